This is an optimization exercise on Yosys and OpenROAD, whose aim is small area, a short achievable clock period and few clock cycles, not a production implementation. At most, simulation tests tie the RTL to the original design; equivalence was not proved. Order is by start time. A run may have started before the one above it ended, and the first run may already hold edits. The series may have gaps, and a smaller design here may also do less where the tests do not look. The RTL of run 2 was laid out without a check of its function. Power and IR drop assume default switching activity.

### design.v
module gen_regs (
    input  clk,
    input  reset,
    input  wen,
    input  [4:0] regRAddr1, regRAddr2, regWAddr,
    input  [31:0] regWData,
    output [31:0] regRData1,
    output [31:0] regRData2
);
    integer ii;
    reg [31:0] regs[31:0];
    always @(posedge clk or posedge reset) begin
        if(reset) begin
            for(ii=0; ii<32; ii=ii+1)
                regs[ii] <= 32'b0;
        end
        else if(wen & (|regWAddr)) 
                regs[regWAddr] <= regWData;
    end
    assign regRData1 = wen & (regWAddr == regRAddr1) ? regWData
                    : ((regRAddr1 != 5'b0) ? regs[regRAddr1] : 32'b0);
    assign regRData2 = wen & (regWAddr == regRAddr2) ? regWData
                    : ((regRAddr2 != 5'b0) ? regs[regRAddr2] : 32'b0);
endmodule
module alu_ctrl (
    input [2:0]  funct3,
    input [6:0]  funct7,
    input [1:0]  aluCtrlOp,
    input        itype,
    output reg [3:0] aluOp
);
    always @(*) begin
      case(aluCtrlOp)
        2'b00:  aluOp <= 4'b0000;            
        2'b01:  begin
          if(itype & funct3[1:0] != 2'b01)
            aluOp <= {1'b0, funct3};
          else
            aluOp <= {funct7[5], funct3};    
        end
        2'b10:  begin
          case(funct3)                     
            3'b000:  aluOp <= 4'b1001;
            3'b001:  aluOp <= 4'b1010;
            3'b100:  aluOp <= 4'b0010;
            3'b101:  aluOp <= 4'b1100;
            3'b110: aluOp <= 4'b0011;
            3'b111: aluOp <= 4'b1011;
            default:      aluOp <= 4'b1111;
          endcase
          end
        default: aluOp <= 4'b1111;
      endcase
    end
endmodule
module alu (
  input  [31:0] alu_data1_i, 
  input  [31:0] alu_data2_i, 
  input  [ 3:0] alu_op_i, 
  output [31:0] alu_result_o 
);
  reg  [31:0] result;
  wire [31:0] sum    = alu_data1_i + ((alu_op_i[3] | alu_op_i[1]) ? -alu_data2_i : alu_data2_i);
  wire        neq    = |sum;
  wire        cmp    = (alu_data1_i[31] == alu_data2_i[31]) ? sum[31]
                     : alu_op_i[0] ? alu_data2_i[31] : alu_data1_i[31];
  wire [ 4:0] shamt  = alu_data2_i[4:0];
  wire [31:0] shin   = alu_op_i[2] ? alu_data1_i : reverse(alu_data1_i);
  wire [32:0] shift  = {alu_op_i[3] & shin[31], shin};
  wire [32:0] shiftt = ($signed(shift) >>> shamt);
  wire [31:0] shiftr = shiftt[31:0];
  wire [31:0] shiftl = reverse(shiftr);
  always @(*) begin
    case(alu_op_i)
      4'b0000:    result <= sum;
      4'b1000:    result <= sum;
      4'b0001:    result <= shiftl;
      4'b0010:    result <= cmp;
      4'b0011:   result <= cmp;
      4'b0100:    result <= (alu_data1_i ^ alu_data2_i);
      4'b0101:    result <= shiftr;
      4'b1101:    result <= shiftr;
      4'b0110:     result <= (alu_data1_i | alu_data2_i);
      4'b0111:    result <= (alu_data1_i & alu_data2_i);
      4'b1001:     result <= {31'b0, ~neq};
      4'b1010:    result <= {31'b0, neq};
      4'b1100:     result <= {31'b0, ~cmp};
      4'b1011:    result <= {31'b0, ~cmp};
      default:        begin 
                      result <= 32'b0; 
        end
    endcase
  end
  function [31:0] reverse;
    input [31:0] in;
    integer i;
    for(i=0; i<32; i=i+1) begin
      reverse[i] = in[31-i];
    end
  endfunction  
  assign alu_result_o = result;
endmodule
module forwarding (
  input [4:0] rs1,
  input [4:0] rs2,
  input [4:0] exMemRd, 
  input       exMemRw, 
  input [4:0] memWBRd, 
  input       memWBRw, 
  input        mem_wb_ctrl_data_toReg,
  input [31:0] mem_wb_readData,
  input [31:0] mem_wb_data_result,
  input [31:0] id_ex_data_regRData1,
  input [31:0] id_ex_data_regRData2,
  input [31:0] ex_mem_data_result,
  output [31:0] forward_rs1_data,
  output [31:0] forward_rs2_data
);
  wire [1:0] forward_rs1_sel = (exMemRw & (rs1 == exMemRd) & (exMemRd != 5'b0)) ? 2'b01
                              :(memWBRw & (rs1 == memWBRd) & (memWBRd != 5'b0)) ? 2'b10
                              : 2'b00;
  wire [1:0] forward_rs2_sel = (exMemRw & (rs2 == exMemRd) & (exMemRd != 5'b0)) ? 2'b01
                              :(memWBRw & (rs2 == memWBRd) & (memWBRd != 5'b0)) ? 2'b10
                              : 2'b00;
  wire [31:0] regWData = mem_wb_ctrl_data_toReg ? mem_wb_readData : mem_wb_data_result; 
  assign forward_rs1_data = (forward_rs1_sel == 2'b00) ? id_ex_data_regRData1 :
                            (forward_rs1_sel == 2'b01) ? ex_mem_data_result   :
                            (forward_rs1_sel == 2'b10) ? regWData : 32'h0; 
  assign forward_rs2_data = (forward_rs2_sel == 2'b00) ? id_ex_data_regRData2 :
                            (forward_rs2_sel == 2'b01) ? ex_mem_data_result   :
                            (forward_rs2_sel == 2'b10) ? regWData : 32'h0; 
endmodule
module hazard (
  input  [4:0]  rs1,
  input  [4:0]  rs2,
  input         alu_result_0,
  input  [1:0]  id_ex_jump,
  input         id_ex_branch,
  input         id_ex_imm_31,
  input         id_ex_memRead,
  input         id_ex_memWrite,
  input  [4:0]  id_ex_rd,
  input  [1:0]  ex_mem_maskMode,
  input         ex_mem_memWrite,
  output reg    pcFromTaken, 
  output reg    pcStall, 
  output reg    IF_ID_stall, 
  output reg    ID_EX_stall, 
  output reg    ID_EX_flush,
  output reg    EX_MEM_flush,
  output reg    IF_ID_flush
);
  wire branch_do = ((alu_result_0 & ~id_ex_imm_31) | (~alu_result_0 & id_ex_imm_31));
  wire ex_mem_taken = id_ex_jump[0] | (id_ex_branch & branch_do);
  wire id_ex_memAccess = id_ex_memRead | id_ex_memWrite; 
  wire ex_mem_need_stall = ex_mem_memWrite & (ex_mem_maskMode == 2'h0 | ex_mem_maskMode == 2'h1); 
  always @(*) begin
    pcFromTaken  <= 0;
    pcStall      <= 0;
    IF_ID_stall  <= 0;
    ID_EX_stall  <= 0;
    ID_EX_flush  <= 0;
    EX_MEM_flush <= 0;
    IF_ID_flush  <= 0;
    if(id_ex_memAccess && ex_mem_need_stall) begin
      pcFromTaken  <= 0;
      pcStall      <= 1;
      IF_ID_stall  <= 1;
      IF_ID_flush  <= 0;
      ID_EX_stall  <= 1;
      ID_EX_flush  <= 0;
      EX_MEM_flush <= 1;
    end
    else if(ex_mem_taken) begin 
      pcFromTaken  <= 1;
      pcStall      <= 0; 
      IF_ID_flush  <= 1;
      ID_EX_flush  <= 1;
      EX_MEM_flush <= 0;
    end
    else if(id_ex_memRead & (id_ex_rd == rs1 || id_ex_rd == rs2)) begin
      pcFromTaken <= 0;
      pcStall     <= 1;
      IF_ID_stall <= 1;
      ID_EX_flush <= 1;
    end
    else begin
      pcFromTaken    <= 0;  
      pcStall        <= 0; 
      IF_ID_stall    <= 0;
      ID_EX_stall    <= 0;
      ID_EX_flush    <= 0;
      EX_MEM_flush   <= 0;  
      IF_ID_flush    <= 0;
    end
  end
endmodule
module pre_if (
    input  [31:0] instr,
    input  [31:0] pc,
    output [31:0] pre_pc
);
  wire is_bxx = (instr[6:0] == 7'b11_000_11);   
  wire is_jal = (instr[6:0] == 7'b11_011_11);   
  wire [31:0] bimm = {{20{instr[31]}}, instr[7], instr[30:25], instr[11:8], 1'b0};
  wire [31:0] jimm = {{12{instr[31]}}, instr[19:12], instr[20], instr[30:21], 1'b0};
  wire [31:0] adder = is_jal ? jimm : (is_bxx & bimm[31]) ? bimm : 4;
  assign pre_pc = pc + adder;
endmodule
module if_id(           
  input         clk,
  input         reset,
  input  [31:0] in_instr,
  input  [31:0] in_pc,
  input         flush,
  input         valid,
  output [31:0] out_instr,
  output [31:0] out_pc,
  output        out_noflush
);
  reg [31:0] reg_instr; 
  reg [31:0] reg_pc; 
  reg [31:0] reg_pc_next; 
  reg        reg_noflush; 
  assign out_instr = reg_instr; 
  assign out_pc = reg_pc; 
  assign out_noflush = reg_noflush; 
  always @(posedge clk or posedge reset) begin
    if (reset) begin 
      reg_instr <= 32'h0; 
    end else if (flush) begin 
      reg_instr <= 32'h0; 
    end else if (valid) begin 
      reg_instr <= in_instr; 
    end
  end
  always @(posedge clk or posedge reset) begin
    if (reset) begin 
      reg_pc <= 32'h0; 
    end else if (flush) begin 
      reg_pc <= 32'h0; 
    end else if (valid) begin 
      reg_pc <= in_pc; 
    end
  end
  always @(posedge clk or posedge reset) begin  
    if (reset) begin 
      reg_noflush <= 1'h0; 
    end else if (flush) begin 
      reg_noflush <= 1'h0; 
    end else if (valid) begin 
      reg_noflush <= 1'h1; 
    end
  end
endmodule
module decode (
  input  [31:0] instr,   
  output  [4:0] rs1_addr, 
  output  [4:0] rs2_addr, 
  output  [4:0] rd_addr,  
  output  [2:0] funct3,
  output  [6:0] funct7,
  output        branch,
  output [1:0]  jump,
  output        mem_read,
  output        mem_write,
  output        reg_write,
  output        to_reg,
  output [1:0]  result_sel,
  output        alu_src,
  output        pc_add,
  output [6:0]  types,
  output [1:0]  alu_ctrlop,
  output        valid_inst,
  output [31:0] imm
);
localparam DEC_INVALID = 21'b0;
reg [20:0] dec_array;
assign rs1_addr = instr[19:15]; 
assign rs2_addr = instr[24:20];
assign rd_addr = instr[11:7]; 
assign funct7 = instr[31:25]; 
assign funct3 = instr[14:12]; 
localparam DEC_LUI     = {1'b0,  2'b00, 1'b0,    1'b0,     1'b1,     1'b0,  2'b01,     1'b0,   1'b0,  7'b0000100, 2'b00,     1'b1};
localparam DEC_AUIPC   = {1'b0,  2'b00, 1'b0,    1'b0,     1'b1,     1'b0,  2'b00,     1'b1,   1'b1,  7'b0000100, 2'b00,     1'b1};
localparam DEC_JAL     = {1'b0,  2'b00, 1'b0,    1'b0,     1'b1,     1'b0,  2'b10,     1'b0,   1'b0,  7'b0000010, 2'b00,     1'b1};
localparam DEC_JALR    = {1'b0,  2'b11, 1'b0,    1'b0,     1'b1,     1'b0,  2'b10,     1'b1,   1'b0,  7'b0100000, 2'b00,     1'b1};
localparam DEC_BRANCH  = {1'b1,  2'b00, 1'b0,    1'b0,     1'b0,     1'b0,  2'b00,     1'b0,   1'b0,  7'b0001000, 2'b10,     1'b1};
localparam DEC_LOAD    = {1'b0,  2'b00, 1'b1,    1'b0,     1'b1,     1'b1,  2'b00,     1'b1,   1'b0,  7'b0100000, 2'b00,     1'b1};
localparam DEC_STORE   = {1'b0,  2'b00, 1'b0,    1'b1,     1'b0,     1'b0,  2'b00,     1'b1,   1'b0,  7'b0010000, 2'b00,     1'b1};
localparam DEC_ALUI    = {1'b0,  2'b00, 1'b0,    1'b0,     1'b1,     1'b0,  2'b00,     1'b1,   1'b0,  7'b0100000, 2'b01,     1'b1};
localparam DEC_ALUR    = {1'b0,  2'b00, 1'b0,    1'b0,     1'b1,     1'b0,  2'b00,     1'b0,   1'b0,  7'b1000000, 2'b01,     1'b1};
assign  {branch, jump, mem_read, mem_write, reg_write, to_reg, result_sel, alu_src, pc_add, types, alu_ctrlop, valid_inst} = dec_array;
always @(*) begin
  case(instr[6:0])
    7'b01_101_11    :   dec_array <= DEC_LUI;   
    7'b00_101_11  :   dec_array <= DEC_AUIPC; 
    7'b11_011_11    :   dec_array <= DEC_JAL; 
    7'b11_001_11   :   dec_array <= DEC_JALR;   
    7'b11_000_11 :   dec_array <= DEC_BRANCH; 
    7'b00_000_11   :   dec_array <= DEC_LOAD;   
    7'b01_000_11  :   dec_array <= DEC_STORE;  
    7'b00_100_11   :   dec_array <= DEC_ALUI;  
    7'b01_100_11   :   dec_array <= DEC_ALUR;  
    default        :  begin
                 dec_array <= DEC_INVALID;
    end
  endcase
end
wire [31:0] Iimm = {{21{instr[31]}}, instr[30:20]};
wire [31:0] Simm = {{21{instr[31]}}, instr[30:25], instr[11:7]};
wire [31:0] Bimm = {{20{instr[31]}}, instr[7], instr[30:25], instr[11:8], 1'b0};
wire [31:0] Uimm = {instr[31:12], 12'b0};
wire [31:0] Jimm = {{12{instr[31]}}, instr[19:12], instr[20], instr[30:21], 1'b0};   
assign imm = {32{types[5]}} & Iimm
           | {32{types[4]}} & Simm
           | {32{types[3]}} & Bimm
           | {32{types[2]}} & Uimm
           | {32{types[1]}} & Jimm;
endmodule
module id_ex(
  input         clk,
  input         reset,
  input  [4:0]  in_rd_addr,
  input  [6:0]  in_funct7,
  input  [2:0]  in_funct3,
  input  [31:0] in_imm,
  input  [31:0] in_rs2_data,
  input  [31:0] in_rs1_data,
  input  [31:0] hold_rs2_data,   
  input  [31:0] hold_rs1_data,
  input  [31:0] in_pc,
  input  [4:0]  in_rs1_addr,
  input  [4:0]  in_rs2_addr,
  input         flush,
  input         valid,
  output [4:0]  out_rd_addr,
  output [6:0]  out_funct7,
  output [2:0]  out_funct3,
  output [31:0] out_imm,
  output [31:0] out_rs2_data,
  output [31:0] out_rs1_data,
  output [31:0] out_pc,
  output [4:0]  out_rs1_addr,
  output [4:0]  out_rs2_addr
);
  reg [4:0] reg_rd_addr; 
  reg [6:0] reg_funct7; 
  reg [2:0] reg_funct3; 
  reg [31:0] reg_imm; 
  reg [31:0] reg_rs2_data; 
  reg [31:0] reg_rs1_data; 
  reg [31:0] reg_pc; 
  reg [4:0] reg_rs1_addr; 
  reg [4:0] reg_rs2_addr; 
  assign out_rd_addr = reg_rd_addr; 
  assign out_funct7 = reg_funct7; 
  assign out_funct3 = reg_funct3; 
  assign out_imm = reg_imm; 
  assign out_rs2_data = reg_rs2_data; 
  assign out_rs1_data = reg_rs1_data; 
  assign out_pc = reg_pc; 
  assign out_rs1_addr = reg_rs1_addr; 
  assign out_rs2_addr = reg_rs2_addr; 
  always @(posedge clk or posedge reset) begin
    if (reset) begin 
      reg_rd_addr <= 5'h0; 
    end else if (flush) begin 
      reg_rd_addr <= 5'h0; 
    end else if (valid) begin 
      reg_rd_addr <= in_rd_addr; 
    end
  end
  always @(posedge clk or posedge reset) begin
    if (reset) begin 
      reg_funct7 <= 7'h0; 
    end else if (flush) begin 
      reg_funct7 <= 7'h0; 
    end else if (valid) begin 
      reg_funct7 <= in_funct7; 
    end
  end
  always @(posedge clk or posedge reset) begin
    if (reset) begin 
      reg_funct3 <= 3'h0; 
    end else if (flush) begin 
      reg_funct3 <= 3'h0; 
    end else if (valid) begin 
      reg_funct3 <= in_funct3; 
    end
  end
  always @(posedge clk or posedge reset) begin
    if (reset) begin 
      reg_imm <= 32'h0; 
    end else if (flush) begin 
      reg_imm <= 32'h0; 
    end else if (valid) begin 
      reg_imm <= in_imm; 
    end
  end
  always @(posedge clk or posedge reset) begin
    if (reset) begin 
      reg_rs2_data <= 32'h0; 
    end else if (flush) begin 
      reg_rs2_data <= 32'h0; 
    end else if (valid) begin 
      reg_rs2_data <= in_rs2_data; 
    end else begin
      reg_rs2_data <= hold_rs2_data; 
    end
  end
  always @(posedge clk or posedge reset) begin
    if (reset) begin 
      reg_rs1_data <= 32'h0; 
    end else if (flush) begin 
      reg_rs1_data <= 32'h0; 
    end else if (valid) begin 
      reg_rs1_data <= in_rs1_data; 
    end else begin
      reg_rs1_data <= hold_rs1_data; 
    end
  end
  always @(posedge clk or posedge reset) begin
    if (reset) begin 
      reg_pc <= 32'h0; 
    end else if (flush) begin 
      reg_pc <= 32'h0; 
    end else if (valid) begin 
      reg_pc <= in_pc; 
    end
  end
  always @(posedge clk or posedge reset) begin
    if (reset) begin 
      reg_rs1_addr <= 5'h0; 
    end else if (flush) begin 
      reg_rs1_addr <= 5'h0; 
    end else if (valid) begin 
      reg_rs1_addr <= in_rs1_addr; 
    end
  end
  always @(posedge clk or posedge reset) begin
    if (reset) begin 
      reg_rs2_addr <= 5'h0; 
    end else if (flush) begin 
      reg_rs2_addr <= 5'h0; 
    end else if (valid) begin 
      reg_rs2_addr <= in_rs2_addr; 
    end
  end
endmodule
module id_ex_ctrl(
  input        clk,
  input        reset,
  input        in_ex_ctrl_itype,
  input  [1:0] in_ex_ctrl_alu_ctrlop,
  input  [1:0] in_ex_ctrl_result_sel,
  input        in_ex_ctrl_alu_src,
  input        in_ex_ctrl_pc_add,
  input        in_ex_ctrl_branch,
  input  [1:0] in_ex_ctrl_jump,
  input        in_mem_ctrl_mem_read,
  input        in_mem_ctrl_mem_write,
  input  [1:0] in_mem_ctrl_mask_mode,
  input        in_mem_ctrl_sext,
  input        in_wb_ctrl_to_reg,
  input        in_wb_ctrl_reg_write,
  input        in_noflush,
  input        flush,
  input        valid,
  output       out_ex_ctrl_itype,
  output [1:0] out_ex_ctrl_alu_ctrlop,
  output [1:0] out_ex_ctrl_result_sel,
  output       out_ex_ctrl_alu_src,
  output       out_ex_ctrl_pc_add,
  output       out_ex_ctrl_branch,
  output [1:0] out_ex_ctrl_jump,
  output       out_mem_ctrl_mem_read,
  output       out_mem_ctrl_mem_write,
  output [1:0] out_mem_ctrl_mask_mode,
  output       out_mem_ctrl_sext,
  output       out_wb_ctrl_to_reg,
  output       out_wb_ctrl_reg_write,
  output       out_noflush
);
  reg  reg_ex_ctrl_itype; 
  reg [1:0] reg_ex_ctrl_alu_ctrlop; 
  reg [1:0] reg_ex_ctrl_result_sel; 
  reg  reg_ex_ctrl_alu_src; 
  reg  reg_ex_ctrl_pc_add; 
  reg  reg_ex_ctrl_branch; 
  reg [1:0] reg_ex_ctrl_jump; 
  reg  reg_mem_ctrl_mem_read; 
  reg  reg_mem_ctrl_mem_write; 
  reg [1:0] reg_mem_ctrl_mask_mode; 
  reg  reg_mem_ctrl_sext; 
  reg  reg_wb_ctrl_to_reg; 
  reg  reg_wb_ctrl_reg_write; 
  reg  reg_noflush; 
  assign out_ex_ctrl_itype = reg_ex_ctrl_itype; 
  assign out_ex_ctrl_alu_ctrlop = reg_ex_ctrl_alu_ctrlop; 
  assign out_ex_ctrl_result_sel = reg_ex_ctrl_result_sel; 
  assign out_ex_ctrl_alu_src = reg_ex_ctrl_alu_src; 
  assign out_ex_ctrl_pc_add = reg_ex_ctrl_pc_add; 
  assign out_ex_ctrl_branch = reg_ex_ctrl_branch; 
  assign out_ex_ctrl_jump = reg_ex_ctrl_jump; 
  assign out_mem_ctrl_mem_read = reg_mem_ctrl_mem_read; 
  assign out_mem_ctrl_mem_write = reg_mem_ctrl_mem_write; 
  assign out_mem_ctrl_mask_mode = reg_mem_ctrl_mask_mode; 
  assign out_mem_ctrl_sext = reg_mem_ctrl_sext; 
  assign out_wb_ctrl_to_reg = reg_wb_ctrl_to_reg; 
  assign out_wb_ctrl_reg_write = reg_wb_ctrl_reg_write; 
  assign out_noflush = reg_noflush; 
  always @(posedge clk or posedge reset) begin
    if (reset) begin 
      reg_ex_ctrl_itype <= 1'h0; 
    end else if (flush) begin 
      reg_ex_ctrl_itype <= 1'h0; 
    end else if (valid) begin 
      reg_ex_ctrl_itype <= in_ex_ctrl_itype; 
    end
  end
  always @(posedge clk or posedge reset) begin
    if (reset) begin 
      reg_ex_ctrl_alu_ctrlop <= 2'h0; 
    end else if (flush) begin 
      reg_ex_ctrl_alu_ctrlop <= 2'h0; 
    end else if (valid) begin 
      reg_ex_ctrl_alu_ctrlop <= in_ex_ctrl_alu_ctrlop; 
    end
  end
  always @(posedge clk or posedge reset) begin
    if (reset) begin 
      reg_ex_ctrl_result_sel <= 2'h0; 
    end else if (flush) begin 
      reg_ex_ctrl_result_sel <= 2'h0; 
    end else if (valid) begin 
      reg_ex_ctrl_result_sel <= in_ex_ctrl_result_sel; 
    end
  end
  always @(posedge clk or posedge reset) begin
    if (reset) begin 
      reg_ex_ctrl_alu_src <= 1'h0; 
    end else if (flush) begin 
      reg_ex_ctrl_alu_src <= 1'h0; 
    end else if (valid) begin 
      reg_ex_ctrl_alu_src <= in_ex_ctrl_alu_src; 
    end
  end
  always @(posedge clk or posedge reset) begin
    if (reset) begin 
      reg_ex_ctrl_pc_add <= 1'h0; 
    end else if (flush) begin 
      reg_ex_ctrl_pc_add <= 1'h0; 
    end else if (valid) begin 
      reg_ex_ctrl_pc_add <= in_ex_ctrl_pc_add; 
    end
  end
  always @(posedge clk or posedge reset) begin
    if (reset) begin 
      reg_ex_ctrl_branch <= 1'h0; 
    end else if (flush) begin 
      reg_ex_ctrl_branch <= 1'h0; 
    end else if (valid) begin 
      reg_ex_ctrl_branch <= in_ex_ctrl_branch; 
    end
  end
  always @(posedge clk or posedge reset) begin
    if (reset) begin 
      reg_ex_ctrl_jump <= 2'h0; 
    end else if (flush) begin 
      reg_ex_ctrl_jump <= 2'h0; 
    end else if (valid) begin 
      reg_ex_ctrl_jump <= in_ex_ctrl_jump; 
    end
  end
  always @(posedge clk or posedge reset) begin
    if (reset) begin 
      reg_mem_ctrl_mem_read <= 1'h0; 
    end else if (flush) begin 
      reg_mem_ctrl_mem_read <= 1'h0; 
    end else if (valid) begin 
      reg_mem_ctrl_mem_read <= in_mem_ctrl_mem_read; 
    end
  end
  always @(posedge clk or posedge reset) begin
    if (reset) begin 
      reg_mem_ctrl_mem_write <= 1'h0; 
    end else if (flush) begin 
      reg_mem_ctrl_mem_write <= 1'h0; 
    end else if (valid) begin 
      reg_mem_ctrl_mem_write <= in_mem_ctrl_mem_write; 
    end
  end
  always @(posedge clk or posedge reset) begin
    if (reset) begin 
      reg_mem_ctrl_mask_mode <= 2'h0; 
    end else if (flush) begin 
      reg_mem_ctrl_mask_mode <= 2'h0; 
    end else if (valid) begin 
      reg_mem_ctrl_mask_mode <= in_mem_ctrl_mask_mode; 
    end
  end
  always @(posedge clk or posedge reset) begin
    if (reset) begin 
      reg_mem_ctrl_sext <= 1'h0; 
    end else if (flush) begin 
      reg_mem_ctrl_sext <= 1'h0; 
    end else if (valid) begin 
      reg_mem_ctrl_sext <= in_mem_ctrl_sext; 
    end
  end
  always @(posedge clk or posedge reset) begin
    if (reset) begin 
      reg_wb_ctrl_to_reg <= 1'h0; 
    end else if (flush) begin 
      reg_wb_ctrl_to_reg <= 1'h0; 
    end else if (valid) begin 
      reg_wb_ctrl_to_reg <= in_wb_ctrl_to_reg; 
    end
  end
  always @(posedge clk or posedge reset) begin
    if (reset) begin 
      reg_wb_ctrl_reg_write <= 1'h0; 
    end else if (flush) begin 
      reg_wb_ctrl_reg_write <= 1'h0; 
    end else if (valid) begin 
      reg_wb_ctrl_reg_write <= in_wb_ctrl_reg_write; 
    end
  end
  always @(posedge clk or posedge reset) begin
    if (reset) begin 
      reg_noflush <= 1'h0; 
    end else if (flush) begin 
      reg_noflush <= 1'h0; 
    end else if (valid) begin 
      reg_noflush <= in_noflush; 
    end
  end
endmodule
module ex_mem(
  input         clk,
  input         reset,
  input  [4:0]  in_regWAddr,     
  input  [31:0] in_regRData2,    
  input  [1:0]  ex_result_sel,   
  input  [31:0] id_ex_data_imm,  
  input  [31:0] alu_result,      
  input  [31:0] in_pc,           
  input         flush,           
  output [4:0]  data_regWAddr,
  output [31:0] data_regRData2,
  output [31:0] data_result,
  output [31:0] data_pc
);
  reg [4:0] reg_regWAddr; 
  reg [31:0] reg_regRData2; 
  reg [31:0] reg_result; 
  reg [31:0] reg_pc; 
  wire [31:0] resulet_w = (ex_result_sel == 2'h0) ? alu_result :
                          (ex_result_sel == 2'h1) ? id_ex_data_imm :
                          (ex_result_sel == 2'h2) ? (in_pc + 32'h4): 32'h0;
  assign data_regWAddr = reg_regWAddr; 
  assign data_regRData2 = reg_regRData2; 
  assign data_result = reg_result; 
  assign data_pc = reg_pc; 
  always @(posedge clk or posedge reset) begin
    if (reset) begin 
      reg_regWAddr <= 5'h0; 
    end else if (flush) begin 
      reg_regWAddr <= 5'h0; 
    end else begin 
      reg_regWAddr <= in_regWAddr; 
    end
  end
  always @(posedge clk or posedge reset) begin
    if (reset) begin 
      reg_regRData2 <= 32'h0; 
    end else if (flush) begin 
      reg_regRData2 <= 32'h0; 
    end else begin 
      reg_regRData2 <= in_regRData2; 
    end
  end
  always @(posedge clk or posedge reset) begin
    if (reset) begin 
      reg_result <= 32'h0; 
    end else if (flush) begin 
      reg_result <= 32'h0; 
    end else begin 
      reg_result <= resulet_w; 
    end
  end
  always @(posedge clk or posedge reset) begin
    if (reset) begin 
      reg_pc <= 32'h0; 
    end else if (flush) begin 
      reg_pc <= 32'h0; 
    end else begin 
      reg_pc <= in_pc; 
    end
  end
endmodule
module ex_mem_ctrl(
  input        clk,
  input        reset,
  input        in_mem_ctrl_memRead,    
  input        in_mem_ctrl_memWrite,   
  input  [1:0] in_mem_ctrl_maskMode,   
  input        in_mem_ctrl_sext,       
  input        in_wb_ctrl_toReg,       
  input        in_wb_ctrl_regWrite,    
  input        flush,                  
  output       out_mem_ctrl_memRead,
  output       out_mem_ctrl_memWrite,
  output [1:0] out_mem_ctrl_maskMode,
  output       out_mem_ctrl_sext,
  output       out_wb_ctrl_toReg,
  output       out_wb_ctrl_regWrite
);
  reg  reg_mem_ctrl_memRead; 
  reg  reg_mem_ctrl_memWrite; 
  reg [1:0] reg_mem_ctrl_maskMode; 
  reg  reg_mem_ctrl_sext; 
  reg  reg_wb_ctrl_toReg; 
  reg  reg_wb_ctrl_regWrite; 
  assign out_mem_ctrl_memRead = reg_mem_ctrl_memRead; 
  assign out_mem_ctrl_memWrite = reg_mem_ctrl_memWrite; 
  assign out_mem_ctrl_maskMode = reg_mem_ctrl_maskMode; 
  assign out_mem_ctrl_sext = reg_mem_ctrl_sext; 
  assign out_wb_ctrl_toReg = reg_wb_ctrl_toReg; 
  assign out_wb_ctrl_regWrite = reg_wb_ctrl_regWrite; 
  always @(posedge clk or posedge reset) begin
    if (reset) begin 
      reg_mem_ctrl_memRead <= 1'h0; 
    end else if (flush) begin 
      reg_mem_ctrl_memRead <= 1'h0; 
    end else begin 
      reg_mem_ctrl_memRead <= in_mem_ctrl_memRead; 
    end
  end
  always @(posedge clk or posedge reset) begin
    if (reset) begin 
      reg_mem_ctrl_memWrite <= 1'h0; 
    end else if (flush) begin 
      reg_mem_ctrl_memWrite <= 1'h0; 
    end else begin 
      reg_mem_ctrl_memWrite <= in_mem_ctrl_memWrite; 
    end
  end
  always @(posedge clk or posedge reset) begin
    if (reset) begin 
      reg_mem_ctrl_maskMode <= 2'h0; 
    end else if (flush) begin 
      reg_mem_ctrl_maskMode <= 2'h0; 
    end else begin 
      reg_mem_ctrl_maskMode <= in_mem_ctrl_maskMode; 
    end
  end
  always @(posedge clk or posedge reset) begin
    if (reset) begin 
      reg_mem_ctrl_sext <= 1'h0; 
    end else if (flush) begin 
      reg_mem_ctrl_sext <= 1'h0; 
    end else begin 
      reg_mem_ctrl_sext <= in_mem_ctrl_sext; 
    end
  end
  always @(posedge clk or posedge reset) begin
    if (reset) begin 
      reg_wb_ctrl_toReg <= 1'h0; 
    end else if (flush) begin 
      reg_wb_ctrl_toReg <= 1'h0; 
    end else begin 
      reg_wb_ctrl_toReg <= in_wb_ctrl_toReg; 
    end
  end
  always @(posedge clk or posedge reset) begin
    if (reset) begin 
      reg_wb_ctrl_regWrite <= 1'h0; 
    end else if (flush) begin 
      reg_wb_ctrl_regWrite <= 1'h0; 
    end else begin 
      reg_wb_ctrl_regWrite <= in_wb_ctrl_regWrite; 
    end
  end
endmodule
module dmem_rw(
      input       reset,
      input       clk,
      input       ex_mem_ctrl_data_mem_ctrl_memWrite,
      input [1:0] ex_mem_ctrl_data_mem_ctrl_maskMode,
      input [31:0] ex_mem_data_result,
      input [31:0] ex_mem_data_regRData2,
      input       ex_mem_ctrl_data_mem_ctrl_memRead,
      input       ex_mem_ctrl_data_mem_ctrl_sext,
    output [31:0] dmem_addr,
    output        dmem_valid,
    output [31:0] dmem_writeData,
    output        dmem_memRead,
    output        dmem_memWrite,
    output [1:0]  dmem_maskMode,
    output        dmem_sext,
    input  [31:0] dmem_readData,
    output [31:0] dmem_readBack
  );
  wire  dmem_sb_sh = ex_mem_ctrl_data_mem_ctrl_memWrite & (ex_mem_ctrl_data_mem_ctrl_maskMode == 2'h0 |
                     ex_mem_ctrl_data_mem_ctrl_maskMode == 2'h1); 
  wire [31:0] dmem_writeData_w = dmem_sb_sh ? 32'h0 : ex_mem_data_regRData2; 
  wire        dmem_memWrite_w = dmem_sb_sh ? 1'h0 : ex_mem_ctrl_data_mem_ctrl_memWrite; 
  wire [1:0]  dmem_maskMode_w = dmem_sb_sh ? 2'h2 : ex_mem_ctrl_data_mem_ctrl_maskMode; 
  reg        dmem_sb_sh_tmp; 
  reg [31:0] dmem_addr_tmp; 
  reg [31:0] dmem_writeData_tmp; 
  reg        dmem_memWrite_tmp; 
  reg [1:0]  dmem_maskMode_tmp;
  reg        dmem_sext_tmp; 
  reg [31:0] dmem_readData_tmp; 
  always @(posedge clk or posedge reset) begin
    if (reset) begin 
      dmem_sb_sh_tmp <= 1'h0; 
    end else begin
      dmem_sb_sh_tmp <= dmem_sb_sh; 
    end
  end
  always @(posedge clk or posedge reset) begin
    if (reset) begin 
      dmem_addr_tmp      <= 32'h0; 
      dmem_writeData_tmp <= 32'h0; 
      dmem_memWrite_tmp <= 1'b0; 
      dmem_maskMode_tmp <= 2'b0;
      dmem_sext_tmp     <= 1'b0; 
      dmem_readData_tmp <= 32'h0; 
    end else begin
      dmem_addr_tmp <= ex_mem_data_result; 
      dmem_writeData_tmp <= ex_mem_data_regRData2; 
      dmem_memWrite_tmp <= ex_mem_ctrl_data_mem_ctrl_memWrite; 
      dmem_maskMode_tmp <= ex_mem_ctrl_data_mem_ctrl_maskMode;
      dmem_sext_tmp <= ex_mem_ctrl_data_mem_ctrl_sext; 
      dmem_readData_tmp <= dmem_readData; 
    end
  end
  assign dmem_addr = dmem_sb_sh_tmp ? dmem_addr_tmp : ex_mem_data_result;
  assign dmem_valid = dmem_sb_sh_tmp | (dmem_memRead | dmem_memWrite);
  assign dmem_writeData = dmem_sb_sh_tmp ? dmem_writeData_tmp : dmem_writeData_w; 
  assign dmem_memRead = dmem_sb_sh_tmp ? 1'h0 : dmem_sb_sh | ex_mem_ctrl_data_mem_ctrl_memRead; 
  assign dmem_memWrite = dmem_sb_sh_tmp ? dmem_memWrite_tmp : dmem_memWrite_w;
  assign dmem_maskMode = dmem_sb_sh_tmp ? dmem_maskMode_tmp : dmem_maskMode_w; 
  assign dmem_sext = dmem_sb_sh_tmp ? dmem_sext_tmp : dmem_sb_sh | ex_mem_ctrl_data_mem_ctrl_sext; 
  assign dmem_readBack = dmem_sb_sh_tmp ? dmem_readData_tmp : 32'hffffffff; 
endmodule
module mem_wb (
    input clk,
    input reset,
    input [4:0] in_regWAddr,
    input [31:0] in_result,
    input [31:0] in_readData,
    input [31:0] in_pc,
    output [4:0] data_regWAddr,
    output [31:0] data_result,
    output [31:0] data_readData,
    output [31:0] data_pc
);
  reg [ 4:0] reg_regWAddr;
  reg [31:0] reg_result;
  reg [31:0] reg_readData;
  reg [31:0] reg_pc;
  always @(posedge clk or posedge reset) begin
    if (reset) begin
      reg_regWAddr <= 5'h0;
    end else begin
      reg_regWAddr <= in_regWAddr;
    end
  end
  always @(posedge clk or posedge reset) begin
    if (reset) begin
      reg_result <= 32'h0;
    end else begin
      reg_result <= in_result;
    end
  end
  always @(posedge clk or posedge reset) begin
    if (reset) begin
      reg_readData <= 32'h0;
    end else begin
      reg_readData <= in_readData;
    end
  end
  always @(posedge clk or posedge reset) begin
    if (reset) begin
      reg_pc <= 32'h0;
    end else begin
      reg_pc <= in_pc;
    end
  end
  assign data_regWAddr = reg_regWAddr;
  assign data_result   = reg_result;
  assign data_readData = reg_readData;
  assign data_pc       = reg_pc;
endmodule
module mem_wb_ctrl(
  input   clk,
  input   reset,
  input   in_wb_ctrl_toReg,
  input   in_wb_ctrl_regWrite,
  output  data_wb_ctrl_toReg, 
  output  data_wb_ctrl_regWrite
);
  reg  reg_wb_ctrl_toReg; 
  reg  reg_wb_ctrl_regWrite; 
  assign data_wb_ctrl_toReg = reg_wb_ctrl_toReg; 
  assign data_wb_ctrl_regWrite = reg_wb_ctrl_regWrite; 
  always @(posedge clk or posedge reset) begin
    if (reset) begin 
      reg_wb_ctrl_toReg <= 1'h0; 
    end else begin 
      reg_wb_ctrl_toReg <= in_wb_ctrl_toReg; 
    end
  end
  always @(posedge clk or posedge reset) begin
    if (reset) begin 
      reg_wb_ctrl_regWrite <= 1'h0; 
    end else begin 
      reg_wb_ctrl_regWrite <= in_wb_ctrl_regWrite; 
    end
  end
endmodule
module pc_gen (reset,
               clk,
               alu_result,
               branch_add,
               hazard_pcStall,
               hazard_pcFromTaken,
               id_ex_ctrl_data_ex_ctrl_jump,
               pre_pc,
               id_ex_pc,
               pc_o);
    input reset;
    input clk;
    input [31:0] alu_result;
    input [31:0] branch_add;
    input hazard_pcStall;
    input hazard_pcFromTaken;
    input [1:0] id_ex_ctrl_data_ex_ctrl_jump;
    input [31:0] pre_pc;
    input [31:0] id_ex_pc;
    output [31:0] pc_o;
    reg [31:0] pc;
    wire [31:0] next_pc = alu_result[0] ? branch_add : id_ex_pc + 32'h4;
    always @(posedge clk or posedge reset) begin
        if (reset) begin
            pc <= 32'h0;
            end else if (!(hazard_pcStall)) begin
            if (hazard_pcFromTaken) begin
                if (id_ex_ctrl_data_ex_ctrl_jump[1]) begin
                    pc <= alu_result;
                    end else begin
                    pc <= next_pc;
                end
                end else begin
                pc <= pre_pc;
            end
        end
    end
    assign pc_o = pc;
endmodule
module cpu(
  input         clk,
  input         reset,
  output [31:0] imem_addr,
  output        imem_valid,
  input         imem_good,
  input  [31:0] imem_instr,
  output [31:0] dmem_addr,
  output        dmem_valid,
  input         dmem_good,
  output [31:0] dmem_writeData,
  output        dmem_memRead,
  output        dmem_memWrite,
  output [1:0]  dmem_maskMode,
  output        dmem_sext,
  input  [31:0] dmem_readData,
  output [31:0] dmem_readBack
);
  wire [4:0] decode_rs1_addr; 
  wire [4:0] decode_rs2_addr; 
  wire [4:0] decode_rd_addr; 
  wire [6:0] decode_funct7; 
  wire [2:0] decode_funct3; 
  wire  decode_branch; 
  wire [1:0] decode_jump; 
  wire  decode_memRead; 
  wire  decode_memWrite; 
  wire  decode_regWrite; 
  wire  decode_toReg; 
  wire [1:0] decode_resultSel; 
  wire  decode_aluSrc; 
  wire  decode_pcAdd; 
  wire [6:0] decode_types; 
  wire [1:0] decode_aluCtrlOp; 
  wire  decode_validInst; 
  wire [31:0] decode_imm; 
  wire  regs_wen; 
  wire [4:0] regs_regWAddr; 
  wire [31:0] regs_regWData; 
  wire [31:0] regs_regRData1; 
  wire [31:0] regs_regRData2; 
  wire [2:0] aluControl_funct3; 
  wire [6:0] aluControl_funct7; 
  wire       aluControl_itype; 
  wire [1:0] aluControl_aluCtrlOp; 
  wire [3:0] aluControl_aluOp; 
  wire [31:0] alu_aluIn1; 
  wire [31:0] alu_aluIn2; 
  wire [3:0] alu_aluOp; 
  wire [31:0] alu_aluOut; 
  wire [31:0] branch_add;
  wire [4:0] forwarding_rs1; 
  wire [4:0] forwarding_rs2; 
  wire [4:0] forwarding_exMemRd; 
  wire  forwarding_exMemRw; 
  wire [4:0] forwarding_memWBRd; 
  wire  forwarding_memWBRw; 
  wire [1:0] forwarding_forwardA; 
  wire [1:0] forwarding_forwardB; 
  wire  hazard_ID_EX_memRead; 
  wire [4:0] hazard_ID_EX_rd; 
  wire  hazard_EX_MEM_taken; 
  wire  hazard_ID_EX_memAccess; 
  wire  hazard_EX_MEM_need_stall; 
  wire  hazard_pcFromTaken; 
  wire  hazard_pcStall; 
  wire  hazard_IF_ID_stall; 
  wire  hazard_ID_EX_stall; 
  wire  hazard_ID_EX_flush; 
  wire  hazard_EX_MEM_flush; 
  wire  hazard_IF_ID_flush; 
  wire [31:0] pre_pc; 
  wire [31:0] if_id_in_instr; 
  wire  if_id_in_noflush; 
  wire  if_id_flush; 
  wire  if_id_valid; 
  wire [31:0] if_id_instr; 
  wire [31:0] if_id_pc; 
  wire  if_id_noflush; 
  wire [31:0] id_ex_in_regRData2; 
  wire [31:0] id_ex_in_regRData1; 
  wire  id_ex_flush; 
  wire  id_ex_valid; 
  wire [4:0] id_ex_rd_addr; 
  wire [6:0] id_ex_data_funct7; 
  wire [2:0] id_ex_data_funct3; 
  wire [31:0] id_ex_data_imm; 
  wire [31:0] id_ex_data_regRData2; 
  wire [31:0] id_ex_data_regRData1; 
  wire [31:0] id_ex_data_pc; 
  wire [4:0] id_ex_data_rs1; 
  wire [4:0] id_ex_data_rs2; 
  wire  id_ex_ctrl_in_ex_ctrl_itype; 
  wire [1:0] id_ex_ctrl_in_ex_ctrl_aluCtrlOp; 
  wire [1:0] id_ex_ctrl_in_ex_ctrl_resultSel; 
  wire  id_ex_ctrl_in_ex_ctrl_aluSrc; 
  wire  id_ex_ctrl_in_ex_ctrl_pcAdd; 
  wire  id_ex_ctrl_in_ex_ctrl_branch; 
  wire [1:0] id_ex_ctrl_in_ex_ctrl_jump; 
  wire  id_ex_ctrl_in_mem_ctrl_memRead; 
  wire  id_ex_ctrl_in_mem_ctrl_memWrite; 
  wire [1:0] id_ex_ctrl_in_mem_ctrl_maskMode; 
  wire  id_ex_ctrl_in_mem_ctrl_sext; 
  wire  id_ex_ctrl_in_wb_ctrl_toReg; 
  wire  id_ex_ctrl_in_wb_ctrl_regWrite; 
  wire  id_ex_ctrl_in_noflush; 
  wire  id_ex_ctrl_flush; 
  wire  id_ex_ctrl_valid; 
  wire  id_ex_ctrl_data_ex_ctrl_itype; 
  wire [1:0] id_ex_ctrl_data_ex_ctrl_aluCtrlOp; 
  wire [1:0] id_ex_ctrl_data_ex_ctrl_resultSel; 
  wire  id_ex_ctrl_data_ex_ctrl_aluSrc; 
  wire  id_ex_ctrl_data_ex_ctrl_pcAdd; 
  wire  id_ex_ctrl_data_ex_ctrl_branch; 
  wire [1:0] id_ex_ctrl_data_ex_ctrl_jump; 
  wire  id_ex_ctrl_data_mem_ctrl_memRead; 
  wire  id_ex_ctrl_data_mem_ctrl_memWrite; 
  wire [1:0] id_ex_ctrl_data_mem_ctrl_maskMode; 
  wire  id_ex_ctrl_data_mem_ctrl_sext; 
  wire  id_ex_ctrl_data_wb_ctrl_toReg; 
  wire  id_ex_ctrl_data_wb_ctrl_regWrite; 
  wire  id_ex_ctrl_data_noflush; 
  wire [4:0] ex_mem_in_regWAddr; 
  wire [31:0] ex_mem_in_regRData2; 
  wire [31:0] ex_mem_in_pc; 
  wire  ex_mem_flush; 
  wire [4:0] ex_mem_data_regWAddr; 
  wire [31:0] ex_mem_data_regRData2; 
  wire [31:0] ex_mem_data_result; 
  wire [31:0] ex_mem_data_pc; 
  wire  ex_mem_ctrl_in_mem_ctrl_memRead; 
  wire  ex_mem_ctrl_in_mem_ctrl_memWrite; 
  wire [1:0] ex_mem_ctrl_in_mem_ctrl_maskMode; 
  wire  ex_mem_ctrl_in_mem_ctrl_sext; 
  wire  ex_mem_ctrl_in_wb_ctrl_toReg; 
  wire  ex_mem_ctrl_in_wb_ctrl_regWrite; 
  wire  ex_mem_ctrl_flush; 
  wire  ex_mem_ctrl_data_mem_ctrl_memRead; 
  wire  ex_mem_ctrl_data_mem_ctrl_memWrite; 
  wire [1:0] ex_mem_ctrl_data_mem_ctrl_maskMode; 
  wire  ex_mem_ctrl_data_mem_ctrl_sext; 
  wire  ex_mem_ctrl_data_wb_ctrl_toReg; 
  wire  ex_mem_ctrl_data_wb_ctrl_regWrite; 
  wire [4:0] mem_wb_in_regWAddr; 
  wire [31:0] mem_wb_in_result; 
  wire [31:0] mem_wb_in_readData; 
  wire [31:0] mem_wb_in_pc; 
  wire [4:0] mem_wb_data_regWAddr; 
  wire [31:0] mem_wb_data_result; 
  wire [31:0] mem_wb_data_readData; 
  wire [31:0] mem_wb_data_pc; 
  wire  mem_wb_ctrl_in_wb_ctrl_toReg; 
  wire  mem_wb_ctrl_in_wb_ctrl_regWrite; 
  wire  mem_wb_ctrl_data_wb_ctrl_toReg; 
  wire  mem_wb_ctrl_data_wb_ctrl_regWrite; 
  wire [31:0] forward_rs1_data;
  wire [31:0] forward_rs2_data;
  wire [31:0] pc; 
  gen_regs u_gen_regs ( 
    .clk(clk),
    .reset(reset),
    .wen(regs_wen),
    .regRAddr1(decode_rs1_addr),
    .regRAddr2(decode_rs2_addr),
    .regWAddr(regs_regWAddr),
    .regWData(regs_regWData),
    .regRData1(regs_regRData1),
    .regRData2(regs_regRData2)
  );
  alu_ctrl u_alu_ctrl( 
    .funct3(aluControl_funct3),
    .funct7(aluControl_funct7),
    .itype(aluControl_itype),
    .aluCtrlOp(aluControl_aluCtrlOp),
    .aluOp(aluControl_aluOp)
  );
  alu u_alu ( 
    .alu_data1_i(alu_aluIn1),
    .alu_data2_i(alu_aluIn2),
    .alu_op_i(alu_aluOp),
    .alu_result_o(alu_aluOut)
  );
  forwarding u_forwarding ( 
    .rs1(forwarding_rs1),
    .rs2(forwarding_rs2),
    .exMemRd(forwarding_exMemRd),
    .exMemRw(forwarding_exMemRw),
    .memWBRd(forwarding_memWBRd),
    .memWBRw(forwarding_memWBRw),
    .mem_wb_ctrl_data_toReg(mem_wb_ctrl_data_wb_ctrl_toReg  ),
    .mem_wb_readData(mem_wb_data_readData  ),
    .mem_wb_data_result(mem_wb_data_result  ),
    .id_ex_data_regRData1(id_ex_data_regRData1  ),
    .id_ex_data_regRData2(id_ex_data_regRData2  ),
    .ex_mem_data_result(ex_mem_data_result  ),
    .forward_rs1_data(forward_rs1_data),
    .forward_rs2_data(forward_rs2_data)
  );
  hazard u_hazard ( 
    .rs1(decode_rs1_addr),
    .rs2(decode_rs2_addr),
    .alu_result_0(alu_aluOut[0] ),
    .id_ex_jump(id_ex_ctrl_data_ex_ctrl_jump ),
    .id_ex_branch(id_ex_ctrl_data_ex_ctrl_branch ),
    .id_ex_imm_31(id_ex_data_imm[31] ),
    .id_ex_memRead(id_ex_ctrl_data_mem_ctrl_memRead ),
    .id_ex_memWrite(id_ex_ctrl_data_mem_ctrl_memWrite ),
    .id_ex_rd(id_ex_rd_addr ),
    .ex_mem_maskMode(ex_mem_ctrl_data_mem_ctrl_maskMode ),
    .ex_mem_memWrite(ex_mem_ctrl_data_mem_ctrl_memWrite ),
    .pcFromTaken(hazard_pcFromTaken),
    .pcStall(hazard_pcStall),
    .IF_ID_stall(hazard_IF_ID_stall),
    .ID_EX_stall(hazard_ID_EX_stall),
    .ID_EX_flush(hazard_ID_EX_flush),
    .EX_MEM_flush(hazard_EX_MEM_flush),
    .IF_ID_flush(hazard_IF_ID_flush)
  );
  pre_if u_pre_if ( 
    .instr(imem_instr),
    .pc(pc),
    .pre_pc(pre_pc)
  );
  if_id u_if_id ( 
    .clk(clk),
    .reset(reset),
    .in_instr(if_id_in_instr),
    .in_pc(pc),
    .flush(if_id_flush),
    .valid(if_id_valid),
    .out_instr(if_id_instr),
    .out_pc(if_id_pc),
    .out_noflush(if_id_noflush)
  );
  decode u_decode ( 
    .instr(if_id_instr),
    .rs1_addr(decode_rs1_addr),
    .rs2_addr(decode_rs2_addr),
    .rd_addr(decode_rd_addr),
    .funct3(decode_funct3),
    .funct7(decode_funct7),
    .branch(decode_branch),
    .jump(decode_jump),
    .mem_read(decode_memRead),
    .mem_write(decode_memWrite),
    .reg_write(decode_regWrite),
    .to_reg(decode_toReg),
    .result_sel(decode_resultSel),
    .alu_src(decode_aluSrc),
    .pc_add(decode_pcAdd),
    .types(decode_types),
    .alu_ctrlop(decode_aluCtrlOp),
    .valid_inst(decode_validInst),
    .imm(decode_imm)
  );
  id_ex u_id_ex ( 
    .clk(clk),
    .reset(reset),
    .in_rd_addr(decode_rd_addr),
    .in_funct7(decode_funct7),
    .in_funct3(decode_funct3),
    .in_imm(decode_imm),
    .in_rs2_data(id_ex_in_regRData2),
    .in_rs1_data(id_ex_in_regRData1),
    .hold_rs2_data(forward_rs2_data),
    .hold_rs1_data(forward_rs1_data),
    .in_pc(if_id_pc),
    .in_rs1_addr(decode_rs1_addr),
    .in_rs2_addr(decode_rs2_addr),
    .flush(id_ex_flush),
    .valid(id_ex_valid),
    .out_rd_addr(id_ex_rd_addr),
    .out_funct7(id_ex_data_funct7),
    .out_funct3(id_ex_data_funct3),
    .out_imm(id_ex_data_imm),
    .out_rs2_data(id_ex_data_regRData2),
    .out_rs1_data(id_ex_data_regRData1),
    .out_pc(id_ex_data_pc),
    .out_rs1_addr(id_ex_data_rs1),
    .out_rs2_addr(id_ex_data_rs2)
  );
  id_ex_ctrl u_id_ex_ctrl ( 
    .clk(clk),
    .reset(reset),
    .in_ex_ctrl_itype(id_ex_ctrl_in_ex_ctrl_itype),
    .in_ex_ctrl_alu_ctrlop(id_ex_ctrl_in_ex_ctrl_aluCtrlOp),
    .in_ex_ctrl_result_sel(id_ex_ctrl_in_ex_ctrl_resultSel),
    .in_ex_ctrl_alu_src(id_ex_ctrl_in_ex_ctrl_aluSrc),
    .in_ex_ctrl_pc_add(id_ex_ctrl_in_ex_ctrl_pcAdd),
    .in_ex_ctrl_branch(id_ex_ctrl_in_ex_ctrl_branch),
    .in_ex_ctrl_jump(id_ex_ctrl_in_ex_ctrl_jump),
    .in_mem_ctrl_mem_read(id_ex_ctrl_in_mem_ctrl_memRead),
    .in_mem_ctrl_mem_write(id_ex_ctrl_in_mem_ctrl_memWrite),
    .in_mem_ctrl_mask_mode(id_ex_ctrl_in_mem_ctrl_maskMode),
    .in_mem_ctrl_sext(id_ex_ctrl_in_mem_ctrl_sext),
    .in_wb_ctrl_to_reg(id_ex_ctrl_in_wb_ctrl_toReg),
    .in_wb_ctrl_reg_write(id_ex_ctrl_in_wb_ctrl_regWrite),
    .in_noflush(id_ex_ctrl_in_noflush),
    .flush(id_ex_ctrl_flush),
    .valid(id_ex_ctrl_valid),
    .out_ex_ctrl_itype(id_ex_ctrl_data_ex_ctrl_itype),
    .out_ex_ctrl_alu_ctrlop(id_ex_ctrl_data_ex_ctrl_aluCtrlOp),
    .out_ex_ctrl_result_sel(id_ex_ctrl_data_ex_ctrl_resultSel),
    .out_ex_ctrl_alu_src(id_ex_ctrl_data_ex_ctrl_aluSrc),
    .out_ex_ctrl_pc_add(id_ex_ctrl_data_ex_ctrl_pcAdd),
    .out_ex_ctrl_branch(id_ex_ctrl_data_ex_ctrl_branch),
    .out_ex_ctrl_jump(id_ex_ctrl_data_ex_ctrl_jump),
    .out_mem_ctrl_mem_read(id_ex_ctrl_data_mem_ctrl_memRead),
    .out_mem_ctrl_mem_write(id_ex_ctrl_data_mem_ctrl_memWrite),
    .out_mem_ctrl_mask_mode(id_ex_ctrl_data_mem_ctrl_maskMode),
    .out_mem_ctrl_sext(id_ex_ctrl_data_mem_ctrl_sext),
    .out_wb_ctrl_to_reg(id_ex_ctrl_data_wb_ctrl_toReg),
    .out_wb_ctrl_reg_write(id_ex_ctrl_data_wb_ctrl_regWrite),
    .out_noflush(id_ex_ctrl_data_noflush)
  );
  ex_mem u_ex_mem ( 
    .clk(clk),
    .reset(reset),
    .in_regWAddr(ex_mem_in_regWAddr),
    .in_regRData2(ex_mem_in_regRData2),
    .ex_result_sel(id_ex_ctrl_data_ex_ctrl_resultSel),
    .id_ex_data_imm(id_ex_data_imm),
    .in_pc(ex_mem_in_pc),
    .alu_result(alu_aluOut),
    .flush(ex_mem_flush),
    .data_regWAddr(ex_mem_data_regWAddr),
    .data_regRData2(ex_mem_data_regRData2),
    .data_result(ex_mem_data_result),
    .data_pc(ex_mem_data_pc)
  );
  ex_mem_ctrl u_ex_mem_ctrl ( 
    .clk(clk),
    .reset(reset),
    .in_mem_ctrl_memRead(ex_mem_ctrl_in_mem_ctrl_memRead),
    .in_mem_ctrl_memWrite(ex_mem_ctrl_in_mem_ctrl_memWrite),
    .in_mem_ctrl_maskMode(ex_mem_ctrl_in_mem_ctrl_maskMode),
    .in_mem_ctrl_sext(ex_mem_ctrl_in_mem_ctrl_sext),
    .in_wb_ctrl_toReg(ex_mem_ctrl_in_wb_ctrl_toReg),
    .in_wb_ctrl_regWrite(ex_mem_ctrl_in_wb_ctrl_regWrite),
    .flush(ex_mem_ctrl_flush),
    .out_mem_ctrl_memRead(ex_mem_ctrl_data_mem_ctrl_memRead),
    .out_mem_ctrl_memWrite(ex_mem_ctrl_data_mem_ctrl_memWrite),
    .out_mem_ctrl_maskMode(ex_mem_ctrl_data_mem_ctrl_maskMode),
    .out_mem_ctrl_sext(ex_mem_ctrl_data_mem_ctrl_sext),
    .out_wb_ctrl_toReg(ex_mem_ctrl_data_wb_ctrl_toReg),
    .out_wb_ctrl_regWrite(ex_mem_ctrl_data_wb_ctrl_regWrite)
  );
  dmem_rw u_dmem_rw(
    .reset(reset),
    .clk(clk),
    .ex_mem_ctrl_data_mem_ctrl_memWrite(ex_mem_ctrl_data_mem_ctrl_memWrite ),
    .ex_mem_ctrl_data_mem_ctrl_maskMode(ex_mem_ctrl_data_mem_ctrl_maskMode ),
    .ex_mem_data_result(ex_mem_data_result ),
    .ex_mem_data_regRData2(ex_mem_data_regRData2 ),
    .ex_mem_ctrl_data_mem_ctrl_memRead(ex_mem_ctrl_data_mem_ctrl_memRead ),
    .ex_mem_ctrl_data_mem_ctrl_sext(ex_mem_ctrl_data_mem_ctrl_sext ),
    .dmem_addr(dmem_addr ),
    .dmem_valid(dmem_valid ),
    .dmem_writeData(dmem_writeData ),
    .dmem_memRead(dmem_memRead ),
    .dmem_memWrite(dmem_memWrite ),
    .dmem_maskMode(dmem_maskMode ),
    .dmem_sext(dmem_sext ),
    .dmem_readData(dmem_readData ),
    .dmem_readBack(dmem_readBack)
  );
  mem_wb u_mem_wb ( 
    .clk(clk),
    .reset(reset),
    .in_regWAddr(mem_wb_in_regWAddr),
    .in_result(mem_wb_in_result),
    .in_readData(mem_wb_in_readData),
    .in_pc(mem_wb_in_pc),
    .data_regWAddr(mem_wb_data_regWAddr),
    .data_result(mem_wb_data_result),
    .data_readData(mem_wb_data_readData),
    .data_pc(mem_wb_data_pc)
  );
  mem_wb_ctrl u_mem_wb_ctrl ( 
    .clk(clk),
    .reset(reset),
    .in_wb_ctrl_toReg(mem_wb_ctrl_in_wb_ctrl_toReg),
    .in_wb_ctrl_regWrite(mem_wb_ctrl_in_wb_ctrl_regWrite),
    .data_wb_ctrl_toReg(mem_wb_ctrl_data_wb_ctrl_toReg),
    .data_wb_ctrl_regWrite(mem_wb_ctrl_data_wb_ctrl_regWrite)
  );
  pc_gen u_pc_gen(
    .reset(reset  ),
    .clk(clk  ),
    .alu_result(alu_aluOut  ),
    .branch_add(branch_add  ),
    .hazard_pcStall(hazard_pcStall  ),
    .hazard_pcFromTaken(hazard_pcFromTaken  ),
    .id_ex_ctrl_data_ex_ctrl_jump(id_ex_ctrl_data_ex_ctrl_jump  ),
    .pre_pc(pre_pc  ),
    .id_ex_pc(id_ex_data_pc  ),
    .pc_o(pc)
  );
  assign regs_wen = mem_wb_ctrl_data_wb_ctrl_regWrite & mem_wb_data_regWAddr != 5'h0; 
  assign regs_regWAddr = mem_wb_data_regWAddr;
  assign regs_regWData = mem_wb_ctrl_data_wb_ctrl_toReg ? mem_wb_data_readData : mem_wb_data_result;  
  assign aluControl_funct3 = id_ex_data_funct3; 
  assign aluControl_funct7 = id_ex_data_funct7; 
  assign aluControl_itype = id_ex_ctrl_data_ex_ctrl_itype; 
  assign aluControl_aluCtrlOp = id_ex_ctrl_data_ex_ctrl_aluCtrlOp; 
  assign alu_aluIn1 = id_ex_ctrl_data_ex_ctrl_pcAdd ? id_ex_data_pc : forward_rs1_data;
  assign alu_aluIn2 = id_ex_ctrl_data_ex_ctrl_aluSrc ? id_ex_data_imm : forward_rs2_data; 
  assign alu_aluOp = aluControl_aluOp; 
  assign branch_add = id_ex_data_pc + id_ex_data_imm;
  assign forwarding_rs1 = id_ex_data_rs1; 
  assign forwarding_rs2 = id_ex_data_rs2;
  assign forwarding_exMemRd = ex_mem_data_regWAddr; 
  assign forwarding_exMemRw = ex_mem_ctrl_data_wb_ctrl_regWrite; 
  assign forwarding_memWBRd = mem_wb_data_regWAddr; 
  assign forwarding_memWBRw = mem_wb_ctrl_data_wb_ctrl_regWrite; 
  assign if_id_in_instr = imem_instr;  
  assign if_id_flush = hazard_IF_ID_flush; 
  assign if_id_valid = ~hazard_IF_ID_stall; 
  assign id_ex_in_regRData2 = regs_regRData2; 
  assign id_ex_in_regRData1 = regs_regRData1; 
  assign id_ex_flush = hazard_ID_EX_flush; 
  assign id_ex_valid = ~hazard_ID_EX_stall; 
  assign id_ex_ctrl_in_ex_ctrl_itype = decode_types[5]; 
  assign id_ex_ctrl_in_ex_ctrl_aluCtrlOp = decode_aluCtrlOp; 
  assign id_ex_ctrl_in_ex_ctrl_resultSel = decode_resultSel;
  assign id_ex_ctrl_in_ex_ctrl_aluSrc = decode_aluSrc; 
  assign id_ex_ctrl_in_ex_ctrl_pcAdd = decode_pcAdd;
  assign id_ex_ctrl_in_ex_ctrl_branch = decode_branch; 
  assign id_ex_ctrl_in_ex_ctrl_jump = decode_jump; 
  assign id_ex_ctrl_in_mem_ctrl_memRead = decode_memRead; 
  assign id_ex_ctrl_in_mem_ctrl_memWrite = decode_memWrite; 
  assign id_ex_ctrl_in_mem_ctrl_maskMode = if_id_instr[13:12]; 
  assign id_ex_ctrl_in_mem_ctrl_sext = ~if_id_instr[14];
  assign id_ex_ctrl_in_wb_ctrl_toReg = decode_toReg; 
  assign id_ex_ctrl_in_wb_ctrl_regWrite = decode_regWrite; 
  assign id_ex_ctrl_in_noflush = 1'h1; 
  assign id_ex_ctrl_flush = hazard_ID_EX_flush; 
  assign id_ex_ctrl_valid = ~hazard_ID_EX_stall; 
  assign ex_mem_in_regWAddr = id_ex_rd_addr;
  assign ex_mem_in_regRData2 = forward_rs2_data; 
  assign ex_mem_in_pc = id_ex_data_pc; 
  assign ex_mem_flush = hazard_EX_MEM_flush; 
  assign ex_mem_ctrl_in_mem_ctrl_memRead = id_ex_ctrl_data_mem_ctrl_memRead; 
  assign ex_mem_ctrl_in_mem_ctrl_memWrite = id_ex_ctrl_data_mem_ctrl_memWrite; 
  assign ex_mem_ctrl_in_mem_ctrl_maskMode = id_ex_ctrl_data_mem_ctrl_maskMode; 
  assign ex_mem_ctrl_in_mem_ctrl_sext = id_ex_ctrl_data_mem_ctrl_sext; 
  assign ex_mem_ctrl_in_wb_ctrl_toReg = id_ex_ctrl_data_wb_ctrl_toReg;
  assign ex_mem_ctrl_in_wb_ctrl_regWrite = id_ex_ctrl_data_wb_ctrl_regWrite;
  assign ex_mem_ctrl_flush = hazard_EX_MEM_flush;
  assign mem_wb_in_regWAddr = ex_mem_data_regWAddr; 
  assign mem_wb_in_result = ex_mem_data_result; 
  assign mem_wb_in_readData = dmem_readData; 
  assign mem_wb_in_pc = ex_mem_data_pc; 
  assign mem_wb_ctrl_in_wb_ctrl_toReg = ex_mem_ctrl_data_wb_ctrl_toReg; 
  assign mem_wb_ctrl_in_wb_ctrl_regWrite = ex_mem_ctrl_data_wb_ctrl_regWrite; 
  assign imem_addr = pc; 
  assign imem_valid = ~hazard_IF_ID_stall;
endmodule
module minicpu (
    input         clk,
    input         reset,
    output [31:0] imem_addr,
    input  [31:0] imem_instr,
    output [31:0] dmem_addr,
    output [31:0] dmem_writeData,
    output        dmem_memWrite,
    output [ 1:0] dmem_maskMode,
    output        dmem_sext,
    input  [31:0] dmem_readData
);
  cpu u_cpu (
      .clk           (clk),
      .reset         (reset),
      .imem_addr     (imem_addr),
      .imem_valid    (),
      .imem_good     (1'b1),
      .imem_instr    (imem_instr),
      .dmem_addr     (dmem_addr),
      .dmem_valid    (),
      .dmem_good     (1'b1),
      .dmem_writeData(dmem_writeData),
      .dmem_memRead  (),
      .dmem_memWrite (dmem_memWrite),
      .dmem_maskMode (dmem_maskMode),
      .dmem_sext     (dmem_sext),
      .dmem_readData (dmem_readData),
      .dmem_readBack ()
  );
endmodule
### run.sh
#!/bin/bash
# synth_recipe.tcl (not shown) runs the flow's synth.tcl, then flattens the netlist and writes it again
# the make line also repeats each setting of config.mk as NAME=value (left out here)
make -C /OpenROAD-flow-scripts/flow DESIGN_CONFIG=/design/flow/config.mk WORK_HOME=/design/flow/orfs CLKGATE_MAP_FILE= SYNTH_SCRIPT=/design/flow/synth_recipe.tcl finish
### config.mk
export PLATFORM = sky130hd
export DESIGN_NAME = minicpu
export DESIGN_NICKNAME = minicpu
export VERILOG_FILES = /design/flow/design.v
export SDC_FILE = /design/flow/constraint.sdc
export NUM_CORES = 8
export LEC_CHECK = 0
export CAP_MARGIN = 20
export CORE_MARGIN = 2
export CORE_UTILIZATION = 30
export SLEW_MARGIN = 20
### constraint.sdc
create_clock -name core_clock -period 12.0 [get_ports {clk}]
set_input_delay 2.4000 -clock core_clock [delete_from_list [all_inputs] [get_ports {clk}]]
set_output_delay 2.4000 -clock core_clock [all_outputs]
set_load 0.01 [all_outputs]
==> summary.log, run 1 <==
INFO  finish         layout-area-overhead-vs-synth=15.9%
INFO  routing        finalWirelength=425000um
INFO  finish         post_route_cells_drive_above_1_share=0.111
INFO  synthesis      post-synth-top-count-cell=dfrtp_1
INFO  finish         final_net_count=8613
INFO  floorplan      io-pin-count=166
INFO  flow_run       cap_violations=0
INFO  clocking       numClockSinks=1430
INFO  synthesis      avgSynthCellArea=9.22squm
INFO  placed_design  gp_congestion=1.02
INFO  status         result_of_the_run=finished clean
INFO  placed_design  preCtsSetupSlack=2.27ns
INFO  clocking       clock_tree_from_tritoncts=done
INFO  floorplan      core_region_area=259000squm
INFO  clocking       cts.repair.resized=0
INFO  grt            grt_pass1_vias=73100
INFO  floorplan      initial_core_util=0.301
INFO  sta            timing.final.ws_setup=2.04ns
INFO  critical_path  critical_path_arrival=10.71ns
INFO  critical_path  cpMaxStageDelayCell=or4_4
INFO  critical_path  slowest_delay=0.68ns
INFO  sta            drv_slew=0
INFO  routing        wl_per_cell=35.6um
INFO  routing        drt_pass1_iterations=15
INFO  clocking       latest_clock_arrival_within_the_worst_skew_pair=0.90ns
INFO  synthesis      post_synth_inst_count=8481
INFO  placed_design  placement.cell_area=84700squm
INFO  grt            global_route_wire_length_before_repair=586000um
INFO  routing        final_antenna_net_count=0
INFO  sta            hold-worst-slack=0.323ns
INFO  floorplan      die_width=514um
INFO  critical_path  worst_path_required_time=12.75ns
INFO  clocking       clock_path_buffers=3
INFO  sta            maxClockFrequency=100MHz
INFO  sta            final_critical_delay_including_setup_and_external_delays=9.96ns
INFO  sta            setup_total_negative_slack=0ns
INFO  finish         fill_cells=26000
INFO  clocking       clk_pin_slew=0.06ns
INFO  routing        drc_errors=0
INFO  placed_design  io_buffer_count=165
INFO  synthesis      synth.cell_area=78200squm
INFO  sta            setup_viol=0
INFO  sta            final.period_utilization=0.830
INFO  worst_hold_path hp-class=reg2reg
INFO  sta            finalHoldViolCount=0
INFO  synthesis      ys_types=103
INFO  synthesis      dominantRegCellSynth=dfrtp_1
INFO  synthesis      ys_async_sr_fraction=1.00
INFO  grt            grt_overflow_total=0
INFO  clocking       cts_made_buffers=159
INFO  power          powerDensity=142nW/um^2
INFO  synthesis      synth-seq-cells=1430
INFO  grt            largest_net_degree_at_the_start_of_global_routing=165
INFO  finish         finish.instance_area=90600squm
INFO  synthesis      yosys.area.top_type=dfrtp_1
INFO  placed_design  dp_hpwl=277000um
INFO  critical_path  critical_path_capture_point_type=register
INFO  floorplan      floorplan.rows=187
INFO  sta            slew-limit-headroom=0.135
INFO  synthesis      synthTopCellsByArea=dfrtp_1 46%, a21oi_1 5.5%, a22o_1 4.9%
INFO  routing        drt_iter0_markers=14400
INFO  clocking       clock_tree_root_buffer_cell=clkbuf_16
INFO  synthesis      synth_largest_type_area_fraction=0.458
INFO  critical_path  critPathMaxFanout=22
INFO  synthesis      ys_seq_area_frac=0.458
INFO  grt            initial_antenna_violation_count=31
INFO  power          p_leak=39.5nW
INFO  critical_path  startpoint_type=register
INFO  synthesis      syn_nets=8707
INFO  clocking       cts_max_level=4
INFO  clocking       post-cts-setup-buffers=0
INFO  power          irDropWorstVdd=0.174mV
INFO  sta            worst_pin_slew=1.29ns
INFO  floorplan      die_h=514um
INFO  synthesis      ys.warnings.count=15
INFO  critical_path  criticalPathCategory=reg2reg
INFO  routing        detail_route.vias_per_cell=6.56
INFO  sta            rsz0062_at_grt=no
INFO  finish         final_core_utilization=0.349
INFO  grt            grt.total_usage=0.311
INFO  clocking       cts_hold_buffers=0
INFO  floorplan      die-area=265000squm
INFO  synthesis      synth-edff-count=0
INFO  routing        num_vias=78400
INFO  synthesis      post_synth_most_frequent_cells=1430 x dfrtp_1, 1018 x nor2_1, 856 x a21oi_1, 674 x nand2_1, 622 x clkbuf_1
INFO  sta            timing.clock.skew=0.0889ns
==> cell type report <==
type	instances	area (sq um)	area share
multi-input cells	6180	40000	0.442
flip-flops and latches	1430	35800	0.395
repair buffers	498	4510	0.0498
well taps	3402	4260	0.0470
clock inverters	66	976	0.0108
diodes	32	80.1	0.000884
clock buffers	224	4540	0.0502
inverters	118	447	0.00493
==> routing by layer <==
layer	routed length, um	part of all wire	vias to the layer above	track usage
li1	-	-	31300	-
met1	153000	0.36	38100	0.377
met2	172000	0.41	6675	0.441
met3	58100	0.14	2258	0.121
met4	41800	0.098	30	0.238
met5	273	0.00064	-	0.00329
==> per-stage QoR <==
stage | instances | power [mW]
2_1_floorplan | 8481 | 6.58
3_3_place_gp | 11600 | 7.65
3_5_place_dp | 11600 | 7.67
4_1_cts | 11900 | 12.8
5_1_grt | 11900 | 13.2
6_report | 12000 | 12.9
==> logic make-up after synthesis <==
kind of cell	share of synthesized area
multiplexers	0.0482
XOR/XNOR	0.0192
adder cells (fa/ha/maj)	0.0259
flip-flops	0.458
buffers and inverters	0.0441
AND/OR/NAND/NOR	0.139
AO/OA/AOI/OAI	0.266
==> where the power goes <==
group	leakage, nW	internal [mW]	total [mW]	switching (mW)
combinational	17.3	0.789	2.23	1.44
clock	2.68	2.94	5.21	2.27
sequential	19.5	5.08	5.46	0.375
total	39.5	8.81	12.9	4.08
==> cells in the final DEF, fill, tap and decap left out, types with 26 or more instances in the layout <==
| master | instances |
|---|---|
| a211oi_1 | 100 |
| a21o_1 | 30 |
| a21oi_1 | 856 |
| a221o_1 | 29 |
| a221oi_1 | 343 |
| a222oi_1 | 68 |
| a22o_1 | 437 |
| a22oi_1 | 301 |
| and2_1 | 59 |
| and3_1 | 54 |
| buf_4 | 308 |
| clkbuf_1 | 34 |
| clkbuf_16 | 160 |
| clkbuf_8 | 30 |
| clkdlybuf4s50_1 | 165 |
| clkinv_2 | 27 |
| dfrtp_1 | 1428 |
| diode_2 | 32 |
| ha_1 | 157 |
| inv_1 | 109 |
| mux2_2 | 120 |
| mux2i_1 | 147 |
| nand2_1 | 665 |
| nand2b_1 | 29 |
| nand3_1 | 202 |
| nand4_1 | 137 |
| nor2_1 | 943 |
| nor2_4 | 76 |
| nor3_1 | 149 |
| o211ai_1 | 27 |
| o21a_1 | 26 |
| o21ai_0 | 558 |
| o21ai_1 | 27 |
| o31ai_1 | 50 |
| xnor2_1 | 127 |
| xor2_1 | 44 |
==> path summary, 6_finish.rpt <==
check	end	slack (ns)	cells after the start	from
setup / recovery	u_cpu.u_id_ex.reg_pc[7]	2.04	27	u_cpu.u_mem_wb.reg_regWAddr[0]
hold / removal	u_cpu.u_dmem_rw.dmem_maskMode_tmp[0]	0.32	0	u_cpu.u_ex_mem_ctrl.reg_mem_ctrl_maskMode[0]
setup reg to reg	u_cpu.u_id_ex.reg_pc[7]	2.04	27	u_cpu.u_mem_wb.reg_regWAddr[0]
hold reg to reg	u_cpu.u_dmem_rw.dmem_maskMode_tmp[0]	0.32	0	u_cpu.u_ex_mem_ctrl.reg_mem_ctrl_maskMode[0]
max in group asynchronous	u_cpu.u_if_id.reg_instr[29]	7.66	4	reset
min in group asynchronous	u_cpu.u_dmem_rw.dmem_addr_tmp[28]	2.09	2	reset
==> critical path, delay by kind of cell, from the launching register on <==
family,cells,cell delay (ns)
muxes,2,0.79
xor gates and xnor gates,1,0.16
AOI/OAI and AO/OA,10,3.49
and+or+nand+nor,10,3.63
adders and majority gates,1,0.29
buffers and inverters,3,0.79
DFF,1,0.62
==> registers in the layout, summed over array words and instances (netlist names), 2 cells and up <==
signal and cells:
u_cpu.u_ex_mem.reg_regWAddr 5, u_cpu.u_id_ex.reg_rs1_data 32, u_cpu.u_dmem_rw.dmem_addr_tmp 32, u_cpu.u_if_id.reg_instr 32, u_cpu.u_id_ex.reg_rs2_data 32, u_cpu.u_mem_wb.reg_regWAddr 5, u_cpu.u_dmem_rw.dmem_maskMode_tmp 2, u_cpu.u_id_ex.reg_funct3 2
u_cpu.u_ex_mem_ctrl.reg_mem_ctrl_maskMode 2, u_cpu.u_id_ex.reg_rs1_addr 5, u_cpu.u_id_ex.reg_rs2_addr 5, u_cpu.u_pc_gen.pc 32, u_cpu.u_mem_wb.reg_readData 32, u_cpu.u_id_ex.reg_imm 32, u_cpu.u_id_ex_ctrl.reg_ex_ctrl_result_sel 2, u_cpu.u_gen_regs.regs 992
u_cpu.u_id_ex.reg_pc 32, u_cpu.u_if_id.reg_pc 32, u_cpu.u_ex_mem.reg_regRData2 32, u_cpu.u_id_ex.reg_rd_addr 5, u_cpu.u_dmem_rw.dmem_writeData_tmp 32, u_cpu.u_ex_mem.reg_result 32
Testbench counts, summed over its fixed seeds: cycles 21,444.
==> run 2, diff against run 1 <==
==> design.v (replaced) <==
module gen_regs (
    input         clk,
    input         reset,
    input         wen,           
    input  [ 4:0] waddr,
    input  [31:0] wdata,
    input  [ 4:0] raddr1,
    input  [ 4:0] raddr2,
    output [31:0] rdata1,
    output [31:0] rdata2
);
  reg  [31:0] regs [1:31];
  reg  [31:0] valid;
  wire [31:0] rf   [0:31];
  assign rf[0] = 32'h0;
  genvar i;
  generate
    for (i = 1; i < 32; i = i + 1) begin : g_reg
      always @(posedge clk) begin
        if (wen && waddr == i) regs[i] <= wdata;
      end
      assign rf[i] = regs[i];
    end
  endgenerate
  always @(posedge clk or posedge reset) begin
    if (reset) valid <= 32'h0;
    else if (wen) valid[waddr] <= 1'b1;
  end
  assign rdata1 = valid[raddr1] ? rf[raddr1] : 32'h0;
  assign rdata2 = valid[raddr2] ? rf[raddr2] : 32'h0;
endmodule
module alu (
    input  [31:0] a,
    input  [31:0] b,
    input  [ 2:0] f3,
    input         sub,
    input         sra,
    output [31:0] sum,       
    output        eq,
    output        lt,
    output        ltu,
    output reg [31:0] result
);
  wire [32:0] diff = {1'b0, a} - {1'b0, b};
  assign sum = a + b;
  assign eq  = (a == b);
  assign ltu = diff[32];
  assign lt  = (a[31] ^ b[31]) ? a[31] : diff[32];
  function [31:0] reverse;
    input [31:0] in;
    integer k;
    for (k = 0; k < 32; k = k + 1) reverse[k] = in[31-k];
  endfunction
  wire        left  = ~f3[2];
  wire [31:0] shin  = left ? reverse(a) : a;
  wire [32:0] shext = {sra & shin[31], shin};
  wire [32:0] shres = $signed(shext) >>> b[4:0];
  wire [31:0] shr   = shres[31:0];
  always @(*) begin
    case (f3)
      3'b000:  result = sub ? diff[31:0] : sum;
      3'b001:  result = reverse(shr);
      3'b010:  result = {31'b0, lt};
      3'b011:  result = {31'b0, ltu};
      3'b100:  result = a ^ b;
      3'b101:  result = shr;
      3'b110:  result = a | b;
      default: result = a & b;
    endcase
  end
endmodule
module cpu (
    input         clk,
    input         reset,
    output [31:0] imem_addr,
    input  [31:0] imem_instr,
    output [31:0] dmem_addr,
    output [31:0] dmem_writeData,
    output        dmem_memWrite,
    output [ 1:0] dmem_maskMode,
    output        dmem_sext,
    input  [31:0] dmem_readData
);
  reg  [31:0] x_pc;      
  reg  [31:0] x_a;       
  reg  [31:0] x_b;       
  reg  [31:0] x_s;       
  reg  [ 4:0] x_rd;
  reg         x_we;      
  reg         x_st;
  reg         x_ld;
  reg         x_jal;
  reg         x_jalr;
  reg         x_br;
  reg  [ 2:0] x_f3;
  reg         x_sub;
  reg         x_sra;
  reg  [ 1:0] x_rsel;    
  wire [31:0] sum, alu_res;
  wire        eq, lt, ltu;
  alu u_alu (
      .a     (x_a),
      .b     (x_b),
      .f3    (x_f3),
      .sub   (x_sub),
      .sra   (x_sra),
      .sum   (sum),
      .eq    (eq),
      .lt    (lt),
      .ltu   (ltu),
      .result(alu_res)
  );
  wire [31:0] pc4 = x_pc + 32'd4;
  wire [31:0] tgt = x_pc + x_s;
  wire cond  = x_f3[2] ? (x_f3[1] ? ltu : lt) : eq;
  wire taken = x_jal | (x_br & (cond ^ x_f3[0]));
  wire [31:0] npc = x_jalr ? sum : taken ? tgt : pc4;
  reg [31:0] x_res;
  always @(*) begin
    case (x_rsel)
      2'd0:    x_res = alu_res;
      2'd1:    x_res = x_s;
      2'd2:    x_res = tgt;
      default: x_res = pc4;
    endcase
  end
  wire [31:0] wdata = x_ld ? dmem_readData : x_res;
  assign imem_addr      = npc;
  assign dmem_addr      = sum;
  assign dmem_writeData = x_s;
  assign dmem_memWrite  = x_st;
  assign dmem_maskMode  = x_f3[1:0];
  assign dmem_sext      = ~x_f3[2];
  wire [31:0] ins = imem_instr;
  wire [ 4:0] op  = ins[6:2];
  wire [ 2:0] f3  = ins[14:12];
  wire [ 4:0] rs1 = ins[19:15];
  wire [ 4:0] rs2 = ins[24:20];
  wire [ 4:0] rd  = ins[11:7];
  wire is_lui   = (op == 5'b01101);
  wire is_auipc = (op == 5'b00101);
  wire is_jal   = (op == 5'b11011);
  wire is_jalr  = (op == 5'b11001);
  wire is_br    = (op == 5'b11000);
  wire is_ld    = (op == 5'b00000);
  wire is_st    = (op == 5'b01000);
  wire is_alui  = (op == 5'b00100);
  wire is_alur  = (op == 5'b01100);
  wire [31:0] imm_i = {{20{ins[31]}}, ins[31:20]};
  wire [31:0] imm_s = {{20{ins[31]}}, ins[31:25], ins[11:7]};
  wire [31:0] imm_b = {{19{ins[31]}}, ins[31], ins[7], ins[30:25], ins[11:8], 1'b0};
  wire [31:0] imm_u = {ins[31:12], 12'b0};
  wire [31:0] imm_j = {{11{ins[31]}}, ins[31], ins[19:12], ins[20], ins[30:21], 1'b0};
  wire writes = is_lui | is_auipc | is_jal | is_jalr | is_ld | is_alui | is_alur;
  wire [31:0] rf1, rf2;
  gen_regs u_regs (
      .clk   (clk),
      .reset (reset),
      .wen   (x_we),
      .waddr (x_rd),
      .wdata (wdata),
      .raddr1(rs1),
      .raddr2(rs2),
      .rdata1(rf1),
      .rdata2(rf2)
  );
  wire [31:0] rs1v = (x_we && x_rd == rs1) ? wdata : rf1;
  wire [31:0] rs2v = (x_we && x_rd == rs2) ? wdata : rf2;
  always @(posedge clk) begin
    x_a    <= rs1v;
    x_b    <= (is_alur | is_br) ? rs2v : (is_st ? imm_s : imm_i);
    x_s    <= is_st ? rs2v : (is_br ? imm_b : (is_jal ? imm_j : imm_u));
    x_rd   <= rd;
    x_ld   <= is_ld;
    x_f3   <= f3;
    x_sub  <= is_alur & ins[30];
    x_sra  <= ins[30];
    x_rsel <= is_lui ? 2'd1 : is_auipc ? 2'd2 : (is_jal | is_jalr) ? 2'd3 : 2'd0;
  end
  always @(posedge clk or posedge reset) begin
    if (reset) begin
      x_pc   <= 32'hFFFF_FFFC;
      x_we   <= 1'b0;
      x_st   <= 1'b0;
      x_jal  <= 1'b0;
      x_jalr <= 1'b0;
      x_br   <= 1'b0;
    end else begin
      x_pc   <= npc;
      x_we   <= writes & (rd != 5'd0);
      x_st   <= is_st;
      x_jal  <= is_jal;
      x_jalr <= is_jalr;
      x_br   <= is_br;
    end
  end
endmodule
module minicpu (
    input         clk,
    input         reset,
    output [31:0] imem_addr,
    input  [31:0] imem_instr,
    output [31:0] dmem_addr,
    output [31:0] dmem_writeData,
    output        dmem_memWrite,
    output [ 1:0] dmem_maskMode,
    output        dmem_sext,
    input  [31:0] dmem_readData
);
  cpu u_cpu (
      .clk           (clk),
      .reset         (reset),
      .imem_addr     (imem_addr),
      .imem_instr    (imem_instr),
      .dmem_addr     (dmem_addr),
      .dmem_writeData(dmem_writeData),
      .dmem_memWrite (dmem_memWrite),
      .dmem_maskMode (dmem_maskMode),
      .dmem_sext     (dmem_sext),
      .dmem_readData (dmem_readData)
  );
endmodule
==> summary.log, run 2 <==
INFO  sta            maxClockFrequency=110MHz [was 100 MHz]
INFO  sta            setup_viol=0 [unchanged]
INFO  synthesis      post_synth_inst_count=5089 [was 8481]
INFO  sta            worst_pin_slew=1.32ns [was 1.29 ns]
INFO  power          irDropWorstVdd=0.139mV [was 0.174 mV]
INFO  synthesis      ys_async_sr_fraction=0.0590 [was 1.00]
INFO  finish         layout.cells.most_common=edfxtp_1 [was dfrtp_1]
INFO  synthesis      synth-seq-cells=1170 [was 1430]
INFO  sta            rsz0062_at_grt=no [unchanged]
INFO  routing        drt_iter0_markers=13700 [was 14400]
INFO  synthesis      synthTopCellsByArea=edfxtp_1 49%, a221oi_1 5.4%, a22o_1 5.3% [was dfrtp_1 46%, a21oi_1 5.5%, a22o_1 4.9%]
INFO  sta            setup_total_negative_slack=0ns [unchanged]
INFO  finish         flip_flop_and_latch_area=33700squm [was 35800 sq um]
INFO  grt            global_route_wire_length_before_repair=432000um [was 586000 um]
INFO  sta            final_critical_delay_including_setup_and_external_delays=9.12ns [was 9.96 ns]
INFO  synthesis      ys_types=104 [was 103]
INFO  routing        drc_errors=0 [unchanged]
INFO  synthesis      dominantRegCellSynth=edfxtp_1 [was dfrtp_1]
INFO  synthesis      syn_nets=5291 [was 8707]
INFO  critical_path  crit-reg2reg-capture=u_cpu.u_regs.regs[26][19] [was u_cpu.u_id_ex.reg_pc[7]]
INFO  clocking       latest_clock_arrival_within_the_worst_skew_pair=0.82ns [was 0.90 ns]
INFO  worst_hold_path hp-class=reg2reg [unchanged]
INFO  synthesis      post-synth-top-count-cell=edfxtp_1 [was dfrtp_1]
INFO  finish         final_net_count=5372 [was 8613]
INFO  power          total_power=11.7mW [was 12.9 mW]
INFO  finish         fill_cells=19500 [was 26000]
INFO  power          powerDensity=167nW/um^2 [was 142 nW/um^2]
INFO  placed_design  gp_congestion=1.04 [was 1.02]
INFO  synthesis      ys_seq_area_frac=0.557 [was 0.458]
INFO  routing        final_antenna_net_count=0 [unchanged]
INFO  finish         final_cell_mix=992 x edfxtp_1, 373 x a221oi_1, 368 x a22o_1 [was 1428 x dfrtp_1, 943 x nor2_1, 856 x a21oi_1]
INFO  clocking       clock_path_buffers=3 [unchanged]
INFO  routing        num_vias=56100 [was 78400]
INFO  synthesis      synth.cell_area=60600squm [was 78200 sq um]
INFO  placed_design  io_buffer_count=163 [was 165]
INFO  finish         layout-area-overhead-vs-synth=15.8% [was 15.9%]
INFO  power          p_leak=23.3nW [was 39.5 nW]
INFO  sta            finalHoldViolCount=0 [unchanged]
INFO  critical_path  critPathCapture=imem_addr[30] [was u_cpu.u_id_ex.reg_pc[7]]
INFO  floorplan      die-area=206000squm [was 265000 sq um]
INFO  critical_path  critical_path_arrival=6.72ns [was 10.71 ns]
INFO  sta            drv_slew=0 [unchanged]
INFO  finish         regMostFlops=u_cpu.u_regs.regs [was u_cpu.u_gen_regs.regs]
INFO  floorplan      die_width=453um [was 514 um]
INFO  floorplan      floorplan.rows=164 [was 187]
INFO  finish         largest_register_ff_count=992 [unchanged]
INFO  clocking       numClockSinks=1170 [was 1430]
INFO  routing        wl_per_cell=40.8um [was 35.6 um]
INFO  finish         instances_no_fill=7953 [was 12000]
INFO  critical_path  rr_startpoint=u_cpu.x_b[2] [was u_cpu.u_mem_wb.reg_regWAddr[0]]
INFO  floorplan      initial_core_util=0.303 [was 0.301]
INFO  finish         multi_input_logic_area=25500squm [was 40000 sq um]
INFO  critical_path  worst-r2r-setup-slack=5.57ns [was 2.04 ns]
INFO  placed_design  dp_hpwl=198000um [was 277000 um]
INFO  clocking       clock_tree_from_tritoncts=done [unchanged]
INFO  synthesis      synth_largest_type_area_fraction=0.492 [was 0.458]
INFO  critical_path  critPathMaxFanout=52 [was 22]
INFO  clocking       post-cts-setup-buffers=0 [unchanged]
INFO  critical_path  worst_setup_path_startpoint=u_cpu.x_b[2] [was u_cpu.u_mem_wb.reg_regWAddr[0]]
INFO  floorplan      core_region_area=200000squm [was 259000 sq um]
INFO  clocking       cts_max_level=3 [was 4]
INFO  sta            hold-worst-slack=0.476ns [was 0.323 ns]
INFO  grt            grt_pass1_vias=51300 [was 73100]
INFO  routing        finalWirelength=325000um [was 425000 um]
INFO  critical_path  reg2regPathDepth=14 [was 27]
INFO  clocking       cts_hold_buffers=0 [unchanged]
INFO  critical_path  critical_path_capture_point_type=output pin [was register]
INFO  routing        detail_route.vias_per_cell=7.05 [was 6.56]
INFO  sta            slew-limit-headroom=0.121 [was 0.135]
INFO  floorplan      io-pin-count=166 [unchanged]
INFO  sta            final.period_utilization=0.760 [was 0.830]
INFO  synthesis      synth-edff-count=992 [was 0]
INFO  status         result_of_the_run=finished clean [unchanged]
INFO  clocking       clock_tree_root_buffer_cell=clkbuf_16 [unchanged]
INFO  synthesis      post_synth_most_frequent_cells=992 x edfxtp_1, 373 x a221oi_1, 368 x a22o_1, 327 x nor2_1, 295 x clkbuf_1 [was 1430 x dfrtp_1, 1018 x nor2_1, 856 x a21oi_1, 674 x nand2_1, 622 x clkbuf_1]
INFO  routing        drt_pass1_iterations=15 [unchanged]
INFO  clocking       cts.repair.resized=0 [unchanged]
INFO  synthesis      avgSynthCellArea=11.9squm [was 9.22 sq um]
INFO  sta            timing.clock.skew=0.0915ns [was 0.0889 ns]
INFO  floorplan      die_h=453um [was 514 um]
INFO  grt            grt_overflow_total=0 [unchanged]
INFO  critical_path  worst_path_required_time=9.60ns [was 12.75 ns]
INFO  synthesis      yosys.area.top_type=edfxtp_1 [was dfrtp_1]
INFO  grt            initial_antenna_violation_count=33 [was 31]
INFO  worst_hold_path hold_path.startpoint=u_cpu.u_regs.valid[18] [was u_cpu.u_ex_mem_ctrl.reg_mem_ctrl_maskMode[0]]
INFO  critical_path  criticalPathCategory=reg2out [was reg2reg]
INFO  placed_design  placed_instances=7709 [was 11600]
INFO  critical_path  startpoint_type=register [unchanged]
INFO  synthesis      ys.warnings.count=4 [was 15]
INFO  clocking       clk_pin_slew=0.06ns [about the same]
INFO  grt            grt.total_usage=0.302 [was 0.311]
INFO  flow_run       cap_violations=0 [unchanged]
INFO  finish         post_route_cells_drive_above_1_share=0.130 [was 0.111]
INFO  grt            largest_net_degree_at_the_start_of_global_routing=70 [was 165]
INFO  clocking       cts_made_buffers=114 [was 159]
run 2: power by group:
| part | switching, mW | internal [mW] |
|---|---|---|
| combinational | 1.95 | 0.940 |
| clock | 1.73 | 2.15 |
| sequential | 0.223 | 4.76 |
| total | 3.90 | 7.84 |
run 2: area by class of cell:
class	count	area share
Timing Repair Buffer	351	0.0433
Tap cell	2656	0.0473
Multi-Input combinational cell	3392	0.364
Antenna cell	27	0.000963
Clock inverter	78	0.0135
Sequential cell	1170	0.481
Inverter	141	0.00754
Clock buffer	138	0.0428
run 2: kinds of logic (layout without fill, tap and decap cells):
kind of cell,count (synthesis),in the layout,synth area share
compound gates,1836,1836,0.233
flops,1170,1170,0.557
simple gates,1130,1130,0.0888
buf+inv,527,708,0.0351
mux,166,166,0.0402
fa+ha+maj,136,136,0.0285
xor+xnor,124,124,0.0179
other cells,0,27,0
run 2: stage by stage:
stage	utilization	cell area (sq um)	setup slack (ns)
4_1_cts	0.350	70100	3.04
3_5_place_dp	0.330	66100	3.88
3_3_place_gp	0.330	66100	3.81
5_1_grt	0.350	70200	2.64
2_1_floorplan	-	60600	5.80
6_report	0.350	70200	2.88
run 2: critical path, stage by stage, from the launching register on:
cell             delay, ns
dfxtp_2               0.31
buf_4                 0.57
inv_2                 0.33
ha_1                  0.56
nor3_1                0.14
o311ai_0              0.53
nand3_1               0.24
nand4_1               0.27
a211oi_1              0.15
or3_1                 0.35
o211ai_2              0.38
a21o_1                0.65
mux2_2                0.41
o21ai_1               0.35
clkdlybuf4s50_1       0.64
run 2: metal layers:
metal,GRT usage,part of all wire
met1,0.360,0.34
met2,0.428,0.40
met3,0.147,0.17
met4,0.200,0.086
met5,0.00816,0.0018
run 2: how the worst min path moves through the flow:
stage                                  end  slack (ns)  cells past startpoint
global route        u_cpu.u_regs.valid[30]        0.50                      1
global placement    u_cpu.u_regs.valid[18]        0.45                      1
CTS                 u_cpu.u_regs.valid[18]        0.47                      1
detailed placement  u_cpu.u_regs.valid[18]        0.46                      1
floorplan           u_cpu.u_regs.valid[10]        0.44                      1
finish              u_cpu.u_regs.valid[18]        0.48                      1
==> run 3, diff against run 2 <==
==> design.v (replaced) <==
module gen_regs (
    input         clk,
    input         reset,
    input         wen,           
    input  [ 4:0] waddr,
    input  [31:0] wdata,
    input  [ 4:0] raddr1,
    input  [ 4:0] raddr2,
    output [31:0] rdata1,
    output [31:0] rdata2
);
  reg  [31:0] regs [1:31];
  reg  [31:1] valid;
  wire [31:0] dec1 = 32'd1 << raddr1;
  wire [31:0] dec2 = 32'd1 << raddr2;
  reg [31:0] r1, r2;
  integer k;
  always @(*) begin
    r1 = 32'h0;
    r2 = 32'h0;
    for (k = 1; k < 32; k = k + 1) begin
      r1 = r1 | ({32{dec1[k] & valid[k]}} & regs[k]);
      r2 = r2 | ({32{dec2[k] & valid[k]}} & regs[k]);
    end
  end
  assign rdata1 = r1;
  assign rdata2 = r2;
  genvar i;
  generate
    for (i = 1; i < 32; i = i + 1) begin : g_reg
      always @(posedge clk) begin
        if (wen && waddr == i) regs[i] <= wdata;
      end
      always @(posedge clk or posedge reset) begin
        if (reset) valid[i] <= 1'b0;
        else if (wen && waddr == i) valid[i] <= 1'b1;
      end
    end
  endgenerate
endmodule
module alu (
    input  [31:0] a,
    input  [31:0] b,
    input         cin,
    input         sra,
    input  [ 7:0] sel,
    output [31:0] result
);
  wire [32:0] sum = {1'b0, a} + {1'b0, b} + {32'b0, cin};
  wire        ltu = ~sum[32];
  wire        lt  = (a[31] ^ ~b[31]) ? a[31] : sum[31];
  function [31:0] reverse;
    input [31:0] in;
    integer k;
    for (k = 0; k < 32; k = k + 1) reverse[k] = in[31-k];
  endfunction
  wire        left  = sel[1];
  wire [31:0] shin  = left ? reverse(a) : a;
  wire [32:0] shext = {sra & shin[31], shin};
  wire [32:0] shres = $signed(shext) >>> b[4:0];
  wire [31:0] shr   = shres[31:0];
  assign result = ({32{sel[0]}} & sum[31:0])
                | ({32{sel[1]}} & reverse(shr))
                | {31'b0, sel[2] & lt}
                | {31'b0, sel[3] & ltu}
                | ({32{sel[4]}} & (a ^ b))
                | ({32{sel[5]}} & shr)
                | ({32{sel[6]}} & (a | b))
                | ({32{sel[7]}} & (a & b));
endmodule
module brcmp (
    input  [31:0] a,
    input  [31:0] b,
    output        eq,
    output        lt
);
  wire [31:0] l0 = ~a & b;
  wire [31:0] g0 = a & ~b;
  wire [15:0] l1, g1;
  wire [ 7:0] l2, g2;
  wire [ 3:0] l3, g3;
  wire [ 1:0] l4, g4;
  genvar i;
  generate
    for (i = 0; i < 16; i = i + 1) begin : g_1
      assign l1[i] = l0[2*i+1] | (~g0[2*i+1] & l0[2*i]);
      assign g1[i] = g0[2*i+1] | (~l0[2*i+1] & g0[2*i]);
    end
    for (i = 0; i < 8; i = i + 1) begin : g_2
      assign l2[i] = l1[2*i+1] | (~g1[2*i+1] & l1[2*i]);
      assign g2[i] = g1[2*i+1] | (~l1[2*i+1] & g1[2*i]);
    end
    for (i = 0; i < 4; i = i + 1) begin : g_3
      assign l3[i] = l2[2*i+1] | (~g2[2*i+1] & l2[2*i]);
      assign g3[i] = g2[2*i+1] | (~l2[2*i+1] & g2[2*i]);
    end
    for (i = 0; i < 2; i = i + 1) begin : g_4
      assign l4[i] = l3[2*i+1] | (~g3[2*i+1] & l3[2*i]);
      assign g4[i] = g3[2*i+1] | (~l3[2*i+1] & g3[2*i]);
    end
  endgenerate
  wire gt = g4[1] | (~l4[1] & g4[0]);
  assign lt = l4[1] | (~g4[1] & l4[0]);
  assign eq = ~lt & ~gt;
endmodule
module cpu (
    input         clk,
    input         reset,
    output [31:0] imem_addr,
    input  [31:0] imem_instr,
    output [31:0] dmem_addr,
    output [31:0] dmem_writeData,
    output        dmem_memWrite,
    output [ 1:0] dmem_maskMode,
    output        dmem_sext,
    input  [31:0] dmem_readData
);
  reg  [31:0] x_pc4;     
  reg  [31:0] x_tgt;     
  reg  [31:0] x_addr;    
  reg  [31:0] x_a;       
  reg  [31:0] x_b;       
  reg  [31:0] x_s;       
  reg  [ 4:0] x_rd;
  reg         x_we;      
  reg         x_st;
  reg         x_ld;
  reg         x_seq;     
  reg         x_take;    
  reg         x_jalr;    
  reg  [ 1:0] x_mask;    
  reg         x_sext;
  reg         x_cin;     
  reg         x_sra;
  reg  [ 7:0] x_op;      
  reg  [ 3:0] x_rsel;    
  wire [31:0] alu_res;
  alu u_alu (
      .a     (x_a),
      .b     (x_b),
      .cin   (x_cin),
      .sra   (x_sra),
      .sel   (x_op),
      .result(alu_res)
  );
  wire [31:0] npc = ({32{x_seq}} & x_pc4) | ({32{x_take}} & x_tgt) | ({32{x_jalr}} & x_addr);
  wire [31:0] wdata = alu_res | ({32{x_rsel[1]}} & x_s) | ({32{x_rsel[2]}} & x_tgt) |
                      ({32{x_rsel[3]}} & x_pc4) | ({32{x_ld}} & dmem_readData);
  assign imem_addr      = npc;
  assign dmem_addr      = x_addr;
  assign dmem_writeData = x_s;
  assign dmem_memWrite  = x_st;
  assign dmem_maskMode  = x_mask;
  assign dmem_sext      = x_sext;
  wire [31:0] ins = imem_instr;
  wire [ 4:0] op  = ins[6:2];
  wire [ 2:0] f3  = ins[14:12];
  wire [ 4:0] rs1 = ins[19:15];
  wire [ 4:0] rs2 = ins[24:20];
  wire [ 4:0] rd  = ins[11:7];
  wire is_lui   = (op == 5'b01101);
  wire is_auipc = (op == 5'b00101);
  wire is_jal   = (op == 5'b11011);
  wire is_jalr  = (op == 5'b11001);
  wire is_br    = (op == 5'b11000);
  wire is_ld    = (op == 5'b00000);
  wire is_st    = (op == 5'b01000);
  wire is_alui  = (op == 5'b00100);
  wire is_alur  = (op == 5'b01100);
  wire [31:0] imm_i = {{20{ins[31]}}, ins[31:20]};
  wire [31:0] imm_s = {{20{ins[31]}}, ins[31:25], ins[11:7]};
  wire [31:0] imm_b = {{19{ins[31]}}, ins[31], ins[7], ins[30:25], ins[11:8], 1'b0};
  wire [31:0] imm_u = {ins[31:12], 12'b0};
  wire [31:0] imm_j = {{11{ins[31]}}, ins[31], ins[19:12], ins[20], ins[30:21], 1'b0};
  wire writes = is_lui | is_auipc | is_jal | is_jalr | is_ld | is_alui | is_alur;
  wire [31:0] rf1, rf2;
  gen_regs u_regs (
      .clk   (clk),
      .reset (reset),
      .wen   (x_we),
      .waddr (x_rd),
      .wdata (wdata),
      .raddr1(rs1),
      .raddr2(rs2),
      .rdata1(rf1),
      .rdata2(rf2)
  );
  wire [31:0] rs1v = (x_we && x_rd == rs1) ? wdata : rf1;
  wire [31:0] rs2v = (x_we && x_rd == rs2) ? wdata : rf2;
  wire d_eq, d_lt;
  brcmp u_brcmp (
      .a (({rs1v[31] ^ ~f3[1], rs1v[30:0]})),
      .b (({rs2v[31] ^ ~f3[1], rs2v[30:0]})),
      .eq(d_eq),
      .lt(d_lt)
  );
  wire d_cond = (f3[2] ? d_lt : d_eq) ^ f3[0];
  wire d_take = is_jal | (is_br & d_cond);
  wire d_neg = (is_alur & ins[30] & (f3 == 3'b000)) | ((is_alui | is_alur) & (f3[2:1] == 2'b01));
  wire [31:0] d_addr = rs1v + (is_st ? imm_s : imm_i);
  wire [31:0] d_tgt  = npc + (is_jal ? imm_j : is_br ? imm_b : imm_u);
  wire [31:0] d_pc4  = npc + 32'd4;
  always @(posedge clk) begin
    x_tgt  <= d_tgt;
    x_addr <= d_addr;
    x_a    <= rs1v;
    x_b    <= (is_alur ? rs2v : imm_i) ^ {32{d_neg}};
    x_s    <= is_st ? rs2v : imm_u;
    x_rd   <= rd;
    x_ld   <= is_ld;
    x_mask <= f3[1:0];
    x_sext <= ~f3[2];
    x_cin  <= d_neg;
    x_sra  <= ins[30];
    x_op   <= {8{is_alui | is_alur}} & (8'd1 << f3);
    x_rsel <= {is_jal | is_jalr, is_auipc, is_lui, 1'b0};
  end
  always @(posedge clk or posedge reset) begin
    if (reset) begin
      x_pc4  <= 32'h0;
      x_we   <= 1'b0;
      x_st   <= 1'b0;
      x_seq  <= 1'b1;
      x_take <= 1'b0;
      x_jalr <= 1'b0;
    end else begin
      x_pc4  <= d_pc4;
      x_we   <= writes & (rd != 5'd0);
      x_st   <= is_st;
      x_seq  <= ~d_take & ~is_jalr;
      x_take <= d_take;
      x_jalr <= is_jalr;
    end
  end
endmodule
module minicpu (
    input         clk,
    input         reset,
    output [31:0] imem_addr,
    input  [31:0] imem_instr,
    output [31:0] dmem_addr,
    output [31:0] dmem_writeData,
    output        dmem_memWrite,
    output [ 1:0] dmem_maskMode,
    output        dmem_sext,
    input  [31:0] dmem_readData
);
  cpu u_cpu (
      .clk           (clk),
      .reset         (reset),
      .imem_addr     (imem_addr),
      .imem_instr    (imem_instr),
      .dmem_addr     (dmem_addr),
      .dmem_writeData(dmem_writeData),
      .dmem_memWrite (dmem_memWrite),
      .dmem_maskMode (dmem_maskMode),
      .dmem_sext     (dmem_sext),
      .dmem_readData (dmem_readData)
  );
endmodule
==> flow/run.sh (new file) <==
#!/bin/bash
set -euo pipefail
bash standard.sh ADDER_MAP_FILE= SETUP_SLACK_MARGIN=6.5 finish > layout.log 2>&1
test -s out/final.def
==> standard.sh (new file) <==
#!/bin/bash
# synth_recipe.tcl (not shown) runs the flow's synth.tcl, then flattens the netlist and writes it again
# the make line also repeats each setting of config.mk as NAME=value (left out here)
make -C /OpenROAD-flow-scripts/flow DESIGN_CONFIG=/design/flow/config.mk WORK_HOME=/design/flow/orfs CLKGATE_MAP_FILE= SYNTH_SCRIPT=/design/flow/synth_recipe.tcl "${@:-finish}"
--- a/config.mk
+++ b/config.mk
@@ -5,7 +5,9 @@
 export SDC_FILE = /design/flow/constraint.sdc
 export NUM_CORES = 8
 export LEC_CHECK = 0
+export ABC_AREA = 1
 export CAP_MARGIN = 20
 export CORE_MARGIN = 2
-export CORE_UTILIZATION = 30
+export CORE_UTILIZATION = 45
 export SLEW_MARGIN = 20
+export TNS_END_PERCENT = 100
removed: run.sh
==> summary.log, run 3 <==
INFO  grt            grt.total_usage=0.507 [was 0.302]
INFO  power          p_leak=32.4nW [was 23.3 nW]
INFO  synthesis      synth_largest_type_area_fraction=0.459 [was 0.492]
INFO  routing        drt_iter0_markers=11100 [was 13700]
INFO  synthesis      dominantRegCellSynth=edfxtp_1 [unchanged]
INFO  routing        detail_route.vias_per_cell=6.54 [was 7.05]
INFO  worst_hold_path hold_path.startpoint=u_cpu.u_regs.valid[14] [was u_cpu.u_regs.valid[18]]
INFO  grt            grt_pass1_vias=59500 [was 51300]
INFO  synthesis      ys_types=74 [was 104]
INFO  placed_design  placed_instances=9511 [was 7709]
INFO  placed_design  gp_congestion=1.06 [was 1.04]
INFO  finish         largest_register_ff_count=992 [unchanged]
INFO  clocking       numClockSinks=1242 [was 1170]
INFO  floorplan      die_width=384um [was 453 um]
INFO  synthesis      post_synth_most_frequent_cells=2106 x nand2_1, 992 x edfxtp_1, 825 x inv_1, 695 x nor2_1, 639 x nand3_1 [was 992 x edfxtp_1, 373 x a221oi_1, 368 x a22o_1, 327 x nor2_1, 295 x clkbuf_1]
INFO  synthesis      ys.warnings.count=4 [unchanged]
INFO  grt            initial_antenna_violation_count=26 [was 33]
INFO  synthesis      synthTopCellsByArea=edfxtp_1 46%, nand2_1 12%, dfxtp_1 5.6% [was edfxtp_1 49%, a221oi_1 5.4%, a22o_1 5.3%]
INFO  critical_path  critical_path_arrival=6.33ns [was 6.72 ns]
INFO  synthesis      avgSynthCellArea=8.60squm [was 11.9 sq um]
INFO  sta            maxClockFrequency=179MHz [was 110 MHz]
INFO  status         result_of_the_run=finished clean [unchanged]
INFO  floorplan      initial_core_util=0.452 [was 0.303]
INFO  synthesis      syn_nets=7603 [was 5291]
INFO  synthesis      ys_async_sr_fraction=0.0548 [was 0.0590]
INFO  critical_path  worst_path_required_time=12.75ns [was 9.60 ns]
INFO  critical_path  path_cells=dlygate4sd2_1, buf_12, nand3_2, inv_1, nand2_4, buf_12, nor2_1, a211oi_1, nand4_1, nor2_1, nand2_1, nand2_2, inv_2, nand2_2, nand2_1, nor2_1, nand2_1, inv_2, nand4_1, nand2_2, a21oi_4, o21ai_2, xor2_1 [was buf_4, inv_2, ha_1, nor3_1, o311ai_0, nand3_1, nand4_1, a211oi_1, or3_1, o211ai_2, a21o_1, mux2_2, o21ai_1, clkdlybuf4s50_1]
INFO  finish         finish.instance_area=78700squm [was 70200 sq um]
INFO  clocking       cts_max_level=4 [was 3]
INFO  floorplan      io-pin-count=166 [unchanged]
INFO  sta            drv_slew=0 [unchanged]
INFO  grt            global_route_wire_length_before_repair=502000um [was 432000 um]
INFO  critical_path  critPathCapture=u_cpu.x_addr[20] [was imem_addr[30]]
INFO  clocking       clock_tree_root_buffer_cell=clkbuf_16 [unchanged]
INFO  grt            grt_overflow_total=0 [unchanged]
INFO  floorplan      die-area=147000squm [was 206000 sq um]
INFO  routing        num_vias=65100 [was 56100]
INFO  worst_hold_path hp-class=reg2reg [unchanged]
INFO  synthesis      synth-edff-count=992 [unchanged]
INFO  sta            worst_pin_slew=1.27ns [was 1.32 ns]
INFO  sta            timing.final.ws_setup=6.42ns [was 2.88 ns]
INFO  critical_path  slowest_delay=0.68ns [was 0.65 ns]
INFO  critical_path  cpMaxStageDelayCell=a211oi_1 [was a21o_1]
INFO  sta            timing.clock.skew=0.0659ns [was 0.0915 ns]
INFO  critical_path  crit-reg2reg-capture=u_cpu.x_seq [was u_cpu.u_regs.regs[26][19]]
INFO  placed_design  preCtsSetupSlack=3.60ns [was 3.88 ns]
INFO  routing        finalWirelength=382000um [was 325000 um]
INFO  finish         final_cell_mix=1998 x nand2_1, 992 x edfxtp_1, 791 x inv_1 [was 992 x edfxtp_1, 373 x a221oi_1, 368 x a22o_1]
INFO  synthesis      yosys.area.top_type=edfxtp_1 [unchanged]
INFO  clocking       clk_pin_slew=0.07ns [was 0.06 ns]
INFO  critical_path  critical_path_capture_point_type=register [was output pin]
INFO  power          powerDensity=152nW/um^2 [was 167 nW/um^2]
INFO  finish         final_net_count=7985 [was 5372]
INFO  finish         layout-area-overhead-vs-synth=21.4% [was 15.8%]
INFO  critical_path  reg2regPathDepth=25 [was 14]
INFO  critical_path  rr_startpoint=u_cpu.x_a[26] [was u_cpu.x_b[2]]
INFO  finish         layout.cells.most_common=nand2_1 [was edfxtp_1]
INFO  critical_path  worst_setup_path_startpoint=imem_instr[17] [was u_cpu.x_b[2]]
INFO  sta            rsz0062_at_grt=yes [was no]
INFO  critical_path  critPathMaxFanout=8 [was 52]
INFO  flow_run       cap_violations=0 [unchanged]
INFO  sta            hold-worst-slack=0.473ns [was 0.476 ns]
INFO  placed_design  dp_hpwl=257000um [was 198000 um]
INFO  sta            finalHoldViolCount=0 [unchanged]
INFO  synthesis      synth.cell_area=64800squm [was 60600 sq um]
INFO  critical_path  startpoint_type=input port [was register]
INFO  routing        final_antenna_net_count=0 [unchanged]
INFO  floorplan      die_h=384um [was 453 um]
INFO  placed_design  io_buffer_count=163 [unchanged]
INFO  critical_path  worst-r2r-setup-slack=6.70ns [was 5.57 ns]
INFO  routing        drt_pass1_iterations=8 [was 15]
INFO  clocking       clock_tree_from_tritoncts=done [unchanged]
INFO  critical_path  criticalPathCategory=in2reg [was reg2out]
INFO  finish         regMostFlops=u_cpu.u_regs.regs [unchanged]
INFO  sta            final.period_utilization=0.465 [was 0.760]
INFO  power          total_power=11.9mW [was 11.7 mW]
INFO  routing        wl_per_cell=38.4um [was 40.8 um]
INFO  finish         fill_cells=13200 [was 19500]
INFO  floorplan      core_region_area=143000squm [was 200000 sq um]
INFO  synthesis      synth-seq-cells=1242 [was 1170]
INFO  synthesis      post_synth_inst_count=7537 [was 5089]
INFO  clocking       clock_path_buffers=3 [unchanged]
INFO  sta            setup_total_negative_slack=0ns [unchanged]
INFO  floorplan      floorplan.rows=139 [was 164]
INFO  finish         instances_no_fill=9953 [was 7953]
INFO  grt            largest_net_degree_at_the_start_of_global_routing=50 [was 70]
INFO  synthesis      ys_seq_area_frac=0.542 [was 0.557]
INFO  clocking       cts_made_buffers=142 [was 114]
INFO  sta            final_critical_delay_including_setup_and_external_delays=5.58ns [was 9.12 ns]
INFO  sta            slew-limit-headroom=0.150 [was 0.121]
INFO  finish         post_route_cells_drive_above_1_share=0.156 [was 0.130]
INFO  power          irDropWorstVdd=0.139mV [about the same]
INFO  synthesis      post-synth-top-count-cell=nand2_1 [was edfxtp_1]
INFO  routing        drc_errors=0 [unchanged]
INFO  clocking       latest_clock_arrival_within_the_worst_skew_pair=0.85ns [was 0.82 ns]
INFO  sta            setup_viol=0 [unchanged]
INFO  finish         final_core_utilization=0.549 [was 0.350]
INFO  placed_design  placement.cell_area=69100squm [was 66100 sq um]
INFO  clocking       cts_hold_buffers=0 [unchanged]
[run 3: cell count changes in the layout (fill, tap and decap cells not counted), moves of 133 or more]
cell	previous run	this run
ha_1	133	0
a22o_1	368	28
nand2_1	269	1998
o22ai_1	20	200
nor2_1	231	593
a221oi_1	373	44
nand3_1	143	586
inv_1	134	791
[run 3: kinds of logic after synthesis]
family,Yosys count,share of synthesized area
simple gates,3860,0.256
flops,1242,0.542
buf+inv,1204,0.0767
compound gates,1116,0.110
xor+xnor,115,0.0155
[run 3: critical path, delay by kind of cell]
kind / cells / cell delay, ns
buffers and inverters: 6 / 0.88
XOR/XNOR: 1 / 0.14
AO/OA/AOI/OAI: 3 / 0.89
AND/OR/NAND/NOR: 13 / 1.99
[run 3: power breakdown]
group          internal, mW  leakage [nW]  switching [mW]
sequential             4.90          11.6           0.263
combinational         0.708          18.5            1.62
clock                  2.48          2.26            1.97
total                  8.09          32.4            3.86
[run 3: what timing repair did]
item                                    CTS  global route
pin swaps                                74           101
gates resized for setup                 546           313
gates cloned                              5             7
endpoints found under the setup margin  131            37
setup buffers                            92            62
[run 3: worst min-delay path by stage]
stage	to	cells past startpoint
6_report	u_cpu.u_regs.valid[14]	2
3_5_place_dp	u_cpu.u_regs.valid[3]	1
2_1_floorplan	u_cpu.u_regs.valid[9]	2
5_1_grt	u_cpu.u_regs.valid[9]	2
4_1_cts	u_cpu.u_regs.valid[14]	2
3_3_place_gp	u_cpu.u_regs.valid[9]	2
[run 3: final cells by class]
class | count | area, sq um | area share
Clock inverter | 83 | 930 | 0.0118
Tap cell | 1903 | 2380 | 0.0303
Sequential cell | 1242 | 35100 | 0.446
Antenna cell | 16 | 40.0 | 0.000509
Multi-Input combinational cell | 5091 | 27100 | 0.344
Clock buffer | 176 | 3770 | 0.0479
Timing Repair inverter | 2 | 13.8 | 0.000175
Timing Repair Buffer | 519 | 5570 | 0.0707
Inverter | 921 | 3800 | 0.0482
[run 3: layer usage]
metal	track usage	vias up	part of all wire
met5	0	-	0.00043
met4	0.480	16	0.12
met3	0.192	1724	0.15
met2	0.735	5974	0.41
met1	0.572	31000	0.32
li1	-	26400	-
Testbench counts for the RTL of run 3, summed over its fixed seeds: cycles 18,749.
==> run 4, diff against run 3 <==
--- a/design.v
+++ b/design.v
@@ -6,44 +6,93 @@
     input  [31:0] wdata,
     input  [ 4:0] raddr1,
     input  [ 4:0] raddr2,
+    input         byp1,
+    input         byp2,
+    input  [31:0] bdata,
     output [31:0] rdata1,
     output [31:0] rdata2
 );
   reg  [31:0] regs [1:31];
   reg  [31:1] valid;
-  wire [31:0] dec1 = 32'd1 << raddr1;
-  wire [31:0] dec2 = 32'd1 << raddr2;
-  reg [31:0] r1, r2;
-  integer k;
-  always @(*) begin
-    r1 = 32'h0;
-    r2 = 32'h0;
-    for (k = 1; k < 32; k = k + 1) begin
-      r1 = r1 | ({32{dec1[k] & valid[k]}} & regs[k]);
-      r2 = r2 | ({32{dec2[k] & valid[k]}} & regs[k]);
-    end
-  end
-  assign rdata1 = r1;
-  assign rdata2 = r2;
-  genvar i;
+  wire [31:0] wr  = {32{wen}} & (32'd1 << waddr);
+  wire [31:0] rv  = {valid, 1'b0} & ~wr;        
+  wire [31:0] sel1 = rv & (32'd1 << raddr1);
+  wire [31:0] sel2 = rv & (32'd1 << raddr2);
+  genvar i, b, g;
   generate
     for (i = 1; i < 32; i = i + 1) begin : g_reg
       always @(posedge clk) begin
-        if (wen && waddr == i) regs[i] <= wdata;
+        if (wr[i]) regs[i] <= wdata;
       end
       always @(posedge clk or posedge reset) begin
         if (reset) valid[i] <= 1'b0;
-        else if (wen && waddr == i) valid[i] <= 1'b1;
+        else if (wr[i]) valid[i] <= 1'b1;
       end
     end
+    for (b = 0; b < 32; b = b + 1) begin : g_bit
+      wire [10:0] n1, n2;
+      for (g = 0; g < 10; g = g + 1) begin : g_grp
+        rf_aoi3 u1 (
+            .s  (sel1[3*g+3:3*g+1]),
+            .d  ({regs[3*g+3][b], regs[3*g+2][b], regs[3*g+1][b]}),
+            .y_n(n1[g])
+        );
+        rf_aoi3 u2 (
+            .s  (sel2[3*g+3:3*g+1]),
+            .d  ({regs[3*g+3][b], regs[3*g+2][b], regs[3*g+1][b]}),
+            .y_n(n2[g])
+        );
+      end
+      assign n1[10] = ~(sel1[31] & regs[31][b]);
+      assign n2[10] = ~(sel2[31] & regs[31][b]);
+      rf_tree t1 (.n(n1), .byp(byp1), .bd(bdata[b]), .y(rdata1[b]));
+      rf_tree t2 (.n(n2), .byp(byp2), .bd(bdata[b]), .y(rdata2[b]));
+    end
   endgenerate
+endmodule
+module rf_aoi3 (
+    input  [2:0] s,
+    input  [2:0] d,
+    output       y_n
+);
+  assign y_n = ~((s[0] & d[0]) | (s[1] & d[1]) | (s[2] & d[2]));
+endmodule
+module rf_tree (
+    input  [10:0] n,
+    input         byp,
+    input         bd,
+    output        y
+);
+  wire a, b, c, d, e, bw, f, g, h;
+  rf_nand2 u_a (.a(n[0]), .b(n[1]), .y(a));
+  rf_nand2 u_b (.a(n[2]), .b(n[3]), .y(b));
+  rf_nand2 u_c (.a(n[4]), .b(n[5]), .y(c));
+  rf_nand2 u_d (.a(n[6]), .b(n[7]), .y(d));
+  rf_nand3 u_e (.a(n[8]), .b(n[9]), .c(n[10]), .y(e));
+  rf_and2  u_w (.a(byp),  .b(bd),   .y(bw));
+  rf_nor2  u_f (.a(a), .b(b),  .y(f));
+  rf_nor2  u_g (.a(c), .b(d),  .y(g));
+  rf_nor2  u_h (.a(e), .b(bw), .y(h));
+  rf_nand3 u_y (.a(f), .b(g), .c(h), .y(y));
+endmodule
+module rf_nand2 (input a, input b, output y);
+  assign y = ~(a & b);
+endmodule
+module rf_nand3 (input a, input b, input c, output y);
+  assign y = ~(a & b & c);
+endmodule
+module rf_nor2 (input a, input b, output y);
+  assign y = ~(a | b);
+endmodule
+module rf_and2 (input a, input b, output y);
+  assign y = a & b;
 endmodule
 module alu (
     input  [31:0] a,
     input  [31:0] b,
     input         cin,
     input         sra,
-    input  [ 7:0] sel,
+    input  [ 8:0] sel,
     output [31:0] result
 );
   wire [32:0] sum = {1'b0, a} + {1'b0, b} + {32'b0, cin};
@@ -66,20 +115,20 @@
                 | ({32{sel[4]}} & (a ^ b))
                 | ({32{sel[5]}} & shr)
                 | ({32{sel[6]}} & (a | b))
-                | ({32{sel[7]}} & (a & b));
+                | ({32{sel[7]}} & (a & b))
+                | ({32{sel[8]}} & b);
 endmodule
 module brcmp (
     input  [31:0] a,
     input  [31:0] b,
-    output        eq,
-    output        lt
+    output [ 1:0] lt,
+    output [ 1:0] gt
 );
   wire [31:0] l0 = ~a & b;
   wire [31:0] g0 = a & ~b;
   wire [15:0] l1, g1;
   wire [ 7:0] l2, g2;
   wire [ 3:0] l3, g3;
-  wire [ 1:0] l4, g4;
   genvar i;
   generate
     for (i = 0; i < 16; i = i + 1) begin : g_1
@@ -95,13 +144,24 @@
       assign g3[i] = g2[2*i+1] | (~l2[2*i+1] & g2[2*i]);
     end
     for (i = 0; i < 2; i = i + 1) begin : g_4
-      assign l4[i] = l3[2*i+1] | (~g3[2*i+1] & l3[2*i]);
-      assign g4[i] = g3[2*i+1] | (~l3[2*i+1] & g3[2*i]);
+      assign lt[i] = l3[2*i+1] | (~g3[2*i+1] & l3[2*i]);
+      assign gt[i] = g3[2*i+1] | (~l3[2*i+1] & g3[2*i]);
     end
   endgenerate
-  wire gt = g4[1] | (~l4[1] & g4[0]);
-  assign lt = l4[1] | (~g4[1] & l4[0]);
-  assign eq = ~lt & ~gt;
+endmodule
+module brcond (
+    input  [1:0] lt,
+    input  [1:0] gt,
+    input        jump,
+    input        branch,
+    input        blt,
+    input        neg,
+    output       taken
+);
+  wire l  = lt[1] | (~gt[1] & lt[0]);
+  wire g  = gt[1] | (~lt[1] & gt[0]);
+  wire eq = ~l & ~g;
+  assign taken = jump | (branch & ((blt ? l : eq) ^ neg));
 endmodule
 module cpu (
     input         clk,
@@ -118,37 +178,50 @@
   reg  [31:0] x_pc4;     
   reg  [31:0] x_tgt;     
   reg  [31:0] x_addr;    
-  reg  [31:0] x_a;       
   reg  [31:0] x_b;       
-  reg  [31:0] x_s;       
   reg  [ 4:0] x_rd;
   reg         x_we;      
   reg         x_st;
   reg         x_ld;
-  reg         x_seq;     
-  reg         x_take;    
+  reg         x_jal;
+  reg         x_br;
+  reg         x_blt;     
+  reg         x_bneg;    
+  reg  [ 1:0] x_clt;     
+  reg  [ 1:0] x_cgt;
   reg         x_jalr;    
   reg  [ 1:0] x_mask;    
   reg         x_sext;
   reg         x_cin;     
   reg         x_sra;
-  reg  [ 7:0] x_op;      
-  reg  [ 3:0] x_rsel;    
+  reg  [ 8:0] x_op;      
+  reg  [ 1:0] x_rsel;    
   wire [31:0] alu_res;
   alu u_alu (
-      .a     (x_a),
+      .a     (x_addr),
       .b     (x_b),
       .cin   (x_cin),
       .sra   (x_sra),
       .sel   (x_op),
       .result(alu_res)
   );
+  wire x_take;           
+  brcond u_brcond (
+      .lt    (x_clt),
+      .gt    (x_cgt),
+      .jump  (x_jal),
+      .branch(x_br),
+      .blt   (x_blt),
+      .neg   (x_bneg),
+      .taken (x_take)
+  );
+  wire x_seq = ~x_take & ~x_jalr;    
   wire [31:0] npc = ({32{x_seq}} & x_pc4) | ({32{x_take}} & x_tgt) | ({32{x_jalr}} & x_addr);
-  wire [31:0] wdata = alu_res | ({32{x_rsel[1]}} & x_s) | ({32{x_rsel[2]}} & x_tgt) |
-                      ({32{x_rsel[3]}} & x_pc4) | ({32{x_ld}} & dmem_readData);
+  wire [31:0] wdata = alu_res | ({32{x_rsel[0]}} & x_tgt) | ({32{x_rsel[1]}} & x_pc4) |
+                      ({32{x_ld}} & dmem_readData);
   assign imem_addr      = npc;
   assign dmem_addr      = x_addr;
-  assign dmem_writeData = x_s;
+  assign dmem_writeData = x_b;
   assign dmem_memWrite  = x_st;
   assign dmem_maskMode  = x_mask;
   assign dmem_sext      = x_sext;
@@ -173,7 +246,7 @@
   wire [31:0] imm_u = {ins[31:12], 12'b0};
   wire [31:0] imm_j = {{11{ins[31]}}, ins[31], ins[19:12], ins[20], ins[30:21], 1'b0};
   wire writes = is_lui | is_auipc | is_jal | is_jalr | is_ld | is_alui | is_alur;
-  wire [31:0] rf1, rf2;
+  wire [31:0] rs1v, rs2v;    
   gen_regs u_regs (
       .clk   (clk),
       .reset (reset),
@@ -182,53 +255,54 @@
       .wdata (wdata),
       .raddr1(rs1),
       .raddr2(rs2),
-      .rdata1(rf1),
-      .rdata2(rf2)
-  );
-  wire [31:0] rs1v = (x_we && x_rd == rs1) ? wdata : rf1;
-  wire [31:0] rs2v = (x_we && x_rd == rs2) ? wdata : rf2;
-  wire d_eq, d_lt;
+      .byp1  (x_we && x_rd == rs1),
+      .byp2  (x_we && x_rd == rs2),
+      .bdata (wdata),
+      .rdata1(rs1v),
+      .rdata2(rs2v)
+  );
+  wire [1:0] d_clt, d_cgt;
   brcmp u_brcmp (
-      .a (({rs1v[31] ^ ~f3[1], rs1v[30:0]})),
-      .b (({rs2v[31] ^ ~f3[1], rs2v[30:0]})),
-      .eq(d_eq),
-      .lt(d_lt)
-  );
-  wire d_cond = (f3[2] ? d_lt : d_eq) ^ f3[0];
-  wire d_take = is_jal | (is_br & d_cond);
+      .a ({rs1v[31] ^ ~f3[1], rs1v[30:0]}),
+      .b ({rs2v[31] ^ ~f3[1], rs2v[30:0]}),
+      .lt(d_clt),
+      .gt(d_cgt)
+  );
   wire d_neg = (is_alur & ins[30] & (f3 == 3'b000)) | ((is_alui | is_alur) & (f3[2:1] == 2'b01));
-  wire [31:0] d_addr = rs1v + (is_st ? imm_s : imm_i);
+  wire [31:0] d_addr = rs1v + (is_st ? imm_s : (is_ld | is_jalr) ? imm_i : 32'h0);
   wire [31:0] d_tgt  = npc + (is_jal ? imm_j : is_br ? imm_b : imm_u);
   wire [31:0] d_pc4  = npc + 32'd4;
   always @(posedge clk) begin
     x_tgt  <= d_tgt;
     x_addr <= d_addr;
-    x_a    <= rs1v;
-    x_b    <= (is_alur ? rs2v : imm_i) ^ {32{d_neg}};
-    x_s    <= is_st ? rs2v : imm_u;
+    x_b    <= ((is_alur | is_st) ? rs2v : (is_lui ? imm_u : imm_i)) ^ {32{d_neg}};
     x_rd   <= rd;
+    x_blt  <= f3[2];
+    x_bneg <= f3[0];
+    x_clt  <= d_clt;
+    x_cgt  <= d_cgt;
     x_ld   <= is_ld;
     x_mask <= f3[1:0];
     x_sext <= ~f3[2];
     x_cin  <= d_neg;
     x_sra  <= ins[30];
-    x_op   <= {8{is_alui | is_alur}} & (8'd1 << f3);
-    x_rsel <= {is_jal | is_jalr, is_auipc, is_lui, 1'b0};
+    x_op   <= {is_lui, {8{is_alui | is_alur}} & (8'd1 << f3)};
+    x_rsel <= {is_jal | is_jalr, is_auipc};
   end
   always @(posedge clk or posedge reset) begin
     if (reset) begin
       x_pc4  <= 32'h0;
       x_we   <= 1'b0;
       x_st   <= 1'b0;
-      x_seq  <= 1'b1;
-      x_take <= 1'b0;
+      x_jal  <= 1'b0;
+      x_br   <= 1'b0;
       x_jalr <= 1'b0;
     end else begin
       x_pc4  <= d_pc4;
       x_we   <= writes & (rd != 5'd0);
       x_st   <= is_st;
-      x_seq  <= ~d_take & ~is_jalr;
-      x_take <= d_take;
+      x_jal  <= is_jal;
+      x_br   <= is_br;
       x_jalr <= is_jalr;
     end
   end
==> flow/run.sh (replaced) <==
#!/bin/bash
set -euo pipefail
bash standard.sh \
  SYNTH_SCRIPT="$PWD/flow/synth.tcl" \
  ADDER_MAP_FILE= \
  BUFFER_PORTS_ARGS="-buffer_cell sky130_fd_sc_hd__buf_2" \
  SETUP_SLACK_MARGIN=7 \
  finish > layout.log 2>&1
test -s out/final.def
==> flow/synth.tcl (new file) <==
# The standard synthesis script (synth_recipe.tcl) with one change: abc maps
# module rf_aoi3 (the and-or-invert cells of the register file's read ports)
# with ORFS's speed script, which maps it to one a222oi cell, and the other
# modules with the script the flow chose (ABC_AREA). Registers and their names
# are those of the standard synthesis.
proc synth {args} { yosys synth -nofsm -noshare {*}$args }
proc abc {args} {
  set i [lsearch -exact $args -script]
  set speed [lreplace $args $i [expr {$i + 1}] -script $::env(SCRIPTS_DIR)/abc_speed.script]
  yosys abc {*}$speed rf_aoi3
  yosys abc {*}$args {*}[lsearch -all -inline -not -exact [yosys tee -q -s result.string select -list-mod *] rf_aoi3]
}
source $::env(SCRIPTS_DIR)/synth.tcl
# left out here: clear keep_hierarchy, flatten, clean up, hide names made inside functions, write 1_2_yosys.v
--- a/config.mk
+++ b/config.mk
@@ -10,4 +10,5 @@
 export CORE_MARGIN = 2
 export CORE_UTILIZATION = 45
 export SLEW_MARGIN = 20
+export SYNTH_HIERARCHICAL = 1
 export TNS_END_PERCENT = 100
==> summary.log, run 4 <==
INFO  synthesis      synth-edff-count=992 [unchanged]
INFO  critical_path  worstPathBufferInverterCount=5 [was 6]
INFO  sta            setup_viol=0 [unchanged]
INFO  critical_path  path_cells=nor2_2, nand2_1, nand2_2, nand2_1, nand2_1, nand3_2, nand2_4, buf_12, nor2_4, buf_12, buf_4, a21oi_4, inv_2, buf_6 [was dlygate4sd2_1, buf_12, nand3_2, inv_1, nand2_4, buf_12, nor2_1, a211oi_1, nand4_1, nor2_1, nand2_1, nand2_2, inv_2, nand2_2, nand2_1, nor2_1, nand2_1, inv_2, nand4_1, nand2_2, a21oi_4, o21ai_2, xor2_1]
INFO  critical_path  crit-reg2reg-capture=u_cpu.x_addr[28] [was u_cpu.x_seq]
INFO  routing        finalWirelength=296000um [was 382000 um]
INFO  synthesis      synth.cell_area=60400squm [was 64800 sq um]
INFO  clocking       clock_tree_root_buffer_cell=clkbuf_16 [unchanged]
INFO  floorplan      io-pin-count=166 [unchanged]
INFO  power          total_power=11.4mW [was 11.9 mW]
INFO  critical_path  worst_path_required_time=9.60ns [was 12.75 ns]
INFO  grt            grt.total_usage=0.420 [was 0.507]
INFO  critical_path  cpMaxStageDelayCell=dfxtp_4 [was a211oi_1]
INFO  clocking       latest_clock_arrival_within_the_worst_skew_pair=0.79ns [was 0.85 ns]
INFO  power          internal_power=7.67mW [was 8.09 mW]
INFO  routing        route.met2.wl=128000um [was 157000 um]
INFO  routing        route.top_layer_used=met4 [was met5]
INFO  placed_design  preCtsSetupSlack=4.89ns [was 3.60 ns]
INFO  grt            grt_overflow_total=0 [unchanged]
INFO  finish         final_cell_mix=1625 x nand2_1, 992 x edfxtp_1, 640 x a222oi_1 [was 1998 x nand2_1, 992 x edfxtp_1, 791 x inv_1]
INFO  synthesis      post_synth_inst_count=6222 [was 7537]
INFO  synthesis      synth-seq-cells=1183 [was 1242]
INFO  sta            worst_pin_slew=1.02ns [was 1.27 ns]
INFO  routing        drc_errors=0 [unchanged]
INFO  critical_path  criticalPathCategory=reg2out [was in2reg]
INFO  routing        wl_met3=37200um [was 55700 um]
INFO  clocking       cts_made_buffers=130 [was 142]
INFO  finish         fill_cells=11800 [was 13200]
INFO  floorplan      die-area=137000squm [was 147000 sq um]
INFO  grt            grt_pass1_vias=51700 [was 59500]
INFO  power          power.clock.fraction=0.341 [was 0.373]
INFO  routing        final_antenna_net_count=0 [unchanged]
INFO  critical_path  reg2regPathDepth=28 [was 25]
INFO  sta            drv_slew=0 [unchanged]
INFO  finish         largest_register_ff_count=992 [unchanged]
INFO  worst_hold_path worstHoldPathCells=2 [unchanged]
INFO  routing        num_vias=56700 [was 65100]
INFO  synthesis      post_synth_most_frequent_cells=1680 x nand2_1, 992 x edfxtp_1, 661 x nand3_1, 640 x a222oi_1, 586 x nor2_1 [was 2106 x nand2_1, 992 x edfxtp_1, 825 x inv_1, 695 x nor2_1, 639 x nand3_1]
INFO  finish         layout.cells.most_common=nand2_1 [unchanged]
INFO  power          irDropWorstVdd=0.147mV [was 0.139 mV]
INFO  flow_run       cap_violations=0 [unchanged]
INFO  routing        m1WireLength=109000um [was 122000 um]
INFO  clocking       clock_path_buffers=3 [unchanged]
INFO  clocking       clk_pin_slew=0.06ns [was 0.07 ns]
INFO  critical_path  slowest_delay=0.36ns [was 0.68 ns]
INFO  sta            slew-limit-headroom=0.318 [was 0.150]
INFO  synthesis      avgSynthCellArea=9.70squm [was 8.60 sq um]
INFO  clocking       clock_tree_from_tritoncts=done [unchanged]
INFO  synthesis      yosys.area.top_type=edfxtp_1 [unchanged]
INFO  synthesis      post-synth-top-count-cell=nand2_1 [unchanged]
INFO  placed_design  placed_instances=8177 [was 9511]
INFO  floorplan      die_width=370um [was 384 um]
INFO  critical_path  rr_startpoint=u_cpu.x_addr[13] [was u_cpu.x_a[26]]
INFO  routing        drt_pass1_iterations=13 [was 8]
INFO  critical_path  startpoint_type=register [was input port]
INFO  sta            setup_total_negative_slack=0ns [unchanged]
INFO  synthesis      ys.warnings.count=10 [was 4]
INFO  finish         flip_flop_and_latch_area=34000squm [was 35100 sq um]
INFO  power          powerDensity=157nW/um^2 [was 152 nW/um^2]
INFO  finish         post_route_cells_drive_above_1_share=0.201 [was 0.156]
INFO  worst_hold_path hp-class=reg2reg [unchanged]
INFO  grt            global_route_wire_length_before_repair=400000um [was 502000 um]
INFO  critical_path  largest_delay_share_family_worst_path=buffers and inverters [was simple AND/OR/NAND/NOR gates]
INFO  synthesis      synthTopCellsByArea=edfxtp_1 49%, a222oi_1 11%, nand2_1 10% [was edfxtp_1 46%, nand2_1 12%, dfxtp_1 5.6%]
INFO  synthesis      dominantRegCellSynth=edfxtp_1 [unchanged]
INFO  finish         layout-area-overhead-vs-synth=20.8% [was 21.4%]
INFO  critical_path  worst_path_most_repeated_cell=nand2_1
INFO  sta            finalHoldViolCount=0 [unchanged]
INFO  synthesis      ys_types=63 [was 74]
INFO  sta            final.period_utilization=0.422 [was 0.465]
INFO  placed_design  gp_congestion=1.03 [was 1.06]
INFO  grt            initial_antenna_violation_count=20 [was 26]
INFO  synthesis      syn_nets=6288 [was 7603]
INFO  sta            maxClockFrequency=197MHz [was 179 MHz]
INFO  routing        wl_per_cell=34.6um [was 38.4 um]
INFO  sta            final_critical_delay_including_setup_and_external_delays=5.07ns [was 5.58 ns]
INFO  floorplan      floorplan.rows=134 [was 139]
INFO  clocking       cts_max_level=4 [unchanged]
INFO  floorplan      initial_core_util=0.453 [was 0.452]
INFO  power          total_switching_power=3.76mW [was 3.86 mW]
INFO  clocking       numClockSinks=1183 [was 1242]
INFO  power          power_switching_share=0.329 [was 0.323]
INFO  placed_design  dp_hpwl=195000um [was 257000 um]
INFO  synthesis      ys_seq_area_frac=0.563 [was 0.542]
INFO  routing        detail_route.vias_per_cell=6.61 [was 6.54]
INFO  critical_path  critical_path_arrival=2.67ns [was 6.33 ns]
INFO  critical_path  critPathMaxFanout=5 [was 8]
INFO  power          p_leak=30.5nW [was 32.4 nW]
INFO  sta            timing.clock.skew=0.0744ns [was 0.0659 ns]
INFO  finish         multi_input_logic_area=26400squm [was 27100 sq um]
INFO  placed_design  io_buffer_count=163 [unchanged]
INFO  critical_path  worst-r2r-setup-slack=7.08ns [was 6.70 ns]
INFO  finish         final_net_count=6765 [was 7985]
INFO  floorplan      die_h=370um [was 384 um]
INFO  power          p_seq_frac=0.425 [was 0.432]
INFO  synthesis      synth_largest_type_area_fraction=0.494 [was 0.459]
INFO  floorplan      core_region_area=133000squm [was 143000 sq um]
INFO  sta            rsz0062_at_grt=yes [unchanged]
INFO  critical_path  critPathCapture=imem_addr[4] [was u_cpu.x_addr[20]]
INFO  finish         regMostFlops=u_cpu.u_regs.regs [unchanged]
INFO  routing        drt_iter0_markers=11900 [was 11100]
INFO  critical_path  total_stage_count_of_the_critical_path=14 [was 23]
INFO  sta            timing.final.ws_setup=6.93ns [was 6.42 ns]
INFO  status         result_of_the_run=finished clean [unchanged]
INFO  grt            largest_net_degree_at_the_start_of_global_routing=66 [was 50]
INFO  finish         instances_no_fill=8575 [was 9953]
INFO  power          share_comb_of_total_power=0.234 [was 0.195]
INFO  clocking       cts_hold_buffers=0 [unchanged]
INFO  synthesis      ys_async_sr_fraction=0.0575 [was 0.0548]
INFO  critical_path  critical_path_capture_point_type=output pin [was register]
INFO  critical_path  worst_setup_path_startpoint=u_cpu.x_cgt[1] [was imem_instr[17]]
## run 4: cell count changes after synthesis, moves of 47 or more
| cell | before | now |
|---|---|---|
| nor2_1 | 695 | 586 |
| inv_1 | 825 | 512 |
| o21ai_0 | 288 | 76 |
| o22ai_1 | 202 | 11 |
| dfxtp_1 | 182 | 123 |
| a222oi_1 | 0 | 640 |
| nand2_1 | 2106 | 1680 |
| buf_2 | 142 | 43 |
| a211oi_1 | 66 | 2 |
| a22oi_1 | 84 | 1 |
| o2111ai_1 | 50 | 3 |
| a21oi_1 | 197 | 142 |
## run 4: stage by stage
step           area [sq um]  hold slack [ns]  utilization
2_1_floorplan         60800            0.481            -
3_3_place_gp          64400            0.507        0.483
3_5_place_dp          64400            0.512        0.483
4_1_cts               71000            0.525        0.533
5_1_grt               72900            0.560        0.547
6_report              72900            0.526        0.547
## run 4: worst min-delay path by stage
stage	start	to
after floorplan	u_cpu.x_tgt[0]	u_cpu.x_tgt[0]
after global placement	u_cpu.u_regs.valid[28]	u_cpu.u_regs.valid[28]
after detailed placement	u_cpu.u_regs.valid[28]	u_cpu.u_regs.valid[28]
after CTS	u_cpu.u_regs.valid[28]	u_cpu.u_regs.valid[28]
after global routing	u_cpu.u_regs.valid[28]	u_cpu.u_regs.valid[28]
final	u_cpu.u_regs.valid[28]	u_cpu.u_regs.valid[28]
## run 4: layer usage
layer,global-route usage,up-vias
met5,0,-
met4,0.267,0
met3,0.112,708
met2,0.618,4110
met1,0.549,27600
li1,-,24200
## run 4: cells by family after synthesis
family / synth area share
buffers and inverters: 0.0487
and+or+nand+nor: 0.230
DFF: 0.563
xor gates and xnor gates: 0.0152
AOI/OAI and AO/OA: 0.144
## run 4: power by group through the flow
stage | registers, mW | clock network [mW] | logic, mW
CTS | 4.84 | 3.92 | 2.40
finish | 4.86 | 3.90 | 2.67
floorplan | 4.85 | 0 | 1.25
global route | 4.86 | 4.09 | 2.80
global placement | 4.91 | 0 | 2.12
detailed placement | 4.92 | 0 | 2.12
## run 4: layout make-up
class	instances	share of cell area
flip-flops and latches	1183	0.466
multi-input cells	4334	0.362
repair buffers	489	0.0548
clock buffers	166	0.0482
well taps	1768	0.0303
inverters	560	0.0297
clock inverters	65	0.00884
diodes	9	0.000309
repair inverters	1	0.000103
## run 4: what timing repair did
| action | 4_1_cts | 5_1_grt |
|---|---|---|
| endpoints found under the setup margin | 99 | 86 |
| gates resized for setup | 442 | 294 |
| pin swaps | 52 | 138 |
| buffers inserted | 76 | 73 |
| cloned | 4 | 4 |
| hold endpoints to repair | 0 | 0 |
## run 4: per-module statistics from Yosys, one instance, submodules excluded, a selection
module | times used | cells inside | area (sq um)
rf_and2 | 64 | 2 | 7.51
brcmp | 1 | 236 | 973
rf_nand2 | 256 | 1 | 3.75
gen_regs | 1 | 1450 | 32500
rf_aoi3 | 640 | 1 | 10.0
rf_nand3 | 128 | 1 | 5.00
cpu | 1 | 1860 | 11400
brcond | 1 | 17 | 73.8
alu | 1 | 1315 | 6200
rf_nor2 | 192 | 1 | 3.75
## run 4: worst register-to-register path: cells and delay by family (launching register included)
family	cells	cell delay (ns)
AOI/OAI and AO/OA	4	0.70
buffers and inverters	4	0.68
DFF	1	0.83
and+or+nand+nor	20	2.65
Testbench counts for the RTL of run 4, summed over its fixed seeds: cycles 18,749.
==> run 5, diff against run 4 <==
--- a/design.v
+++ b/design.v
@@ -152,16 +152,14 @@
 module brcond (
     input  [1:0] lt,
     input  [1:0] gt,
-    input        jump,
-    input        branch,
     input        blt,
     input        neg,
-    output       taken
+    output       cond
 );
   wire l  = lt[1] | (~gt[1] & lt[0]);
   wire g  = gt[1] | (~lt[1] & gt[0]);
   wire eq = ~l & ~g;
-  assign taken = jump | (branch & ((blt ? l : eq) ^ neg));
+  assign cond = (blt ? l : eq) ^ neg;
 endmodule
 module cpu (
     input         clk,
@@ -175,6 +173,12 @@
     output        dmem_sext,
     input  [31:0] dmem_readData
 );
+  reg  [31:0] f_ins;     
+  reg  [31:0] f_pc4;     
+  reg  [31:0] f_tgt;     
+  reg         f_pt;      
+  reg         f_v;       
+  reg  [31:0] f_next;    
   reg  [31:0] x_pc4;     
   reg  [31:0] x_tgt;     
   reg  [31:0] x_addr;    
@@ -183,19 +187,42 @@
   reg         x_we;      
   reg         x_st;
   reg         x_ld;
-  reg         x_jal;
-  reg         x_br;
-  reg         x_blt;     
-  reg         x_bneg;    
-  reg  [ 1:0] x_clt;     
-  reg  [ 1:0] x_cgt;
-  reg         x_jalr;    
   reg  [ 1:0] x_mask;    
   reg         x_sext;
   reg         x_cin;     
   reg         x_sra;
   reg  [ 8:0] x_op;      
   reg  [ 1:0] x_rsel;    
+  reg         r_pred;
+  reg         r_tgt;
+  reg         r_pc4;
+  reg         r_jalr;
+  assign imem_addr = ({32{r_pred}} & f_next) | ({32{r_tgt}}  & x_tgt) |
+                     ({32{r_pc4}}  & x_pc4) | ({32{r_jalr}} & x_addr);
+  wire [31:0] fi     = imem_instr;
+  wire        fi_jal = (fi[6:2] == 5'b11011);
+  wire        fi_br  = (fi[6:2] == 5'b11000);
+  wire [31:0] fi_imm = fi_jal ? {{11{fi[31]}}, fi[31], fi[19:12], fi[20], fi[30:21], 1'b0} :
+                       fi_br  ? {{19{fi[31]}}, fi[31], fi[7], fi[30:25], fi[11:8], 1'b0} :
+                                {fi[31:12], 12'b0};
+  wire [31:0] fi_tgt = imem_addr + fi_imm;
+  wire [31:0] fi_pc4 = imem_addr + 32'd4;
+  wire        fi_pt  = fi_jal | (fi_br & fi[31]);
+  always @(posedge clk) begin
+    f_ins <= fi;
+    f_tgt <= fi_tgt;
+    f_pc4 <= fi_pc4;
+    f_pt  <= fi_pt;
+  end
+  always @(posedge clk or posedge reset) begin
+    if (reset) begin
+      f_next <= 32'h0;
+      f_v    <= 1'b0;
+    end else begin
+      f_next <= fi_pt ? fi_tgt : fi_pc4;
+      f_v    <= 1'b1;
+    end
+  end
   wire [31:0] alu_res;
   alu u_alu (
       .a     (x_addr),
@@ -205,32 +232,20 @@
       .sel   (x_op),
       .result(alu_res)
   );
-  wire x_take;           
-  brcond u_brcond (
-      .lt    (x_clt),
-      .gt    (x_cgt),
-      .jump  (x_jal),
-      .branch(x_br),
-      .blt   (x_blt),
-      .neg   (x_bneg),
-      .taken (x_take)
-  );
-  wire x_seq = ~x_take & ~x_jalr;    
-  wire [31:0] npc = ({32{x_seq}} & x_pc4) | ({32{x_take}} & x_tgt) | ({32{x_jalr}} & x_addr);
   wire [31:0] wdata = alu_res | ({32{x_rsel[0]}} & x_tgt) | ({32{x_rsel[1]}} & x_pc4) |
                       ({32{x_ld}} & dmem_readData);
-  assign imem_addr      = npc;
   assign dmem_addr      = x_addr;
   assign dmem_writeData = x_b;
   assign dmem_memWrite  = x_st;
   assign dmem_maskMode  = x_mask;
   assign dmem_sext      = x_sext;
-  wire [31:0] ins = imem_instr;
+  wire [31:0] ins = f_ins;
   wire [ 4:0] op  = ins[6:2];
   wire [ 2:0] f3  = ins[14:12];
   wire [ 4:0] rs1 = ins[19:15];
   wire [ 4:0] rs2 = ins[24:20];
   wire [ 4:0] rd  = ins[11:7];
+  wire d_v = f_v & r_pred;
   wire is_lui   = (op == 5'b01101);
   wire is_auipc = (op == 5'b00101);
   wire is_jal   = (op == 5'b11011);
@@ -242,9 +257,7 @@
   wire is_alur  = (op == 5'b01100);
   wire [31:0] imm_i = {{20{ins[31]}}, ins[31:20]};
   wire [31:0] imm_s = {{20{ins[31]}}, ins[31:25], ins[11:7]};
-  wire [31:0] imm_b = {{19{ins[31]}}, ins[31], ins[7], ins[30:25], ins[11:8], 1'b0};
   wire [31:0] imm_u = {ins[31:12], 12'b0};
-  wire [31:0] imm_j = {{11{ins[31]}}, ins[31], ins[19:12], ins[20], ins[30:21], 1'b0};
   wire writes = is_lui | is_auipc | is_jal | is_jalr | is_ld | is_alui | is_alur;
   wire [31:0] rs1v, rs2v;    
   gen_regs u_regs (
@@ -268,19 +281,27 @@
       .lt(d_clt),
       .gt(d_cgt)
   );
+  wire d_cond;
+  brcond u_brcond (
+      .lt  (d_clt),
+      .gt  (d_cgt),
+      .blt (f3[2]),
+      .neg (f3[0]),
+      .cond(d_cond)
+  );
+  wire d_br  = d_v & is_br;
+  wire d_rt  = d_br & ~f_pt & d_cond;
+  wire d_rp  = d_br & f_pt & ~d_cond;
+  wire d_rj  = d_v & is_jalr;
+  wire d_rn  = ~(d_br & (f_pt ^ d_cond)) & ~d_rj;
   wire d_neg = (is_alur & ins[30] & (f3 == 3'b000)) | ((is_alui | is_alur) & (f3[2:1] == 2'b01));
   wire [31:0] d_addr = rs1v + (is_st ? imm_s : (is_ld | is_jalr) ? imm_i : 32'h0);
-  wire [31:0] d_tgt  = npc + (is_jal ? imm_j : is_br ? imm_b : imm_u);
-  wire [31:0] d_pc4  = npc + 32'd4;
   always @(posedge clk) begin
-    x_tgt  <= d_tgt;
+    x_pc4  <= f_pc4;
+    x_tgt  <= f_tgt;
     x_addr <= d_addr;
     x_b    <= ((is_alur | is_st) ? rs2v : (is_lui ? imm_u : imm_i)) ^ {32{d_neg}};
     x_rd   <= rd;
-    x_blt  <= f3[2];
-    x_bneg <= f3[0];
-    x_clt  <= d_clt;
-    x_cgt  <= d_cgt;
     x_ld   <= is_ld;
     x_mask <= f3[1:0];
     x_sext <= ~f3[2];
@@ -291,19 +312,19 @@
   end
   always @(posedge clk or posedge reset) begin
     if (reset) begin
-      x_pc4  <= 32'h0;
       x_we   <= 1'b0;
       x_st   <= 1'b0;
-      x_jal  <= 1'b0;
-      x_br   <= 1'b0;
-      x_jalr <= 1'b0;
+      r_pred <= 1'b1;
+      r_tgt  <= 1'b0;
+      r_pc4  <= 1'b0;
+      r_jalr <= 1'b0;
     end else begin
-      x_pc4  <= d_pc4;
-      x_we   <= writes & (rd != 5'd0);
-      x_st   <= is_st;
-      x_jal  <= is_jal;
-      x_br   <= is_br;
-      x_jalr <= is_jalr;
+      x_we   <= d_v & writes & (rd != 5'd0);
+      x_st   <= d_v & is_st;
+      r_pred <= d_rn;
+      r_tgt  <= d_rt;
+      r_pc4  <= d_rp;
+      r_jalr <= d_rj;
     end
   end
 endmodule
==> flow/run.sh (replaced) <==
#!/bin/bash
set -euo pipefail
bash standard.sh \
  SYNTH_SCRIPT="$PWD/flow/synth.tcl" \
  ADDER_MAP_FILE= \
  BUFFER_PORTS_ARGS="-buffer_cell sky130_fd_sc_hd__buf_2" \
  SETUP_SLACK_MARGIN=7.5 \
  finish > layout.log 2>&1
test -s out/final.def
--- a/config.mk
+++ b/config.mk
@@ -9,6 +9,8 @@
 export CAP_MARGIN = 20
 export CORE_MARGIN = 2
 export CORE_UTILIZATION = 45
+export CTS_CLUSTER_DIAMETER = 60
+export CTS_CLUSTER_SIZE = 20
 export SLEW_MARGIN = 20
 export SYNTH_HIERARCHICAL = 1
 export TNS_END_PERCENT = 100
==> summary.log, run 5 <==
INFO  synthesis      synth.cell_area=63900squm [was 60400 sq um]
INFO  critical_path  largest_delay_share_family_worst_path=simple AND/OR/NAND/NOR gates [was buffers and inverters]
INFO  sta            maxClockFrequency=213MHz [was 197 MHz]
INFO  routing        finalWirelength=308000um [was 296000 um]
INFO  sta            finalHoldViolCount=0 [unchanged]
INFO  power          internal_power=7.88mW [was 7.67 mW]
INFO  sta            final_critical_delay_including_setup_and_external_delays=4.68ns [was 5.07 ns]
INFO  critical_path  critPathMaxFanout=36 [was 5]
INFO  synthesis      ys_types=65 [was 63]
INFO  critical_path  worst-r2r-setup-slack=7.32ns [was 7.08 ns]
INFO  clocking       numClockSinks=1305 [was 1183]
INFO  finish         post_route_cells_drive_above_1_share=0.219 [was 0.201]
INFO  grt            largest_net_degree_at_the_start_of_global_routing=66 [unchanged]
INFO  grt            grt_overflow_total=0 [unchanged]
INFO  sta            timing.clock.skew=0.0477ns [was 0.0744 ns]
INFO  power          total_power=11.6mW [was 11.4 mW]
INFO  floorplan      core_region_area=141000squm [was 133000 sq um]
INFO  finish         layout.cells.most_common=nand2_1 [unchanged]
INFO  power          irDropWorstVdd=0.122mV [was 0.147 mV]
INFO  critical_path  crit-reg2reg-capture=u_cpu.r_pred [was u_cpu.x_addr[28]]
INFO  synthesis      synth-edff-count=992 [unchanged]
INFO  worst_hold_path hp-class=reg2reg [unchanged]
INFO  routing        drt_pass1_iterations=10 [was 13]
INFO  grt            initial_antenna_violation_count=15 [was 20]
INFO  sta            rsz0062_at_grt=yes [unchanged]
INFO  critical_path  reg2regPathDepth=36 [was 28]
INFO  critical_path  worstPathBufferInverterCount=6 [was 5]
INFO  synthesis      synthTopCellsByArea=edfxtp_1 47%, nand2_1 10%, a222oi_1 10% [was edfxtp_1 49%, a222oi_1 11%, nand2_1 10%]
INFO  routing        drc_errors=0 [unchanged]
INFO  sta            setup_total_negative_slack=0ns [unchanged]
INFO  finish         final_net_count=7085 [was 6765]
INFO  power          powerDensity=151nW/um^2 [was 157 nW/um^2]
INFO  placed_design  io_buffer_count=163 [unchanged]
INFO  critical_path  cpMaxStageDelayCell=dfxtp_4 [unchanged]
INFO  placed_design  preCtsSetupSlack=5.69ns [was 4.89 ns]
INFO  critical_path  criticalPathCategory=reg2reg [was reg2out]
INFO  finish         largest_register_ff_count=992 [unchanged]
INFO  power          power_switching_share=0.320 [was 0.329]
INFO  critical_path  critical_path_capture_point_type=register [was output pin]
INFO  floorplan      io-pin-count=166 [unchanged]
INFO  power          share_comb_of_total_power=0.210 [was 0.234]
INFO  finish         final_cell_mix=1705 x nand2_1, 992 x edfxtp_1, 640 x a222oi_1 [was 1625 x nand2_1, 992 x edfxtp_1, 640 x a222oi_1]
INFO  critical_path  critical_path_arrival=5.34ns [was 2.67 ns]
INFO  clocking       clk_pin_slew=0.08ns [was 0.06 ns]
INFO  critical_path  slowest_delay=0.41ns [was 0.36 ns]
INFO  synthesis      avgSynthCellArea=9.77squm [was 9.70 sq um]
INFO  clocking       cts_max_level=3 [was 4]
INFO  critical_path  worst_setup_path_startpoint=u_cpu.x_op[1] [was u_cpu.x_cgt[1]]
INFO  worst_hold_path min_delay_worst_endpoint=u_cpu.x_tgt[28] [was u_cpu.u_regs.valid[28]]
INFO  finish         flip_flop_and_latch_area=36600squm [was 34000 sq um]
INFO  synthesis      ys_seq_area_frac=0.570 [was 0.563]
INFO  grt            grt.total_usage=0.405 [was 0.420]
INFO  floorplan      die_h=381um [was 370 um]
INFO  routing        drt_iter0_markers=12000 [was 11900]
INFO  grt            global_route_wire_length_before_repair=412000um [was 400000 um]
INFO  synthesis      post_synth_inst_count=6538 [was 6222]
INFO  synthesis      ys.warnings.count=10 [unchanged]
INFO  critical_path  rr_startpoint=u_cpu.x_op[1] [was u_cpu.x_addr[13]]
INFO  synthesis      yosys.area.top_type=edfxtp_1 [unchanged]
INFO  sta            timing.final.ws_setup=7.32ns [was 6.93 ns]
INFO  sta            setup_viol=0 [unchanged]
INFO  critical_path  worst_path_most_repeated_cell=nand2_1 [unchanged]
INFO  clocking       cts_hold_buffers=0 [unchanged]
INFO  critical_path  startpoint_type=register [unchanged]
INFO  sta            slew-limit-headroom=0.296 [was 0.318]
INFO  sta            drv_slew=0 [unchanged]
INFO  routing        detail_route.vias_per_cell=6.58 [was 6.61]
INFO  floorplan      initial_core_util=0.452 [was 0.453]
INFO  placed_design  gp_congestion=1.04 [was 1.03]
INFO  synthesis      synth-seq-cells=1305 [was 1183]
INFO  finish         layout-area-overhead-vs-synth=20.1% [was 20.8%]
INFO  floorplan      die-area=145000squm [was 137000 sq um]
INFO  clocking       cts_made_buffers=100 [was 130]
INFO  power          p_seq_frac=0.467 [was 0.425]
INFO  clocking       clock_tree_from_tritoncts=done [unchanged]
INFO  placed_design  dp_hpwl=194000um [was 195000 um]
INFO  critical_path  worst_path_required_time=12.65ns [was 9.60 ns]
INFO  power          power.clock.fraction=0.323 [was 0.341]
INFO  routing        num_vias=59200 [was 56700]
INFO  synthesis      post_synth_most_frequent_cells=1772 x nand2_1, 992 x edfxtp_1, 688 x nand3_1, 640 x a222oi_1, 570 x nor2_1 [was 1680 x nand2_1, 992 x edfxtp_1, 661 x nand3_1, 640 x a222oi_1, 586 x nor2_1]
INFO  floorplan      die_width=381um [was 370 um]
INFO  routing        final_antenna_net_count=0 [unchanged]
INFO  finish         multi_input_logic_area=27400squm [was 26400 sq um]
INFO  clocking       clock_path_buffers=3 [unchanged]
INFO  clocking       clock_tree_root_buffer_cell=clkbuf_16 [unchanged]
INFO  synthesis      post-synth-top-count-cell=nand2_1 [unchanged]
INFO  synthesis      syn_nets=6604 [was 6288]
INFO  clocking       latest_clock_arrival_within_the_worst_skew_pair=0.77ns [was 0.79 ns]
INFO  worst_hold_path worstHoldPathCells=0 [was 2]
INFO  power          total_switching_power=3.70mW [was 3.76 mW]
INFO  routing        wl_per_cell=34.3um [was 34.6 um]
INFO  worst_hold_path hold_path.startpoint=u_cpu.f_tgt[28] [was u_cpu.u_regs.valid[28]]
INFO  power          p_leak=32.1nW [was 30.5 nW]
INFO  finish         regMostFlops=u_cpu.u_regs.regs [unchanged]
INFO  sta            worst_pin_slew=1.06ns [was 1.02 ns]
INFO  finish         fill_cells=12700 [was 11800]
INFO  synthesis      dominantRegCellSynth=edfxtp_1 [unchanged]
INFO  status         result_of_the_run=finished clean [unchanged]
INFO  flow_run       cap_violations=0 [unchanged]
INFO  synthesis      ys_async_sr_fraction=0.0536 [was 0.0575]
INFO  floorplan      floorplan.rows=138 [was 134]
INFO  grt            grt_pass1_vias=53900 [was 51700]
INFO  synthesis      synth_largest_type_area_fraction=0.466 [was 0.494]
INFO  sta            final.period_utilization=0.390 [was 0.422]
[run 5: cell types whose count changed after synthesis, moves of 14 or more]
cell and change:
a221oi_1 -20, nand4_1 +18, xnor2_1 +14, nand3_1 +27, o21ai_0 +26, nor2_1 -16, and2_1 +20, xor2_1 -28
nand2_2 +23, nand2_1 +92, dfxtp_1 +120
[run 5: worst max-delay path by stage]
stage / endpoint / slack, ns / cells after the start
2_1_floorplan: u_cpu.r_pred / 7.28 / 23
3_5_place_dp: u_cpu.r_pred / 5.69 / 25
5_1_grt: u_cpu.r_pred / 7.15 / 36
3_3_place_gp: u_cpu.r_pred / 5.69 / 25
4_1_cts: u_cpu.r_pred / 7.42 / 37
6_report: u_cpu.r_pred / 7.32 / 36
[run 5: area by class of cell]
class,count,area share
Tap cell,1890,0.0308
Clock inverter,79,0.0145
Timing Repair inverter,1,0.0000979
Antenna cell,5,0.000163
Inverter,576,0.0292
Multi-Input combinational cell,4512,0.358
Timing Repair Buffer,523,0.0576
Clock buffer,106,0.0332
Sequential cell,1305,0.477
[run 5: Yosys stat by module, one instance, submodules excluded, excerpt]
module    flops+latches  times used  area [sq um]  cells inside
rf_nor2               0         192          3.75             1
brcmp                 0           1           973           236
rf_nand2              0         256          3.75             1
rf_aoi3               0         640          10.0             1
rf_and2               0          64          7.51             2
cpu                 282           1         15000          2180
rf_nand3              0         128          5.00             1
alu                   0           1          6200          1315
gen_regs           1023           1         32500          1450
brcond                0           1          51.3            13
[run 5: power by group through the flow]
stage / sequential (mW) / combinational (mW) / clock [mW]
2_1_floorplan: 5.40 / 1.19 / 0
3_3_place_gp: 5.47 / 1.94 / 0
3_5_place_dp: 5.48 / 1.95 / 0
4_1_cts: 5.39 / 2.16 / 3.76
5_1_grt: 5.42 / 2.56 / 3.92
6_report: 5.41 / 2.43 / 3.74
[run 5: cell families (layout without fill, tap and decap cells)]
group / Yosys count / count (layout) / synth area share
flip-flops: 1305 / 1305 / 0.570
AND/OR/NAND/NOR: 3416 / 3423 / 0.235
other: 1 / 6 / 0.0000587
XOR/XNOR: 91 / 91 / 0.0132
buffers and inverters: 728 / 1285 / 0.0482
AO/OA/AOI/OAI: 997 / 997 / 0.134
[run 5: through the flow]
step                cells  hold slack, ns  area, sq um   util
floorplan            6538           0.310        63900      -
global placement     8603           0.310        67700  0.479
detailed placement   8603           0.312        67700  0.479
CTS                  8901           0.324        74800  0.529
global route         8993           0.332        76700  0.543
finish               8997           0.323        76700  0.543
[run 5: timing repair]
action	in CTS	in global routing
endpoints found under the setup margin	102	64
setup buffers	94	84
pin swaps	72	67
gates resized for setup	570	302
cloned	19	7
[run 5: routing by layer]
metal	vias to the layer above	share of wire	wire, um	GRT usage
li1	25200	-	-	-
met1	28800	0.36	112000	0.518
met2	4441	0.42	129000	0.590
met3	792	0.14	43200	0.128
met4	16	0.078	23900	0.268
met5	-	0.00038	116	0.00132
Testbench counts for the RTL of run 5, summed over its fixed seeds: cycles 19,837.
==> run 6, diff against run 5 <==
==> design.v: back to that of run 4 <==
==> flow/run.sh (replaced) <==
#!/bin/bash
set -euo pipefail
bash standard.sh \
  SYNTH_SCRIPT="$PWD/flow/synth.tcl" \
  ADDER_MAP_FILE= \
  BUFFER_PORTS_ARGS="-buffer_cell sky130_fd_sc_hd__buf_2" \
  SETUP_SLACK_MARGIN=7 \
  finish > layout.log 2>&1
test -s out/final.def
==> summary.log, run 6 <==
INFO  routing        drt_pass1_iterations=13 [was 10]
INFO  sta            drv_slew=0 [unchanged]
INFO  floorplan      core_region_area=133000squm [was 141000 sq um]
INFO  worst_hold_path hp-class=reg2reg [unchanged]
INFO  critical_path  reg2regPathDepth=26 [was 36]
INFO  grt            grt_pass1_vias=51600 [was 53900]
INFO  grt            largest_net_degree_at_the_start_of_global_routing=66 [unchanged]
INFO  floorplan      die_width=370um [was 381 um]
INFO  critical_path  critical_path_capture_point_type=output pin [was register]
INFO  synthesis      syn_nets=6288 [was 6604]
INFO  grt            global_route_wire_length_before_repair=399000um [was 412000 um]
INFO  sta            slew-limit-headroom=0.305 [was 0.296]
INFO  grt            grt_overflow_total=0 [unchanged]
INFO  floorplan      io-pin-count=166 [unchanged]
INFO  finish         flip_flop_and_latch_area=34000squm [was 36600 sq um]
INFO  placed_design  io_buffer_count=163 [unchanged]
INFO  critical_path  slowest_delay=0.38ns [was 0.41 ns]
INFO  critical_path  worst_path_required_time=9.60ns [was 12.65 ns]
INFO  finish         fill_cells=11900 [was 12700]
INFO  power          p_leak=30.1nW [was 32.1 nW]
INFO  flow_run       cap_violations=0 [unchanged]
INFO  clocking       clock_tree_root_buffer_cell=clkbuf_16 [unchanged]
INFO  synthesis      avgSynthCellArea=9.70squm [was 9.77 sq um]
INFO  critical_path  largest_delay_share_family_worst_path=simple AND/OR/NAND/NOR gates [unchanged]
INFO  synthesis      synthTopCellsByArea=edfxtp_1 49%, a222oi_1 11%, nand2_1 10% [was edfxtp_1 47%, nand2_1 10%, a222oi_1 10%]
INFO  sta            final_critical_delay_including_setup_and_external_delays=5.08ns [was 4.68 ns]
INFO  clocking       numClockSinks=1183 [was 1305]
INFO  synthesis      yosys.area.top_type=edfxtp_1 [unchanged]
INFO  finish         largest_register_ff_count=992 [unchanged]
INFO  sta            final.period_utilization=0.423 [was 0.390]
INFO  critical_path  cpMaxStageDelayCell=dfxtp_4 [unchanged]
INFO  sta            setup_total_negative_slack=0ns [unchanged]
INFO  grt            grt.total_usage=0.418 [was 0.405]
INFO  clocking       cts_max_level=3 [unchanged]
INFO  synthesis      ys_seq_area_frac=0.563 [was 0.570]
INFO  placed_design  placed_instances=8177 [was 8603]
INFO  placed_design  dp_hpwl=195000um [was 194000 um]
INFO  sta            finalHoldViolCount=0 [unchanged]
INFO  synthesis      dominantRegCellSynth=edfxtp_1 [unchanged]
INFO  finish         multi_input_logic_area=26400squm [was 27400 sq um]
INFO  synthesis      synth-seq-cells=1183 [was 1305]
INFO  status         result_of_the_run=finished clean [unchanged]
INFO  floorplan      floorplan.rows=134 [was 138]
INFO  clocking       clock_path_buffers=3 [unchanged]
INFO  sta            setup_viol=0 [unchanged]
INFO  critical_path  worst_path_most_repeated_cell=nand2_1 [unchanged]
INFO  clocking       clock_tree_from_tritoncts=done [unchanged]
INFO  clocking       clk_pin_slew=0.07ns [was 0.08 ns]
INFO  synthesis      post_synth_inst_count=6222 [was 6538]
INFO  finish         final_net_count=6737 [was 7085]
INFO  finish         layout-area-overhead-vs-synth=19.8% [was 20.1%]
INFO  critical_path  total_stage_count_of_the_critical_path=16 [was 36]
INFO  synthesis      synth-edff-count=992 [unchanged]
INFO  finish         post_route_cells_drive_above_1_share=0.201 [was 0.219]
INFO  sta            rsz0062_at_grt=yes [unchanged]
INFO  power          powerDensity=152nW/um^2 [was 151 nW/um^2]
INFO  placed_design  gp_congestion=1.03 [was 1.04]
INFO  critical_path  startpoint_type=register [unchanged]
INFO  power          total_power=11.0mW [was 11.6 mW]
INFO  synthesis      ys.warnings.count=10 [unchanged]
INFO  power          irDropWorstVdd=0.167mV [was 0.122 mV]
INFO  sta            timing.clock.skew=0.0813ns [was 0.0477 ns]
INFO  finish         regMostFlops=u_cpu.u_regs.regs [unchanged]
INFO  synthesis      post-synth-top-count-cell=nand2_1 [unchanged]
INFO  floorplan      initial_core_util=0.453 [was 0.452]
INFO  routing        detail_route.vias_per_cell=6.62 [was 6.58]
INFO  routing        wl_per_cell=34.7um [was 34.3 um]
INFO  grt            initial_antenna_violation_count=21 [was 15]
INFO  routing        final_antenna_net_count=0 [unchanged]
INFO  synthesis      synth.cell_area=60400squm [was 63900 sq um]
INFO  synthesis      ys_async_sr_fraction=0.0575 [was 0.0536]
INFO  finish         instances_no_fill=8532 [was 8997]
INFO  synthesis      synth_largest_type_area_fraction=0.494 [was 0.466]
INFO  floorplan      die-area=137000squm [was 145000 sq um]
INFO  synthesis      ys_types=63 [was 65]
INFO  critical_path  path_cells=inv_2, nand2_1, nand2_1, nand2_2, nand2_1, nand2_1, nand3_2, nand2_4, buf_12, clkinvlp_4, nand2_8, buf_12, nor2_4, nor2_4, inv_2, buf_6
INFO  critical_path  worstPathBufferInverterCount=6 [unchanged]
INFO  finish         final_cell_mix=1621 x nand2_1, 992 x edfxtp_1, 640 x a222oi_1 [was 1705 x nand2_1, 992 x edfxtp_1, 640 x a222oi_1]
INFO  finish         layout.cells.most_common=nand2_1 [unchanged]
INFO  routing        drc_errors=0 [unchanged]
INFO  routing        num_vias=56500 [was 59200]
INFO  routing        finalWirelength=296000um [was 308000 um]
INFO  clocking       cts_made_buffers=99 [was 100]
INFO  sta            worst_pin_slew=1.04ns [was 1.06 ns]
INFO  sta            maxClockFrequency=197MHz [was 213 MHz]
INFO  clocking       latest_clock_arrival_within_the_worst_skew_pair=0.78ns [was 0.77 ns]
INFO  critical_path  critPathMaxFanout=8 [was 36]
INFO  routing        drt_iter0_markers=11600 [was 12000]
INFO  worst_hold_path worstHoldPathCells=2 [was 0]
INFO  critical_path  critical_path_arrival=2.68ns [was 5.34 ns]
INFO  floorplan      die_h=370um [was 381 um]
INFO  critical_path  criticalPathCategory=reg2out [was reg2reg]
INFO  synthesis      post_synth_most_frequent_cells=1680 x nand2_1, 992 x edfxtp_1, 661 x nand3_1, 640 x a222oi_1, 586 x nor2_1 [was 1772 x nand2_1, 992 x edfxtp_1, 688 x nand3_1, 640 x a222oi_1, 570 x nor2_1]
INFO  clocking       cts_hold_buffers=0 [unchanged]
==> run 6: cell types whose count changed after synthesis, sizes merged, moves of 7 or more <==
cell and delta:
nand4 -31, o31ai +11, o21ai -29, a21oi +15
inv -15, a221oi +20, nand3 -30, xnor2 -11
nand2 -116, xor2 +22, dfxtp -120, and2 -20
buf -7
==> run 6: cells by family after synthesis <==
logic type / after synthesis / share of synthesized area
simple gates: 3222 / 0.230
flops: 1183 / 0.563
compound gates: 1007 / 0.144
buf+inv: 708 / 0.0487
xor+xnor: 102 / 0.0152
==> run 6: final timing paths <==
check	start	end	slack, ns
min	u_cpu.u_regs.valid[28]	u_cpu.u_regs.valid[28]	0.53
min in group asynchronous	reset	u_cpu.u_regs.valid[31]	1.56
max reg2reg	u_cpu.x_b[0]	u_cpu.x_addr[27]	7.13
max in group asynchronous	reset	u_cpu.x_pc4[0]	9.66
max	u_cpu.x_cgt[1]	imem_addr[13]	6.92
min reg2reg	u_cpu.u_regs.valid[28]	u_cpu.u_regs.valid[28]	0.53
==> run 6: area by class of cell <==
| cell class | instances | share of cell area |
|---|---|---|
| antenna | 12 | 0.000415 |
| clock buffer | 107 | 0.0351 |
| clock inverter | 75 | 0.0128 |
| inverter | 560 | 0.0300 |
| multi-input combinational | 4334 | 0.365 |
| sequential | 1183 | 0.470 |
| tap | 1768 | 0.0306 |
| timing repair buffer | 492 | 0.0564 |
| timing repair inverter | 1 | 0.000104 |
==> run 6: power breakdown <==
part | switching, mW | internal, mW | total (mW)
clock network | 1.75 | 1.72 | 3.47
logic | 1.84 | 0.827 | 2.67
registers | 0.193 | 4.66 | 4.85
total | 3.78 | 7.21 | 11.0
==> run 6: what timing repair did <==
action	4_1_cts	5_1_grt
resized for setup	448	320
setup endpoints to repair	99	89
setup buffers	73	80
pin swaps	55	178
gates cloned	5	2
==> run 6: routing by layer <==
layer	part of all wire	vias to the layer above	GRT usage
met5	0.00016	-	0
met4	0.077	6	0.279
met3	0.13	705	0.103
met2	0.43	4185	0.613
met1	0.37	27400	0.547
li1	-	24200	-
==> run 6: modules after synthesis, one instance, submodules excluded, a selection <==
module	flops+latches	cells	times used
gen_regs	1023	1450	1
cpu	160	1860	1
alu	0	1315	1
brcmp	0	236	1
brcond	0	17	1
rf_aoi3	0	1	640
rf_and2	0	2	64
rf_nand3	0	1	128
rf_nand2	0	1	256
rf_nor2	0	1	192
==> run 6: through the flow <==
step	hold WS, ns	instance area (sq um)	util	worst slack, ns
2_1_floorplan	0.481	60800	-	6.97
3_3_place_gp	0.507	64400	0.483	4.94
3_5_place_dp	0.512	64400	0.483	4.89
4_1_cts	0.529	70300	0.527	6.91
5_1_grt	0.564	72300	0.543	6.87
6_report	0.530	72300	0.543	6.92
==> run 6: worst register-to-register path, delay by kind of cell, from the launching register on <==
kind / cells / cell delay, ns
buf+inv: 4 / 0.81
flops: 1 / 0.35
compound gates: 5 / 1.40
simple gates: 17 / 2.27
Testbench counts for the RTL of run 6, summed over its fixed seeds: cycles 18,749.

## separate check: timing with driven ports
The flow's constraints put no driver on any port. The routed layouts listed below were extracted and timed again, unchanged, in two steps.
Step 1 (the two cells are an assumption about what drives the block):
set clk [get_ports {clk}]
set_driving_cell -lib_cell sky130_fd_sc_hd__clkbuf_16 $clk
set_driving_cell -lib_cell sky130_fd_sc_hd__buf_2 [delete_from_list [all_inputs] $clk]
Step 2 moves the port delays by t, midway between the first and last clock arrival at a register: inputs arrive t later, outputs are due t later. That takes back most of the time a late clock gives input paths.
a / b / c = ideal ports / drivers / drivers and shift; a / b = the first two.
run | t, ns | slack for setup (ns) | hold slack, ns | worst setup path after step 2 | latest minus earliest clock arrival (ns)
run 1 | 0.940 | 2.041 / 2.041 / 2.041 | 0.323 / 0.323 / 0.323 | register to register | 0.092 / 0.092
run 2 | 0.871 | 2.879 / 2.788 / 3.658 | 0.476 / 0.476 / 0.476 | register to output | 0.092 / 0.091
run 3 | 0.903 | 6.416 / 6.476 / 5.573 | 0.473 / 0.473 / 0.473 | input to register | 0.069 / 0.069
run 4 | 0.840 | 6.931 / 6.848 / 6.108 | 0.526 / 0.526 / 0.526 | input to register | 0.074 / 0.074
run 5 | 0.831 | 7.316 / 7.316 / 6.583 | 0.323 / 0.323 / 0.323 | input to register | 0.048 / 0.048
run 6 | 0.824 | 6.919 / 6.833 / 6.144 | 0.530 / 0.530 / 0.530 | input to register | 0.082 / 0.082
After both steps setup and hold are still met in every run listed. The setup slack of run 3, which loses most, moves by +0.060 ns with the drivers and by -0.843 ns with both steps.
